This design comes from an exercise in tuning for small area on the open sky130 flow, not from production work.
Function was checked by simulation only, so behaviour that the tests miss may differ from the original.
Order is by start time. A run may have started before the one above it ended, and the first run may already hold edits.
The series may have gaps, and a smaller design here may also do less where the tests do not look.
The clock cells of runs 8, 9 and 13 to 16 come from the design's own scripts or RTL, not from TritonCTS.
No driver is modelled on the clock port, so clock power and skew are understated where the tree is cut down; a real chip needs a root buffer or a tree.

==> design/flow/design.v <==
module debounce(
	input reset, clk, in,
	output reg steady,
	output fall);
parameter limit = 150;
reg [7:0] count;
reg old;
assign fall = !reset && (in == old) && (count == limit) && steady && !old;
always@(posedge clk)begin
	if(reset)begin
		count <= 0;
		old <= in;
		steady <= in;
	end
	else if(in != old)begin
		old <= in;
		count <= 0;
	end
	else if(count == limit)begin
		steady <= old;
	end
	else begin
		count <= count + 1'd1;
	end
end
endmodule
module select_seg( 
	input clk,
	input reset,
	input [11:0]in,
	output reg [2:0]this_seg,
	output reg [6:0]seg);
	reg [4:0] times;
	reg [3:0] cur_data;
	reg [11:0] deci_data;
	reg [11:0] temp1, temp2;
	always@(posedge clk)begin
		if(reset)begin
			times <= 0;
			this_seg <= 3'b011;
			cur_data <= 0;
			deci_data <= 0;
			temp1 <= 0;
			temp2 <= 0;
			seg <= 7'b1000000;
		end
		else begin
		deci_data[11:8] <= in / 7'd100 % 4'd10;
		temp1 <= in % 7'd100;
		deci_data[7:4] <= temp1 / 4'd10;
		temp2 <= temp1 % 4'd10;
		deci_data[3:0] <= temp2;
		case(times)
			5'd00:begin this_seg <= 3'b011; cur_data <= deci_data[11:8]; end
			5'd10:begin this_seg <= 3'b101; cur_data <= deci_data[7:4];end
			5'd20:begin this_seg <= 3'b110; cur_data <= deci_data[3:0];end
		endcase
		times <= times + 1;
		if(times == 5'd30) times <= 0;
		case(cur_data)
			4'b0000: seg <= 7'b1000000;     
			4'b0001: seg <= 7'b1111001;     
			4'b0010: seg <= 7'b0100100;     
			4'b0011: seg <= 7'b0110000;     
			4'b0100: seg <= 7'b0011001;     
			4'b0101: seg <= 7'b0010010;     
			4'b0110: seg <= 7'b0000010;     
			4'b0111: seg <= 7'b1111000;     
			4'b1000: seg <= 7'b0000000;     
			4'b1001: seg <= 7'b0010000;     
		endcase
		end
	end
endmodule
module sell_machine_2( 
	input clk,
	input in_5j, in_1y, in_5y,
	input in_buy1, in_buy2,
	input reset, in_refund,
	output reg out_less, out_take, out_money,
	output [2:0] which_seg, output [6:0] seg);
reg [3:0] next_state, cur_state;
wire [11:0] now_money; 
reg [5:0] count1, count2; 
reg [5:0] num_c1, num_c2, num_c3; 
reg [3:0] elapsed_time; 
reg [11:0] slow_clk; 
reg init; 
wire in_5j0, in_1y0, in_5y0;
wire fall_5j, fall_1y, fall_5y;
debounce de1(reset, clk, in_5j, in_5j0, fall_5j);
debounce de2(reset, clk, in_1y, in_1y0, fall_1y);
debounce de3(reset, clk, in_5y, in_5y0, fall_5y);
parameter [3:0] IDLE = 0,
					 SHOP_1 = 1,
					 SHOP_2 = 2,
					 SELL = 3,
					 ERROR = 4,
					 CHECK = 5,
					 REFUND = 6;
parameter [5:0] price1 = 6'd15,
					 price2 = 6'd25,
					 coin1 = 6'd5,
					 coin2 = 6'd10,
					 coin3 = 6'd50;
always@(posedge clk)begin
	if(reset || init)begin
		elapsed_time <= 4'h0;
		slow_clk <= 12'b0;
	end
	else begin
		if(slow_clk == 12'd4000)begin
			elapsed_time <= elapsed_time + 4'h1;
			slow_clk <= 12'd0;
		end
		else begin
			slow_clk <= slow_clk + 12'd1;
		end
	end
end
always@(posedge clk)begin
	if(reset || in_refund)begin
		num_c1 <= 0;
	end
	else if(fall_5j)begin
		num_c1 <= num_c1 + 1;
	end
end
always@(posedge clk)begin
	if(reset || in_refund)begin
		num_c2 <= 0;
	end
	else if(fall_1y)begin
		num_c2 <= num_c2 + 1;
	end
end
always@(posedge clk)begin
	if(reset || in_refund)begin
		num_c3 <= 0;
	end
	else if(fall_5y)begin
		num_c3 <= num_c3 + 1;
	end
end
always@(*)
begin
	init = 1'b1;
	if(reset)begin
		next_state = IDLE;
	end
	else begin
	case(cur_state)
		IDLE:
			begin
				next_state = IDLE;
				if(in_buy1)begin
					if(now_money < 15)begin
						next_state = ERROR;
					end
					else begin
						next_state = SHOP_1;
					end
				end
				else if(in_buy2)begin
					if(now_money < 25)begin
						next_state = ERROR;
					end
					else begin
						next_state = SHOP_2;
					end
				end
				else if(in_refund)begin
					next_state = REFUND;
				end
			end
		SHOP_1:
			begin
				next_state = CHECK;
			end
		SHOP_2:
			begin
				next_state = CHECK;
			end
		CHECK:
			begin
				if(elapsed_time>4'h2)begin
					next_state=IDLE;
				end
				else begin
					init = 0;
					next_state = CHECK;
				end
			end
		ERROR:
			begin
				if(elapsed_time>4'h2)begin
					next_state=IDLE;
				end
				else begin
					init = 0;
					next_state = ERROR;
				end
			end
		REFUND:
			begin
				if(elapsed_time>4'h2)begin
					next_state=IDLE;
				end
				else begin
					init = 0;
					next_state = REFUND;
				end
			end
		default:
			begin
				next_state = IDLE;
			end
	endcase
	end
end
always@(posedge clk)begin
	if(reset)begin
		cur_state <= IDLE;
	end
	else begin
		cur_state <= next_state;
	end
end
always@(posedge clk)begin
	if(reset)begin
		count1 <= 0;
		count2 <= 0;
		out_less <= 0;
		out_money <= 0;
		out_take <= 0;
	end
	else begin
		case(next_state)
			IDLE:begin
				out_less <= 0;
				out_money <= 0;
				out_take <= 0;
			end
			SHOP_1:begin
				count1 <= count1 + 1;
			end
			SHOP_2:begin
				count2 <= count2 + 1;
			end
			CHECK:begin
				out_take <= 1;
			end
			ERROR:begin
				out_less <= 1;
			end
			REFUND:begin
				out_money <= 1;
				count1 <= 0;
				count2 <= 0;
			end
		endcase
	end
end
assign now_money = num_c1*coin1 + num_c2*coin2 + num_c3*coin3 - count1*price1 - count2*price2;
select_seg s1(clk, reset, now_money, which_seg, seg);
endmodule
==> design/flow/run.sh <==
#!/bin/bash
# synth_recipe.tcl (not shown) runs the flow's synth.tcl, then flattens the netlist and writes it again
# the make line also repeats each setting of config.mk as NAME=value (left out here)
make -C /OpenROAD-flow-scripts/flow DESIGN_CONFIG=/design/flow/config.mk WORK_HOME=/design/flow/orfs CLKGATE_MAP_FILE= SYNTH_SCRIPT=/design/flow/synth_recipe.tcl finish
==> design/flow/config.mk <==
export PLATFORM = sky130hd
export DESIGN_NAME = sell_machine_2
export DESIGN_NICKNAME = sell_machine_2
export VERILOG_FILES = /design/flow/design.v
export SDC_FILE = /design/flow/constraint.sdc
export NUM_CORES = 4
export LEC_CHECK = 0
export CAP_MARGIN = 20
export CORE_MARGIN = 2
export CORE_UTILIZATION = 40
export SLEW_MARGIN = 20
==> design/flow/constraint.sdc <==
create_clock -name core_clock -period 20.0 [get_ports {clk}]
set_input_delay 4.0000 -clock core_clock [delete_from_list [all_inputs] [get_ports {clk}]]
set_output_delay 4.0000 -clock core_clock [all_outputs]
set_load 0.01 [all_outputs]
==> results of run 1 <==
## cells by family (layout without fill, tap and decap cells)
| family | after synthesis | in the layout | synth area share (%) |
|---|---|---|---|
| flip-flops | 129 | 129 | 24.7 |
| AND/OR/NAND/NOR | 420 | 420 | 19.5 |
| XOR/XNOR | 96 | 96 | 8.20 |
| AO/OA/AOI/OAI | 252 | 252 | 16.9 |
| buffers and inverters | 173 | 185 | 6.42 |
| adder cells (fa/ha/maj) | 158 | 158 | 22.3 |
| multiplexers | 20 | 20 | 2.02 |
| other | 1 | 6 | 0.0350 |
## area by class of cell
type / instances / share of cell area, %
Clock inverter: 15 / 1.18
Timing Repair Buffer: 27 / 2.09
Sequential cell: 129 / 22.5
Inverter: 126 / 4.05
Clock buffer: 17 / 3.62
Tap cell: 335 / 3.57
Multi-Input combinational cell: 952 / 63.0
## final timing paths
kind	start	endpoint
hold reg to reg	s1.temp2[3]$_SDFF_PP0_	s1.deci_data[3]$_SDFF_PP0_
setup reg to reg	num_c2[3]$_SDFFE_PP0P_	s1.deci_data[10]$_SDFF_PP0_
setup / recovery	num_c2[3]$_SDFFE_PP0P_	s1.deci_data[10]$_SDFF_PP0_
hold / removal	s1.temp2[3]$_SDFF_PP0_	s1.deci_data[3]$_SDFF_PP0_
## cell usage after synthesis (4+ instances only)
library cell,instances
o211ai_1,9
a21o_1,11
nand3_1,50
edfxtp_1,6
o21a_1,7
or2_2,11
o22ai_1,6
a31oi_1,10
nor3_1,23
buf_1,6
nand2b_1,12
nand3b_1,6
mux2i_1,7
nor2_1,151
mux2_2,11
ha_1,102
dfxtp_1,123
xor2_1,43
xnor2_1,50
inv_1,125
nand4b_1,5
nand4_1,17
o31ai_1,6
and2_1,15
nand2_1,62
o21ai_1,6
o31a_1,4
a21oi_1,62
fa_1,55
and3_1,11
a22oi_1,5
clkbuf_1,33
o21bai_1,4
o21ai_0,46
and4_1,6
nor4_1,6
or3_1,9
a211oi_1,9
nor2b_1,19
a21boi_0,6
## layer usage
layer	vias to the layer above	GRT usage [%]	share of wire, %
met1	3987	22.0	48
met4	0	4.69	1.1
met5	-	0	0
li1	4310	-	-
met3	20	2.17	2.8
met2	145	27.3	48
## worst reg2reg max path, delay by kind of cell (launching register included)
kind / cells / cell delay [ns]
xor+xnor: 1 / 0.59
compound gates: 8 / 1.71
fa+ha+maj: 10 / 4.16
flops: 1 / 0.41
simple gates: 8 / 1.84
mux: 1 / 0.31
buf+inv: 5 / 0.26
## state kept, by name, summed over array words and instances, names as in the netlist, 3 cells and up
signal / flops
s1.deci_data: 12
s1.temp1: 12
slow_clk: 12
de1.count: 8
de2.count: 8
de3.count: 8
s1.seg: 7
count1: 6
count2: 6
num_c1: 6
num_c2: 6
num_c3: 6
s1.times: 5
elapsed_time: 4
s1.cur_data: 4
s1.temp2: 4
cur_state: 3
s1.this_seg: 3
## stage by stage
stage / instances / util [%] / setup WS [ns]
6_report: 1601 / 44.8 / 10.62
5_1_grt: 1601 / 44.8 / 9.98
3_5_place_dp: 1568 / 42.7 / 10.74
3_3_place_gp: 1568 / 42.7 / 10.93
4_1_cts: 1600 / 44.8 / 10.69
2_1_floorplan: 1254 / - / 11.67
## layout by cell type, fill, tap and decap left out, types with 43 or more instances in the layout
cell type  count
a21oi_1       62
dfxtp_1      123
fa_1          55
ha_1         102
inv_1        125
nand2_1       62
nand3_1       50
nor2_1       151
o21ai_0       46
xnor2_1       50
xor2_1        43
==> results.sh, run 1 <==
export IMPL_outcome="finished clean"
export IMPL_place_gp_congestion=0.852
export IMPL_core_um2=26200
export IMPL_synth_seq_area_share_pct=24.7
export IMPL_grt_antenna_before_repair=0
export IMPL_post_route_min_period_ns=9.38
export IMPL_synth_area_um2=10700
export IMPL_worst_path_max_delay_cell="xnor3_1"
export IMPL_start_util_pct=40.9
export IMPL_hold_violations=0
export IMPL_synth_ff_type="dfxtp_1"
export IMPL_syn2layout_area_growth_pct=9.66
export IMPL_yosys_top_cells_area="dfxtp_1 23%, ha_1 12%, fa_1 10%"
export IMPL_final_setup_skew_ns=0.0146
export IMPL_fmax_mhz=107
export IMPL_cpLargestDelayFamily="adder cells"
export IMPL_die_width_um=168
export IMPL_ios=21
export IMPL_ant_nets=0
export IMPL_synth_cell_types=107
export IMPL_fin_nets=1418
export IMPL_postCtsSetupRepairBufs=0
export IMPL_slew_headroom_pct=26.1
export IMPL_setup_violations=0
export IMPL_clkSlewWorstSetupHoldPaths_ns=0.06
export IMPL_crit_path_max_fanout=13
export IMPL_fin_hold_ws_ns=0.436
export IMPL_routedWlPerCell_um=13.7
export IMPL_cp_end_kind="flop"
export IMPL_cts_root_buf="clkbuf_16"
export IMPL_criticalPathCategory="reg2reg"
export IMPL_wirelength_mm=22.0
export IMPL_place_area_um2=11200
export IMPL_rsz0062_at_grt="no"
export IMPL_dieArea_um2=28100
export IMPL_h_tree_depth=4
export IMPL_yosysWarningCount=3
export IMPL_maxCapViolCount=0
export IMPL_grt_max_degree=47
export IMPL_crit_top_cell="fa_1"
export IMPL_drtIter0Drc=410
export IMPL_stdcell_area_um2=11700
export IMPL_rrSetupSlack_ns=10.62
export IMPL_synth_seq_cells=129
export IMPL_antenna_cells=0
export IMPL_synthCells=1249
export IMPL_die_y_um=168
export IMPL_fin_crit_sh_pct=46.9
export IMPL_max_stage_delay_ns=0.59
export IMPL_whs_path_depth=1
export IMPL_track_usage_pct=16.3
export IMPL_via_count=8462
export IMPL_io_buffers=20
export IMPL_hold_class="reg2reg"
export IMPL_seq_area_um2=2640
export IMPL_num_rows=59
export IMPL_numCtsBuffers=17
export IMPL_worst_ep_arrival_time_ns=9.67
export IMPL_clock_latency_ns=0.42
export IMPL_drcViolationCount=0
export IMPL_synthArstFlopShare_pct=0
export IMPL_synth_top_area_share_pct=23.0
export IMPL_holdBufCountCts=0
export IMPL_avgSynthCellArea_um2=8.58
export IMPL_required_ns=20.30
export IMPL_finalSetupTns_ns=0
export IMPL_drive_gt1_share_pct=8.06
export IMPL_synth_edff_count=6
export IMPL_dp_hpwl_mm=16.8
export IMPL_synth_largest_area_cell="dfxtp_1"
export IMPL_crit_buf_inv=5
export IMPL_clock_sinks=129
export IMPL_cp_depth=33
export IMPL_drv_slew=0
export IMPL_firstDrtPassIters=5
export IMPL_grt_remaining_overflow=0
export IMPL_grt_pass1_wl_mm=38.3
export IMPL_tightest_slew_ns=1.10
export IMPL_worstRegToRegCells=33
export IMPL_cts_tree="built"
export IMPL_vias_per_cell=5.29
export IMPL_first_global_vias=8078
export IMPL_clk_path_buf_depth=2
export IMPL_ctsResizeCount=0
export IMPL_cp_start_kind="flop"
export IMPL_multiInputGateArea_um2=7400
export IMPL_fillers=2541
Power of run 1 is not shown: default switching activity piles up to over one toggle a cycle in this logic, so the estimate is an artifact.
==> run 2: changes to the inputs <==
==> design/flow/design.v (replaced) <==
module debounce(
	input reset, clk, in,
	output reg steady,
	output fall);
reg [7:0] count;
reg old;
wire same = (in == old);
wire term = (count == 8'd150);
assign fall = same && term && steady && !old;
always@(posedge clk)begin
	old <= in;
	if(reset || !same) count <= 0;
	else if(!term) count <= count + 1'd1;
	if(reset || (same && term)) steady <= in;
end
endmodule
module select_seg(
	input [9:0] x,
	input neg,
	output [3:0] hund, tens, ones);
	wire [7:0] z = x[9:2];
	wire [5:0] g = z % 8'd50;
	wire [2:0] r = g % 6'd5;
	assign hund = g / 6'd5;
	assign tens = {r, x[1]};
	assign ones = {1'b0, x[0], x[0] & neg, x[0] ^ neg};
endmodule
module sell_machine_2( 
	input clk,
	input in_5j, in_1y, in_5y,
	input in_buy1, in_buy2,
	input reset, in_refund,
	output reg out_less, out_take, out_money,
	output [2:0] which_seg, output [6:0] seg);
reg shop;
reg [5:0] n1, n2;
reg [5:0] c5, c10, c50;
reg [13:0] timer;
wire f5, f10, f50;
wire s5, s10, s50;
debounce de1(reset, clk, in_5j, s5, f5);
debounce de2(reset, clk, in_1y, s10, f10);
debounce de3(reset, clk, in_5y, s50, f50);
always@(posedge clk)begin
	if(reset || in_refund) c5 <= 0; else if(f5) c5 <= c5 + 1'd1;
	if(reset || in_refund) c10 <= 0; else if(f10) c10 <= c10 + 1'd1;
	if(reset || in_refund) c50 <= 0; else if(f50) c50 <= c50 + 1'd1;
end
wire signed [11:0] xs = {6'd0, c5} + {5'd0, c10, 1'b0} + {3'd0, c50, 3'b0} + {5'd0, c50, 1'b0}
                      - {6'd0, n1} - {5'd0, n1, 1'b0} - {6'd0, n2} - {4'd0, n2, 2'b0};
wire neg = xs[11];
wire [9:0] xm = xs[9:0] + (neg ? 10'd819 : 10'd0);
wire lt15 = !neg && (xs[9:0] < 10'd3);
wire lt25 = !neg && (xs[9:0] < 10'd5);
wire busy = out_take | out_less | out_money;
wire idle = !busy && !shop;
wire done = (timer == 14'd12003);
always@(posedge clk)begin
	if(reset || !busy || done) timer <= 0;
	else timer <= timer + 1'd1;
end
wire go1 = idle && in_buy1;
wire go2 = idle && !in_buy1 && in_buy2;
wire gor = idle && !in_buy1 && !in_buy2 && in_refund;
wire ok1 = go1 && !lt15;
wire ok2 = go2 && !lt25;
always@(posedge clk)begin
	if(reset) begin
		shop <= 0; out_take <= 0; out_less <= 0; out_money <= 0;
	end else begin
		shop <= ok1 || ok2;
		out_take <= shop || (out_take && !done);
		out_less <= (go1 && lt15) || (go2 && lt25) || (out_less && !done);
		out_money <= gor || (out_money && !done);
	end
	if(reset || gor) n1 <= 0; else if(ok1) n1 <= n1 + 1'd1;
	if(reset || gor) n2 <= 0; else if(ok2) n2 <= n2 + 1'd1;
end
reg [4:0] times;
reg [2:0] wsel;
reg [3:0] dig, shown;
wire [3:0] hund, tens, ones;
select_seg conv(xm, neg, hund, tens, ones);
always@(posedge clk)begin
	if(reset) begin
		times <= 0; wsel <= 3'b011; dig <= 0; shown <= 0;
	end else begin
		times <= (times == 5'd30) ? 5'd0 : times + 1'd1;
		case(times)
			5'd0: wsel <= 3'b011;
			5'd10: wsel <= 3'b101;
			5'd20: wsel <= 3'b110;
		endcase
		case(times)
			5'd30: dig <= hund;
			5'd8: dig <= tens;
			5'd17: dig <= ones;
		endcase
		if(times == 5'd1 || times == 5'd11 || times == 5'd21) shown <= dig;
	end
end
assign which_seg = wsel;
reg [6:0] pat;
always@(*)begin
	case(shown)
		4'd0: pat = 7'b1000000;
		4'd1: pat = 7'b1111001;
		4'd2: pat = 7'b0100100;
		4'd3: pat = 7'b0110000;
		4'd4: pat = 7'b0011001;
		4'd5: pat = 7'b0010010;
		4'd6: pat = 7'b0000010;
		4'd7: pat = 7'b1111000;
		4'd8: pat = 7'b0000000;
		4'd9: pat = 7'b0010000;
		default: pat = 7'b1111111;
	endcase
end
assign seg = pat;
endmodule
==> results.sh, run 2 <==
export IMPL_outcome="finished clean"
export IMPL_crit_buf_inv=7
export IMPL_dp_hpwl_mm=10.4
export IMPL_grt_pass1_wl_mm=23.4
export IMPL_r2r_start="n1[2]$_SDFFE_PP0P_"
export IMPL_finalSetupTns_ns=0
export IMPL_fin_hold_ws_ns=0.462
export IMPL_cts_root_buf="clkbuf_16"
export IMPL_drv_slew=0
export IMPL_rsz0062_at_grt="no"
export IMPL_slew_headroom_pct=46.3
export IMPL_largest_reg_flops=14
export IMPL_max_stage_delay_ns=0.54
export IMPL_fin_crit_sh_pct=49.0
export IMPL_ctsResizeCount=0
export IMPL_tightest_slew_ns=0.798
export IMPL_clock_latency_ns=0.35
export IMPL_synthAdderAreaFrac_pct=18.0
export IMPL_grt_max_degree=29
export IMPL_die_width_um=139
export IMPL_vias_per_cell=4.99
export IMPL_avgSynthCellArea_um2=8.79
export IMPL_cpLargestDelayFamily="adder cells"
export IMPL_post_route_min_period_ns=9.81
export IMPL_io_buffers=20
export IMPL_synth_top_area_share_pct=27.0
export IMPL_synth_mux_area_share_pct=2.69
export IMPL_die_y_um=139
export IMPL_routedWlPerCell_um=12.6
export IMPL_clock_sinks=101
export IMPL_maxCapViolCount=0
export IMPL_postCtsSetupRepairBufs=0
export IMPL_wirelength_mm=13.6
export IMPL_synth_seq_area_share_pct=28.2
export IMPL_synth_cell_types=89
export IMPL_ios=21
export IMPL_synth_simple_area_share_pct=20.4
export IMPL_synth_seq_cells=101
export IMPL_drive_gt1_share_pct=8.07
export IMPL_cp_end_kind="flop"
export IMPL_fin_nets=929
export IMPL_ant_nets=0
export IMPL_grt_antenna_before_repair=0
export IMPL_place_gp_congestion=0.816
export IMPL_synth_largest_area_cell="dfxtp_1"
export IMPL_track_usage_pct=14.5
export IMPL_antenna_cells=0
export IMPL_numCtsBuffers=9
export IMPL_required_ns=20.22
export IMPL_firstDrtPassIters=4
export IMPL_most_common_layout_cells="126 x nor2_1, 98 x dfxtp_1, 84 x inv_1"
export IMPL_worst_ep_arrival_time_ns=10.03
export IMPL_worstHoldStart="timer[0]$_SDFF_PP0_"
export IMPL_cp_start_kind="flop"
export IMPL_first_global_vias=5074
export IMPL_yosys_top_cells_area="dfxtp_1 27%, fa_1 9.6%, ha_1 8.3%"
export IMPL_cts_tree="built"
export IMPL_syn2layout_area_growth_pct=9.66
export IMPL_regMostFlops="timer"
export IMPL_via_count=5349
export IMPL_worst_path_max_delay_cell="fa_1"
export IMPL_fillers=1738
export IMPL_drcViolationCount=0
export IMPL_drtIter0Drc=343
export IMPL_grt_remaining_overflow=0
export IMPL_num_rows=49
export IMPL_multiInputGateArea_um2=4780
export IMPL_synth_ff_type="dfxtp_1"
export IMPL_fmax_mhz=102
export IMPL_crit_path_max_fanout=19
export IMPL_clk_path_buf_depth=2
export IMPL_final_common_cell="nor2_1"
export IMPL_hold_violations=0
export IMPL_yosysMostFrequentCell="nor2_1"
export IMPL_synth_compound_area_share_pct=13.7
export IMPL_hold_class="reg2reg"
export IMPL_synth_xor_xnor_area_share_pct=11.0
export IMPL_final_setup_skew_ns=0.00792
export IMPL_synth_area_um2=7270
export IMPL_crit_start="n1[2]$_SDFFE_PP0P_"
export IMPL_utilization_pct=44.5
export IMPL_netlist_top_cells_count="126 x nor2_1, 98 x dfxtp_1, 84 x inv_1, 48 x ha_1, 40 x xnor2_1"
export IMPL_dieArea_um2=19300
export IMPL_synth_top_family_by_area="simple AND/OR/NAND/NOR gates"
export IMPL_h_tree_depth=3
export IMPL_start_util_pct=40.6
export IMPL_seq_area_um2=2050
export IMPL_yosysWarningCount=2
export IMPL_synth_edff_count=3
export IMPL_core_um2=17900
export IMPL_synthCells=827
export IMPL_synthArstFlopShare_pct=0
export IMPL_setup_violations=0
export IMPL_criticalPathCategory="reg2reg"
export IMPL_holdBufCountCts=0
export IMPL_clkSlewWorstSetupHoldPaths_ns=0.07
run 2: cell types whose count changed after synthesis, moves of 10 or more:
cell	delta
ha_1	-54
inv_1	-41
a21oi_1	-34
dfxtp_1	-25
nor2_1	-25
o21ai_0	-25
nand2_1	-23
fa_1	-20
nor3_1	-19
clkbuf_1	-16
nor2b_1	-15
and2_1	-11
nand3_1	-11
xnor2_1	-10
run 2: path summary, 6_finish.rpt:
kind,endpoint,slack (ns),cells past startpoint
worst max-delay path,dig[0]$_SDFFE_PP0P_,10.19,41
worst min-delay path,timer[0]$_SDFF_PP0_,0.46,1
worst max register to register,dig[0]$_SDFFE_PP0P_,10.19,41
worst min register to register,timer[0]$_SDFF_PP0_,0.46,1
run 2: cell type report:
cell class,count,area share [%]
Clock buffer,11,2.92
Clock inverter,5,0.722
Inverter,85,4.00
Multi-Input combinational cell,616,60.0
Sequential cell,101,25.7
Tap cell,229,3.59
Timing Repair Buffer,25,2.98
run 2: routing by layer:
| metal | share of wire, % | wire length (um) | vias to the layer above | track usage [%] |
|---|---|---|---|---|
| met1 | 50 | 6810 | 2468 | 19.6 |
| li1 | - | - | 2801 | - |
| met5 | 0 | 0 | - | 0 |
| met2 | 46 | 6170 | 63 | 23.2 |
| met3 | 2.8 | 383 | 17 | 3.38 |
| met4 | 1.4 | 189 | 0 | 4.09 |
run 2: metrics by stage:
step	area (um^2)	setup slack, ns	instances
after floorplan	7270	10.90	827
after global placement	7680	10.48	1056
after detailed placement	7680	10.21	1056
after CTS	7970	10.17	1072
after global routing	7970	9.36	1072
final	7970	10.19	1072
run 2: kinds of logic (layout without fill, tap and decap cells):
kind of cell    count (synthesis)  in the layout
compound gates                131            131
flops                         101            101
fa+ha+maj                      84             84
xor+xnor                       83             83
buf+inv                       110            126
simple gates                  300            300
mux                            18             18
Power of run 2 is left out for the same reason.
==> run 3: changes to the inputs <==
==> design/flow/design.v (replaced) <==
module debounce(
	input reset, clk, in,
	output reg steady,
	output fall);
reg [7:0] q;    
reg old;
wire same = ~(in ^ old);
wire clr = reset | ~same;
wire term = q[0] & q[2] & ~q[3] & q[5] & ~q[6];
assign fall = same & term & steady & ~old;
always @(posedge clk) begin
	old <= in;
	q <= clr ? 8'd0 : {~q[6], ~q[5], ~q[4], q[3], ~q[2], ~q[1], ~q[0], q[7] ^ q[4]};
	if (reset | (same & term)) steady <= in;
end
endmodule
module select_seg(
	input [10:0] y,
	output neg, lt15, lt25,
	output [3:0] hund, tens, ones);
function automatic ltc(input [10:0] v, input [10:0] k);   
	integer i; reg r;
	begin r = 1'b0; for (i = 0; i < 11; i = i + 1) r = k[i] ? (~v[i] | r) : (~v[i] & r); ltc = r; end
endfunction
assign neg = ltc(y, 11'd504);
assign lt15 = ~neg & ltc(y, 11'd507);
assign lt25 = ~neg & ltc(y, 11'd509);
wire [1:0] l = y[1:0];
wire c = neg & (l[0] | l[1]);            
wire v0 = l[0] ^ neg;                    
wire v1 = l[1] ^ (neg & ~l[0]);          
wire [8:0] k = y[10:2];
wire cv_1;
wire cv_2;
wire cv_3;
wire cv_4;
wire cv_5;
wire cv_6;
wire cv_7;
wire cv_8;
wire cv_9;
wire cv_10;
wire cv_11;
wire cv_12;
wire cv_13;
wire cv_14;
wire cv_15;
wire cv_16;
wire cv_17;
wire cv_18;
wire cv_19;
wire cv_20;
wire cv_21;
wire cv_22;
wire cv_23;
wire cv_24;
wire cv_25;
wire cv_26;
wire cv_27;
wire cv_28;
wire cv_29;
wire cv_30;
assign cv_1 = k[0] ^ k[5] ^ k[7];
assign cv_2 = (k[0] & k[5]) | (k[7] & (k[0] ^ k[5]));
assign cv_3 = k[1] ^ k[5] ^ k[6];
assign cv_4 = (k[1] & k[5]) | (k[6] & (k[1] ^ k[5]));
assign cv_5 = k[2] ^ k[5] ^ k[6];
assign cv_6 = (k[2] & k[5]) | (k[6] & (k[2] ^ k[5]));
assign cv_7 = cv_2 ^ cv_3 ^ k[7];
assign cv_8 = (cv_2 & cv_3) | (k[7] & (cv_2 ^ cv_3));
assign cv_9 = cv_4 ^ cv_5 ^ k[8];
assign cv_10 = (cv_4 & cv_5) | (k[8] & (cv_4 ^ cv_5));
assign cv_11 = cv_6 ^ k[3] ^ k[6];
assign cv_12 = (cv_6 & k[3]) | (k[6] & (cv_6 ^ k[3]));
assign cv_13 = cv_8 ^ cv_9 ^ neg;
assign cv_14 = (cv_8 & cv_9) | (neg & (cv_8 ^ cv_9));
assign cv_15 = cv_14 ^ cv_10 ^ cv_11;
assign cv_16 = (cv_14 & cv_10) | (cv_11 & (cv_14 ^ cv_10));
assign cv_17 = cv_16 ^ cv_12 ^ k[4];
assign cv_18 = (cv_16 & cv_12) | (k[4] & (cv_16 ^ cv_12));
assign cv_19 = cv_1 ^ c;
assign cv_20 = cv_1 & c;
assign cv_21 = cv_7 ^ k[8] ^ cv_20;
assign cv_22 = (cv_7 & k[8]) | (cv_20 & (cv_7 ^ k[8]));
assign cv_23 = cv_13 ^ cv_22;
assign cv_24 = cv_13 & cv_22;
assign cv_25 = cv_15 ^ cv_24;
assign cv_26 = cv_15 & cv_24;
assign cv_27 = cv_17 ^ cv_26;
assign cv_28 = cv_17 & cv_26;
assign cv_29 = cv_18 ^ cv_28;
assign cv_30 = cv_18 & cv_28;
wire [6:0] s = {cv_30, cv_29, cv_27, cv_25, cv_23, cv_21, cv_19};
wire [5:0] pp;   
assign pp[0] = (~s[0] & ~s[2] & ~s[3] & ~s[4] & s[5]) | (s[0] & s[1] & ~s[2] & s[4] & ~s[5]) | (s[0] & ~s[1] & ~s[2] & ~s[3] & s[4]) | (s[0] & s[1] & s[2] & ~s[3] & ~s[4]) | (~s[0] & s[1] & s[2] & ~s[3] & s[4]) | (~s[0] & s[2] & s[3] & ~s[4] & ~s[5]) | (s[0] & ~s[2] & s[3] & s[4] & s[5]) | (~s[0] & ~s[1] & s[6]) | (~s[0] & s[1] & s[2] & s[4] & s[5]) | (~s[0] & s[1] & ~s[2] & ~s[4] & s[5]) | (s[0] & s[1] & s[2] & ~s[4] & s[5]) | (~s[0] & s[2] & ~s[3] & s[4] & s[5]) | (s[0] & s[2] & ~s[3] & ~s[4] & s[5]) | (~s[0] & ~s[1] & s[2] & s[3] & ~s[4]) | (~s[0] & ~s[1] & s[2] & ~s[4] & ~s[5]) | (s[0] & ~s[1] & s[2] & s[3] & s[4] & ~s[5]) | (s[0] & ~s[1] & ~s[2] & s[3] & ~s[4] & ~s[5]) | (~s[0] & ~s[1] & ~s[2] & s[3] & s[4] & ~s[5]) | (~s[0] & s[1] & ~s[2] & ~s[3] & ~s[4] & ~s[6]);
assign pp[1] = (~s[0] & s[1] & ~s[3] & ~s[4] & s[5]) | (s[1] & ~s[2] & s[3] & s[4] & s[5]) | (~s[1] & ~s[2] & ~s[3] & s[4] & s[5]) | (~s[0] & ~s[1] & s[3] & s[4] & ~s[5]) | (s[0] & s[1] & ~s[2] & ~s[3] & ~s[5]) | (~s[0] & ~s[1] & s[6]) | (s[0] & ~s[1] & ~s[2] & ~s[3] & s[5]) | (s[0] & ~s[1] & s[2] & s[3] & ~s[5]) | (s[0] & s[1] & s[3] & s[4] & s[5]) | (s[0] & ~s[1] & ~s[3] & s[4] & s[5]) | (s[1] & s[2] & ~s[3] & ~s[4] & s[5]) | (s[1] & ~s[2] & ~s[3] & s[4] & ~s[5]) | (s[0] & s[1] & ~s[3] & s[4] & ~s[5]) | (~s[0] & s[1] & s[2] & ~s[3] & s[5]) | (~s[1] & ~s[2] & s[3] & ~s[4] & ~s[5]) | (s[0] & s[1] & ~s[2] & s[3] & s[5]) | (~s[0] & ~s[1] & s[2] & ~s[3] & ~s[4] & ~s[5]) | (~s[0] & ~s[1] & s[2] & s[3] & ~s[4] & s[5]) | (~s[0] & s[1] & s[2] & s[3] & ~s[4] & ~s[5]);
assign pp[2] = (s[0] & s[6]) | (s[0] & ~s[1] & ~s[2] & s[3] & s[4] & ~s[5]) | (~s[0] & s[1] & ~s[2] & ~s[3] & s[4] & s[5]) | (s[0] & ~s[1] & s[2] & s[3] & ~s[4] & s[5]) | (~s[0] & ~s[1] & ~s[2] & s[3] & ~s[4] & s[5]) | (s[0] & s[1] & ~s[2] & ~s[3] & ~s[4] & s[5]) | (~s[0] & s[1] & s[2] & s[3] & s[4] & ~s[5]) | (~s[0] & ~s[1] & s[2] & ~s[3] & s[4] & ~s[5]) | (s[0] & s[1] & s[2] & s[3] & ~s[4] & ~s[5]) | (~s[0] & s[1] & ~s[2] & s[3] & ~s[4] & ~s[5]) | (s[0] & ~s[1] & s[2] & ~s[3] & ~s[4] & ~s[5]) | (~s[0] & ~s[1] & s[2] & s[3] & s[4] & s[5]) | (s[0] & s[1] & s[2] & ~s[3] & s[4] & s[5]) | (~s[0] & ~s[1] & ~s[2] & ~s[3] & ~s[4] & ~s[5] & ~s[6]);
assign pp[3] = (s[0] & ~s[2] & ~s[4] & s[5]) | (~s[2] & ~s[3] & s[4] & ~s[5]) | (~s[2] & s[3] & s[4] & s[5]) | (~s[2] & ~s[3] & ~s[4] & s[5]) | (~s[1] & s[2] & s[3] & ~s[4] & s[5]) | (s[1] & s[2] & ~s[3] & ~s[4] & ~s[5]) | (~s[0] & s[1] & ~s[2] & s[3] & ~s[4]) | (~s[1] & ~s[2] & s[3] & ~s[4] & ~s[5]) | (s[1] & s[6]) | (~s[0] & ~s[1] & s[3] & s[4] & s[5]) | (~s[0] & ~s[1] & ~s[3] & s[4] & ~s[5]) | (s[0] & s[1] & s[2] & s[3] & s[4] & ~s[5]);
assign pp[4] = (~s[1] & s[2] & s[3] & ~s[4]) | (~s[2] & ~s[3] & s[4] & ~s[5]) | (~s[2] & s[3] & ~s[4] & s[5]) | (s[2] & ~s[3] & ~s[4] & s[5]) | (s[6]) | (s[2] & s[3] & ~s[4] & ~s[5]) | (s[1] & s[2] & s[3] & s[4] & s[5]) | (s[0] & s[1] & s[3] & ~s[4] & ~s[5]) | (s[0] & ~s[1] & s[2] & s[3] & s[5]) | (~s[0] & ~s[1] & ~s[3] & s[4] & ~s[5]);
assign pp[5] = (~s[0] & ~s[2] & ~s[3] & s[4] & s[5]) | (s[1] & s[2] & s[3] & ~s[4] & s[5]) | (~s[1] & ~s[2] & s[3] & s[4] & ~s[5]) | (s[1] & s[2] & ~s[3] & s[4] & ~s[5]) | (~s[1] & ~s[2] & ~s[3] & s[4] & s[5]) | (s[0] & s[2] & ~s[3] & s[4] & ~s[5]) | (~s[0] & ~s[1] & ~s[2] & ~s[3] & ~s[4] & ~s[5] & ~s[6]);
wire [2:0] p1 = pp[5:3], p0 = pp[2:0];
wire w = p1[0] ^ p0[0] ^ k[0] ^ c;       
assign hund = {w & (p1[2] | (p1[1] & p1[0])), w ? ~(p1[2] | (p1[1] & p1[0])) : p1[2], w ? (p1[1] ^ p1[0]) : p1[1], p1[0] ^ w};
assign tens = {p0, v1};
assign ones = {1'b0, v0, v0 & neg, v0 ^ neg};
endmodule
module sell_machine_2( 
	input clk,
	input in_5j, in_1y, in_5y,
	input in_buy1, in_buy2,
	input reset, in_refund,
	output reg out_less, out_take, out_money,
	output [2:0] which_seg, output [6:0] seg);
reg shop;                  
reg [5:0] c5, c10, c50;    
reg [5:0] m1, m2;          
reg [13:0] tq;             
wire f5, f10, f50;
wire s5, s10, s50;
debounce de1(reset, clk, in_5j, s5, f5);
debounce de2(reset, clk, in_1y, s10, f10);
debounce de3(reset, clk, in_5y, s50, f50);
function automatic [5:0] inc6(input [5:0] v, input en);
	integer i; reg k;
	begin k = en; for (i = 0; i < 6; i = i + 1) begin inc6[i] = v[i] ^ k; k = k & v[i]; end end
endfunction
function automatic [5:0] dec6(input [5:0] v, input en);
	integer i; reg k;
	begin k = en; for (i = 0; i < 6; i = i + 1) begin dec6[i] = v[i] ^ k; k = k & ~v[i]; end end
endfunction
wire cclr = reset | in_refund;
always @(posedge clk) begin
	c5 <= cclr ? 6'd0 : inc6(c5, f5);
	c10 <= cclr ? 6'd0 : inc6(c10, f10);
	c50 <= cclr ? 6'd0 : inc6(c50, f50);
end
wire [10:0] y;
wire ms_1;
wire ms_2;
wire ms_3;
wire ms_4;
wire ms_5;
wire ms_6;
wire ms_7;
wire ms_8;
wire ms_9;
wire ms_10;
wire ms_11;
wire ms_12;
wire ms_13;
wire ms_14;
wire ms_15;
wire ms_16;
wire ms_17;
wire ms_18;
wire ms_19;
wire ms_20;
wire ms_21;
wire ms_22;
wire ms_23;
wire ms_24;
wire ms_25;
wire ms_26;
wire ms_27;
wire ms_28;
wire ms_29;
wire ms_30;
wire ms_31;
wire ms_32;
wire ms_33;
wire ms_34;
wire ms_35;
wire ms_36;
wire ms_37;
wire ms_38;
wire ms_39;
wire ms_40;
wire ms_41;
wire ms_42;
wire ms_43;
wire ms_44;
wire ms_45;
wire ms_46;
wire ms_47;
wire ms_48;
wire ms_49;
wire ms_50;
wire ms_51;
wire ms_52;
wire ms_53;
wire ms_54;
wire ms_55;
wire ms_56;
wire ms_57;
wire ms_58;
wire ms_59;
wire ms_60;
wire ms_61;
wire ms_62;
wire ms_63;
wire ms_64;
wire ms_65;
wire ms_66;
wire ms_67;
wire ms_68;
wire ms_69;
wire ms_70;
wire ms_71;
wire ms_72;
wire ms_73;
wire ms_74;
wire ms_75;
wire ms_76;
wire ms_77;
wire ms_78;
wire ms_79;
wire ms_80;
wire ms_81;
wire ms_82;
wire ms_83;
wire ms_84;
assign ms_1 = c5[0] ^ m1[0] ^ m2[0];
assign ms_2 = (c5[0] & m1[0]) | (m2[0] & (c5[0] ^ m1[0]));
assign ms_3 = c5[1] ^ c10[0] ^ c50[0];
assign ms_4 = (c5[1] & c10[0]) | (c50[0] & (c5[1] ^ c10[0]));
assign ms_5 = m1[1] ^ m1[0] ^ m2[1];
assign ms_6 = (m1[1] & m1[0]) | (m2[1] & (m1[1] ^ m1[0]));
assign ms_7 = c5[2] ^ c10[1] ^ c50[1];
assign ms_8 = (c5[2] & c10[1]) | (c50[1] & (c5[2] ^ c10[1]));
assign ms_9 = m1[2] ^ m1[1] ^ m2[2];
assign ms_10 = (m1[2] & m1[1]) | (m2[2] & (m1[2] ^ m1[1]));
assign ms_11 = c5[3] ^ c10[2] ^ c50[2];
assign ms_12 = (c5[3] & c10[2]) | (c50[2] & (c5[3] ^ c10[2]));
assign ms_13 = c50[0] ^ m1[3] ^ m1[2];
assign ms_14 = (c50[0] & m1[3]) | (m1[2] & (c50[0] ^ m1[3]));
assign ms_15 = c5[4] ^ c10[3] ^ c50[3];
assign ms_16 = (c5[4] & c10[3]) | (c50[3] & (c5[4] ^ c10[3]));
assign ms_17 = c50[1] ^ m1[4] ^ m1[3];
assign ms_18 = (c50[1] & m1[4]) | (m1[3] & (c50[1] ^ m1[4]));
assign ms_19 = c5[5] ^ c10[4] ^ c50[4];
assign ms_20 = (c5[5] & c10[4]) | (c50[4] & (c5[5] ^ c10[4]));
assign ms_21 = c50[2] ^ m1[5] ^ m1[4];
assign ms_22 = (c50[2] & m1[5]) | (m1[4] & (c50[2] ^ m1[5]));
assign ms_23 = c10[5] ^ c50[5] ^ c50[3];
assign ms_24 = (c10[5] & c50[5]) | (c50[3] & (c10[5] ^ c50[5]));
assign ms_25 = ms_2 ^ ms_3 ^ ms_5;
assign ms_26 = (ms_2 & ms_3) | (ms_5 & (ms_2 ^ ms_3));
assign ms_27 = ms_4 ^ ms_6 ^ ms_7;
assign ms_28 = (ms_4 & ms_6) | (ms_7 & (ms_4 ^ ms_6));
assign ms_29 = ms_8 ^ ms_10 ^ ms_11;
assign ms_30 = (ms_8 & ms_10) | (ms_11 & (ms_8 ^ ms_10));
assign ms_31 = ms_13 ^ m2[3] ^ m2[1];
assign ms_32 = (ms_13 & m2[3]) | (m2[1] & (ms_13 ^ m2[3]));
assign ms_33 = ms_12 ^ ms_14 ^ ms_15;
assign ms_34 = (ms_12 & ms_14) | (ms_15 & (ms_12 ^ ms_14));
assign ms_35 = ms_17 ^ m2[4] ^ m2[2];
assign ms_36 = (ms_17 & m2[4]) | (m2[2] & (ms_17 ^ m2[4]));
assign ms_37 = ms_16 ^ ms_18 ^ ms_19;
assign ms_38 = (ms_16 & ms_18) | (ms_19 & (ms_16 ^ ms_18));
assign ms_39 = ms_21 ^ m2[5] ^ m2[3];
assign ms_40 = (ms_21 & m2[5]) | (m2[3] & (ms_21 ^ m2[5]));
assign ms_41 = ms_20 ^ ms_22 ^ ms_23;
assign ms_42 = (ms_20 & ms_22) | (ms_23 & (ms_20 ^ ms_22));
assign ms_43 = ms_24 ^ c50[4] ^ m2[5];
assign ms_44 = (ms_24 & c50[4]) | (m2[5] & (ms_24 ^ c50[4]));
assign ms_45 = ms_26 ^ ms_27 ^ ms_9;
assign ms_46 = (ms_26 & ms_27) | (ms_9 & (ms_26 ^ ms_27));
assign ms_47 = ms_28 ^ ms_29 ^ ms_31;
assign ms_48 = (ms_28 & ms_29) | (ms_31 & (ms_28 ^ ms_29));
assign ms_49 = ms_30 ^ ms_32 ^ ms_33;
assign ms_50 = (ms_30 & ms_32) | (ms_33 & (ms_30 ^ ms_32));
assign ms_51 = ms_34 ^ ms_36 ^ ms_37;
assign ms_52 = (ms_34 & ms_36) | (ms_37 & (ms_34 ^ ms_36));
assign ms_53 = ms_38 ^ ms_40 ^ ms_41;
assign ms_54 = (ms_38 & ms_40) | (ms_41 & (ms_38 ^ ms_40));
assign ms_55 = ms_48 ^ ms_49 ^ ms_35;
assign ms_56 = (ms_48 & ms_49) | (ms_35 & (ms_48 ^ ms_49));
assign ms_57 = ms_50 ^ ms_51 ^ ms_39;
assign ms_58 = (ms_50 & ms_51) | (ms_39 & (ms_50 ^ ms_51));
assign ms_59 = ms_52 ^ ms_53 ^ m1[5];
assign ms_60 = (ms_52 & ms_53) | (m1[5] & (ms_52 ^ ms_53));
assign ms_61 = ms_54 ^ ms_42 ^ ms_43;
assign ms_62 = (ms_54 & ms_42) | (ms_43 & (ms_54 ^ ms_42));
assign ms_63 = ms_58 ^ ms_59 ^ m2[4];
assign ms_64 = (ms_58 & ms_59) | (m2[4] & (ms_58 ^ ms_59));
assign ms_65 = ms_62 ^ ms_44 ^ c50[5];
assign ms_66 = (ms_62 & ms_44) | (c50[5] & (ms_62 ^ ms_44));
assign ms_67 = ms_64 ^ ms_60 ^ ms_61;
assign ms_68 = (ms_64 & ms_60) | (ms_61 & (ms_64 ^ ms_60));
assign ms_69 = ms_45 ^ m2[0];
assign ms_70 = ms_45 & m2[0];
assign ms_71 = ms_46 ^ ms_47 ^ ms_70;
assign ms_72 = (ms_46 & ms_47) | (ms_70 & (ms_46 ^ ms_47));
assign ms_73 = ms_55 ^ ms_72;
assign ms_74 = ms_55 & ms_72;
assign ms_75 = ms_56 ^ ms_57 ^ ms_74;
assign ms_76 = (ms_56 & ms_57) | (ms_74 & (ms_56 ^ ms_57));
assign ms_77 = ms_63 ^ ms_76;
assign ms_78 = ms_63 & ms_76;
assign ms_79 = ms_67 ^ ms_78;
assign ms_80 = ms_67 & ms_78;
assign ms_81 = ms_68 ^ ms_65 ^ ms_80;
assign ms_82 = (ms_68 & ms_65) | (ms_80 & (ms_68 ^ ms_65));
assign ms_83 = ms_66 ^ ms_82;
assign ms_84 = ms_66 & ms_82;
assign y = {ms_84, ms_83, ms_81, ms_79, ms_77, ms_75, ms_73, ms_71, ms_69, ms_25, ms_1};
wire neg, lt15, lt25;
wire [3:0] hund, tens, ones;
select_seg conv(y, neg, lt15, lt25, hund, tens, ones);
wire busy = out_take | out_less | out_money;
wire idle = ~busy & ~shop;
wire done = tq[13] & tq[12] & ~tq[11] & ~tq[10] & ~tq[9] & tq[7] & tq[5] & ~tq[4] & tq[2] & ~tq[1] & ~tq[0];
always @(posedge clk) begin
	tq <= (reset | ~busy | done) ? 14'd0 : {tq[12:0], ~(tq[13] ^ tq[4] ^ tq[1])};
end
wire go1 = idle & in_buy1;
wire go2 = idle & ~in_buy1 & in_buy2;
wire gor = idle & ~in_buy1 & ~in_buy2 & in_refund;
wire ok1 = go1 & ~lt15;
wire ok2 = go2 & ~lt25;
always @(posedge clk) begin
	if (reset) begin
		shop <= 0; out_take <= 0; out_less <= 0; out_money <= 0;
	end else begin
		shop <= ok1 | ok2;
		out_take <= shop | (out_take & ~done);
		out_less <= (go1 & lt15) | (go2 & lt25) | (out_less & ~done);
		out_money <= gor | (out_money & ~done);
	end
	m1 <= (reset | gor) ? 6'h3f : dec6(m1, ok1);
	m2 <= (reset | gor) ? 6'h3f : dec6(m2, ok2);
end
reg [4:0] times;
reg [2:0] wsel;
reg [3:0] dig, shown;
always @(posedge clk) begin
	if (reset) begin
		times <= 0; wsel <= 3'b011; dig <= 0; shown <= 0;
	end else begin
		times <= (times == 5'd30) ? 5'd0 : times + 1'd1;
		case (times)
			5'd0: wsel <= 3'b011;
			5'd10: wsel <= 3'b101;
			5'd20: wsel <= 3'b110;
		endcase
		case (times)
			5'd30: dig <= hund;
			5'd8: dig <= tens;
			5'd17: dig <= ones;
		endcase
		if (times == 5'd1 || times == 5'd11 || times == 5'd21) shown <= dig;
	end
end
assign which_seg = wsel;
wire [6:0] pat;
assign pat[0] = (~shown[0] & ~shown[1] & shown[2]) | (shown[0] & ~shown[1] & ~shown[2] & ~shown[3]);
assign pat[1] = (~shown[0] & shown[1] & shown[2]) | (shown[0] & ~shown[1] & shown[2]);
assign pat[2] = (~shown[0] & shown[1] & ~shown[2]);
assign pat[3] = (~shown[0] & ~shown[1] & shown[2]) | (shown[0] & shown[1] & shown[2]) | (shown[0] & ~shown[1] & ~shown[2] & ~shown[3]);
assign pat[4] = (shown[0]) | (~shown[1] & shown[2]);
assign pat[5] = (shown[1] & ~shown[2]) | (shown[0] & shown[1]) | (shown[0] & ~shown[2] & ~shown[3]);
assign pat[6] = (~shown[1] & ~shown[2] & ~shown[3]) | (shown[0] & shown[1] & shown[2]);
assign seg = pat;
endmodule
--- a/design/flow/config.mk
+++ b/design/flow/config.mk
@@ -5,6 +5,7 @@
 export SDC_FILE = /design/flow/constraint.sdc
 export NUM_CORES = 4
 export LEC_CHECK = 0
+export ABC_AREA = 1
 export CAP_MARGIN = 20
 export CORE_MARGIN = 2
 export CORE_UTILIZATION = 40
==> results.sh, run 3 <==
export IMPL_regMostFlops="tq"
export IMPL_synth_seq_area_share_pct=32.5
export IMPL_dieArea_um2=15700
export IMPL_grt_max_degree=19
export IMPL_setup_violations=0
export IMPL_cp_start_kind="flop"
export IMPL_final_common_cell="inv_1"
export IMPL_cp_end_kind="flop"
export IMPL_maxCapViolCount=0
export IMPL_grt_antenna_before_repair=0
export IMPL_avgSynthCellArea_um2=8.13
export IMPL_via_count=4465
export IMPL_synth_largest_area_cell="dfxtp_1"
export IMPL_synth_ff_type="dfxtp_1"
export IMPL_vias_per_cell=4.80
export IMPL_grt_pass1_wl_mm=19.7
export IMPL_ctsResizeCount=0
export IMPL_cts_tree="built"
export IMPL_holdBufCountCts=0
export IMPL_most_common_layout_cells="146 x inv_1, 107 x nor2_1, 103 x nand2_1"
export IMPL_num_rows=44
export IMPL_drcViolationCount=0
export IMPL_synth_seq_cells=94
export IMPL_synthCells=724
export IMPL_syn2layout_area_growth_pct=10.6
export IMPL_synth_cell_types=42
export IMPL_cts_root_buf="clkbuf_16"
export IMPL_yosysMostFrequentCell="inv_1"
export IMPL_finalSetupTns_ns=0
export IMPL_clk_path_buf_depth=2
export IMPL_io_buffers=20
export IMPL_clock_sinks=94
export IMPL_hold_violations=0
export IMPL_slew_headroom_pct=57.0
export IMPL_required_ns=20.23
export IMPL_max_stage_delay_ns=0.61
export IMPL_worst_ep_arrival_time_ns=9.20
export IMPL_core_um2=14500
export IMPL_antenna_cells=0
export IMPL_ios=21
export IMPL_final_setup_skew_ns=0.00745
export IMPL_routedWlPerCell_um=11.9
export IMPL_drive_gt1_share_pct=8.18
export IMPL_hold_class="reg2reg"
export IMPL_clkSlewWorstSetupHoldPaths_ns=0.07
export IMPL_numCtsBuffers=9
export IMPL_synth_area_um2=5890
export IMPL_firstDrtPassIters=5
export IMPL_track_usage_pct=15.2
export IMPL_rsz0062_at_grt="no"
export IMPL_drtIter0Drc=236
export IMPL_yosys_top_cells_area="dfxtp_1 31%, fa_1 16%, inv_1 9.3%"
export IMPL_wirelength_mm=11.1
export IMPL_criticalPathCategory="reg2reg"
export IMPL_first_global_vias=4499
export IMPL_fmax_mhz=111
export IMPL_place_gp_congestion=0.885
export IMPL_postCtsSetupRepairBufs=0
export IMPL_largest_reg_flops=14
export IMPL_tightest_slew_ns=0.643
export IMPL_synth_edff_count=3
export IMPL_ant_nets=0
export IMPL_yosysWarningCount=3
export IMPL_die_y_um=125
export IMPL_outcome="finished clean"
export IMPL_clock_latency_ns=0.34
export IMPL_dp_hpwl_mm=9.02
export IMPL_die_width_um=125
export IMPL_drv_slew=0
export IMPL_h_tree_depth=3
export IMPL_worst_path_max_delay_cell="fa_1"
export IMPL_synthArstFlopShare_pct=0
export IMPL_fin_crit_sh_pct=44.9
export IMPL_post_route_min_period_ns=8.97
export IMPL_grt_remaining_overflow=0
export IMPL_crit_path_max_fanout=11
export IMPL_fin_nets=838
export IMPL_start_util_pct=40.7
export IMPL_crit_top_cell="fa_1"
export IMPL_netlist_top_cells_count="146 x inv_1, 107 x nor2_1, 103 x nand2_1, 91 x dfxtp_1, 47 x fa_1"
export IMPL_synth_top_area_share_pct=30.9
## run 3: critical path, delay by kind of cell, from the launching register on
family / cells / cell delay, ns
AO/OA/AOI/OAI: 4 / 0.69
flip-flops: 1 / 0.34
buffers and inverters: 8 / 0.60
AND/OR/NAND/NOR: 2 / 0.22
adder cells (fa/ha/maj): 16 / 7.02
## run 3: cell families after synthesis
family                   synth area share (%)
flip-flops                               32.5
AND/OR/NAND/NOR                          22.5
AO/OA/AOI/OAI                            6.18
buffers and inverters                    12.0
XOR/XNOR                                 1.93
adder cells (fa/ha/maj)                  24.9
## run 3: layout make-up
| cell class | instances | area, um^2 |
|---|---|---|
| Clock buffer | 9 | 225 |
| Multi-Input combinational cell | 458 | 3280 |
| Clock inverter | 7 | 65.1 |
| Tap cell | 184 | 230 |
| Fill cell | 1444 | 7970 |
| Sequential cell | 94 | 1910 |
| Inverter | 158 | 601 |
| Timing Repair Buffer | 20 | 200 |
## run 3: layer usage
layer | GRT usage [%] | vias to the layer above | routed length (um) | share of wire [%]
met2 | 27.6 | 94 | 5680 | 51
met3 | 3.34 | 26 | 359 | 3.2
li1 | - | 2260 | - | -
met1 | 17.3 | 2085 | 4750 | 43
met5 | 0 | - | 0 | 0
met4 | 6.01 | 0 | 323 | 2.9
## run 3: metrics by stage
step | cell area [um^2] | util (%) | setup slack (ns) | hold slack (ns) | cells
2_1_floorplan | 5890 | - | 11.59 | 0.368 | 724
3_3_place_gp | 6210 | 42.9 | 11.18 | 0.374 | 914
3_5_place_dp | 6220 | 43.0 | 10.99 | 0.373 | 914
4_1_cts | 6510 | 45.0 | 11.00 | 0.389 | 930
5_1_grt | 6510 | 45.0 | 10.54 | 0.402 | 930
6_report | 6510 | 45.0 | 11.03 | 0.384 | 930
## run 3: path summary, 6_finish.rpt
kind	startpoint	slack (ns)	to	depth (start not counted)
setup / recovery	c5[5]$_SDFF_PP0_	11.03	dig[1]$_SDFFE_PP0P_	30
hold / removal	de1.q[1]$_SDFF_PP0_	0.38	de1.q[2]$_SDFF_PP0_	1
setup reg to reg	c5[5]$_SDFF_PP0_	11.03	dig[1]$_SDFFE_PP0P_	30
hold reg to reg	de1.q[1]$_SDFF_PP0_	0.38	de1.q[2]$_SDFF_PP0_	1
Power of run 3 is left out for the same reason.
==> run 4: changes to the inputs <==
--- a/design/flow/config.mk
+++ b/design/flow/config.mk
@@ -9,4 +9,7 @@
 export CAP_MARGIN = 20
 export CORE_MARGIN = 2
 export CORE_UTILIZATION = 40
+export CTS_BUF_LIST = sky130_fd_sc_hd__clkbuf_8
+export CTS_CLUSTER_DIAMETER = 200
+export CTS_CLUSTER_SIZE = 40
 export SLEW_MARGIN = 20
==> results.sh, run 4 <==
export IMPL_outcome="finished clean"
export IMPL_dp_hpwl_mm=9.02
export IMPL_netlist_top_cells_count="146 x inv_1, 107 x nor2_1, 103 x nand2_1, 91 x dfxtp_1, 47 x fa_1"
export IMPL_syn2layout_area_growth_pct=8.84
export IMPL_most_common_layout_cells="146 x inv_1, 107 x nor2_1, 103 x nand2_1"
export IMPL_tightest_slew_ns=0.640
export IMPL_finalSetupTns_ns=0
export IMPL_drv_slew=0
export IMPL_worst_path_max_delay_cell="fa_1"
export IMPL_io_buffers=20
export IMPL_rrSetupSlack_ns=11.03
export IMPL_criticalPathCategory="reg2reg"
export IMPL_yosysMostFrequentCell="inv_1"
export IMPL_routedWlPerCell_um=11.9
export IMPL_avgSynthCellArea_um2=8.13
export IMPL_final_setup_skew_ns=0.00981
export IMPL_firstDrtPassIters=4
export IMPL_synthArstFlopShare_pct=0
export IMPL_synth_top_area_share_pct=30.9
export IMPL_synth_seq_area_share_pct=32.5
export IMPL_synth_area_um2=5890
export IMPL_track_usage_pct=15.2
export IMPL_wirelength_mm=11.1
export IMPL_max_stage_delay_ns=0.61
export IMPL_rsz0062_at_grt="no"
export IMPL_core_um2=14500
export IMPL_start_util_pct=40.7
export IMPL_hold_violations=0
export IMPL_fin_crit_sh_pct=44.8
export IMPL_fin_nets=838
export IMPL_postCtsSetupRepairBufs=0
export IMPL_h_tree_depth=3
export IMPL_yosys_top_cells_area="dfxtp_1 31%, fa_1 16%, inv_1 9.3%"
export IMPL_final_common_cell="inv_1"
export IMPL_place_gp_congestion=0.885
export IMPL_drive_gt1_share_pct=8.18
export IMPL_synth_seq_cells=94
export IMPL_clock_sinks=94
export IMPL_drcViolationCount=0
export IMPL_synth_ff_type="dfxtp_1"
export IMPL_ios=21
export IMPL_holdBufCountCts=0
export IMPL_grt_pass1_wl_mm=19.7
export IMPL_ant_nets=0
export IMPL_stdcell_area_um2=6410
export IMPL_vias_per_cell=4.77
export IMPL_clock_latency_ns=0.37
export IMPL_first_global_vias=4493
export IMPL_via_count=4436
export IMPL_clkSlewWorstSetupHoldPaths_ns=0.10
export IMPL_dieArea_um2=15700
export IMPL_antenna_cells=0
export IMPL_grt_antenna_before_repair=0
export IMPL_fin_hold_ws_ns=0.388
export IMPL_utilization_pct=44.3
export IMPL_cp_end_kind="flop"
export IMPL_maxCapViolCount=0
export IMPL_ctsResizeCount=0
export IMPL_synth_largest_area_cell="dfxtp_1"
export IMPL_synthCells=724
export IMPL_synth_cell_types=42
export IMPL_largest_reg_flops=14
export IMPL_place_area_um2=6220
export IMPL_die_y_um=125
export IMPL_fmax_mhz=112
export IMPL_crit_top_cell="fa_1"
export IMPL_drtIter0Drc=217
export IMPL_die_width_um=125
export IMPL_cp_start_kind="flop"
export IMPL_num_rows=44
export IMPL_cts_root_buf="clkbuf_8"
export IMPL_synth_edff_count=3
export IMPL_numCtsBuffers=9
export IMPL_clk_path_buf_depth=2
export IMPL_grt_remaining_overflow=0
export IMPL_slew_headroom_pct=57.2
export IMPL_hold_class="reg2reg"
export IMPL_required_ns=20.26
export IMPL_post_route_min_period_ns=8.97
export IMPL_crit_path_max_fanout=11
export IMPL_regMostFlops="tq"
export IMPL_yosysWarningCount=3
export IMPL_grt_max_degree=19
export IMPL_worst_ep_arrival_time_ns=9.23
export IMPL_setup_violations=0
export IMPL_cts_tree="built"
[run 4: cell count changes in the layout (fill, tap and decap cells not counted)]
cell       before  now
clkbuf_16       9    0
clkbuf_8        0    9
[run 4: cell type report]
type / instances / area (um^2)
flip-flops and latches: 94 / 1910
repair buffers: 20 / 200
multi-input cells: 458 / 3280
clock inverters: 7 / 65.1
fillers: 1453 / 8070
inverters: 158 / 601
clock buffers: 9 / 124
well taps: 184 / 230
[run 4: worst paths after layout]
path / endpoint / startpoint / depth (start not counted)
hold reg to reg: de1.q[2]$_SDFF_PP0_ / de1.q[1]$_SDFF_PP0_ / 1
hold / removal: de1.q[2]$_SDFF_PP0_ / de1.q[1]$_SDFF_PP0_ / 1
setup / recovery: dig[1]$_SDFFE_PP0P_ / c5[5]$_SDFF_PP0_ / 30
setup reg to reg: dig[1]$_SDFFE_PP0P_ / c5[5]$_SDFF_PP0_ / 30
[run 4: logic make-up (layout without fill, tap and decap cells)]
group / after synthesis / in the layout / share of synthesized area (%)
AND/OR/NAND/NOR: 293 / 293 / 22.5
AO/OA/AOI/OAI: 63 / 63 / 6.18
buffers and inverters: 172 / 194 / 12.0
flip-flops: 94 / 94 / 32.5
XOR/XNOR: 13 / 13 / 1.93
adder cells (fa/ha/maj): 89 / 89 / 24.9
[run 4: critical path, delay by kind of cell (launching register included)]
kind	cells	cell delay, ns
fa+ha+maj	16	7.02
compound gates	4	0.69
buf+inv	8	0.60
flops	1	0.35
simple gates	2	0.22
[run 4: layer usage]
layer / vias to the layer above / routed length [um] / share of wire [%] / global-route usage, %
met1: 2084 / 4720 / 43 / 17.2
met5: - / 0 / 0 / 0
met3: 26 / 334 / 3.0 / 3.85
li1: 2257 / - / - / -
met4: 0 / 318 / 2.9 / 5.42
met2: 69 / 5700 / 51 / 27.6
[run 4: through the flow]
| stage | std cells | setup slack, ns |
|---|---|---|
| 2_1_floorplan | 724 | 11.59 |
| 3_3_place_gp | 914 | 11.18 |
| 3_5_place_dp | 914 | 10.99 |
| 4_1_cts | 930 | 10.99 |
| 5_1_grt | 930 | 10.53 |
| 6_report | 930 | 11.03 |
Power of run 4 is left out for the same reason.
==> run 5: changes to the inputs <==
==> design/flow/flow/run.sh (new file) <==
#!/bin/bash
# Own layout flow: the standard ORFS flow, with an area-oriented ABC mapping script
# (and no pre-mapping ABC pass in Yosys) and a clock tree without dummy loads.
set -euo pipefail
W=$(pwd)
rm -rf "$W/scripts_own"
cp -r "$FLOW_HOME/scripts" "$W/scripts_own"
cp "$W/flow/abc_area.script" "$W/scripts_own/abc_area.script"
export CTS_ARGS="-sink_clustering_enable -repair_clock_nets -dont_use_dummy_load -buf_list sky130_fd_sc_hd__clkbuf_8"
bash standard.sh SCRIPTS_DIR="$W/scripts_own" SYNTH_ARGS=-noabc ABC_AREA=1 finish > "$W/standard_flow.log" 2>&1
==> design/flow/flow/abc_area.script (new file) <==
strash
dc2
&get -n
&st
&dch -f
&nf -R 1000 -a
&put
topo
==> design/flow/standard.sh (new file) <==
#!/bin/bash
# synth_recipe.tcl (not shown) runs the flow's synth.tcl, then flattens the netlist and writes it again
# the make line also repeats each setting of config.mk as NAME=value (left out here)
make -C /OpenROAD-flow-scripts/flow DESIGN_CONFIG=/design/flow/config.mk WORK_HOME=/design/flow/orfs CLKGATE_MAP_FILE= SYNTH_SCRIPT=/design/flow/synth_recipe.tcl "${@:-finish}"
--- a/design/flow/config.mk
+++ b/design/flow/config.mk
@@ -9,7 +9,4 @@
 export CAP_MARGIN = 20
 export CORE_MARGIN = 2
 export CORE_UTILIZATION = 40
-export CTS_BUF_LIST = sky130_fd_sc_hd__clkbuf_8
-export CTS_CLUSTER_DIAMETER = 200
-export CTS_CLUSTER_SIZE = 40
 export SLEW_MARGIN = 20
removed: design/flow/run.sh
==> results.sh, run 5 <==
export IMPL_synth_cell_types=43
export IMPL_yosys_top_cells_area="dfxtp_1 35%, fa_1 18%, ha_1 10%"
export IMPL_criticalPathCategory="reg2reg"
export IMPL_drv_slew=0
export IMPL_post_route_min_period_ns=9.24
export IMPL_routedWlPerCell_um=13.1
export IMPL_r2r_start="c50[5]$_SDFF_PP0_"
export IMPL_crit_top_cell="fa_1"
export IMPL_synth_edff_count=3
export IMPL_place_gp_congestion=0.917
export IMPL_synth_top_area_share_pct=35.4
export IMPL_worst_path_max_delay_cell="fa_1"
export IMPL_cp_start_kind="flop"
export IMPL_required_ns=20.22
export IMPL_rrSetupSlack_ns=10.76
export IMPL_tightest_slew_ns=0.967
export IMPL_clock_sinks=94
export IMPL_ctsResizeCount=0
export IMPL_postCtsSetupRepairBufs=0
export IMPL_holdBufCountCts=0
export IMPL_crit_path_max_fanout=16
export IMPL_worst_ep_arrival_time_ns=9.46
export IMPL_regMostFlops="tq"
export IMPL_antenna_cells=0
export IMPL_num_rows=41
export IMPL_setup_violations=0
export IMPL_clock_latency_ns=0.35
export IMPL_syn2layout_area_growth_pct=10.7
export IMPL_most_common_layout_cells="91 x dfxtp_1, 69 x nor2_1, 47 x fa_1"
export IMPL_grt_antenna_before_repair=0
export IMPL_drtIter0Drc=234
export IMPL_synth_largest_area_cell="dfxtp_1"
export IMPL_clk_path_buf_depth=2
export IMPL_io_buffers=20
export IMPL_holdPathEnd="de2.q[2]$_SDFF_PP0_"
export IMPL_fin_nets=641
export IMPL_synth_seq_cells=94
export IMPL_rsz0062_at_grt="no"
export IMPL_wirelength_mm=9.36
export IMPL_grt_max_degree=26
export IMPL_die_y_um=117
export IMPL_core_um2=12600
export IMPL_outcome="finished clean"
export IMPL_finalSetupTns_ns=0
export IMPL_yosysWarningCount=3
export IMPL_final_common_cell="dfxtp_1"
export IMPL_die_width_um=117
export IMPL_whs_path_depth=1
export IMPL_cts_root_buf="clkbuf_8"
export IMPL_cts_tree="built"
export IMPL_synthCells=511
export IMPL_drive_gt1_share_pct=2.03
export IMPL_slew_headroom_pct=35.3
export IMPL_ant_nets=0
export IMPL_synth_area_um2=5150
export IMPL_grt_pass1_wl_mm=16.4
export IMPL_vias_per_cell=5.07
export IMPL_hold_class="reg2reg"
export IMPL_avgSynthCellArea_um2=10.1
export IMPL_hold_violations=0
export IMPL_track_usage_pct=14.5
export IMPL_grt_remaining_overflow=0
export IMPL_netlist_top_cells_count="91 x dfxtp_1, 69 x nor2_1, 47 x fa_1, 43 x ha_1, 43 x nand2_1"
export IMPL_cp_end_kind="flop"
export IMPL_yosysMostFrequentCell="dfxtp_1"
export IMPL_firstDrtPassIters=4
export IMPL_fin_crit_sh_pct=46.2
export IMPL_max_stage_delay_ns=0.61
export IMPL_fmax_mhz=108
export IMPL_worstHoldStart="de2.q[1]$_SDFF_PP0_"
export IMPL_final_setup_skew_ns=0.0226
export IMPL_crit_chain="fa_1 -> fa_1 -> fa_1 -> fa_1 -> fa_1 -> fa_1 -> ha_1 -> fa_1 -> fa_1 -> fa_1 -> fa_1 -> fa_1 -> fa_1 -> ha_1 -> ha_1 -> nor2_1 -> o21ai_0 -> nand4_1 -> a21oi_1 -> xnor2_1 -> xnor2_1 -> mux2_1 -> a221oi_1 -> a211oi_1"
export IMPL_via_count=3618
export IMPL_dieArea_um2=13800
export IMPL_synth_ff_type="dfxtp_1"
export IMPL_largest_reg_flops=14
export IMPL_ios=21
export IMPL_first_global_vias=3592
export IMPL_crit_buf_inv=0
export IMPL_crit_start="c50[5]$_SDFF_PP0_"
export IMPL_cpLargestDelayFamily="adder cells"
export IMPL_worstRegToRegCells=24
export IMPL_maxCapViolCount=0
export IMPL_numCtsBuffers=9
export IMPL_clkSlewWorstSetupHoldPaths_ns=0.09
export IMPL_start_util_pct=41.0
export IMPL_drcViolationCount=0
export IMPL_synth_seq_area_share_pct=37.1
export IMPL_h_tree_depth=3
export IMPL_synthArstFlopShare_pct=0
export IMPL_r2r_end="dig[1]$_SDFFE_PP0P_"
export IMPL_dp_hpwl_mm=7.44
==> run 5: changes by cell type after synthesis, moves of 6 or more <==
| cell | delta |
|---|---|
| inv_1 | -146 |
| nor2_1 | -38 |
| nand2b_1 | +10 |
| clkinv_1 | +24 |
| clkbuf_1 | -6 |
| nor2b_1 | +7 |
| nand2_2 | -10 |
| nand3_1 | -16 |
| inv_2 | -10 |
| nand2_1 | -60 |
| and2_0 | +30 |
==> run 5: final cells by class <==
cell class                 instances  area [um^2]
inverter                          24         90.1
fill                            1212         6870
tap                              172          215
timing repair buffer              21          208
clock buffer                       9          124
sequential                        94         1910
multi-input combinational        393         3150
==> run 5: worst max path at each step <==
stage / end / slack (ns) / depth (start not counted)
finish: dig[1]$_SDFFE_PP0P_ / 10.76 / 24
global route: dig[1]$_SDFFE_PP0P_ / 10.38 / 24
CTS: dig[1]$_SDFFE_PP0P_ / 10.76 / 24
detailed placement: dig[1]$_SDFFE_PP0P_ / 10.80 / 24
global placement: dig[1]$_SDFFE_PP0P_ / 10.89 / 26
floorplan: dig[1]$_SDFFE_PP0P_ / 11.37 / 22
==> run 5: logic make-up (layout without fill, tap and decap cells) <==
| group | count (synthesis) | count (layout) | share of synthesized area [%] |
|---|---|---|---|
| and+or+nand+nor | 209 | 209 | 19.6 |
| DFF | 94 | 94 | 37.1 |
| adders and majority gates | 90 | 90 | 28.7 |
| AOI/OAI and AO/OA | 71 | 71 | 8.70 |
| buffers and inverters | 24 | 54 | 1.75 |
| xor gates and xnor gates | 19 | 19 | 3.23 |
| muxes | 4 | 4 | 0.802 |
==> run 5: per-stage QoR <==
stage / hold WS, ns / utilization [%] / instance area (um^2) / std cells / setup slack [ns]
2_1_floorplan: 0.368 / - / 5150 / 511 / 11.37
3_3_place_gp: 0.374 / 44.3 / 5570 / 704 / 10.89
3_5_place_dp: 0.378 / 44.3 / 5570 / 704 / 10.80
4_1_cts: 0.398 / 45.3 / 5690 / 713 / 10.76
5_1_grt: 0.406 / 45.3 / 5700 / 713 / 10.38
6_report: 0.393 / 45.3 / 5700 / 713 / 10.76
==> run 5: layer usage <==
layer / part of all wire (%) / track usage, %
met5: 0 / 0
met4: 1.8 / 4.97
met3: 3.7 / 3.60
met2: 49 / 24.4
met1: 46 / 18.1
Power of run 5 is left out for the same reason.
==> run 6: changes to the inputs <==
--- a/design/flow/design.v
+++ b/design/flow/design.v
@@ -14,21 +14,22 @@
 	if (reset | (same & term)) steady <= in;
 end
 endmodule
-module select_seg(
-	input [10:0] y,
-	output neg, lt15, lt25,
-	output [3:0] hund, tens, ones);
-function automatic ltc(input [10:0] v, input [10:0] k);   
+module select_seg(input [10:0] y, output neg, lt15, lt25, output [3:0] hund, tens, ones);
+function automatic ltc(input [10:0] v, input [10:0] k);
 	integer i; reg r;
 	begin r = 1'b0; for (i = 0; i < 11; i = i + 1) r = k[i] ? (~v[i] | r) : (~v[i] & r); ltc = r; end
 endfunction
+function automatic gec7(input [6:0] v, input [6:0] k);
+	integer i; reg r;
+	begin r = 1'b1; for (i = 0; i < 7; i = i + 1) r = k[i] ? (v[i] & r) : (v[i] | r); gec7 = r; end
+endfunction
 assign neg = ltc(y, 11'd504);
 assign lt15 = ~neg & ltc(y, 11'd507);
 assign lt25 = ~neg & ltc(y, 11'd509);
 wire [1:0] l = y[1:0];
-wire c = neg & (l[0] | l[1]);            
-wire v0 = l[0] ^ neg;                    
-wire v1 = l[1] ^ (neg & ~l[0]);          
+wire c = neg & (l[0] | l[1]);
+wire v0 = l[0] ^ neg;
+wire v1 = l[1] ^ (neg & ~l[0]);
 wire [8:0] k = y[10:2];
 wire cv_1;
 wire cv_2;
@@ -60,46 +61,69 @@
 wire cv_28;
 wire cv_29;
 wire cv_30;
+wire cv_31;
+wire cv_32;
+wire cv_33;
+wire cv_34;
+wire cv_35;
+wire cv_36;
+wire cv_37;
+wire cv_38;
+wire cv_39;
+wire cv_40;
 assign cv_1 = k[0] ^ k[5] ^ k[7];
 assign cv_2 = (k[0] & k[5]) | (k[7] & (k[0] ^ k[5]));
 assign cv_3 = k[1] ^ k[5] ^ k[6];
 assign cv_4 = (k[1] & k[5]) | (k[6] & (k[1] ^ k[5]));
 assign cv_5 = k[2] ^ k[5] ^ k[6];
 assign cv_6 = (k[2] & k[5]) | (k[6] & (k[2] ^ k[5]));
-assign cv_7 = cv_2 ^ cv_3 ^ k[7];
-assign cv_8 = (cv_2 & cv_3) | (k[7] & (cv_2 ^ cv_3));
-assign cv_9 = cv_4 ^ cv_5 ^ k[8];
-assign cv_10 = (cv_4 & cv_5) | (k[8] & (cv_4 ^ cv_5));
-assign cv_11 = cv_6 ^ k[3] ^ k[6];
-assign cv_12 = (cv_6 & k[3]) | (k[6] & (cv_6 ^ k[3]));
-assign cv_13 = cv_8 ^ cv_9 ^ neg;
-assign cv_14 = (cv_8 & cv_9) | (neg & (cv_8 ^ cv_9));
-assign cv_15 = cv_14 ^ cv_10 ^ cv_11;
-assign cv_16 = (cv_14 & cv_10) | (cv_11 & (cv_14 ^ cv_10));
-assign cv_17 = cv_16 ^ cv_12 ^ k[4];
-assign cv_18 = (cv_16 & cv_12) | (k[4] & (cv_16 ^ cv_12));
+assign cv_7 = k[3] ^ k[6] ^ 1'b1;
+assign cv_8 = (k[3] & k[6]) | (1'b1 & (k[3] ^ k[6]));
+assign cv_9 = cv_2 ^ cv_3 ^ k[7];
+assign cv_10 = (cv_2 & cv_3) | (k[7] & (cv_2 ^ cv_3));
+assign cv_11 = cv_4 ^ cv_5 ^ k[8];
+assign cv_12 = (cv_4 & cv_5) | (k[8] & (cv_4 ^ cv_5));
+assign cv_13 = cv_8 ^ k[4] ^ 1'b1;
+assign cv_14 = (cv_8 & k[4]) | (1'b1 & (cv_8 ^ k[4]));
+assign cv_15 = cv_10 ^ cv_11 ^ neg;
+assign cv_16 = (cv_10 & cv_11) | (neg & (cv_10 ^ cv_11));
+assign cv_17 = cv_12 ^ cv_6 ^ cv_7;
+assign cv_18 = (cv_12 & cv_6) | (cv_7 & (cv_12 ^ cv_6));
 assign cv_19 = cv_1 ^ c;
 assign cv_20 = cv_1 & c;
-assign cv_21 = cv_7 ^ k[8] ^ cv_20;
-assign cv_22 = (cv_7 & k[8]) | (cv_20 & (cv_7 ^ k[8]));
-assign cv_23 = cv_13 ^ cv_22;
-assign cv_24 = cv_13 & cv_22;
-assign cv_25 = cv_15 ^ cv_24;
-assign cv_26 = cv_15 & cv_24;
-assign cv_27 = cv_17 ^ cv_26;
-assign cv_28 = cv_17 & cv_26;
-assign cv_29 = cv_18 ^ cv_28;
-assign cv_30 = cv_18 & cv_28;
+assign cv_21 = cv_9 ^ k[8] ^ cv_20;
+assign cv_22 = (cv_9 & k[8]) | (cv_20 & (cv_9 ^ k[8]));
+assign cv_23 = cv_15 ^ cv_22;
+assign cv_24 = cv_15 & cv_22;
+assign cv_25 = cv_16 ^ cv_17 ^ cv_24;
+assign cv_26 = (cv_16 & cv_17) | (cv_24 & (cv_16 ^ cv_17));
+assign cv_27 = cv_18 ^ cv_13 ^ cv_26;
+assign cv_28 = (cv_18 & cv_13) | (cv_26 & (cv_18 ^ cv_13));
+assign cv_29 = cv_14 ^ cv_28;
+assign cv_30 = cv_14 & cv_28;
+assign cv_31 = s[0] ^ d0;
+assign cv_32 = s[0] & d0;
+assign cv_33 = s[1] ^ d1 ^ cv_32;
+assign cv_34 = (s[1] & d1) | (cv_32 & (s[1] ^ d1));
+assign cv_35 = s[2] ^ d2 ^ cv_34;
+assign cv_36 = (s[2] & d2) | (cv_34 & (s[2] ^ d2));
+assign cv_37 = s[3] ^ d3 ^ cv_36;
+assign cv_38 = (s[3] & d3) | (cv_36 & (s[3] ^ d3));
+assign cv_39 = s[4] ^ d4 ^ cv_38;
+assign cv_40 = (s[4] & d4) | (cv_38 & (s[4] ^ d4));
 wire [6:0] s = {cv_30, cv_29, cv_27, cv_25, cv_23, cv_21, cv_19};
-wire [5:0] pp;   
-assign pp[0] = (~s[0] & ~s[2] & ~s[3] & ~s[4] & s[5]) | (s[0] & s[1] & ~s[2] & s[4] & ~s[5]) | (s[0] & ~s[1] & ~s[2] & ~s[3] & s[4]) | (s[0] & s[1] & s[2] & ~s[3] & ~s[4]) | (~s[0] & s[1] & s[2] & ~s[3] & s[4]) | (~s[0] & s[2] & s[3] & ~s[4] & ~s[5]) | (s[0] & ~s[2] & s[3] & s[4] & s[5]) | (~s[0] & ~s[1] & s[6]) | (~s[0] & s[1] & s[2] & s[4] & s[5]) | (~s[0] & s[1] & ~s[2] & ~s[4] & s[5]) | (s[0] & s[1] & s[2] & ~s[4] & s[5]) | (~s[0] & s[2] & ~s[3] & s[4] & s[5]) | (s[0] & s[2] & ~s[3] & ~s[4] & s[5]) | (~s[0] & ~s[1] & s[2] & s[3] & ~s[4]) | (~s[0] & ~s[1] & s[2] & ~s[4] & ~s[5]) | (s[0] & ~s[1] & s[2] & s[3] & s[4] & ~s[5]) | (s[0] & ~s[1] & ~s[2] & s[3] & ~s[4] & ~s[5]) | (~s[0] & ~s[1] & ~s[2] & s[3] & s[4] & ~s[5]) | (~s[0] & s[1] & ~s[2] & ~s[3] & ~s[4] & ~s[6]);
-assign pp[1] = (~s[0] & s[1] & ~s[3] & ~s[4] & s[5]) | (s[1] & ~s[2] & s[3] & s[4] & s[5]) | (~s[1] & ~s[2] & ~s[3] & s[4] & s[5]) | (~s[0] & ~s[1] & s[3] & s[4] & ~s[5]) | (s[0] & s[1] & ~s[2] & ~s[3] & ~s[5]) | (~s[0] & ~s[1] & s[6]) | (s[0] & ~s[1] & ~s[2] & ~s[3] & s[5]) | (s[0] & ~s[1] & s[2] & s[3] & ~s[5]) | (s[0] & s[1] & s[3] & s[4] & s[5]) | (s[0] & ~s[1] & ~s[3] & s[4] & s[5]) | (s[1] & s[2] & ~s[3] & ~s[4] & s[5]) | (s[1] & ~s[2] & ~s[3] & s[4] & ~s[5]) | (s[0] & s[1] & ~s[3] & s[4] & ~s[5]) | (~s[0] & s[1] & s[2] & ~s[3] & s[5]) | (~s[1] & ~s[2] & s[3] & ~s[4] & ~s[5]) | (s[0] & s[1] & ~s[2] & s[3] & s[5]) | (~s[0] & ~s[1] & s[2] & ~s[3] & ~s[4] & ~s[5]) | (~s[0] & ~s[1] & s[2] & s[3] & ~s[4] & s[5]) | (~s[0] & s[1] & s[2] & s[3] & ~s[4] & ~s[5]);
-assign pp[2] = (s[0] & s[6]) | (s[0] & ~s[1] & ~s[2] & s[3] & s[4] & ~s[5]) | (~s[0] & s[1] & ~s[2] & ~s[3] & s[4] & s[5]) | (s[0] & ~s[1] & s[2] & s[3] & ~s[4] & s[5]) | (~s[0] & ~s[1] & ~s[2] & s[3] & ~s[4] & s[5]) | (s[0] & s[1] & ~s[2] & ~s[3] & ~s[4] & s[5]) | (~s[0] & s[1] & s[2] & s[3] & s[4] & ~s[5]) | (~s[0] & ~s[1] & s[2] & ~s[3] & s[4] & ~s[5]) | (s[0] & s[1] & s[2] & s[3] & ~s[4] & ~s[5]) | (~s[0] & s[1] & ~s[2] & s[3] & ~s[4] & ~s[5]) | (s[0] & ~s[1] & s[2] & ~s[3] & ~s[4] & ~s[5]) | (~s[0] & ~s[1] & s[2] & s[3] & s[4] & s[5]) | (s[0] & s[1] & s[2] & ~s[3] & s[4] & s[5]) | (~s[0] & ~s[1] & ~s[2] & ~s[3] & ~s[4] & ~s[5] & ~s[6]);
-assign pp[3] = (s[0] & ~s[2] & ~s[4] & s[5]) | (~s[2] & ~s[3] & s[4] & ~s[5]) | (~s[2] & s[3] & s[4] & s[5]) | (~s[2] & ~s[3] & ~s[4] & s[5]) | (~s[1] & s[2] & s[3] & ~s[4] & s[5]) | (s[1] & s[2] & ~s[3] & ~s[4] & ~s[5]) | (~s[0] & s[1] & ~s[2] & s[3] & ~s[4]) | (~s[1] & ~s[2] & s[3] & ~s[4] & ~s[5]) | (s[1] & s[6]) | (~s[0] & ~s[1] & s[3] & s[4] & s[5]) | (~s[0] & ~s[1] & ~s[3] & s[4] & ~s[5]) | (s[0] & s[1] & s[2] & s[3] & s[4] & ~s[5]);
-assign pp[4] = (~s[1] & s[2] & s[3] & ~s[4]) | (~s[2] & ~s[3] & s[4] & ~s[5]) | (~s[2] & s[3] & ~s[4] & s[5]) | (s[2] & ~s[3] & ~s[4] & s[5]) | (s[6]) | (s[2] & s[3] & ~s[4] & ~s[5]) | (s[1] & s[2] & s[3] & s[4] & s[5]) | (s[0] & s[1] & s[3] & ~s[4] & ~s[5]) | (s[0] & ~s[1] & s[2] & s[3] & s[5]) | (~s[0] & ~s[1] & ~s[3] & s[4] & ~s[5]);
-assign pp[5] = (~s[0] & ~s[2] & ~s[3] & s[4] & s[5]) | (s[1] & s[2] & s[3] & ~s[4] & s[5]) | (~s[1] & ~s[2] & s[3] & s[4] & ~s[5]) | (s[1] & s[2] & ~s[3] & s[4] & ~s[5]) | (~s[1] & ~s[2] & ~s[3] & s[4] & s[5]) | (s[0] & s[2] & ~s[3] & s[4] & ~s[5]) | (~s[0] & ~s[1] & ~s[2] & ~s[3] & ~s[4] & ~s[5] & ~s[6]);
-wire [2:0] p1 = pp[5:3], p0 = pp[2:0];
-wire w = p1[0] ^ p0[0] ^ k[0] ^ c;       
+wire q1 = gec7(s, 7'd25), q2 = gec7(s, 7'd50), q3 = gec7(s, 7'd75);
+wire e1 = q2, e0 = (q1 & ~q2) | q3;
+wire d0 = e0, d1 = e0 ^ e1, d2 = e0 | e1, d3 = e1 & ~e0, d4 = e1 & e0;
+wire [4:0] p = {cv_39, cv_37, cv_35, cv_33, cv_31};
+wire [2:0] p1, p0;
+assign p1[0] = (~p[2] & ~p[3] & p[4]) | (~p[1] & ~p[2] & p[3] & ~p[4]) | (p[1] & p[2] & ~p[3] & ~p[4]) | (p[0] & p[1] & p[2] & p[3]) | (p[0] & p[2] & ~p[3] & ~p[4]);
+assign p0[0] = (p[0] & p[2] & p[4]) | (p[0] & p[1] & ~p[2] & ~p[4]) | (~p[0] & ~p[2] & ~p[3] & p[4]) | (p[0] & ~p[2] & ~p[3] & ~p[4]) | (p[0] & ~p[1] & p[2] & p[3]) | (~p[0] & ~p[1] & ~p[2] & p[3] & ~p[4]) | (~p[0] & p[1] & p[2] & ~p[3] & ~p[4]);
+assign p1[1] = (p[1] & p[3]) | (~p[2] & ~p[3] & p[4]) | (p[2] & p[3]);
+assign p0[1] = (~p[1] & p[2] & p[3]) | (~p[0] & p[1] & p[4]) | (p[1] & ~p[2] & ~p[3] & ~p[4]) | (p[0] & p[1] & p[2] & ~p[3]) | (~p[0] & ~p[1] & p[3] & ~p[4]) | (p[0] & ~p[1] & ~p[2] & p[4]);
+assign p1[2] = (p[2] & p[4]) | (p[3] & p[4]);
+assign p0[2] = (p[3] & p[4]) | (p[0] & p[1] & ~p[2] & p[4]) | (p[0] & ~p[1] & ~p[2] & p[3]) | (~p[0] & p[1] & p[2] & p[3]) | (~p[0] & ~p[1] & p[2] & ~p[3] & ~p[4]);
+wire w = p1[0] ^ p0[0] ^ k[0] ^ c;
 assign hund = {w & (p1[2] | (p1[1] & p1[0])), w ? ~(p1[2] | (p1[1] & p1[0])) : p1[2], w ? (p1[1] ^ p1[0]) : p1[1], p1[0] ^ w};
 assign tens = {p0, v1};
 assign ones = {1'b0, v0, v0 & neg, v0 ^ neg};
@@ -331,27 +355,25 @@
 	m2 <= (reset | gor) ? 6'h3f : dec6(m2, ok2);
 end
 reg [4:0] times;
-reg [2:0] wsel;
+reg first;
 reg [3:0] dig, shown;
+wire t_h = (times == 5'd30), t_t = (times == 5'd8), t_o = (times == 5'd17);
+wire t_show = (times == 5'd1) | (times == 5'd11) | (times == 5'd21);
 always @(posedge clk) begin
+	first <= reset;
 	if (reset) begin
-		times <= 0; wsel <= 3'b011; dig <= 0; shown <= 0;
+		times <= 0; dig <= 0; shown <= 0;
 	end else begin
-		times <= (times == 5'd30) ? 5'd0 : times + 1'd1;
-		case (times)
-			5'd0: wsel <= 3'b011;
-			5'd10: wsel <= 3'b101;
-			5'd20: wsel <= 3'b110;
-		endcase
-		case (times)
-			5'd30: dig <= hund;
-			5'd8: dig <= tens;
-			5'd17: dig <= ones;
-		endcase
-		if (times == 5'd1 || times == 5'd11 || times == 5'd21) shown <= dig;
+		times <= t_h ? 5'd0 : times + 1'd1;
+		if (t_h) dig <= hund;
+		else if (t_t) dig <= tens;
+		else if (t_o) dig <= ones;
+		if (t_show) shown <= dig;
 	end
 end
-assign which_seg = wsel;
+assign which_seg[0] = (times[0] & ~times[4]) | (times[1] & ~times[4]) | (~times[2] & ~times[3] & times[4]) | (times[3] & ~times[4]) | (~times[0] & ~times[1] & times[2] & ~times[3]) | (first);
+assign which_seg[1] = (~times[3] & ~times[4]) | (times[3] & times[4]) | (times[1] & times[2] & times[4]) | (~times[0] & ~times[2] & ~times[4]) | (times[0] & times[2] & times[4]) | (~times[1] & ~times[2] & times[3]);
+assign which_seg[2] = (times[4]) | (times[2] & times[3]) | (times[0] & times[1] & times[3]) | (~times[0] & ~times[1] & ~times[2] & ~times[3] & ~first);
 wire [6:0] pat;
 assign pat[0] = (~shown[0] & ~shown[1] & shown[2]) | (shown[0] & ~shown[1] & ~shown[2] & ~shown[3]);
 assign pat[1] = (~shown[0] & shown[1] & shown[2]) | (shown[0] & ~shown[1] & shown[2]);
--- a/design/flow/flow/run.sh
+++ b/design/flow/flow/run.sh
@@ -6,5 +6,6 @@
 rm -rf "$W/scripts_own"
 cp -r "$FLOW_HOME/scripts" "$W/scripts_own"
 cp "$W/flow/abc_area.script" "$W/scripts_own/abc_area.script"
-export CTS_ARGS="-sink_clustering_enable -repair_clock_nets -dont_use_dummy_load -buf_list sky130_fd_sc_hd__clkbuf_8"
+export CTS_ARGS="-sink_clustering_enable -sink_clustering_size 100 -sink_clustering_max_diameter 1000 -repair_clock_nets -dont_use_dummy_load -buf_list sky130_fd_sc_hd__clkbuf_16"
+export BUFFER_PORTS_ARGS="-buffer_cell sky130_fd_sc_hd__buf_1"
 bash standard.sh SCRIPTS_DIR="$W/scripts_own" SYNTH_ARGS=-noabc ABC_AREA=1 finish > "$W/standard_flow.log" 2>&1
==> results.sh, run 6 <==
export IMPL_max_stage_delay_ns=0.69
export IMPL_holdBufCountCts=0
export IMPL_wirelength_mm=8.39
export IMPL_synth_area_um2=5060
export IMPL_fin_nets=626
export IMPL_grt_util_met1_pct=15.3
export IMPL_first_global_vias=3330
export IMPL_tightest_slew_ns=0.930
export IMPL_outcome="finished clean"
export IMPL_die_y_um=116
export IMPL_numCtsBuffers=9
export IMPL_via_count=3307
export IMPL_synth_edff_count=3
export IMPL_fin_crit_sh_pct=55.3
export IMPL_criticalPathCategory="reg2reg"
export IMPL_synth_compound_area_share_pct=6.73
export IMPL_cts_root_buf="clkbuf_16"
export IMPL_hold_class="reg2reg"
export IMPL_drive_gt1_share_pct=2.13
export IMPL_netlist_top_cells_count="89 x dfxtp_1, 59 x nor2_1, 50 x fa_1, 50 x ha_1, 37 x clkinv_1"
export IMPL_setup_violations=0
export IMPL_clk_path_buf_depth=2
export IMPL_avgSynthCellArea_um2=10.4
export IMPL_synth_ff_type="dfxtp_1"
export IMPL_synthArstFlopShare_pct=0
export IMPL_fillers=1182
export IMPL_io_buffers=20
export IMPL_routedWlPerCell_um=12.2
export IMPL_grt_antenna_before_repair=0
export IMPL_dp_hpwl_mm=6.75
export IMPL_ant_nets=0
export IMPL_grt_pass1_wl_mm=14.4
export IMPL_synth_mux_area_share_pct=1.04
export IMPL_dieArea_um2=13600
export IMPL_ctsResizeCount=0
export IMPL_yosysMostFrequentCell="dfxtp_1"
export IMPL_ios=21
export IMPL_firstDrtPassIters=4
export IMPL_crit_path_max_fanout=9
export IMPL_grt_max_degree=24
export IMPL_cp_start_kind="flop"
export IMPL_synth_seq_cells=92
export IMPL_drv_slew=0
export IMPL_worst_path_max_delay_cell="fa_1"
export IMPL_track_usage_pct=13.7
export IMPL_die_width_um=116
export IMPL_r2r_start="c50[5]$_SDFF_PP0_"
export IMPL_start_util_pct=40.6
export IMPL_synth_xor_xnor_area_share_pct=3.64
export IMPL_post_route_min_period_ns=11.06
export IMPL_largest_reg_flops=14
export IMPL_synthAdderAreaFrac_pct=32.1
export IMPL_final_setup_skew_ns=0.0140
export IMPL_worst_ep_arrival_time_ns=11.27
export IMPL_hold_violations=0
export IMPL_vias_per_cell=4.81
export IMPL_crit_start="c50[5]$_SDFF_PP0_"
export IMPL_required_ns=20.21
export IMPL_num_rows=41
export IMPL_clkSlewWorstSetupHoldPaths_ns=0.06
export IMPL_grt_use_met3_pct=3.53
export IMPL_grt_use_met2_pct=25.0
export IMPL_clock_latency_ns=0.34
export IMPL_yosys_top_cells_area="dfxtp_1 35%, fa_1 20%, ha_1 12%"
export IMPL_crit_top_cell="fa_1"
export IMPL_antenna_cells=0
export IMPL_cts_tree="built"
export IMPL_finalSetupTns_ns=0
export IMPL_synth_simple_area_share_pct=16.7
export IMPL_synth_top_area_share_pct=35.2
export IMPL_yosysWarningCount=3
export IMPL_fmax_mhz=90.4
export IMPL_synth_cell_types=35
export IMPL_synth_largest_area_cell="dfxtp_1"
export IMPL_regMostFlops="tq"
export IMPL_drcViolationCount=0
export IMPL_maxCapViolCount=0
export IMPL_drtIter0Drc=113
export IMPL_h_tree_depth=3
export IMPL_worstHoldStart="de3.q[1]$_SDFF_PP0_"
export IMPL_final_common_cell="dfxtp_1"
export IMPL_most_common_layout_cells="89 x dfxtp_1, 59 x nor2_1, 50 x fa_1, 50 x ha_1, 37 x clkinv_1"
export IMPL_place_gp_congestion=0.783
export IMPL_grt_remaining_overflow=0
export IMPL_synthCells=486
export IMPL_slew_headroom_pct=37.8
export IMPL_syn2layout_area_growth_pct=10.4
export IMPL_synth_seq_area_share_pct=37.0
export IMPL_rsz0062_at_grt="no"
export IMPL_synth_top_family_by_area="adder cells"
export IMPL_clock_sinks=92
export IMPL_core_um2=12500
export IMPL_cp_end_kind="flop"
export IMPL_grt_busiest_layer="met2"
export IMPL_postCtsSetupRepairBufs=0
run 6: cell count changes in the layout (fill, tap and decap cells not counted), moves of 7 or more:
cell             change
buf_1               +20
clkdlybuf4s50_1     -20
ha_1                 +7
clkbuf_16            +9
nor2_1              -10
clkinv_1            +13
nand3_1              -7
clkbuf_8             -9
nand2_1             -10
run 6: final cells by class:
class / count / area (um^2) / area share [%]
Multi-Input combinational cell: 357 / 3050 / 54.7
Sequential cell: 92 / 1870 / 33.5
Timing Repair Buffer: 21 / 82.6 / 1.48
Tap cell: 172 / 215 / 3.85
Inverter: 37 / 139 / 2.49
Clock buffer: 9 / 225 / 4.03
run 6: cell families after synthesis:
logic type / Yosys count
adder cells (fa/ha/maj): 100
AND/OR/NAND/NOR: 173
buffers and inverters: 37
flip-flops: 92
XOR/XNOR: 21
multiplexers: 5
AO/OA/AOI/OAI: 58
run 6: critical path: cells and delay by family, from the launching register on:
family,cells,cell delay [ns]
adders and majority gates,19,7.87
DFF,1,0.41
muxes,1,0.36
and+or+nand+nor,3,0.61
xor gates and xnor gates,2,0.44
buffers and inverters,3,0.29
AOI/OAI and AO/OA,6,0.94
run 6: final timing paths:
check                                           end  slack [ns]  depth (start not counted)
worst min register to register  de3.q[2]$_SDFF_PP0_        0.37                          1
worst max register to register  dig[1]$_SDFFE_PP0P_        8.94                         34
worst min-delay path            de3.q[2]$_SDFF_PP0_        0.37                          1
worst max-delay path            dig[1]$_SDFFE_PP0P_        8.94                         34
run 6: per-layer routing:
metal,part of all wire (%),vias to the layer above
li1,-,1676
met3,3.2,17
met5,0,-
met4,1.8,0
met2,52,47
met1,43,1567
run 6: through the flow:
step	instance area [um^2]	cells	util [%]	hold WS [ns]	setup WS [ns]
2_1_floorplan	5060	486	-	0.368	9.56
3_3_place_gp	5360	679	43.0	0.372	9.25
3_5_place_dp	5360	679	43.0	0.386	8.94
4_1_cts	5580	688	44.8	0.380	8.91
5_1_grt	5590	688	44.8	0.383	8.29
6_report	5590	688	44.8	0.374	8.94
Power of run 6 is left out for the same reason.
==> run 7: changes to the inputs <==
==> design/flow/flow/run.sh (replaced) <==
#!/bin/bash
# Own layout flow: the standard ORFS flow, with an area-oriented ABC mapping script
# (and no pre-mapping ABC pass in Yosys) and a clock tree without dummy loads.
set -euo pipefail
W=$(pwd)
rm -rf "$W/scripts_own"
cp -r "$FLOW_HOME/scripts" "$W/scripts_own"
cp "$W/flow/abc_area.script" "$W/scripts_own/abc_area.script"
export CTS_ARGS="-sink_clustering_enable -repair_clock_nets -dont_use_dummy_load -buf_list sky130_fd_sc_hd__clkbuf_8"
export BUFFER_PORTS_ARGS="-buffer_cell sky130_fd_sc_hd__buf_1"
bash standard.sh SCRIPTS_DIR="$W/scripts_own" SYNTH_ARGS=-noabc ABC_AREA=1 finish > "$W/standard_flow.log" 2>&1
==> results.sh, run 7 <==
export IMPL_worst_path_max_delay_cell="fa_1"
export IMPL_finalSetupTns_ns=0
export IMPL_rsz0062_at_grt="no"
export IMPL_criticalPathCategory="reg2reg"
export IMPL_synth_edff_count=3
export IMPL_crit_top_cell="fa_1"
export IMPL_yosysMostFrequentCell="dfxtp_1"
export IMPL_start_util_pct=40.6
export IMPL_yosys_top_cells_area="dfxtp_1 35%, fa_1 20%, ha_1 12%"
export IMPL_vias_per_cell=4.81
export IMPL_syn2layout_area_growth_pct=8.43
export IMPL_grt_max_degree=24
export IMPL_synth_area_um2=5060
export IMPL_synth_seq_area_share_pct=37.0
export IMPL_holdBufCountCts=0
export IMPL_place_ws_ns=8.94
export IMPL_ctsResizeCount=0
export IMPL_largest_reg_flops=14
export IMPL_drcViolationCount=0
export IMPL_most_common_layout_cells="89 x dfxtp_1, 59 x nor2_1, 50 x fa_1, 50 x ha_1, 37 x clkinv_1"
export IMPL_first_global_vias=3327
export IMPL_maxCapViolCount=0
export IMPL_cts_tree="built"
export IMPL_crit_buf_inv=3
export IMPL_fin_ws_ns=8.98
export IMPL_clkSlewWorstSetupHoldPaths_ns=0.08
export IMPL_regMostFlops="tq"
export IMPL_slew_headroom_pct=36.9
export IMPL_routedWlPerCell_um=12.1
export IMPL_postCtsSetupRepairBufs=0
export IMPL_synthArstFlopShare_pct=0
export IMPL_wirelength_mm=8.32
export IMPL_die_y_um=116
export IMPL_tightest_slew_ns=0.944
export IMPL_track_usage_pct=13.5
export IMPL_stdcell_area_um2=5490
export IMPL_fillers=1196
export IMPL_drv_slew=0
export IMPL_hold_violations=0
export IMPL_setup_violations=0
export IMPL_drive_gt1_share_pct=2.13
export IMPL_yosysWarningCount=3
export IMPL_outcome="finished clean"
export IMPL_synth_cell_types=35
export IMPL_cp_end_kind="flop"
export IMPL_ant_nets=0
export IMPL_synth_largest_area_cell="dfxtp_1"
export IMPL_fin_crit_sh_pct=55.1
export IMPL_final_common_cell="dfxtp_1"
export IMPL_h_tree_depth=3
export IMPL_cpLargestDelayFamily="adder cells"
export IMPL_via_count=3306
export IMPL_worst_ep_arrival_time_ns=11.25
export IMPL_synth_ff_type="dfxtp_1"
export IMPL_fin_nets=626
export IMPL_fmax_mhz=90.7
export IMPL_grt_antenna_before_repair=0
export IMPL_clock_sinks=92
export IMPL_drtIter0Drc=134
export IMPL_synth_top_area_share_pct=35.2
export IMPL_firstDrtPassIters=6
export IMPL_max_stage_delay_ns=0.68
export IMPL_crit_path_max_fanout=9
export IMPL_numCtsBuffers=9
export IMPL_die_width_um=116
export IMPL_dp_hpwl_mm=6.75
export IMPL_avgSynthCellArea_um2=10.4
export IMPL_post_route_min_period_ns=11.02
export IMPL_grt_pass1_wl_mm=14.2
export IMPL_clock_latency_ns=0.36
export IMPL_ios=21
export IMPL_grt_remaining_overflow=0
export IMPL_antenna_cells=0
export IMPL_synth_seq_cells=92
export IMPL_fin_hold_ws_ns=0.368
export IMPL_netlist_top_cells_count="89 x dfxtp_1, 59 x nor2_1, 50 x fa_1, 50 x ha_1, 37 x clkinv_1"
export IMPL_required_ns=20.23
export IMPL_final_setup_skew_ns=0.0187
export IMPL_io_buffers=20
export IMPL_synthCells=486
export IMPL_dieArea_um2=13600
export IMPL_num_rows=41
export IMPL_core_um2=12500
export IMPL_place_gp_congestion=0.783
export IMPL_place_area_um2=5360
export IMPL_cts_root_buf="clkbuf_8"
export IMPL_clk_path_buf_depth=2
export IMPL_hold_class="reg2reg"
export IMPL_cp_start_kind="flop"
run 7: cell counts after synthesis:
Identical to the previous run, type by type.
run 7: final timing paths:
path                  startpoint  cells after the start                   to  slack, ns
max            c50[5]$_SDFF_PP0_                     34  dig[1]$_SDFFE_PP0P_       8.98
min          de3.q[1]$_SDFF_PP0_                      1  de3.q[2]$_SDFF_PP0_       0.37
max reg2reg    c50[5]$_SDFF_PP0_                     34  dig[1]$_SDFFE_PP0P_       8.98
min reg2reg  de3.q[1]$_SDFF_PP0_                      1  de3.q[2]$_SDFF_PP0_       0.37
run 7: final cells by class:
class	instances	area [um^2]	share of cell area, %
repair buffers	21	82.6	1.51
clock buffers	9	124	2.26
multi-input cells	357	3050	55.7
inverters	37	139	2.53
well taps	172	215	3.92
flip-flops and latches	92	1870	34.1
run 7: worst reg2reg max path, delay by kind of cell, from the launching register on:
kind                     cells  cell delay, ns
flip-flops                   1            0.42
adder cells (fa/ha/maj)     19            7.87
multiplexers                 1            0.34
AO/OA/AOI/OAI                6            0.94
buffers and inverters        3            0.29
XOR/XNOR                     2            0.43
AND/OR/NAND/NOR              3            0.61
run 7: cells by family (layout without fill, tap and decap cells):
kind of cell    count (synthesis)  after routing  share of synthesized area, %
fa+ha+maj                     100            100                          32.1
mux                             5              5                          1.04
flops                          92             92                          37.0
xor+xnor                       21             21                          3.64
buf+inv                        37             67                          2.74
simple gates                  173            173                          16.7
compound gates                 58             58                          6.73
run 7: per-stage QoR:
stage / cells / util [%]
6_report: 688 / 44.0
5_1_grt: 688 / 44.0
4_1_cts: 688 / 44.0
3_5_place_dp: 679 / 43.0
3_3_place_gp: 679 / 43.0
2_1_floorplan: 486 / -
run 7: per-layer routing:
layer	track usage, %	share of wire (%)	routed length, um	vias to the layer above
met4	5.40	1.9	155	0
met1	15.0	43	3600	1564
met5	0	0	0	-
met2	24.8	52	4310	51
met3	3.37	3.2	264	16
li1	-	-	-	1675
Power of run 7 is left out for the same reason.
==> run 8: changes to the inputs <==
--- a/design/flow/flow/run.sh
+++ b/design/flow/flow/run.sh
@@ -6,6 +6,9 @@
 rm -rf "$W/scripts_own"
 cp -r "$FLOW_HOME/scripts" "$W/scripts_own"
 cp "$W/flow/abc_area.script" "$W/scripts_own/abc_area.script"
+sed -i "s|^log_cmd clock_tree_synthesis .*|source $W/flow/own_cts.tcl|" "$W/scripts_own/cts.tcl"
+grep -q own_cts.tcl "$W/scripts_own/cts.tcl"
+export OWN_CLOCK_LEAF=sky130_fd_sc_hd__clkbuf_4 OWN_CLOCK_ROOT=sky130_fd_sc_hd__clkbuf_8 OWN_CLOCK_CLUSTERS=10
 export CTS_ARGS="-sink_clustering_enable -repair_clock_nets -dont_use_dummy_load -buf_list sky130_fd_sc_hd__clkbuf_8"
 export BUFFER_PORTS_ARGS="-buffer_cell sky130_fd_sc_hd__buf_1"
 bash standard.sh SCRIPTS_DIR="$W/scripts_own" SYNTH_ARGS=-noabc ABC_AREA=1 finish > "$W/standard_flow.log" 2>&1
==> design/flow/flow/own_cts.tcl (new file) <==
# Clock tree: the flip-flops are split into clusters by position (k-means); each cluster gets
# a leaf clock buffer at its centre, and one root buffer at the centre of the leaves drives them.
set block [ord::get_db_block]
set db [ord::get_db]
set dbu [$block getDbUnitsPerMicron]
set clknet [$block findNet clk]
set ffs {}
foreach it [$clknet getITerms] {
  lappend ffs $it
}
set pts {}
foreach it $ffs {
  set bb [[$it getInst] getBBox]
  lappend pts [list [expr {([$bb xMin] + [$bb xMax]) / 2.0}] [expr {([$bb yMin] + [$bb yMax]) / 2.0}]]
}
set n [llength $ffs]
set k $::env(OWN_CLOCK_CLUSTERS)
# initial centres: spread over the sorted order by x then y
set order [lsort -real -index 0 [lmap p $pts i [lsearch -all $pts *] {list [lindex $p 0] [lindex $p 1]}]]
set cents {}
for {set c 0} {$c < $k} {incr c} {
  lappend cents [lindex $order [expr {int(($c + 0.5) * $n / $k)}]]
}
for {set iter 0} {$iter < 50} {incr iter} {
  set assign {}
  foreach p $pts {
    set best 0; set bd 1e30
    for {set c 0} {$c < $k} {incr c} {
      set cc [lindex $cents $c]
      set d [expr {abs([lindex $p 0] - [lindex $cc 0]) + abs([lindex $p 1] - [lindex $cc 1])}]
      if {$d < $bd} { set bd $d; set best $c }
    }
    lappend assign $best
  }
  set new {}
  for {set c 0} {$c < $k} {incr c} {
    set sx 0; set sy 0; set m 0
    foreach p $pts a $assign { if {$a == $c} { set sx [expr {$sx + [lindex $p 0]}]; set sy [expr {$sy + [lindex $p 1]}]; incr m } }
    if {$m > 0} { lappend new [list [expr {$sx / $m}] [expr {$sy / $m}]] } else { lappend new [lindex $cents $c] }
  }
  set cents $new
}
set leafm [$db findMaster $::env(OWN_CLOCK_LEAF)]
set rootm [$db findMaster $::env(OWN_CLOCK_ROOT)]
set rootnet [odb::dbNet_create $block clk_root]
$rootnet setSigType CLOCK
set rx 0; set ry 0
for {set c 0} {$c < $k} {incr c} {
  set cc [lindex $cents $c]
  set buf [odb::dbInst_create $block $leafm clkbuf_leaf_$c]
  set lnet [odb::dbNet_create $block clk_leaf_$c]
  $lnet setSigType CLOCK
  [$buf findITerm A] connect $rootnet
  [$buf findITerm X] connect $lnet
  set m 0
  foreach it $ffs a $assign { if {$a == $c} { $it disconnect; $it connect $lnet; incr m } }
  $buf setLocation [expr {int([lindex $cc 0])}] [expr {int([lindex $cc 1])}]
  $buf setPlacementStatus PLACED
  set rx [expr {$rx + [lindex $cc 0]}]; set ry [expr {$ry + [lindex $cc 1]}]
  puts "own_cts: leaf $c drives $m flip-flops at [expr {[lindex $cc 0] / $dbu}] [expr {[lindex $cc 1] / $dbu}]"
}
set root [odb::dbInst_create $block $rootm clkbuf_root]
[$root findITerm A] connect $clknet
[$root findITerm X] connect $rootnet
$root setLocation [expr {int($rx / $k)}] [expr {int($ry / $k)}]
$root setPlacementStatus PLACED
set_propagated_clock [all_clocks]
==> results.sh, run 8 <==
export IMPL_grt_max_degree=24
export IMPL_fmax_mhz=90.8
export IMPL_synth_seq_cells=92
export IMPL_worstHoldStart="de2.q[1]$_SDFF_PP0_"
export IMPL_antenna_cells=0
export IMPL_synthCells=486
export IMPL_synth_area_um2=5060
export IMPL_core_um2=12500
export IMPL_track_usage_pct=12.6
export IMPL_place_gp_congestion=0.783
export IMPL_netlist_top_cells_count="89 x dfxtp_1, 59 x nor2_1, 50 x fa_1, 50 x ha_1, 37 x clkinv_1"
export IMPL_clkSlewWorstSetupHoldPaths_ns=0.11
export IMPL_grt_remaining_overflow=0
export IMPL_cp_start_kind="flop"
export IMPL_maxCapViolCount=0
export IMPL_largest_reg_flops=14
export IMPL_ant_nets=0
export IMPL_synth_ff_type="dfxtp_1"
export IMPL_hold_class="reg2reg"
export IMPL_postCtsSetupRepairBufs=0
export IMPL_routedWlPerCell_um=11.9
export IMPL_max_stage_delay_ns=0.69
export IMPL_grt_use_met2_pct=24.3
export IMPL_worst_ep_arrival_time_ns=11.30
export IMPL_crit_top_cell="fa_1"
export IMPL_grt_use_met3_pct=1.66
export IMPL_dieArea_um2=13600
export IMPL_yosysWarningCount=3
export IMPL_grt_antenna_before_repair=0
export IMPL_via_count=3319
export IMPL_drive_gt1_share_pct=2.51
export IMPL_worst_path_max_delay_cell="fa_1"
export IMPL_fin_crit_sh_pct=55.1
export IMPL_setup_violations=0
export IMPL_crit_buf_inv=3
export IMPL_synthArstFlopShare_pct=0
export IMPL_grt_busiest_layer="met2"
export IMPL_utilization_pct=43.7
export IMPL_required_ns=20.29
export IMPL_start_util_pct=40.6
export IMPL_fillers=1198
export IMPL_synth_seq_area_share_pct=37.0
export IMPL_final_setup_skew_ns=0.0528
export IMPL_finalSetupTns_ns=0
export IMPL_cp_end_kind="flop"
export IMPL_grt_pass1_wl_mm=14.1
export IMPL_hold_violations=0
export IMPL_die_y_um=116
export IMPL_synth_edff_count=3
export IMPL_dp_hpwl_mm=6.75
export IMPL_fin_nets=628
export IMPL_crit_start="c50[5]$_SDFF_PP0_"
export IMPL_yosysMostFrequentCell="dfxtp_1"
export IMPL_io_buffers=20
export IMPL_synth_cell_types=35
export IMPL_die_width_um=116
export IMPL_cpLargestDelayFamily="adder cells"
export IMPL_crit_path_max_fanout=9
export IMPL_post_route_min_period_ns=11.01
export IMPL_r2r_start="c50[5]$_SDFF_PP0_"
export IMPL_ctsResizeCount=0
export IMPL_syn2layout_area_growth_pct=7.74
export IMPL_regMostFlops="tq"
export IMPL_final_common_cell="dfxtp_1"
export IMPL_criticalPathCategory="reg2reg"
export IMPL_synth_top_area_share_pct=35.2
export IMPL_grt_util_met1_pct=14.9
export IMPL_drv_slew=0
export IMPL_first_global_vias=3343
export IMPL_slew_headroom_pct=39.1
export IMPL_rsz0062_at_grt="no"
export IMPL_num_rows=41
export IMPL_firstDrtPassIters=5
export IMPL_drtIter0Drc=118
export IMPL_most_common_layout_cells="89 x dfxtp_1, 59 x nor2_1, 50 x fa_1, 50 x ha_1, 37 x clkinv_1"
export IMPL_vias_per_cell=4.81
export IMPL_clock_latency_ns=0.39
export IMPL_synth_largest_area_cell="dfxtp_1"
export IMPL_avgSynthCellArea_um2=10.4
export IMPL_drcViolationCount=0
export IMPL_tightest_slew_ns=0.911
export IMPL_holdBufCountCts=0
export IMPL_outcome="finished clean"
export IMPL_ios=21
export IMPL_wirelength_mm=8.19
export IMPL_yosys_top_cells_area="dfxtp_1 35%, fa_1 20%, ha_1 12%"
==> run 8: cell counts after synthesis <==
No cell type changed its count.
==> run 8: logic make-up after synthesis <==
group           after synthesis  share of synthesized area, %
fa+ha+maj                   100                          32.1
buf+inv                      37                          2.74
simple gates                173                          16.7
flops                        92                          37.0
compound gates               58                          6.73
mux                           5                          1.04
xor+xnor                     21                          3.64
==> run 8: path summary, 6_finish.rpt <==
check | endpoint | slack [ns] | cells after the start
worst max register to register | dig[1]$_SDFFE_PP0P_ | 8.99 | 34
worst max-delay path | dig[1]$_SDFFE_PP0P_ | 8.99 | 34
worst min-delay path | de2.q[2]$_SDFF_PP0_ | 0.39 | 1
worst min register to register | de2.q[2]$_SDFF_PP0_ | 0.39 | 1
==> run 8: final cells by class <==
type / instances / area [um^2] / area share [%]
buffer: 11 / 88.8 / 1.63
inverter: 37 / 139 / 2.55
multi-input combinational: 357 / 3050 / 56.0
sequential: 92 / 1870 / 34.3
tap: 172 / 215 / 3.95
timing repair buffer: 21 / 82.6 / 1.51
==> run 8: worst reg2reg max path, delay by kind of cell (launching register included) <==
kind | cells | cell delay, ns
mux | 1 | 0.34
fa+ha+maj | 19 | 7.86
xor+xnor | 2 | 0.42
simple gates | 3 | 0.61
buf+inv | 3 | 0.29
compound gates | 6 | 0.94
flops | 1 | 0.43
==> run 8: stage by stage <==
| stage | worst slack [ns] | hold WS (ns) | instance area [um^2] | std cells |
|---|---|---|---|---|
| 3_5_place_dp | 8.94 | 0.386 | 5360 | 679 |
| 4_1_cts | 8.93 | 0.396 | 5450 | 690 |
| 2_1_floorplan | 9.56 | 0.368 | 5060 | 486 |
| 6_report | 8.99 | 0.390 | 5450 | 690 |
| 5_1_grt | 8.34 | 0.406 | 5450 | 690 |
| 3_3_place_gp | 9.25 | 0.372 | 5360 | 679 |
==> run 8: per-layer routing <==
metal / share of wire (%) / wire [um]
met5: 0 / 0
met1: 43 / 3490
met2: 51 / 4170
met4: 2.6 / 209
met3: 3.9 / 316
Power of run 8 is left out for the same reason.
==> run 9: changes to the inputs <==
--- a/design/flow/flow/run.sh
+++ b/design/flow/flow/run.sh
@@ -8,7 +8,7 @@
 cp "$W/flow/abc_area.script" "$W/scripts_own/abc_area.script"
 sed -i "s|^log_cmd clock_tree_synthesis .*|source $W/flow/own_cts.tcl|" "$W/scripts_own/cts.tcl"
 grep -q own_cts.tcl "$W/scripts_own/cts.tcl"
-export OWN_CLOCK_LEAF=sky130_fd_sc_hd__clkbuf_4 OWN_CLOCK_ROOT=sky130_fd_sc_hd__clkbuf_8 OWN_CLOCK_CLUSTERS=10
+export OWN_CLOCK_LEAF=sky130_fd_sc_hd__clkbuf_8 OWN_CLOCK_ROOT=sky130_fd_sc_hd__clkbuf_4 OWN_CLOCK_CLUSTERS=6
 export CTS_ARGS="-sink_clustering_enable -repair_clock_nets -dont_use_dummy_load -buf_list sky130_fd_sc_hd__clkbuf_8"
 export BUFFER_PORTS_ARGS="-buffer_cell sky130_fd_sc_hd__buf_1"
 bash standard.sh SCRIPTS_DIR="$W/scripts_own" SYNTH_ARGS=-noabc ABC_AREA=1 finish > "$W/standard_flow.log" 2>&1
==> results.sh, run 9 <==
export IMPL_num_rows=41
export IMPL_regMostFlops="tq"
export IMPL_whs_path_depth=1
export IMPL_yosys_top_cells_area="dfxtp_1 35%, fa_1 20%, ha_1 12%"
export IMPL_synth_seq_cells=92
export IMPL_yosysMostFrequentCell="dfxtp_1"
export IMPL_core_um2=12500
export IMPL_synth_top_area_share_pct=35.2
export IMPL_tightest_slew_ns=0.926
export IMPL_synth_largest_area_cell="dfxtp_1"
export IMPL_netlist_top_cells_count="89 x dfxtp_1, 59 x nor2_1, 50 x fa_1, 50 x ha_1, 37 x clkinv_1"
export IMPL_clkSlewWorstSetupHoldPaths_ns=0.09
export IMPL_holdBufCountCts=0
export IMPL_multiInputGateArea_um2=3050
export IMPL_yosysWarningCount=3
export IMPL_drive_gt1_share_pct=1.75
export IMPL_seq_area_um2=1870
export IMPL_drv_slew=0
export IMPL_synthCells=486
export IMPL_stdcell_area_um2=5450
export IMPL_grt_antenna_before_repair=0
export IMPL_routedWlPerCell_um=12.0
export IMPL_hold_class="reg2reg"
export IMPL_worstHoldStart="de2.q[1]$_SDFF_PP0_"
export IMPL_finalSetupTns_ns=0
export IMPL_criticalPathCategory="reg2reg"
export IMPL_clock_latency_ns=0.43
export IMPL_utilization_pct=43.7
export IMPL_grt_remaining_overflow=0
export IMPL_synth_ff_type="dfxtp_1"
export IMPL_r2r_start="c50[5]$_SDFF_PP0_"
export IMPL_avgSynthCellArea_um2=10.4
export IMPL_fin_nets=624
export IMPL_first_global_vias=3307
export IMPL_cpLargestDelayFamily="adder cells"
export IMPL_r2r_end="dig[1]$_SDFFE_PP0P_"
export IMPL_via_count=3297
export IMPL_place_area_um2=5360
export IMPL_grt_max_degree=24
export IMPL_crit_path_max_fanout=6
export IMPL_maxCapViolCount=0
export IMPL_fin_hold_ws_ns=0.390
export IMPL_firstDrtPassIters=5
export IMPL_outcome="finished clean"
export IMPL_wirelength_mm=8.25
export IMPL_dp_hpwl_mm=6.75
export IMPL_required_ns=20.32
export IMPL_synth_area_um2=5060
export IMPL_holdPathEnd="de2.q[2]$_SDFF_PP0_"
export IMPL_fin_crit_sh_pct=55.1
export IMPL_grt_pass1_wl_mm=14.1
export IMPL_post_route_min_period_ns=11.02
export IMPL_fillers=1202
export IMPL_max_stage_delay_ns=0.59
export IMPL_synthArstFlopShare_pct=0
export IMPL_place_gp_congestion=0.783
export IMPL_start_util_pct=40.6
export IMPL_synth_seq_area_share_pct=37.0
export IMPL_crit_top_cell="fa_1"
export IMPL_synth_cell_types=35
export IMPL_worst_path_max_delay_cell="fa_1"
export IMPL_antenna_cells=0
export IMPL_track_usage_pct=12.6
export IMPL_die_y_um=116
export IMPL_final_setup_skew_ns=0.0155
export IMPL_final_common_cell="dfxtp_1"
export IMPL_synth_edff_count=3
export IMPL_drcViolationCount=0
export IMPL_most_common_layout_cells="89 x dfxtp_1, 59 x nor2_1, 50 x fa_1, 50 x ha_1, 37 x clkinv_1"
export IMPL_largest_reg_flops=14
export IMPL_rsz0062_at_grt="no"
export IMPL_hold_violations=0
export IMPL_syn2layout_area_growth_pct=7.76
export IMPL_worst_ep_arrival_time_ns=11.34
export IMPL_ctsResizeCount=0
export IMPL_vias_per_cell=4.81
export IMPL_rrSetupSlack_ns=8.98
export IMPL_io_buffers=20
export IMPL_die_width_um=116
export IMPL_postCtsSetupRepairBufs=0
export IMPL_worstRegToRegCells=35
export IMPL_ios=21
export IMPL_dieArea_um2=13600
export IMPL_cp_start_kind="flop"
export IMPL_slew_headroom_pct=38.0
export IMPL_fmax_mhz=90.7
export IMPL_crit_buf_inv=3
export IMPL_setup_violations=0
export IMPL_drtIter0Drc=138
export IMPL_cp_end_kind="flop"
export IMPL_ant_nets=0
run 9: stage by stage:
step           setup WS, ns  cells
2_1_floorplan          9.56    486
3_3_place_gp           9.25    679
3_5_place_dp           8.94    679
4_1_cts                8.94    686
5_1_grt                8.33    686
6_report               8.98    686
run 9: logic make-up after synthesis:
family	share of synthesized area, %
AOI/OAI and AO/OA	6.73
DFF	37.0
muxes	1.04
and+or+nand+nor	16.7
buffers and inverters	2.74
xor gates and xnor gates	3.64
adders and majority gates	32.1
run 9: worst max path at each step:
stage / startpoint / endpoint / slack [ns] / cells past startpoint
6_report: c50[5]$_SDFF_PP0_ / dig[1]$_SDFFE_PP0P_ / 8.98 / 35
5_1_grt: c50[5]$_SDFF_PP0_ / dig[1]$_SDFFE_PP0P_ / 8.33 / 34
3_3_place_gp: c50[5]$_SDFF_PP0_ / dig[1]$_SDFFE_PP0P_ / 9.25 / 35
3_5_place_dp: c50[5]$_SDFF_PP0_ / dig[1]$_SDFFE_PP0P_ / 8.94 / 34
4_1_cts: c50[5]$_SDFF_PP0_ / dig[1]$_SDFFE_PP0P_ / 8.94 / 34
2_1_floorplan: c10[5]$_SDFF_PP0_ / dig[1]$_SDFFE_PP0P_ / 9.56 / 35
run 9: layout make-up:
type / instances / share of cell area (%)
flip-flops and latches: 92 / 34.3
well taps: 172 / 3.95
repair buffers: 21 / 1.51
plain buffers: 7 / 1.65
multi-input cells: 357 / 56.0
inverters: 37 / 2.55
run 9: layer usage:
| layer | vias to the layer above | track usage [%] | routed length [um] |
|---|---|---|---|
| li1 | 1671 | - | - |
| met1 | 1556 | 15.1 | 3580 |
| met2 | 50 | 24.4 | 4190 |
| met3 | 20 | 1.66 | 330 |
| met4 | 0 | 2.06 | 148 |
| met5 | - | 0 | 0 |
Power of run 9 is left out for the same reason.
==> run 10: changes to the inputs <==
--- a/design/flow/design.v
+++ b/design/flow/design.v
@@ -135,7 +135,6 @@
 	input reset, in_refund,
 	output reg out_less, out_take, out_money,
 	output [2:0] which_seg, output [6:0] seg);
-reg shop;                  
 reg [5:0] c5, c10, c50;    
 reg [5:0] m1, m2;          
 reg [13:0] tq;             
@@ -332,21 +331,22 @@
 wire [3:0] hund, tens, ones;
 select_seg conv(y, neg, lt15, lt25, hund, tens, ones);
 wire busy = out_take | out_less | out_money;
-wire idle = ~busy & ~shop;
+wire shop = ~busy & tq[0];
+wire idle = ~busy & ~tq[0];
 wire done = tq[13] & tq[12] & ~tq[11] & ~tq[10] & ~tq[9] & tq[7] & tq[5] & ~tq[4] & tq[2] & ~tq[1] & ~tq[0];
-always @(posedge clk) begin
-	tq <= (reset | ~busy | done) ? 14'd0 : {tq[12:0], ~(tq[13] ^ tq[4] ^ tq[1])};
-end
 wire go1 = idle & in_buy1;
 wire go2 = idle & ~in_buy1 & in_buy2;
 wire gor = idle & ~in_buy1 & ~in_buy2 & in_refund;
 wire ok1 = go1 & ~lt15;
 wire ok2 = go2 & ~lt25;
 always @(posedge clk) begin
+	tq[13:1] <= (reset | ~busy | done) ? 13'd0 : tq[12:0];
+	tq[0] <= reset ? 1'b0 : ~busy ? (ok1 | ok2) : done ? 1'b0 : ~(tq[13] ^ tq[4] ^ tq[1]);
+end
+always @(posedge clk) begin
 	if (reset) begin
-		shop <= 0; out_take <= 0; out_less <= 0; out_money <= 0;
+		out_take <= 0; out_less <= 0; out_money <= 0;
 	end else begin
-		shop <= ok1 | ok2;
 		out_take <= shop | (out_take & ~done);
 		out_less <= (go1 & lt15) | (go2 & lt25) | (out_less & ~done);
 		out_money <= gor | (out_money & ~done);
@@ -354,26 +354,26 @@
 	m1 <= (reset | gor) ? 6'h3f : dec6(m1, ok1);
 	m2 <= (reset | gor) ? 6'h3f : dec6(m2, ok2);
 end
-reg [4:0] times;
-reg first;
+reg [1:0] sa;
+reg [3:0] sb;
 reg [3:0] dig, shown;
-wire t_h = (times == 5'd30), t_t = (times == 5'd8), t_o = (times == 5'd17);
-wire t_show = (times == 5'd1) | (times == 5'd11) | (times == 5'd21);
+wire sa3 = sa[1] & sa[0];
+wire sb9 = sb[3] & sb[0];
+wire t_h = sa[1] & ~sa[0] & sb9;                           
+wire t_t = ~sa[1] & ~sa[0] & sb[2] & sb[1] & sb[0];        
+wire t_o = ~sa[1] & sa[0] & sb[2] & sb[1] & ~sb[0];        
+wire t_show = ~sb[3] & ~sb[2] & ~sb[1] & ~sb[0] & ~sa3;    
 always @(posedge clk) begin
-	first <= reset;
 	if (reset) begin
-		times <= 0; dig <= 0; shown <= 0;
+		sa <= 2'd3; sb <= 4'd1; dig <= 0; shown <= 0;
 	end else begin
-		times <= t_h ? 5'd0 : times + 1'd1;
-		if (t_h) dig <= hund;
-		else if (t_t) dig <= tens;
-		else if (t_o) dig <= ones;
+		sb <= (sa3 | sb9) ? 4'd0 : sb + 1'd1;
+		sa <= sa3 ? 2'd0 : sa + sb9;
+		if (t_h | t_t | t_o) dig <= sa[1] ? hund : sa[0] ? ones : tens;
 		if (t_show) shown <= dig;
 	end
 end
-assign which_seg[0] = (times[0] & ~times[4]) | (times[1] & ~times[4]) | (~times[2] & ~times[3] & times[4]) | (times[3] & ~times[4]) | (~times[0] & ~times[1] & times[2] & ~times[3]) | (first);
-assign which_seg[1] = (~times[3] & ~times[4]) | (times[3] & times[4]) | (times[1] & times[2] & times[4]) | (~times[0] & ~times[2] & ~times[4]) | (times[0] & times[2] & times[4]) | (~times[1] & ~times[2] & times[3]);
-assign which_seg[2] = (times[4]) | (times[2] & times[3]) | (times[0] & times[1] & times[3]) | (~times[0] & ~times[1] & ~times[2] & ~times[3] & ~first);
+assign which_seg = {~((~sa[1] & ~sa[0]) | (sa3 & sb[0])), ~(~sa[1] & sa[0]), ~((sa[1] & ~sa[0]) | (sa3 & ~sb[0]))};
 wire [6:0] pat;
 assign pat[0] = (~shown[0] & ~shown[1] & shown[2]) | (shown[0] & ~shown[1] & ~shown[2] & ~shown[3]);
 assign pat[1] = (~shown[0] & shown[1] & shown[2]) | (shown[0] & ~shown[1] & shown[2]);
==> design/flow/flow/run.sh (replaced) <==
#!/bin/bash
# Own layout flow: the standard ORFS flow, with an area-oriented ABC mapping script
# (and no pre-mapping ABC pass in Yosys) and a clock tree without dummy loads.
set -euo pipefail
W=$(pwd)
rm -rf "$W/scripts_own"
cp -r "$FLOW_HOME/scripts" "$W/scripts_own"
cp "$W/flow/abc_area.script" "$W/scripts_own/abc_area.script"
export CTS_ARGS="-sink_clustering_enable -repair_clock_nets -dont_use_dummy_load -buf_list sky130_fd_sc_hd__clkbuf_8"
export BUFFER_PORTS_ARGS="-buffer_cell sky130_fd_sc_hd__buf_1"
bash standard.sh SCRIPTS_DIR="$W/scripts_own" SYNTH_ARGS=-noabc ABC_AREA=1 finish > "$W/standard_flow.log" 2>&1
removed: design/flow/flow/own_cts.tcl
==> results.sh, run 10 <==
export IMPL_yosysMostFrequentCell="dfxtp_1"
export IMPL_holdBufCountCts=0
export IMPL_clk_path_buf_depth=2
export IMPL_synth_xor_xnor_area_share_pct=2.86
export IMPL_synth_compound_area_share_pct=7.38
export IMPL_core_um2=12000
export IMPL_ctsResizeCount=0
export IMPL_hold_violations=0
export IMPL_outcome="finished clean"
export IMPL_largest_reg_flops=14
export IMPL_clock_sinks=91
export IMPL_synth_seq_area_share_pct=37.8
export IMPL_first_global_vias=3280
export IMPL_r2r_start="c50[3]$_SDFF_PP0_"
export IMPL_start_util_pct=41.0
export IMPL_whs_path_depth=1
export IMPL_via_count=3194
export IMPL_routedWlPerCell_um=12.6
export IMPL_worst_ep_arrival_time_ns=11.86
export IMPL_synth_cell_types=40
export IMPL_wirelength_mm=8.15
export IMPL_drive_gt1_share_pct=2.01
export IMPL_track_usage_pct=13.8
export IMPL_most_common_layout_cells="88 x dfxtp_1, 55 x nor2_1, 50 x fa_1"
export IMPL_r2r_end="dig[2]$_SDFFE_PP0P_"
export IMPL_crit_top_cell="fa_1"
export IMPL_required_ns=20.20
export IMPL_worst_path_max_delay_cell="fa_1"
export IMPL_synth_top_area_share_pct=36.0
export IMPL_grt_pass1_wl_mm=14.5
export IMPL_synth_simple_area_share_pct=16.9
export IMPL_yosysWarningCount=3
export IMPL_num_rows=40
export IMPL_die_y_um=115
export IMPL_netlist_top_cells_count="88 x dfxtp_1, 55 x nor2_1, 50 x fa_1, 44 x ha_1, 37 x nand2_1"
export IMPL_synth_mux_area_share_pct=0.638
export IMPL_synthArstFlopShare_pct=0
export IMPL_crit_path_max_fanout=10
export IMPL_io_buffers=20
export IMPL_grt_remaining_overflow=0
export IMPL_synthAdderAreaFrac_pct=31.7
export IMPL_regMostFlops="tq"
export IMPL_synthCells=468
export IMPL_criticalPathCategory="reg2reg"
export IMPL_synth_area_um2=4900
export IMPL_drcViolationCount=0
export IMPL_avgSynthCellArea_um2=10.5
export IMPL_yosys_top_cells_area="dfxtp_1 36%, fa_1 20%, ha_1 11%"
export IMPL_rrSetupSlack_ns=8.33
export IMPL_synth_ff_type="dfxtp_1"
export IMPL_syn2layout_area_growth_pct=7.97
export IMPL_antenna_cells=0
export IMPL_post_route_min_period_ns=11.67
export IMPL_final_setup_skew_ns=0.0228
export IMPL_fmax_mhz=85.7
export IMPL_maxCapViolCount=0
export IMPL_ios=21
export IMPL_ant_nets=0
export IMPL_dieArea_um2=13200
export IMPL_die_width_um=115
export IMPL_holdPathEnd="de3.q[2]$_SDFF_PP0_"
export IMPL_rsz0062_at_grt="no"
export IMPL_worstRegToRegCells=36
export IMPL_firstDrtPassIters=4
export IMPL_cp_start_kind="flop"
export IMPL_grt_antenna_before_repair=0
export IMPL_fin_crit_sh_pct=58.3
export IMPL_tightest_slew_ns=0.994
export IMPL_drtIter0Drc=260
export IMPL_fillers=1122
export IMPL_max_stage_delay_ns=0.58
export IMPL_cts_tree="built"
export IMPL_h_tree_depth=3
export IMPL_cp_end_kind="flop"
export IMPL_finalSetupTns_ns=0
export IMPL_synth_largest_area_cell="dfxtp_1"
export IMPL_vias_per_cell=4.95
export IMPL_dp_hpwl_mm=6.51
export IMPL_numCtsBuffers=9
export IMPL_final_common_cell="dfxtp_1"
export IMPL_worstHoldStart="de3.q[1]$_SDFF_PP0_"
export IMPL_synth_seq_cells=91
export IMPL_drv_slew=0
export IMPL_synth_top_family_by_area="adder cells"
export IMPL_grt_max_degree=26
export IMPL_cts_root_buf="clkbuf_8"
export IMPL_clock_latency_ns=0.35
export IMPL_postCtsSetupRepairBufs=0
export IMPL_fin_nets=602
export IMPL_slew_headroom_pct=33.6
export IMPL_setup_violations=0
export IMPL_hold_class="reg2reg"
export IMPL_synth_edff_count=3
export IMPL_place_gp_congestion=0.753
export IMPL_clkSlewWorstSetupHoldPaths_ns=0.09
[run 10: changes by cell type after synthesis, sizes merged, moves of 3 or more]
| cell | delta |
|---|---|
| a21oi | -4 |
| or3 | +3 |
| nand2 | +4 |
| nor2 | -4 |
| nand3 | -5 |
| a211oi | +4 |
| ha | -6 |
| nor2b | -3 |
| a31oi | +3 |
| xor2 | -5 |
[run 10: how the worst max path moves through the flow]
stage	cells past startpoint	slack [ns]	end	start
final	36	8.33	dig[2]$_SDFFE_PP0P_	c50[3]$_SDFF_PP0_
after CTS	36	8.27	dig[2]$_SDFFE_PP0P_	c50[2]$_SDFF_PP0_
after floorplan	35	8.98	dig[1]$_SDFFE_PP0P_	c10[5]$_SDFF_PP0_
after global routing	38	7.53	dig[2]$_SDFFE_PP0P_	m1[1]$_SDFF_PP1_
after global placement	35	8.61	dig[1]$_SDFFE_PP0P_	c50[4]$_SDFF_PP0_
after detailed placement	36	8.29	dig[2]$_SDFFE_PP0P_	c50[4]$_SDFF_PP0_
[run 10: cells by family (layout without fill, tap and decap cells)]
family          after synthesis  count (layout)
compound gates               60              60
xor+xnor                     16              16
fa+ha+maj                    94              94
buf+inv                      36              66
flops                        91              91
mux                           3               3
simple gates                168             168
[run 10: through the flow]
step | worst slack, ns | util (%) | hold WS (ns) | cells | cell area (um^2)
final | 8.33 | 44.2 | 0.394 | 645 | 5290
after CTS | 8.27 | 44.2 | 0.398 | 645 | 5290
after detailed placement | 8.29 | 43.2 | 0.382 | 636 | 5170
after global placement | 8.61 | 43.2 | 0.374 | 636 | 5170
after floorplan | 8.98 | - | 0.368 | 468 | 4900
after global routing | 7.53 | 44.2 | 0.414 | 645 | 5290
[run 10: cell type report]
class,count,area [um^2],area share [%]
clock buffer,9,124,2.34
inverter,36,135,2.55
multi-input combinational,341,2910,55.1
sequential,91,1850,35.0
tap,147,184,3.48
timing repair buffer,21,82.6,1.56
[run 10: critical path, delay by kind of cell, from the launching register on]
family | cells | cell delay (ns)
buf+inv | 3 | 0.29
xor+xnor | 4 | 1.12
flops | 1 | 0.41
fa+ha+maj | 19 | 7.55
simple gates | 4 | 0.96
compound gates | 6 | 1.19
[run 10: routing by layer]
metal | up-vias | track usage (%) | part of all wire [%] | wire length, um
met4 | 0 | 3.90 | 1.4 | 116
met1 | 1520 | 17.7 | 47 | 3870
met2 | 47 | 23.0 | 48 | 3880
met3 | 11 | 3.44 | 3.5 | 284
met5 | - | 0 | 0 | 0
li1 | 1616 | - | - | -
Power of run 10 is left out for the same reason.
==> run 11: changes to the inputs <==
==> design/flow/flow/abc_area.script (replaced) <==
strash
&get -n
&deepsyn -T 60
&put
&get -n
&st
&dch -f
&nf -R 1000 -a
&put
topo
==> results.sh, run 11 <==
export IMPL_worstHoldStart="de3.q[1]$_SDFF_PP0_"
export IMPL_required_ns=20.23
export IMPL_fin_nets=589
export IMPL_grt_pass1_wl_mm=13.8
export IMPL_utilization_pct=44.0
export IMPL_die_y_um=114
export IMPL_hold_class="reg2reg"
export IMPL_yosys_top_cells_area="dfxtp_1 36%, fa_1 21%, ha_1 11%"
export IMPL_synth_seq_cells=91
export IMPL_clkSlewWorstSetupHoldPaths_ns=0.07
export IMPL_outcome="finished clean"
export IMPL_rrSetupSlack_ns=8.89
export IMPL_final_setup_skew_ns=0.0228
export IMPL_vias_per_cell=4.88
export IMPL_regMostFlops="tq"
export IMPL_syn2layout_area_growth_pct=8.16
export IMPL_post_route_min_period_ns=11.11
export IMPL_postCtsSetupRepairBufs=0
export IMPL_worst_path_max_delay_cell="fa_1"
export IMPL_h_tree_depth=3
export IMPL_synthArstFlopShare_pct=0
export IMPL_stdcell_area_um2=5260
export IMPL_wirelength_mm=7.90
export IMPL_grt_antenna_before_repair=0
export IMPL_synth_top_area_share_pct=36.2
export IMPL_core_um2=12000
export IMPL_place_gp_congestion=0.745
export IMPL_crit_start="c50[4]$_SDFF_PP0_"
export IMPL_yosysMostFrequentCell="dfxtp_1"
export IMPL_grt_max_degree=27
export IMPL_drive_gt1_share_pct=2.27
export IMPL_io_buffers=20
export IMPL_place_area_um2=5140
export IMPL_avgSynthCellArea_um2=10.7
export IMPL_worst_ep_arrival_time_ns=11.33
export IMPL_cts_root_buf="clkbuf_8"
export IMPL_maxCapViolCount=0
export IMPL_first_global_vias=3008
export IMPL_synth_simple_area_share_pct=16.9
export IMPL_largest_reg_flops=14
export IMPL_finalSetupTns_ns=0
export IMPL_ctsResizeCount=0
export IMPL_worstRegToRegCells=34
export IMPL_final_common_cell="dfxtp_1"
export IMPL_most_common_layout_cells="88 x dfxtp_1, 50 x fa_1, 45 x nor2_1"
export IMPL_rsz0062_at_grt="no"
export IMPL_synth_edff_count=3
export IMPL_criticalPathCategory="reg2reg"
export IMPL_ant_nets=0
export IMPL_netlist_top_cells_count="88 x dfxtp_1, 50 x fa_1, 45 x nor2_1, 44 x ha_1, 38 x nand2_1"
export IMPL_firstDrtPassIters=6
export IMPL_crit_top_cell="fa_1"
export IMPL_fmax_mhz=90.0
export IMPL_synth_top_family_by_area="adder cells"
export IMPL_drv_slew=0
export IMPL_grt_remaining_overflow=0
export IMPL_ios=21
export IMPL_tightest_slew_ns=0.828
export IMPL_synth_largest_area_cell="dfxtp_1"
export IMPL_r2r_start="c50[4]$_SDFF_PP0_"
export IMPL_synth_seq_area_share_pct=38.1
export IMPL_synthCells=455
export IMPL_dieArea_um2=13100
export IMPL_via_count=3086
export IMPL_antenna_cells=0
export IMPL_endpoint="dig[1]$_SDFFE_PP0P_"
export IMPL_die_width_um=114
export IMPL_start_util_pct=40.7
export IMPL_holdBufCountCts=0
export IMPL_drtIter0Drc=125
export IMPL_hold_violations=0
export IMPL_synth_area_um2=4860
export IMPL_crit_path_max_fanout=5
export IMPL_fin_crit_sh_pct=55.5
export IMPL_dp_hpwl_mm=6.37
export IMPL_clock_latency_ns=0.35
export IMPL_fillers=1124
export IMPL_setup_violations=0
export IMPL_r2r_end="dig[1]$_SDFFE_PP0P_"
export IMPL_yosysWarningCount=3
export IMPL_synth_mux_area_share_pct=0
export IMPL_drcViolationCount=0
export IMPL_synth_xor_xnor_area_share_pct=3.60
export IMPL_synthAdderAreaFrac_pct=31.9
export IMPL_synth_compound_area_share_pct=6.95
export IMPL_clk_path_buf_depth=2
export IMPL_synth_cell_types=36
export IMPL_cts_tree="built"
export IMPL_numCtsBuffers=9
export IMPL_max_stage_delay_ns=0.58
export IMPL_synth_ff_type="dfxtp_1"
export IMPL_track_usage_pct=13.2
export IMPL_num_rows=40
export IMPL_cp_start_kind="flop"
export IMPL_cp_end_kind="flop"
export IMPL_routedWlPerCell_um=12.5
export IMPL_clock_sinks=91
export IMPL_slew_headroom_pct=44.6
==> run 11: cell count changes in the layout (fill, tap and decap cells not counted), sizes merged, moves of 3 or more <==
cell	delta
nor2	-10
a211oi	-5
a21oi	-5
a22o	+7
xor2	+5
or3	-3
nand4	-4
a31oi	-3
o21ai	-3
nor2b	+4
==> run 11: kinds of logic after synthesis <==
logic type | count (synthesis)
AOI/OAI and AO/OA | 52
xor gates and xnor gates | 20
adders and majority gates | 94
buffers and inverters | 34
DFF | 91
and+or+nand+nor | 164
==> run 11: worst max-delay path, delay by kind of cell, from the launching register on <==
kind | cells | cell delay (ns)
flip-flops | 1 | 0.42
adder cells (fa/ha/maj) | 19 | 7.72
AND/OR/NAND/NOR | 4 | 0.45
XOR/XNOR | 3 | 0.95
buffers and inverters | 3 | 0.28
AO/OA/AOI/OAI | 5 | 1.17
==> run 11: worst min path at each step <==
stage                               end  slack [ns]  cells after the start
floorplan           de1.q[2]$_SDFF_PP0_        0.37                      1
global placement    de1.q[2]$_SDFF_PP0_        0.37                      1
detailed placement  de2.q[2]$_SDFF_PP0_        0.38                      1
CTS                 de3.q[2]$_SDFF_PP0_        0.39                      1
global route        de2.q[2]$_SDFF_PP0_        0.39                      1
finish              de3.q[2]$_SDFF_PP0_        0.38                      1
==> run 11: routing by layer <==
metal / vias up / wire length [um] / global-route usage (%)
met5: - / 0 / 0
met4: 0 / 90 / 4.15
met3: 8 / 238 / 3.65
met2: 42 / 3520 / 20.6
met1: 1461 / 4050 / 18.1
li1: 1575 / - / -
==> run 11: cell type report <==
type                            count  area, um^2  area share, %
Inverter                           34         128           2.43
Timing Repair Buffer               21        82.6           1.57
Tap cell                          147         184           3.50
Clock buffer                        9         124           2.35
Multi-Input combinational cell    330        2890           54.9
Sequential cell                    91        1850           35.2
==> run 11: metrics by stage <==
step | std cells | setup slack [ns] | hold slack (ns)
final | 632 | 8.89 | 0.385
after global routing | 632 | 8.24 | 0.394
after CTS | 632 | 8.92 | 0.389
after detailed placement | 623 | 8.95 | 0.376
after global placement | 623 | 9.22 | 0.369
after floorplan | 455 | 9.59 | 0.368
Power of run 11 is left out for the same reason.
==> run 12: changes to the inputs <==
--- a/design/flow/design.v
+++ b/design/flow/design.v
@@ -23,9 +23,12 @@
 	integer i; reg r;
 	begin r = 1'b1; for (i = 0; i < 7; i = i + 1) r = k[i] ? (v[i] & r) : (v[i] | r); gec7 = r; end
 endfunction
-assign neg = ltc(y, 11'd504);
-assign lt15 = ~neg & ltc(y, 11'd507);
-assign lt25 = ~neg & ltc(y, 11'd509);
+wire top = ~y[10] & ~y[9];
+wire all6 = &y[8:3];
+assign neg = top & ~all6;                               
+wire win = top & all6;                                  
+assign lt15 = win & ~y[2] & ~(y[1] & y[0]);             
+assign lt25 = win & (~y[2] | (~y[1] & ~y[0]));          
 wire [1:0] l = y[1:0];
 wire c = neg & (l[0] | l[1]);
 wire v0 = l[0] ^ neg;
@@ -77,30 +80,30 @@
 assign cv_4 = (k[1] & k[5]) | (k[6] & (k[1] ^ k[5]));
 assign cv_5 = k[2] ^ k[5] ^ k[6];
 assign cv_6 = (k[2] & k[5]) | (k[6] & (k[2] ^ k[5]));
-assign cv_7 = k[3] ^ k[6] ^ 1'b1;
-assign cv_8 = (k[3] & k[6]) | (1'b1 & (k[3] ^ k[6]));
-assign cv_9 = cv_2 ^ cv_3 ^ k[7];
-assign cv_10 = (cv_2 & cv_3) | (k[7] & (cv_2 ^ cv_3));
-assign cv_11 = cv_4 ^ cv_5 ^ k[8];
-assign cv_12 = (cv_4 & cv_5) | (k[8] & (cv_4 ^ cv_5));
-assign cv_13 = cv_8 ^ k[4] ^ 1'b1;
-assign cv_14 = (cv_8 & k[4]) | (1'b1 & (cv_8 ^ k[4]));
-assign cv_15 = cv_10 ^ cv_11 ^ neg;
-assign cv_16 = (cv_10 & cv_11) | (neg & (cv_10 ^ cv_11));
-assign cv_17 = cv_12 ^ cv_6 ^ cv_7;
-assign cv_18 = (cv_12 & cv_6) | (cv_7 & (cv_12 ^ cv_6));
+assign cv_7 = cv_2 ^ cv_3 ^ k[7];
+assign cv_8 = (cv_2 & cv_3) | (k[7] & (cv_2 ^ cv_3));
+assign cv_9 = cv_4 ^ cv_5 ^ k[8];
+assign cv_10 = (cv_4 & cv_5) | (k[8] & (cv_4 ^ cv_5));
+assign cv_11 = cv_6 ^ k[3] ^ k[6];
+assign cv_12 = (cv_6 & k[3]) | (k[6] & (cv_6 ^ k[3]));
+assign cv_13 = cv_8 ^ cv_9 ^ neg;
+assign cv_14 = (cv_8 & cv_9) | (neg & (cv_8 ^ cv_9));
+assign cv_15 = cv_14 ^ cv_10 ^ cv_11;
+assign cv_16 = (cv_14 & cv_10) | (cv_11 & (cv_14 ^ cv_10));
+assign cv_17 = cv_16 ^ cv_12 ^ k[4];
+assign cv_18 = (cv_16 & cv_12) | (k[4] & (cv_16 ^ cv_12));
 assign cv_19 = cv_1 ^ c;
 assign cv_20 = cv_1 & c;
-assign cv_21 = cv_9 ^ k[8] ^ cv_20;
-assign cv_22 = (cv_9 & k[8]) | (cv_20 & (cv_9 ^ k[8]));
-assign cv_23 = cv_15 ^ cv_22;
-assign cv_24 = cv_15 & cv_22;
-assign cv_25 = cv_16 ^ cv_17 ^ cv_24;
-assign cv_26 = (cv_16 & cv_17) | (cv_24 & (cv_16 ^ cv_17));
-assign cv_27 = cv_18 ^ cv_13 ^ cv_26;
-assign cv_28 = (cv_18 & cv_13) | (cv_26 & (cv_18 ^ cv_13));
-assign cv_29 = cv_14 ^ cv_28;
-assign cv_30 = cv_14 & cv_28;
+assign cv_21 = cv_7 ^ k[8] ^ cv_20;
+assign cv_22 = (cv_7 & k[8]) | (cv_20 & (cv_7 ^ k[8]));
+assign cv_23 = cv_13 ^ cv_22;
+assign cv_24 = cv_13 & cv_22;
+assign cv_25 = cv_15 ^ cv_24;
+assign cv_26 = cv_15 & cv_24;
+assign cv_27 = cv_17 ^ cv_26;
+assign cv_28 = cv_17 & cv_26;
+assign cv_29 = cv_18 ^ cv_28;
+assign cv_30 = cv_18 & cv_28;
 assign cv_31 = s[0] ^ d0;
 assign cv_32 = s[0] & d0;
 assign cv_33 = s[1] ^ d1 ^ cv_32;
@@ -112,9 +115,10 @@
 assign cv_39 = s[4] ^ d4 ^ cv_38;
 assign cv_40 = (s[4] & d4) | (cv_38 & (s[4] ^ d4));
 wire [6:0] s = {cv_30, cv_29, cv_27, cv_25, cv_23, cv_21, cv_19};
-wire q1 = gec7(s, 7'd25), q2 = gec7(s, 7'd50), q3 = gec7(s, 7'd75);
-wire e1 = q2, e0 = (q1 & ~q2) | q3;
-wire d0 = e0, d1 = e0 ^ e1, d2 = e0 | e1, d3 = e1 & ~e0, d4 = e1 & e0;
+wire q0 = |s;
+wire q1 = gec7(s, 7'd26), q2 = gec7(s, 7'd51);
+wire [4:0] dd = q2 ? 5'd13 : q1 ? 5'd6 : q0 ? 5'd31 : 5'd24;
+wire d0 = dd[0], d1 = dd[1], d2 = dd[2], d3 = dd[3], d4 = dd[4];
 wire [4:0] p = {cv_39, cv_37, cv_35, cv_33, cv_31};
 wire [2:0] p1, p0;
 assign p1[0] = (~p[2] & ~p[3] & p[4]) | (~p[1] & ~p[2] & p[3] & ~p[4]) | (p[1] & p[2] & ~p[3] & ~p[4]) | (p[0] & p[1] & p[2] & p[3]) | (p[0] & p[2] & ~p[3] & ~p[4]);
==> results.sh, run 12 <==
export IMPL_outcome="finished clean"
export IMPL_hold_class="reg2reg"
export IMPL_dp_hpwl_mm=6.52
export IMPL_post_route_min_period_ns=11.30
export IMPL_grt_use_met3_pct=3.67
export IMPL_largest_reg_flops=14
export IMPL_synth_area_um2=4820
export IMPL_netlist_top_cells_count="88 x dfxtp_1, 50 x fa_1, 45 x nor2_1, 43 x ha_1, 42 x nand2_1"
export IMPL_track_usage_pct=13.8
export IMPL_synth_seq_cells=91
export IMPL_crit_start="c50[5]$_SDFF_PP0_"
export IMPL_slew_headroom_pct=45.3
export IMPL_io_buffers=20
export IMPL_postCtsSetupRepairBufs=0
export IMPL_yosysWarningCount=3
export IMPL_wirelength_mm=8.03
export IMPL_rsz0062_at_grt="no"
export IMPL_hold_violations=0
export IMPL_grt_busiest_layer="met2"
export IMPL_ios=21
export IMPL_finalSetupTns_ns=0
export IMPL_holdBufCountCts=0
export IMPL_synth_seq_area_share_pct=38.4
export IMPL_clkSlewWorstSetupHoldPaths_ns=0.08
export IMPL_synth_largest_area_cell="dfxtp_1"
export IMPL_regMostFlops="tq"
export IMPL_criticalPathCategory="reg2reg"
export IMPL_num_rows=40
export IMPL_clock_sinks=91
export IMPL_h_tree_depth=3
export IMPL_maxCapViolCount=0
export IMPL_r2r_end="dig[1]$_SDFFE_PP0P_"
export IMPL_vias_per_cell=4.94
export IMPL_drcViolationCount=0
export IMPL_crit_top_cell="fa_1"
export IMPL_clk_path_buf_depth=2
export IMPL_synthCells=446
export IMPL_crit_path_max_fanout=6
export IMPL_routedWlPerCell_um=12.9
export IMPL_first_global_vias=3160
export IMPL_worst_path_max_delay_cell="fa_1"
export IMPL_final_setup_skew_ns=0.0165
export IMPL_required_ns=20.25
export IMPL_worstRegToRegCells=35
export IMPL_cp_start_kind="flop"
export IMPL_die_width_um=114
export IMPL_start_util_pct=40.6
export IMPL_core_um2=11900
export IMPL_cts_root_buf="clkbuf_8"
export IMPL_die_y_um=114
export IMPL_antenna_cells=0
export IMPL_setup_violations=0
export IMPL_r2r_start="c50[5]$_SDFF_PP0_"
export IMPL_yosysMostFrequentCell="dfxtp_1"
export IMPL_yosys_top_cells_area="dfxtp_1 37%, fa_1 21%, ha_1 11%"
export IMPL_dieArea_um2=12900
export IMPL_fin_crit_sh_pct=56.5
export IMPL_grt_antenna_before_repair=0
export IMPL_rrSetupSlack_ns=8.70
export IMPL_synth_edff_count=3
export IMPL_avgSynthCellArea_um2=10.8
export IMPL_worst_ep_arrival_time_ns=11.55
export IMPL_tightest_slew_ns=0.817
export IMPL_cp_end_kind="flop"
export IMPL_ant_nets=0
export IMPL_endpoint="dig[1]$_SDFFE_PP0P_"
export IMPL_clock_latency_ns=0.35
export IMPL_synth_top_area_share_pct=36.6
export IMPL_drv_slew=0
export IMPL_ctsResizeCount=0
export IMPL_synth_cell_types=41
export IMPL_grt_util_met1_pct=18.4
export IMPL_place_gp_congestion=0.779
export IMPL_synth_ff_type="dfxtp_1"
export IMPL_drtIter0Drc=102
export IMPL_drive_gt1_share_pct=2.10
export IMPL_syn2layout_area_growth_pct=8.10
export IMPL_fmax_mhz=88.5
export IMPL_most_common_layout_cells="88 x dfxtp_1, 50 x fa_1, 45 x nor2_1"
export IMPL_grt_use_met2_pct=22.6
export IMPL_cts_tree="built"
export IMPL_grt_remaining_overflow=0
export IMPL_synthArstFlopShare_pct=0
export IMPL_max_stage_delay_ns=0.60
export IMPL_fin_nets=579
export IMPL_grt_max_degree=25
export IMPL_firstDrtPassIters=4
export IMPL_final_common_cell="dfxtp_1"
export IMPL_numCtsBuffers=9
export IMPL_grt_pass1_wl_mm=14.3
export IMPL_via_count=3080
[run 12: changes by cell type after synthesis, moves of 3 or more]
cell	delta
xor2_1	-3
nand2_1	+4
xnor2_1	+6
and3_1	+12
clkinv_1	-5
and2_0	-15
[run 12: kinds of logic after synthesis]
| kind of cell | count (synthesis) | synth area share (%) |
|---|---|---|
| multiplexers | 2 | 0.415 |
| AO/OA/AOI/OAI | 49 | 6.47 |
| XOR/XNOR | 23 | 4.18 |
| flip-flops | 91 | 38.4 |
| AND/OR/NAND/NOR | 159 | 16.3 |
| buffers and inverters | 29 | 2.26 |
| adder cells (fa/ha/maj) | 93 | 31.9 |
[run 12: layout make-up]
class                           instances  area, um^2
Clock buffer                            9         124
Multi-Input combinational cell        326        2860
Sequential cell                        91        1850
Fill cell                            1125        6650
Timing Repair Buffer                   21        82.6
Tap cell                              147         184
Inverter                               29         109
[run 12: worst min path at each step]
| stage | from | to | slack (ns) | cells past startpoint |
|---|---|---|---|---|
| 2_1_floorplan | de1.q[1]$_SDFF_PP0_ | de1.q[2]$_SDFF_PP0_ | 0.37 | 1 |
| 3_3_place_gp | de1.q[1]$_SDFF_PP0_ | de1.q[2]$_SDFF_PP0_ | 0.37 | 1 |
| 3_5_place_dp | de2.q[1]$_SDFF_PP0_ | de2.q[2]$_SDFF_PP0_ | 0.38 | 1 |
| 4_1_cts | de2.q[1]$_SDFF_PP0_ | de2.q[2]$_SDFF_PP0_ | 0.39 | 1 |
| 5_1_grt | de3.q[1]$_SDFF_PP0_ | de3.q[2]$_SDFF_PP0_ | 0.40 | 1 |
| 6_report | de2.q[1]$_SDFF_PP0_ | de2.q[2]$_SDFF_PP0_ | 0.39 | 1 |
[run 12: layer usage]
metal | part of all wire (%) | up-vias
met4 | 0.83 | 0
met1 | 48 | 1484
met5 | 0 | -
met3 | 2.8 | 5
li1 | - | 1547
met2 | 48 | 44
[run 12: stage by stage]
step	hold WS, ns	util [%]	setup WS, ns	instance area, um^2	std cells
after floorplan	0.368	-	9.29	4820	446
after global routing	0.399	43.9	8.03	5210	623
after CTS	0.389	43.9	8.66	5210	623
after detailed placement	0.376	42.9	8.68	5080	614
final	0.388	43.9	8.70	5210	623
after global placement	0.369	42.9	9.02	5080	614
[run 12: worst max-delay path: cells and delay by family (launching register included)]
kind | cells | cell delay, ns
simple gates | 3 | 0.54
flops | 1 | 0.42
buf+inv | 1 | 0.07
fa+ha+maj | 19 | 7.87
xor+xnor | 5 | 1.16
compound gates | 5 | 0.70
mux | 2 | 0.44
Power of run 12 is left out for the same reason.
==> run 13: changes to the inputs <==
--- a/design/flow/design.v
+++ b/design/flow/design.v
@@ -362,16 +362,19 @@
 reg [3:0] sb;
 reg [3:0] dig, shown;
 wire sa3 = sa[1] & sa[0];
-wire sb9 = sb[3] & sb[0];
-wire t_h = sa[1] & ~sa[0] & sb9;                           
-wire t_t = ~sa[1] & ~sa[0] & sb[2] & sb[1] & sb[0];        
-wire t_o = ~sa[1] & sa[0] & sb[2] & sb[1] & ~sb[0];        
-wire t_show = ~sb[3] & ~sb[2] & ~sb[1] & ~sb[0] & ~sa3;    
+wire sb9 = (sb[1] & ~sb[3]);
+wire sb7 = (sb[1] & ~sb[2]);
+wire sb6 = (sb[0] & sb[1]);
+wire sb0 = (~sb[0] & ~sb[2] & ~sb[3]);
+wire t_h = sa[1] & ~sa[0] & sb9;    
+wire t_t = ~sa[1] & ~sa[0] & sb7;   
+wire t_o = ~sa[1] & sa[0] & sb6;    
+wire t_show = sb0 & ~sa3;           
 always @(posedge clk) begin
 	if (reset) begin
-		sa <= 2'd3; sb <= 4'd1; dig <= 0; shown <= 0;
+		sa <= 2'd3; sb <= 4'b0001; dig <= 0; shown <= 0;
 	end else begin
-		sb <= (sa3 | sb9) ? 4'd0 : sb + 1'd1;
+		sb <= (sa3 | sb9) ? 4'd0 : {sb[2], ~sb[1], sb[0], sb[2] ^ sb[3]};
 		sa <= sa3 ? 2'd0 : sa + sb9;
 		if (t_h | t_t | t_o) dig <= sa[1] ? hund : sa[0] ? ones : tens;
 		if (t_show) shown <= dig;
--- a/design/flow/flow/run.sh
+++ b/design/flow/flow/run.sh
@@ -6,6 +6,9 @@
 rm -rf "$W/scripts_own"
 cp -r "$FLOW_HOME/scripts" "$W/scripts_own"
 cp "$W/flow/abc_area.script" "$W/scripts_own/abc_area.script"
+sed -i "s|^log_cmd clock_tree_synthesis .*|source $W/flow/own_cts.tcl|" "$W/scripts_own/cts.tcl"
+grep -q own_cts.tcl "$W/scripts_own/cts.tcl"
+export OWN_CLOCK_LEAF=sky130_fd_sc_hd__clkbuf_16 OWN_CLOCK_ROOT=none OWN_CLOCK_CLUSTERS=4
 export CTS_ARGS="-sink_clustering_enable -repair_clock_nets -dont_use_dummy_load -buf_list sky130_fd_sc_hd__clkbuf_8"
 export BUFFER_PORTS_ARGS="-buffer_cell sky130_fd_sc_hd__buf_1"
 bash standard.sh SCRIPTS_DIR="$W/scripts_own" SYNTH_ARGS=-noabc ABC_AREA=1 finish > "$W/standard_flow.log" 2>&1
==> design/flow/flow/own_cts.tcl (new file) <==
# Clock tree: the flip-flops are split into clusters by position (k-means); each cluster gets
# a leaf clock buffer at its centre, and one root buffer at the centre of the leaves drives them.
set block [ord::get_db_block]
set db [ord::get_db]
set dbu [$block getDbUnitsPerMicron]
set clknet [$block findNet clk]
set ffs {}
foreach it [$clknet getITerms] {
  lappend ffs $it
}
set pts {}
foreach it $ffs {
  set bb [[$it getInst] getBBox]
  lappend pts [list [expr {([$bb xMin] + [$bb xMax]) / 2.0}] [expr {([$bb yMin] + [$bb yMax]) / 2.0}]]
}
set n [llength $ffs]
set k $::env(OWN_CLOCK_CLUSTERS)
# initial centres: spread over the sorted order by x then y
set order [lsort -real -index 0 [lmap p $pts i [lsearch -all $pts *] {list [lindex $p 0] [lindex $p 1]}]]
set cents {}
for {set c 0} {$c < $k} {incr c} {
  lappend cents [lindex $order [expr {int(($c + 0.5) * $n / $k)}]]
}
for {set iter 0} {$iter < 50} {incr iter} {
  set assign {}
  foreach p $pts {
    set best 0; set bd 1e30
    for {set c 0} {$c < $k} {incr c} {
      set cc [lindex $cents $c]
      set d [expr {abs([lindex $p 0] - [lindex $cc 0]) + abs([lindex $p 1] - [lindex $cc 1])}]
      if {$d < $bd} { set bd $d; set best $c }
    }
    lappend assign $best
  }
  set new {}
  for {set c 0} {$c < $k} {incr c} {
    set sx 0; set sy 0; set m 0
    foreach p $pts a $assign { if {$a == $c} { set sx [expr {$sx + [lindex $p 0]}]; set sy [expr {$sy + [lindex $p 1]}]; incr m } }
    if {$m > 0} { lappend new [list [expr {$sx / $m}] [expr {$sy / $m}]] } else { lappend new [lindex $cents $c] }
  }
  set cents $new
}
set leafm [$db findMaster $::env(OWN_CLOCK_LEAF)]
set rootnet [odb::dbNet_create $block clk_root]
$rootnet setSigType CLOCK
set rx 0; set ry 0
for {set c 0} {$c < $k} {incr c} {
  set cc [lindex $cents $c]
  set buf [odb::dbInst_create $block $leafm clkbuf_leaf_$c]
  set lnet [odb::dbNet_create $block clk_leaf_$c]
  $lnet setSigType CLOCK
  [$buf findITerm A] connect $rootnet
  [$buf findITerm X] connect $lnet
  set m 0
  foreach it $ffs a $assign { if {$a == $c} { $it disconnect; $it connect $lnet; incr m } }
  $buf setLocation [expr {int([lindex $cc 0])}] [expr {int([lindex $cc 1])}]
  $buf setPlacementStatus PLACED
  set rx [expr {$rx + [lindex $cc 0]}]; set ry [expr {$ry + [lindex $cc 1]}]
  puts "own_cts: leaf $c drives $m flip-flops at [expr {[lindex $cc 0] / $dbu}] [expr {[lindex $cc 1] / $dbu}]"
}
if {$::env(OWN_CLOCK_ROOT) eq "none"} {
  # the clock port drives the leaf buffers directly
  foreach it [$rootnet getITerms] { $it disconnect; $it connect $clknet }
  odb::dbNet_destroy $rootnet
} else {
  set rootm [$db findMaster $::env(OWN_CLOCK_ROOT)]
  set root [odb::dbInst_create $block $rootm clkbuf_root]
  [$root findITerm A] connect $clknet
  [$root findITerm X] connect $rootnet
  $root setLocation [expr {int($rx / $k)}] [expr {int($ry / $k)}]
  $root setPlacementStatus PLACED
}
set_propagated_clock [all_clocks]
==> results.sh, run 13 <==
export IMPL_regMostFlops="tq"
export IMPL_drtIter0Drc=106
export IMPL_grt_antenna_before_repair=0
export IMPL_finalSetupTns_ns=0
export IMPL_r2r_end="dig[2]$_SDFFE_PP0P_"
export IMPL_first_global_vias=3124
export IMPL_r2r_start="c50[5]$_SDFF_PP0_"
export IMPL_grt_max_degree=27
export IMPL_syn2layout_area_growth_pct=7.67
export IMPL_dieArea_um2=12900
export IMPL_rsz0062_at_grt="no"
export IMPL_hold_class="reg2reg"
export IMPL_final_common_cell="dfxtp_1"
export IMPL_setup_violations=0
export IMPL_fin_crit_sh_pct=55.1
export IMPL_synthCells=439
export IMPL_track_usage_pct=12.8
export IMPL_synth_largest_area_cell="dfxtp_1"
export IMPL_clkSlewWorstSetupHoldPaths_ns=0.09
export IMPL_fmax_mhz=90.8
export IMPL_dp_hpwl_mm=6.54
export IMPL_worstRegToRegCells=35
export IMPL_synth_cell_types=41
export IMPL_synth_area_um2=4800
export IMPL_wl_met1_mm=3.91
export IMPL_holdBufCountCts=0
export IMPL_route_met3_wl_um=239
export IMPL_dr_wl_met2_mm=3.65
export IMPL_final_setup_skew_ns=0.0114
export IMPL_largest_reg_flops=14
export IMPL_post_route_min_period_ns=11.01
export IMPL_yosysWarningCount=3
export IMPL_ios=21
export IMPL_max_stage_delay_ns=0.60
export IMPL_synthArstFlopShare_pct=0
export IMPL_io_buffers=20
export IMPL_holdPathEnd="de3.q[2]$_SDFF_PP0_"
export IMPL_yosysMostFrequentCell="dfxtp_1"
export IMPL_crit_path_max_fanout=4
export IMPL_rrSetupSlack_ns=8.99
export IMPL_synth_ff_type="dfxtp_1"
export IMPL_synth_seq_area_share_pct=38.6
export IMPL_tightest_slew_ns=0.817
export IMPL_hold_violations=0
export IMPL_ant_nets=0
export IMPL_crit_buf_inv=1
export IMPL_place_gp_congestion=0.760
export IMPL_drive_gt1_share_pct=1.29
export IMPL_die_y_um=113
export IMPL_grt_pass1_wl_mm=14.1
export IMPL_crit_top_cell="fa_1"
export IMPL_synth_top_area_share_pct=36.7
export IMPL_cp_end_kind="flop"
export IMPL_ctsResizeCount=0
export IMPL_required_ns=20.05
export IMPL_synth_edff_count=3
export IMPL_drv_slew=0
export IMPL_drcViolationCount=0
export IMPL_worst_ep_arrival_time_ns=11.07
export IMPL_core_um2=11600
export IMPL_worst_path_max_delay_cell="fa_1"
export IMPL_grt_remaining_overflow=0
export IMPL_num_rows=39
export IMPL_top_layer_used="met4"
export IMPL_worstHoldStart="de3.q[1]$_SDFF_PP0_"
export IMPL_netlist_top_cells_count="88 x dfxtp_1, 50 x fa_1, 45 x nor2_1, 42 x ha_1, 34 x and2_0"
export IMPL_maxCapViolCount=0
export IMPL_routedWlPerCell_um=12.9
export IMPL_yosys_top_cells_area="dfxtp_1 37%, fa_1 21%, ha_1 11%"
export IMPL_fin_nets=566
export IMPL_antenna_cells=0
export IMPL_slew_headroom_pct=45.3
export IMPL_cp_start_kind="flop"
export IMPL_firstDrtPassIters=4
export IMPL_synth_seq_cells=91
export IMPL_clock_latency_ns=0.16
export IMPL_criticalPathCategory="reg2reg"
export IMPL_most_common_layout_cells="88 x dfxtp_1, 50 x fa_1, 45 x nor2_1"
export IMPL_die_width_um=113
export IMPL_outcome="finished clean"
export IMPL_via_count=2993
export IMPL_wirelength_mm=7.85
export IMPL_start_util_pct=41.5
export IMPL_cpLargestDelayFamily="adder cells"
export IMPL_avgSynthCellArea_um2=10.9
export IMPL_postCtsSetupRepairBufs=0
export IMPL_whs_path_depth=1
export IMPL_vias_per_cell=4.93
## run 13: final cells by class
type / instances / area, um^2
inverter: 25 / 93.8
buffer: 4 / 100
tap: 143 / 179
multi-input combinational: 323 / 2860
sequential: 91 / 1850
timing repair buffer: 21 / 82.6
fill: 1114 / 6400
## run 13: cells by family (layout without fill, tap and decap cells)
kind of cell    Yosys count  count (layout)  synth area share (%)
flops                    91              91                  38.6
simple gates            159             159                  16.7
buf+inv                  25              50                  1.96
compound gates           49              49                  6.68
mux                       1               1                 0.209
xor+xnor                 22              22                  4.02
fa+ha+maj                92              92                  31.8
## run 13: worst max-delay path by stage
| stage | startpoint | endpoint | slack (ns) | depth (start not counted) |
|---|---|---|---|---|
| after detailed placement | c50[5]$_SDFF_PP0_ | dig[2]$_SDFFE_PP0P_ | 8.95 | 35 |
| after floorplan | c10[5]$_SDFF_PP0_ | dig[2]$_SDFFE_PP0P_ | 9.51 | 35 |
| after global routing | m2[1]$_SDFF_PP1_ | dig[2]$_SDFFE_PP0P_ | 8.29 | 37 |
| after CTS | c50[5]$_SDFF_PP0_ | dig[2]$_SDFFE_PP0P_ | 8.93 | 35 |
| final | c50[5]$_SDFF_PP0_ | dig[2]$_SDFFE_PP0P_ | 8.99 | 35 |
| after global placement | c50[4]$_SDFF_PP0_ | dig[2]$_SDFFE_PP0P_ | 9.25 | 35 |
## run 13: stage by stage
| step | instances | hold WS (ns) | cell area (um^2) | setup slack [ns] | util (%) |
|---|---|---|---|---|---|
| global placement | 603 | 0.375 | 5060 | 9.25 | 43.7 |
| floorplan | 439 | 0.368 | 4800 | 9.51 | - |
| detailed placement | 603 | 0.374 | 5060 | 8.95 | 43.8 |
| global route | 607 | 0.403 | 5160 | 8.29 | 44.7 |
| finish | 607 | 0.386 | 5160 | 8.99 | 44.7 |
| CTS | 607 | 0.388 | 5160 | 8.93 | 44.7 |
## run 13: worst register-to-register path, delay by kind of cell (launching register included)
family          cells  cell delay [ns]
compound gates      4             0.63
xor+xnor            5             1.06
fa+ha+maj          19             7.88
simple gates        6             0.87
flops               1             0.42
buf+inv             1             0.07
## run 13: per-layer routing
| layer | track usage (%) | vias to the layer above |
|---|---|---|
| met5 | 0 | - |
| met4 | 1.14 | 0 |
| met1 | 18.6 | 1439 |
| li1 | - | 1515 |
| met3 | 0.797 | 5 |
| met2 | 22.0 | 34 |
Power of run 13 is left out for the same reason.
==> run 14: changes to the inputs <==
--- a/design/flow/design.v
+++ b/design/flow/design.v
@@ -337,15 +337,15 @@
 wire busy = out_take | out_less | out_money;
 wire shop = ~busy & tq[0];
 wire idle = ~busy & ~tq[0];
-wire done = tq[13] & tq[12] & ~tq[11] & ~tq[10] & ~tq[9] & tq[7] & tq[5] & ~tq[4] & tq[2] & ~tq[1] & ~tq[0];
+wire done = tq[13] & ~tq[11] & tq[10] & tq[8] & ~tq[7] & tq[6] & tq[5] & ~tq[3] & ~tq[2] & ~tq[1] & tq[0];
 wire go1 = idle & in_buy1;
 wire go2 = idle & ~in_buy1 & in_buy2;
 wire gor = idle & ~in_buy1 & ~in_buy2 & in_refund;
 wire ok1 = go1 & ~lt15;
 wire ok2 = go2 & ~lt25;
 always @(posedge clk) begin
-	tq[13:1] <= (reset | ~busy | done) ? 13'd0 : tq[12:0];
-	tq[0] <= reset ? 1'b0 : ~busy ? (ok1 | ok2) : done ? 1'b0 : ~(tq[13] ^ tq[4] ^ tq[1]);
+	tq[13:1] <= (reset | ~busy | done) ? 13'd0 : ~tq[12:0];
+	tq[0] <= reset ? 1'b0 : ~busy ? (ok1 | ok2) : done ? 1'b0 : tq[13] ^ tq[10] ^ tq[6];
 end
 always @(posedge clk) begin
 	if (reset) begin
==> design/flow/flow/run.sh (replaced) <==
#!/bin/bash
# Own layout flow: the standard ORFS flow (bash standard.sh, same synthesis script and
# registers), with these changes:
#  - Yosys runs without its pre-mapping ABC pass (SYNTH_ARGS=-noabc) and ABC maps with the
#    area-oriented script flow/abc_area.script;
#  - the ports are buffered with buf_1;
#  - the clock tree is flow/own_cts.tcl: the flip-flops are split into OWN_CLOCK_CLUSTERS groups
#    by position, each driven by one clock buffer (OWN_CLOCK_LEAF) that the clock port drives.
# All tool output goes to standard_flow.log and to ORFS's own logs under orfs/logs.
set -euo pipefail
W=$(pwd)
rm -rf "$W/scripts_own"
cp -r "$FLOW_HOME/scripts" "$W/scripts_own"
cp "$W/flow/abc_area.script" "$W/scripts_own/abc_area.script"
sed -i "s|^log_cmd clock_tree_synthesis .*|source $W/flow/own_cts.tcl|" "$W/scripts_own/cts.tcl"
grep -q own_cts.tcl "$W/scripts_own/cts.tcl"
export OWN_CLOCK_LEAF=sky130_fd_sc_hd__clkbuf_16 OWN_CLOCK_ROOT=none OWN_CLOCK_CLUSTERS=4
export BUFFER_PORTS_ARGS="-buffer_cell sky130_fd_sc_hd__buf_1"
bash standard.sh SCRIPTS_DIR="$W/scripts_own" SYNTH_ARGS=-noabc ABC_AREA=1 finish > "$W/standard_flow.log" 2>&1
==> design/flow/flow/abc_area.script (replaced) <==
strash
dc2
&get -n
&deepsyn -T 60
&put
&get -n
&st
&synch2
&nf -R 1000 -a
&put
topo
==> results.sh, run 14 <==
export IMPL_cp_start_kind="flop"
export IMPL_cpLargestDelayFamily="adder cells"
export IMPL_syn2layout_area_growth_pct=7.64
export IMPL_final_setup_skew_ns=0.00899
export IMPL_crit_path_max_fanout=7
export IMPL_slew_headroom_pct=45.4
export IMPL_holdBufCountCts=0
export IMPL_num_rows=40
export IMPL_whs_path_depth=1
export IMPL_holdPathEnd="de1.q[2]$_SDFF_PP0_"
export IMPL_r2r_end="dig[1]$_SDFFE_PP0P_"
export IMPL_crit_buf_inv=1
export IMPL_setup_violations=0
export IMPL_grt_remaining_overflow=0
export IMPL_avgSynthCellArea_um2=10.7
export IMPL_most_common_layout_cells="88 x dfxtp_1, 61 x nor2_1, 50 x fa_1"
export IMPL_finalNonFillerCells=619
export IMPL_worstHoldStart="de1.q[1]$_SDFF_PP0_"
export IMPL_fin_nets=574
export IMPL_criticalPathCategory="reg2reg"
export IMPL_finalSetupTns_ns=0
export IMPL_ant_nets=0
export IMPL_maxCapViolCount=0
export IMPL_grt_pass1_wl_mm=13.8
export IMPL_worstRegToRegCells=37
export IMPL_place_ws_ns=8.46
export IMPL_worst_ep_arrival_time_ns=11.60
export IMPL_hold_class="reg2reg"
export IMPL_firstDrtPassIters=4
export IMPL_ios=21
export IMPL_cp_end_kind="flop"
export IMPL_vias_per_cell=4.91
export IMPL_synth_area_um2=4800
export IMPL_netlist_top_cells_count="88 x dfxtp_1, 61 x nor2_1, 50 x fa_1, 42 x ha_1, 31 x nand2_1"
export IMPL_synth_cell_types=41
export IMPL_die_width_um=114
export IMPL_dp_hpwl_mm=6.26
export IMPL_ctsResizeCount=0
export IMPL_clkSlewWorstSetupHoldPaths_ns=0.09
export IMPL_hold_violations=0
export IMPL_rrSetupSlack_ns=8.44
export IMPL_largest_reg_flops=14
export IMPL_io_buffers=20
export IMPL_dieArea_um2=12900
export IMPL_drtIter0Drc=145
export IMPL_routedWlPerCell_um=12.3
export IMPL_start_util_pct=40.5
export IMPL_clock_latency_ns=0.15
export IMPL_fmax_mhz=86.5
export IMPL_drv_slew=0
export IMPL_fin_ws_ns=8.44
export IMPL_synth_largest_area_cell="dfxtp_1"
export IMPL_yosys_top_cells_area="dfxtp_1 37%, fa_1 21%, ha_1 11%"
export IMPL_place_gp_congestion=0.728
export IMPL_post_route_min_period_ns=11.56
export IMPL_die_y_um=114
export IMPL_regMostFlops="tq"
export IMPL_track_usage_pct=12.4
export IMPL_synth_top_area_share_pct=36.7
export IMPL_drive_gt1_share_pct=1.06
export IMPL_first_global_vias=3157
export IMPL_grt_antenna_before_repair=0
export IMPL_fin_hold_ws_ns=0.388
export IMPL_crit_top_cell="fa_1"
export IMPL_synthArstFlopShare_pct=0
export IMPL_grt_max_degree=27
export IMPL_max_stage_delay_ns=0.60
export IMPL_core_um2=11900
export IMPL_final_common_cell="dfxtp_1"
export IMPL_wirelength_mm=7.60
export IMPL_r2r_start="c50[4]$_SDFF_PP0_"
export IMPL_required_ns=20.03
export IMPL_yosysMostFrequentCell="dfxtp_1"
export IMPL_fin_crit_sh_pct=57.8
export IMPL_yosysWarningCount=3
export IMPL_worst_path_max_delay_cell="fa_1"
export IMPL_synth_seq_cells=91
export IMPL_antenna_cells=0
export IMPL_rsz0062_at_grt="no"
export IMPL_drcViolationCount=0
export IMPL_tightest_slew_ns=0.816
export IMPL_synth_seq_area_share_pct=38.6
export IMPL_synthCells=447
export IMPL_outcome="finished clean"
export IMPL_synth_ff_type="dfxtp_1"
export IMPL_via_count=3042
export IMPL_postCtsSetupRepairBufs=0
export IMPL_synth_edff_count=3
export IMPL_place_inst=615
==> run 14: cell count changes after synthesis, moves of 3 or more <==
cell / previous run / this run
and2_0: 34 / 20
o21a_1: 1 / 5
a21oi_1: 13 / 10
a31oi_1: 4 / 0
nand2b_1: 7 / 12
xor2_1: 4 / 7
xnor2_1: 18 / 14
nor2_1: 45 / 61
==> run 14: worst max path at each step <==
stage | cells after the start | slack (ns) | end | from
6_report | 37 | 8.44 | dig[1]$_SDFFE_PP0P_ | c50[4]$_SDFF_PP0_
4_1_cts | 37 | 8.42 | dig[1]$_SDFFE_PP0P_ | c50[4]$_SDFF_PP0_
2_1_floorplan | 37 | 9.07 | dig[1]$_SDFFE_PP0P_ | c10[5]$_SDFF_PP0_
5_1_grt | 38 | 7.70 | dig[1]$_SDFFE_PP0P_ | c50[4]$_SDFF_PP0_
3_3_place_gp | 37 | 8.73 | dig[1]$_SDFFE_PP0P_ | c50[5]$_SDFF_PP0_
3_5_place_dp | 37 | 8.46 | dig[1]$_SDFFE_PP0P_ | c50[4]$_SDFF_PP0_
==> run 14: layer usage <==
metal  global-route usage, %  part of all wire [%]
met1                    17.2                    49
met2                    22.8                    48
met3                   0.744                   2.0
met4                   0.488                  0.50
met5                       0                     0
==> run 14: cells by family after synthesis <==
kind of cell	count (synthesis)	share of synthesized area, %
simple gates	167	16.8
mux	2	0.417
flops	91	38.6
buf+inv	27	2.11
compound gates	47	6.47
xor+xnor	21	3.83
fa+ha+maj	92	31.8
==> run 14: through the flow <==
step,utilization (%),instance area (um^2)
after floorplan,-,4800
after CTS,43.6,5170
after detailed placement,42.7,5070
after global routing,43.6,5170
after global placement,42.7,5070
final,43.6,5170
==> run 14: cell type report <==
| class | instances | area [um^2] |
|---|---|---|
| Tap cell | 147 | 184 |
| Sequential cell | 91 | 1850 |
| Fill cell | 1134 | 6700 |
| Buffer | 4 | 100 |
| Timing Repair Buffer | 21 | 82.6 |
| Multi-Input combinational cell | 329 | 2850 |
| Inverter | 27 | 101 |
Power of run 14 is left out for the same reason.
==> run 15: changes to the inputs <==
--- a/design/flow/design.v
+++ b/design/flow/design.v
@@ -148,12 +148,12 @@
 debounce de2(reset, clk, in_1y, s10, f10);
 debounce de3(reset, clk, in_5y, s50, f50);
 function automatic [5:0] inc6(input [5:0] v, input en);
-	integer i; reg k;
-	begin k = en; for (i = 0; i < 6; i = i + 1) begin inc6[i] = v[i] ^ k; k = k & v[i]; end end
+	integer i;
+	begin for (i = 0; i < 6; i = i + 1) inc6[i] = v[i] ^ (en & ((v & ((6'd1 << i) - 6'd1)) == ((6'd1 << i) - 6'd1))); end
 endfunction
 function automatic [5:0] dec6(input [5:0] v, input en);
-	integer i; reg k;
-	begin k = en; for (i = 0; i < 6; i = i + 1) begin dec6[i] = v[i] ^ k; k = k & ~v[i]; end end
+	integer i;
+	begin for (i = 0; i < 6; i = i + 1) dec6[i] = v[i] ^ (en & ((v & ((6'd1 << i) - 6'd1)) == 6'd0)); end
 endfunction
 wire cclr = reset | in_refund;
 always @(posedge clk) begin
==> design/flow/flow/abc_area.script (replaced) <==
strash
dc2
&get -n
&deepsyn -J 20 -T 600
&put
&get -n
&st
&synch2
&nf -R 1000 -a
&put
topo
==> results.sh, run 15 <==
export IMPL_io_buffers=20
export IMPL_synth_area_um2=4710
export IMPL_endpoint="dig[2]$_SDFFE_PP0P_"
export IMPL_postCtsSetupRepairBufs=0
export IMPL_cp_end_kind="flop"
export IMPL_start_util_pct=41.1
export IMPL_grt_remaining_overflow=0
export IMPL_crit_start="c50[3]$_SDFF_PP0_"
export IMPL_syn2layout_area_growth_pct=7.65
export IMPL_routedWlPerCell_um=12.9
export IMPL_synthArstFlopShare_pct=0
export IMPL_r2r_end="dig[2]$_SDFFE_PP0P_"
export IMPL_drtIter0Drc=166
export IMPL_required_ns=20.05
export IMPL_synth_edff_count=3
export IMPL_synth_seq_area_share_pct=39.3
export IMPL_regMostFlops="tq"
export IMPL_fin_nets=557
export IMPL_grt_antenna_before_repair=0
export IMPL_r2r_start="c50[3]$_SDFF_PP0_"
export IMPL_crit_path_max_fanout=6
export IMPL_synthCells=450
export IMPL_worstRegToRegCells=34
export IMPL_synth_seq_cells=91
export IMPL_place_gp_congestion=0.851
export IMPL_fillers=1095
export IMPL_yosys_top_cells_area="dfxtp_1 37%, fa_1 21%, ha_1 6.1%"
export IMPL_core_um2=11500
export IMPL_clkSlewWorstSetupHoldPaths_ns=0.09
export IMPL_final_setup_skew_ns=0.0109
export IMPL_synth_largest_area_cell="dfxtp_1"
export IMPL_hold_class="reg2reg"
export IMPL_first_global_vias=3175
export IMPL_num_rows=39
export IMPL_drv_slew=0
export IMPL_maxCapViolCount=0
export IMPL_outcome="finished clean"
export IMPL_die_y_um=113
export IMPL_max_stage_delay_ns=0.60
export IMPL_yosysMostFrequentCell="dfxtp_1"
export IMPL_ios=21
export IMPL_worst_path_max_delay_cell="fa_1"
export IMPL_cp_start_kind="flop"
export IMPL_synth_top_area_share_pct=37.4
export IMPL_grt_max_degree=25
export IMPL_finalNonFillerCells=617
export IMPL_setup_violations=0
export IMPL_via_count=3128
export IMPL_grt_pass1_wl_mm=14.3
export IMPL_yosysWarningCount=3
export IMPL_vias_per_cell=5.07
export IMPL_largest_reg_flops=14
export IMPL_drcViolationCount=0
export IMPL_synth_ff_type="dfxtp_1"
export IMPL_netlist_top_cells_count="88 x dfxtp_1, 72 x nor2_1, 50 x fa_1, 28 x nand2_1, 23 x ha_1"
export IMPL_rrSetupSlack_ns=8.42
export IMPL_tightest_slew_ns=0.849
export IMPL_crit_top_cell="fa_1"
export IMPL_hold_violations=0
export IMPL_most_common_layout_cells="88 x dfxtp_1, 72 x nor2_1, 50 x fa_1"
export IMPL_firstDrtPassIters=4
export IMPL_dieArea_um2=12700
export IMPL_criticalPathCategory="reg2reg"
export IMPL_ant_nets=0
export IMPL_fin_crit_sh_pct=57.9
export IMPL_avgSynthCellArea_um2=10.5
export IMPL_fmax_mhz=86.4
export IMPL_worst_ep_arrival_time_ns=11.63
export IMPL_holdBufCountCts=0
export IMPL_ctsResizeCount=0
export IMPL_dp_hpwl_mm=6.42
export IMPL_post_route_min_period_ns=11.58
export IMPL_wirelength_mm=7.93
export IMPL_track_usage_pct=12.9
export IMPL_die_width_um=113
export IMPL_final_common_cell="dfxtp_1"
export IMPL_rsz0062_at_grt="no"
export IMPL_drive_gt1_share_pct=1.05
export IMPL_clock_latency_ns=0.15
export IMPL_place_inst=613
export IMPL_finalSetupTns_ns=0
export IMPL_synth_cell_types=42
export IMPL_antenna_cells=0
export IMPL_slew_headroom_pct=43.4
-- run 15: cell types whose count changed in the layout (fill, tap and decap cells not counted), sizes merged, moves of 7 or more --
| cell | previous run | this run |
|---|---|---|
| ha | 42 | 23 |
| and2 | 20 | 8 |
| a21oi | 10 | 21 |
| nor2 | 61 | 72 |
| clkinv | 27 | 20 |
-- run 15: worst min-delay path by stage --
| stage | startpoint | depth (start not counted) | end |
|---|---|---|---|
| 2_1_floorplan | de1.q[1]$_SDFF_PP0_ | 1 | de1.q[2]$_SDFF_PP0_ |
| 3_3_place_gp | tq[12]$_SDFF_PP0_ | 1 | tq[13]$_SDFF_PP0_ |
| 3_5_place_dp | tq[12]$_SDFF_PP0_ | 1 | tq[13]$_SDFF_PP0_ |
| 4_1_cts | tq[12]$_SDFF_PP0_ | 1 | tq[13]$_SDFF_PP0_ |
| 5_1_grt | tq[12]$_SDFF_PP0_ | 1 | tq[13]$_SDFF_PP0_ |
| 6_report | tq[12]$_SDFF_PP0_ | 1 | tq[13]$_SDFF_PP0_ |
-- run 15: layer usage --
layer	track usage, %	routed length, um	up-vias
met5	0	0	-
met4	0.976	59	0
met3	0.864	208	5
met2	23.1	3850	35
met1	17.9	3810	1522
li1	-	-	1566
-- run 15: cell type report --
type,instances,area (um^2),share of cell area (%)
multi-input cells,339,2790,55.0
flip-flops and latches,91,1850,36.5
well taps,143,179,3.53
plain buffers,4,100,1.97
repair buffers,20,75.1,1.48
inverters,20,75.1,1.48
-- run 15: metrics by stage --
| stage | worst slack (ns) | util [%] | area, um^2 | hold slack (ns) |
|---|---|---|---|---|
| after floorplan | 9.07 | - | 4710 | 0.368 |
| after global placement | 8.70 | 43.3 | 4960 | 0.371 |
| after detailed placement | 8.39 | 43.3 | 4970 | 0.374 |
| after CTS | 8.40 | 44.2 | 5070 | 0.388 |
| after global routing | 7.65 | 44.2 | 5070 | 0.397 |
| final | 8.42 | 44.2 | 5070 | 0.388 |
-- run 15: critical path, delay by kind of cell (launching register included) --
| family | cells | cell delay, ns |
|---|---|---|
| simple gates | 2 | 0.32 |
| buf+inv | 1 | 0.07 |
| flops | 1 | 0.46 |
| xor+xnor | 4 | 0.98 |
| fa+ha+maj | 19 | 7.93 |
| compound gates | 8 | 1.71 |
-- run 15: cell families (layout without fill, tap and decap cells) --
group | Yosys count | count (layout) | share of synthesized area, %
buffers and inverters | 20 | 44 | 1.59
DFF | 91 | 91 | 39.3
and+or+nand+nor | 177 | 177 | 18.0
xor gates and xnor gates | 26 | 26 | 4.84
muxes | 2 | 2 | 0.452
AOI/OAI and AO/OA | 61 | 61 | 8.40
adders and majority gates | 73 | 73 | 27.4
Power of run 15 is left out for the same reason.
==> run 16: changes to the inputs <==
--- a/design/flow/flow/run.sh
+++ b/design/flow/flow/run.sh
@@ -14,6 +14,6 @@
 cp "$W/flow/abc_area.script" "$W/scripts_own/abc_area.script"
 sed -i "s|^log_cmd clock_tree_synthesis .*|source $W/flow/own_cts.tcl|" "$W/scripts_own/cts.tcl"
 grep -q own_cts.tcl "$W/scripts_own/cts.tcl"
-export OWN_CLOCK_LEAF=sky130_fd_sc_hd__clkbuf_16 OWN_CLOCK_ROOT=none OWN_CLOCK_CLUSTERS=4
+export OWN_CLOCK_LEAF=sky130_fd_sc_hd__clkbuf_16 OWN_CLOCK_ROOT=none OWN_CLOCK_CLUSTERS=3
 export BUFFER_PORTS_ARGS="-buffer_cell sky130_fd_sc_hd__buf_1"
 bash standard.sh SCRIPTS_DIR="$W/scripts_own" SYNTH_ARGS=-noabc ABC_AREA=1 finish > "$W/standard_flow.log" 2>&1
==> results.sh, run 16 <==
export IMPL_yosys_top_cells_area="dfxtp_1 37%, fa_1 21%, ha_1 6.1%"
export IMPL_dr_wl_met2_mm=3.83
export IMPL_crit_top_cell="fa_1"
export IMPL_cpLargestDelayFamily="adder cells"
export IMPL_num_rows=39
export IMPL_final_common_cell="dfxtp_1"
export IMPL_firstDrtPassIters=4
export IMPL_final_setup_skew_ns=0.0230
export IMPL_synthCells=450
export IMPL_drcViolationCount=0
export IMPL_setup_violations=0
export IMPL_whs_path_depth=1
export IMPL_worstRegToRegCells=34
export IMPL_crit_start="c50[3]$_SDFF_PP0_"
export IMPL_largest_reg_flops=14
export IMPL_slew_headroom_pct=43.0
export IMPL_cp_start_kind="flop"
export IMPL_postCtsSetupRepairBufs=0
export IMPL_fin_crit_sh_pct=58.2
export IMPL_syn2layout_area_growth_pct=7.12
export IMPL_synthArstFlopShare_pct=0
export IMPL_rrSetupSlack_ns=8.36
export IMPL_most_common_layout_cells="88 x dfxtp_1, 72 x nor2_1, 50 x fa_1"
export IMPL_grt_antenna_before_repair=0
export IMPL_via_count=3119
export IMPL_io_buffers=20
export IMPL_ant_nets=0
export IMPL_fin_nets=556
export IMPL_synth_seq_cells=91
export IMPL_synth_top_area_share_pct=37.4
export IMPL_grt_pass1_wl_mm=14.2
export IMPL_r2r_start="c50[3]$_SDFF_PP0_"
export IMPL_drtIter0Drc=157
export IMPL_outcome="finished clean"
export IMPL_synth_largest_area_cell="dfxtp_1"
export IMPL_first_global_vias=3137
export IMPL_stdcell_area_um2=5040
export IMPL_clock_latency_ns=0.18
export IMPL_netlist_top_cells_count="88 x dfxtp_1, 72 x nor2_1, 50 x fa_1, 28 x nand2_1, 23 x ha_1"
export IMPL_crit_path_max_fanout=6
export IMPL_place_gp_congestion=0.851
export IMPL_wl_met1_mm=3.84
export IMPL_crit_buf_inv=1
export IMPL_yosysMostFrequentCell="dfxtp_1"
export IMPL_holdPathEnd="tq[13]$_SDFF_PP0_"
export IMPL_rsz0062_at_grt="no"
export IMPL_required_ns=20.07
export IMPL_ctsResizeCount=0
export IMPL_drv_slew=0
export IMPL_place_ws_ns=8.39
export IMPL_fmax_mhz=85.9
export IMPL_synth_ff_type="dfxtp_1"
export IMPL_die_width_um=113
export IMPL_grt_max_degree=36
export IMPL_vias_per_cell=5.06
export IMPL_synth_area_um2=4710
export IMPL_r2r_end="dig[2]$_SDFFE_PP0P_"
export IMPL_holdBufCountCts=0
export IMPL_dp_hpwl_mm=6.42
export IMPL_post_route_min_period_ns=11.64
export IMPL_antenna_cells=0
export IMPL_regMostFlops="tq"
export IMPL_cp_end_kind="flop"
export IMPL_max_stage_delay_ns=0.60
export IMPL_route_met3_wl_um=191
export IMPL_fin_ws_ns=8.36
export IMPL_die_y_um=113
export IMPL_synth_edff_count=3
export IMPL_place_area_um2=4970
export IMPL_start_util_pct=41.1
export IMPL_hold_class="reg2reg"
export IMPL_worst_path_max_delay_cell="fa_1"
export IMPL_maxCapViolCount=0
export IMPL_routedWlPerCell_um=12.9
export IMPL_finalSetupTns_ns=0
export IMPL_ios=21
export IMPL_dieArea_um2=12700
export IMPL_hold_violations=0
export IMPL_avgSynthCellArea_um2=10.5
export IMPL_wirelength_mm=7.92
export IMPL_worst_ep_arrival_time_ns=11.71
export IMPL_clkSlewWorstSetupHoldPaths_ns=0.12
export IMPL_track_usage_pct=12.9
export IMPL_synth_cell_types=42
export IMPL_synth_seq_area_share_pct=39.3
export IMPL_tightest_slew_ns=0.855
export IMPL_drive_gt1_share_pct=0.846
export IMPL_grt_remaining_overflow=0
export IMPL_worstHoldStart="tq[12]$_SDFF_PP0_"
export IMPL_top_layer_used="met4"
export IMPL_core_um2=11500
export IMPL_criticalPathCategory="reg2reg"
export IMPL_yosysWarningCount=3
-- run 16: cell types whose count changed in the layout (fill, tap and decap cells not counted) --
| cell | previous run | this run |
|---|---|---|
| clkbuf_16 | 4 | 3 |
-- run 16: worst register-to-register path, delay by kind of cell, from the launching register on --
kind	cells	cell delay [ns]
xor gates and xnor gates	4	0.98
and+or+nand+nor	2	0.32
DFF	1	0.47
buffers and inverters	1	0.07
AOI/OAI and AO/OA	8	1.71
adders and majority gates	19	7.98
-- run 16: how the worst max path moves through the flow --
stage	endpoint	slack (ns)	depth (start not counted)
floorplan	dig[2]$_SDFFE_PP0P_	9.07	34
global placement	dig[2]$_SDFFE_PP0P_	8.70	34
detailed placement	dig[2]$_SDFFE_PP0P_	8.39	34
CTS	dig[2]$_SDFFE_PP0P_	8.37	34
global route	dig[1]$_SDFFE_PP0P_	7.60	34
finish	dig[2]$_SDFFE_PP0P_	8.36	34
-- run 16: stage by stage --
step / instances / utilization [%] / hold slack [ns]
2_1_floorplan: 450 / - / 0.368
4_1_cts: 616 / 44.0 / 0.389
5_1_grt: 616 / 44.0 / 0.398
6_report: 616 / 44.0 / 0.389
3_3_place_gp: 613 / 43.3 / 0.371
3_5_place_dp: 613 / 43.3 / 0.374
-- run 16: logic make-up (layout without fill, tap and decap cells) --
group	count (synthesis)	count (layout)	synth area share (%)
AND/OR/NAND/NOR	177	177	18.0
flip-flops	91	91	39.3
adder cells (fa/ha/maj)	73	73	27.4
AO/OA/AOI/OAI	61	61	8.40
XOR/XNOR	26	26	4.84
buffers and inverters	20	43	1.59
multiplexers	2	2	0.452
-- run 16: final cells by class --
cell class,instances,area (um^2)
multi-input cells,339,2790
fillers,1099,6420
well taps,143,179
repair buffers,20,75.1
plain buffers,3,75.1
inverters,20,75.1
flip-flops and latches,91,1850
-- run 16: metal layers --
layer	track usage (%)	vias to the layer above
li1	-	1563
met1	18.0	1520
met2	23.2	31
met3	0.864	5
met4	0.732	0
met5	0	-
Power of run 16 is left out for the same reason.

## what the ideal ports hide
No port has a modelled driver above. Below, the same layouts with a new extraction and two added sets of constraints. Step 1 sets driving cells, clkbuf_16 on the clock port and buf_2 on the other inputs (assumed; they add their load-dependent delay and slew). Step 2 also shifts input and output timing later by t, the mid clock arrival at the registers, as if the neighbouring blocks saw the same clock. Slacks: no drivers / after step 1 / after step 2; pairs: no drivers / after step 1.
run	t (ns)	slack for setup (ns)	worst hold slack (ns)
run 1	0.462	10.625 / 10.625 / 10.625	0.436 / 0.436 / 0.436
run 2	0.389	10.193 / 10.193 / 10.193	0.462 / 0.462 / 0.462
run 3	0.381	11.028 / 11.028 / 11.028	0.384 / 0.384 / 0.384
run 4	0.399	11.032 / 11.032 / 11.032	0.388 / 0.388 / 0.388
run 5	0.373	10.763 / 10.763 / 10.763	0.393 / 0.393 / 0.393
run 6	0.366	8.935 / 8.935 / 8.935	0.374 / 0.374 / 0.374
run 7	0.380	8.977 / 8.977 / 8.977	0.368 / 0.368 / 0.368
run 8	0.396	8.987 / 8.987 / 8.987	0.390 / 0.390 / 0.390
run 9	0.451	8.978 / 8.978 / 8.978	0.390 / 0.390 / 0.390
run 10	0.366	8.333 / 8.333 / 8.333	0.394 / 0.394 / 0.394
run 11	0.370	8.894 / 8.894 / 8.894	0.385 / 0.385 / 0.385
run 12	0.367	8.696 / 8.696 / 8.696	0.388 / 0.388 / 0.388
run 13	0.227	8.985 / 8.985 / 8.985	0.386 / 0.386 / 0.386
run 14	0.221	8.438 / 8.438 / 8.438	0.388 / 0.388 / 0.388
run 15	0.223	8.423 / 8.423 / 8.423	0.388 / 0.388 / 0.388
run 16	0.227	8.362 / 8.362 / 8.362	0.389 / 0.389 / 0.389
After both steps setup and hold are still met in every run listed.
